From an optimization exercise on the open Yosys and OpenROAD flow, aimed at small area, a short achievable clock period and few clock cycles; shortcuts taken in it are not production practice. At most, simulation tests tie the RTL to the original design; equivalence was not proved. The runs stand in the order in which they began. Some may have run side by side, so a run need not build on the results above it, and the first need not be the original design. Not every run is shown, and edits may drop behaviour that the tests do not exercise. No functional check of the RTL was part of runs 5, 6, 14, 20 and 27. In runs 11 to 29 the design's own scripts or RTL, not TritonCTS, make the clock network. No driver is modelled on the clock port, so clock power and skew are understated where the tree is cut down; a real chip needs a root buffer or a tree.

==> flow/design.v <==
`timescale 1ns/10ps
module LBP ( clk, reset, gray_addr, gray_req, gray_ready, gray_data, lbp_addr, lbp_valid, lbp_data, finish);
input clk;
input reset;
output reg [13:0] gray_addr;
output reg gray_req;
input gray_ready;
input [7:0] gray_data;
output reg [13:0] lbp_addr;
output reg lbp_valid;
output reg [7:0] lbp_data;
output reg finish;
reg [2:0] state, next_state;
reg [6:0] x, y;
reg [3:0] counter;
wire [6:0] x_b, x_f, y_b, y_f;
assign x_b = x - 7'd1;
assign x_f = x + 7'd1;
assign y_b = y - 7'd1;
assign y_f = y + 7'd1;
wire [13:0] g0_addr, g1_addr, g2_addr, g3_addr, g4_addr, g5_addr, g6_addr, g7_addr;
reg [13:0] gc_addr;
assign g0_addr = {y_b, x_b};  
assign g1_addr = {y_b, x};    
assign g2_addr = {y_b, x_f};  
assign g3_addr = {y, x_b};    
assign g4_addr = {y, x_f};    
assign g5_addr = {y_f, x_b};  
assign g6_addr = {y_f, x};    
assign g7_addr = {y_f, x_f};  
reg [7:0] gc_data;
wire [3:0] counter_minus_one;
assign counter_minus_one = counter - 4'd1;
parameter IDLE = 3'd0;
parameter READ_CENTER = 3'd1;
parameter READ_NEIGHBORS = 3'd2;
parameter RESULT = 3'd3;
parameter FINISH = 3'd4;
always@(posedge clk or posedge reset) begin
    if(reset) state <= IDLE;
    else state <= next_state;
end
always@(*) begin
    case(state)
        IDLE: begin
            if(gray_ready) next_state = READ_CENTER;
            else next_state = IDLE;
        end
        READ_CENTER: next_state = READ_NEIGHBORS;
        READ_NEIGHBORS: begin
            if(counter == 4'd8) next_state = RESULT;
            else next_state = READ_NEIGHBORS;
        end
        RESULT: begin
            if(gc_addr == 14'd16254) next_state = FINISH;  
            else next_state = READ_CENTER;
        end
        FINISH: next_state = FINISH;
        default: next_state = IDLE;
    endcase
end
always@(posedge clk or posedge reset) begin
    if(reset) begin
        x <= 7'd1;
        y <= 7'd1;
    end
    else if(next_state == RESULT && x == 7'd126) begin
        x <= 7'd1;
        y <= y + 7'd1;
    end
    else if(next_state == RESULT) begin
        x <= x + 7'd1;
    end
end
always@(posedge clk or posedge reset) begin
    if(reset) counter <= 4'd0;
    else if(next_state == READ_NEIGHBORS) counter <= counter + 4'd1;
    else if(state == RESULT) counter <= 4'd0;
end
always@(posedge clk or posedge reset) begin
    if(reset) gc_addr <= 14'd129;  
    else if(next_state == READ_CENTER) gc_addr <= {y, x};
end
always@(posedge clk or posedge reset) begin
    if(reset) gray_req <= 1'b0;
    else if(next_state == READ_CENTER || next_state == READ_NEIGHBORS) gray_req <= 1'b1;
    else gray_req <= 1'b0;
end
always@(posedge clk or posedge reset) begin
    if(reset) lbp_valid <= 1'b0;
    else if(next_state == RESULT) lbp_valid <= 1'b1;
    else lbp_valid <= 1'b0;
end
always@(posedge clk or posedge reset) begin
    if(reset) finish <= 1'b0;
    else if(state == FINISH) finish <= 1'b1;
end
always@(posedge clk or posedge reset) begin
    if(reset) gray_addr <= 14'd0;
    else if(next_state == READ_CENTER) gray_addr <= {y, x};
    else if(next_state == READ_NEIGHBORS) begin
        case(counter)
            4'd0: gray_addr <= g0_addr;
            4'd1: gray_addr <= g1_addr;
            4'd2: gray_addr <= g2_addr;
            4'd3: gray_addr <= g3_addr;
            4'd4: gray_addr <= g4_addr;
            4'd5: gray_addr <= g5_addr;
            4'd6: gray_addr <= g6_addr;
            4'd7: gray_addr <= g7_addr;
            default: gray_addr <= 14'd0;
        endcase
    end
end
always@(posedge clk or posedge reset) begin
    if(reset) lbp_addr <= 14'd0;
    else if(next_state == RESULT) lbp_addr <= gc_addr;
end
always@(posedge clk or posedge reset) begin
    if(reset) begin
        lbp_data <= 8'd0;
        gc_data <= 8'd0;
    end
    else if(state == READ_CENTER) begin
        gc_data <= gray_data;  
        lbp_data <= 8'd0;     
    end
    else if(state == READ_NEIGHBORS) begin
        if(counter > 4'd0 && gray_data >= gc_data) begin
            lbp_data <= lbp_data | (8'd1 << counter_minus_one);
        end
    end
end
endmodule
==> flow/run.sh <==
#!/bin/bash
# synth_recipe.tcl (not shown) runs the flow's synth.tcl, then flattens the netlist and writes it again
# the make line also repeats each setting of config.mk as NAME=value (left out here)
make -C /OpenROAD-flow-scripts/flow DESIGN_CONFIG=/design/flow/config.mk WORK_HOME=/design/flow/orfs CLKGATE_MAP_FILE= SYNTH_SCRIPT=/design/flow/synth_recipe.tcl finish
==> flow/config.mk <==
export PLATFORM = sky130hd
export DESIGN_NAME = LBP
export DESIGN_NICKNAME = LBP
export VERILOG_FILES = /design/flow/design.v
export SDC_FILE = /design/flow/constraint.sdc
export NUM_CORES = 4
export LEC_CHECK = 0
export CAP_MARGIN = 20
export CORE_MARGIN = 2
export CORE_UTILIZATION = 40
export SLEW_MARGIN = 20
==> flow/constraint.sdc <==
create_clock -name core_clock -period 4.0 [get_ports {clk}]
set_input_delay 0.8000 -clock core_clock [delete_from_list [all_inputs] [get_ports {clk}]]
set_output_delay 0.8000 -clock core_clock [all_outputs]
set_load 0.01 [all_outputs]
==> flow_summary.yaml, run 1 <==
synthesis:
  netlist_area_um2: 4450
  syn_nets: 491
  synth_area_per_cell_um2: 9.65
  synth_ff_type: "dfrtp_1"
  yosysWarnings: 1
  yosysUniqueCellTypes: 58
  netlist_instances: 461
  ys_ff_latch: 82
  async_flop_share_pct: 100
  synth_commonest_cells: "83 x nand2_1, 78 x dfrtp_1, 29 x o21ai_0"
  yosysTopAreaCellShare_pct: 43.9
  yosysMostFrequentCell: "nand2_1"
  synth_edf_count: 0
  synthTopCellsByArea: "dfrtp_1 44%, nand2_1 7.0%, ha_1 5.3%"
  synth_top_area_cell: "dfrtp_1"
  seq_area_frac_synth_pct: 46.3
drt:
  ant_nets: 0
  m1WireLength_um: 4790
  wl_met2_um: 4430
  wire_per_inst_um: 15.3
  vias_per_cell: 5.45
  drt_iter0_markers: 157
  routed.top_layer: "met4"
  drc_errors: 0
  met3_length_um: 407
  drtPass1Iterations: 4
  wl_um: 9750
  num_vias: 3471
cts:
  cts.path.max_buffers: 2
  post_cts_resize_count: 0
  cts_setup_buffers: 0
  cts_tree: "built"
  clk_pin_slew_ns: 0.08
  insertion_delay_ns: 0.37
  hold_buffers: 0
  htreeDepth: 3
  cts-buffers-inserted: 9
  cts_root_buffer: "clkbuf_8"
  cts.sinks: 82
timing:
  fmax_ghz: 0.380
  tightestPinTransition_ns: 0.995
  setup-violations-final: 0
  tns_ns: 0
  rsz0062_at_grt: "no"
  slew_violations: 0
  min_period_ns: 2.63
  skew_ns: 0.0163
  finalHoldViolCount: 0
  period_share_pct: 65.8
  slew_headroom_pct: 33.7
critical_path:
  setup.worst_path.class: "register to register"
  path_cells: "inv_1, ha_1, and3b_2, o31a_1, nor2_1, o21ai_0, o211ai_1"
  critPathBufInv: 1
  start_kind: "register"
  cp_max_fo: 24
  critPathMaxStageDelay_ns: 0.80
  r2r_setup_slack_ns: 1.37
  arrival_ns: 2.84
  slowest_stage: "o31a_1"
  reg2reg_depth: 7
  cp_data_required_time_ns: 4.21
  worstSetupEndpointType: "register"
  reg2reg_to: "gray_addr[0]$_DFFE_PP0P_"
  cp_top_family: "compound AO/OA/AOI/OAI gates"
  regToRegStartpoint: "counter[0]$_DFFE_PP0P_"
worst_hold_path:
  holdPathEnd: "finish$_DFFE_PP0P_"
  hold_path_class: "register to register"
  min_delay_path_depth: 1
  worstHoldStart: "finish$_DFFE_PP0P_"
floorplan:
  rows: 38
  die_h_um: 109
  io_pins: 50
  die_width_um: 109
  core_area_um2: 10800
  start_util_pct: 41.0
  die_area_um2: 12000
place:
  gp_congestion: 0.878
  io_buffers: 49
  hpwl_um: 6600
finish:
  drive_gt1_share_pct: 10.7
  multi_input_area_um2: 2130
  syn_to_final_growth_pct: 17.2
  regArea_um2: 2060
  nFillCells: 1044
  finalNetCount: 522
  diodes: 0
outcome:
  outcome: "timing/DRC/antenna clean"
global_route:
  grt_pass1_vias: 3306
  antenna_found_initial: 0
  grt_usage_pct: 17.8
  grt_overflow: 0
  grt_pass1_wl_um: 16600
  grt_max_degree: 39
job:
  cap_violations: 0
[per-layer routing]
metal	vias to the layer above	GRT usage (%)
met4	0	6.24
li1	1681	-
met2	67	26.3
met5	-	0
met1	1710	25.2
met3	13	4.51
[cell usage in the layout, fill, tap and decap left out, drive strengths merged, types with 2 or more instances in the layout]
master and count:
a211oi 3, a21o 3, a21oi 7, a221o 3
a221oi 12, a22oi 12, a311oi 3, a32o 3
a41o 2, and3 6, buf 3, bufinv 3
clkbuf 10, clkdlybuf4s50 49, clkinv 3, dfrtp 78
dfstp 4, ha 19, inv 23, mux2 14
mux2i 4, nand2 83, nand2b 7, nand3 10
nand4 3, nand4b 2, nor2 25, nor2b 3
nor3 12, nor4 2, o211ai 3, o21ai 43
o31a 2, o31ai 9, or3 4, or3b 2
or4 2, xnor2 8
[flip-flops by register name, summed over array words and instances, names as in the netlist, 3 cells and up]
| name | cells |
|---|---|
| y | 7 |
| lbp_addr | 14 |
| gray_addr | 14 |
| lbp_data | 8 |
| counter | 4 |
| gc_addr | 14 |
| x | 7 |
| state | 3 |
| gc_data | 8 |
[how the worst max path moves through the flow]
stage | start | to | slack [ns] | cells past startpoint
detailed placement | gray_data[0] | lbp_data[3]$_DFFE_PP0P_ | 1.30 | 8
CTS | counter[0]$_DFFE_PP0P_ | gray_addr[0]$_DFFE_PP0P_ | 1.38 | 7
finish | counter[0]$_DFFE_PP0P_ | gray_addr[0]$_DFFE_PP0P_ | 1.37 | 7
global placement | gray_data[0] | lbp_data[3]$_DFFE_PP0P_ | 1.39 | 8
global route | counter[0]$_DFFE_PP0P_ | gray_addr[0]$_DFFE_PP0P_ | 1.16 | 7
floorplan | reset | counter[0]$_DFFE_PP0P_ | 1.10 | 1
[final cells by class]
type	instances	share of cell area (%)
Sequential cell	82	39.5
Multi-Input combinational cell	323	40.8
Timing Repair Buffer	52	9.84
Inverter	24	1.75
Tap cell	140	3.36
Clock inverter	6	2.14
Clock buffer	10	2.64
[per-stage QoR]
step           worst slack, ns  utilization [%]  std cells  cell area (um^2)  hold slack, ns
2_1_floorplan             1.10                -        461              4450           0.454
3_3_place_gp              1.39             45.7        621              4960           0.452
3_5_place_dp              1.30             45.8        621              4960           0.457
4_1_cts                   1.38             48.1        637              5210           0.473
5_1_grt                   1.16             48.1        637              5210           0.513
6_report                  1.37             48.1        637              5210           0.468
[cells by family (layout without fill, tap and decap cells)]
group	Yosys count	count (layout)	share of synthesized area, %
multiplexers	18	18	4.45
flip-flops	82	82	46.3
AND/OR/NAND/NOR	168	168	18.8
buffers and inverters	56	92	6.11
AO/OA/AOI/OAI	110	110	17.5
XOR/XNOR	8	8	1.58
adder cells (fa/ha/maj)	19	19	5.35
Testbench counts, summed over its fixed seeds: cycles 1,270,096.
Power of run 1 is not shown: the default activity estimate is doubtful for this run.
==> run 2: changes to the inputs <==
==> flow/design.v (replaced) <==
`timescale 1ns/10ps
module LBP ( clk, reset, gray_addr, gray_req, gray_ready, gray_data, lbp_addr, lbp_valid, lbp_data, finish);
input clk;
input reset;
output reg [13:0] gray_addr;
output reg gray_req;
input gray_ready;
input [7:0] gray_data;
output reg [13:0] lbp_addr;
output reg lbp_valid;
output reg [7:0] lbp_data;
output reg finish;
reg [2:0] r;                        
wire [6:0] gx = gray_addr[6:0];
wire [6:0] gy = gray_addr[13:7];
wire col_end = &r;
wire strip_end = col_end & (&gx);
wire is_last = (&gx) & (&gy);
always @(posedge clk or posedge reset) begin
    if (reset) begin
        gray_addr <= 14'd0;
        r <= 3'd0;
        gray_req <= 1'b0;
        finish <= 1'b0;
        lbp_valid <= 1'b0;
    end else begin
        lbp_valid <= gray_req & (|r[2:1]) & (|gx[6:1]);
        if (gray_req) begin
            r <= r + 3'd1;
            if (col_end) begin
                gray_addr[6:0] <= gx + 7'd1;
                gray_addr[13:7] <= strip_end ? gy - 7'd1 : gy - 7'd7;
            end else begin
                gray_addr[13:7] <= gy + 7'd1;
            end
            if (is_last) begin
                gray_req <= 1'b0;
                finish <= 1'b1;
            end
        end else if (gray_ready & ~finish) begin
            gray_req <= 1'b1;
        end
    end
end
reg [7:0] c1, c2, c3, c4, c5, c6, c7, c8, c9;
wire ge0 = gray_data >= c9;
wire le0 = c9 >= gray_data;
wire ge1 = c1 >= c9;
wire le1 = c9 >= c1;
wire ge2 = c2 >= c9;
wire le2 = c9 >= c2;
wire ge8 = c8 >= c9;
wire le8 = c9 >= c8;
reg [8:0] d0;    
reg [7:0] d1;    
reg [6:0] d2;    
reg       d8;    
always @(posedge clk) begin
    c1 <= gray_data; c2 <= c1; c3 <= c2; c4 <= c3; c5 <= c4;
    c6 <= c5; c7 <= c6; c8 <= c7; c9 <= c8;
    d0 <= {d0[7:0], le0};
    d1 <= {d1[6:0], le1};
    d2 <= {d2[5:0], le2};
    d8 <= le8;
    lbp_data <= {ge0, ge8, d2[6], ge1, d1[7], ge2, d8, d0[8]};
    lbp_addr <= {gy - 7'd1, gx - 7'd1};
end
endmodule
==> run 2 against run 1 <==
  * Still clean
  * Sequential share of layout area grew 11 points
  * Cell area up 9.4%
  * Clock-buffer cell count grew 9
  * Fmax rose by 6.3%
  * Clock skew down 0.010 ns
  * Global-route usage down 5.3 points
  * Non-clock buffer count is 2 lower
  * First-iteration DRC count is 68% lower
  * Critical path depth down 6
  * Via count fell by 25%
  * Routed wire length fell by 33%
  * Synthesized cell count decreased by 21%
  * Critical endpoint is now gray_addr[2]
==> flow_summary.yaml, run 2 <==
finish:
  syn_to_final_growth_pct: 27.1
  top_regs: "gray_addr (14), lbp_addr (14), d0 (9)"
  diodes: 0
  drive_gt1_share_pct: 10.3
  fin_cells: 577
  mostFrequentLayoutCells: "119 x dfxtp_1, 49 x clkdlybuf4s50_1, 41 x inv_1"
  finalNetCount: 473
  final_common_cell: "dfxtp_1"
  final_cell_area_um2: 5700
floorplan:
  io_pins: 50
  die_width_um: 110
  start_util_pct: 41.2
  rows: 38
  die_h_um: 110
  core_area_um2: 10900
  die_area_um2: 12100
synthesis:
  synth_ff_type: "dfxtp_1"
  yosysTopAreaCellShare_pct: 53.1
  ys_ff_latch: 139
  synth_commonest_cells: "119 x dfxtp_1, 41 x inv_1, 38 x ha_1"
  synthTopCellsByArea: "dfxtp_1 53%, dfrtp_1 11%, ha_1 11%"
  synthXorXnorAreaFrac_pct: 4.69
  synth_top_family_by_area: "adder cells"
  synth_top_area_cell: "dfxtp_1"
  syn_nets: 411
  synth.mux.area_fraction_pct: 0.502
  synth_compound_area_share_pct: 5.44
  yosysUniqueCellTypes: 44
  yosysMostFrequentCell: "dfxtp_1"
  yosysWarnings: 1
  netlist_instances: 362
  async_flop_share_pct: 14.4
  netlist_area_um2: 4490
  seq_area_frac_synth_pct: 64.3
  synth_edf_count: 0
  yosys.area_share.adder_pct: 10.6
  synth_area_per_cell_um2: 12.4
  synth-simple-area-share_pct: 9.96
global_route:
  grt_max_degree: 21
  use_met3_pct: 4.80
  grt_pass1_wl_um: 11000
  grt_overflow: 0
  grt_usage_pct: 12.4
  grt_pass1_vias: 2466
  top_usage_layer: "met2"
  grt_use_met1_pct: 14.6
  antenna_found_initial: 0
  grt_util_met2_pct: 18.8
timing:
  period_share_pct: 61.9
  finalHoldViolCount: 0
  rsz0062_at_grt: "no"
  skew_ns: 0.00628
  setup-violations-final: 0
  slew_violations: 0
  tns_ns: 0
  whs_ns: 0.323
  min_period_ns: 2.48
  tightestPinTransition_ns: 0.773
  fmax_ghz: 0.404
  slew_headroom_pct: 48.4
critical_path:
  arrival_ns: 1.68
  slowest_stage: "clkdlybuf4s50_1"
  critPathMaxStageDelay_ns: 0.61
  worstSetupEndpointType: "output port"
  critPathBufInv: 1
  cp_top_family: "buffers and inverters"
  path_cells: "clkdlybuf4s50_1"
  cp_data_required_time_ns: 3.20
  setup.worst_path.class: "register to output port"
  start_kind: "register"
  cp_max_fo: 9
drt:
  drt_iter0_markers: 50
  wire_per_inst_um: 11.3
  drtPass1Iterations: 4
  ant_nets: 0
  drc_errors: 0
  num_vias: 2601
  vias_per_cell: 4.51
  wl_um: 6530
cts:
  htreeDepth: 4
  cts_setup_buffers: 0
  insertion_delay_ns: 0.52
  cts_tree: "built"
  post_cts_resize_count: 0
  hold_buffers: 0
  cts_root_buffer: "clkbuf_8"
  cts.path.max_buffers: 2
  clk_pin_slew_ns: 0.06
  cts.sinks: 139
  cts-buffers-inserted: 17
place:
  gp_congestion: 0.719
  hpwl_um: 4710
  postPlaceCellArea_um2: 5110
  dp_cells: 545
  io_buffers: 49
worst_hold_path:
  hold_path_class: "register to register"
outcome:
  outcome: "timing/DRC/antenna clean"
job:
  cap_violations: 0
## run 2: cell types whose count changed in the layout (fill, tap and decap cells not counted), moves of 12 or more
cell and change:
dfxtp_1 +119, nand2_1 -75, dfrtp_1 -58, o21ai_0 -24
ha_1 +19, inv_1 +19, clkbuf_16 +17, mux2_2 -14
xor2_1 +14, a22oi_1 -12, nor2_1 -12
## run 2: per-stage QoR
stage | util (%) | worst slack, ns
floorplan | - | 1.98
global placement | 47.0 | 1.43
detailed placement | 47.0 | 1.40
CTS | 52.4 | 1.48
global route | 52.4 | 1.44
finish | 52.4 | 1.52
## run 2: cell type report
class	count	area [um^2]
clock buffers	19	453
clock inverters	13	136
fillers	984	5190
inverters	42	158
multi-input cells	174	1400
flip-flops and latches	139	2880
well taps	140	175
repair buffers	50	498
## run 2: kinds of logic after synthesis
logic type / Yosys count
xor+xnor: 24
fa+ha+maj: 38
simple gates: 72
flops: 139
compound gates: 38
buf+inv: 49
mux: 2
## run 2: layer usage
| metal | vias up | routed length, um | part of all wire (%) |
|---|---|---|---|
| li1 | 1322 | - | - |
| met1 | 1204 | 3090 | 47 |
| met2 | 57 | 2890 | 44 |
| met3 | 18 | 355 | 5.4 |
| met4 | 0 | 196 | 3.0 |
| met5 | - | 0 | 0 |
## run 2: worst paths after layout
kind / startpoint / end / slack (ns) / cells past startpoint
min: c6[0]$_DFF_P_ / c7[0]$_DFF_P_ / 0.32 / 0
max reg2reg: r[0]$_DFFE_PP0P_ / gray_addr[13]$_DFFE_PP0P_ / 2.28 / 6
min in group asynchronous: reset / gray_addr[3]$_DFFE_PP0P_ / 0.73 / 2
min reg2reg: c6[0]$_DFF_P_ / c7[0]$_DFF_P_ / 0.32 / 0
max: gray_addr[2]$_DFFE_PP0P_ / gray_addr[2] / 1.52 / 1
max in group asynchronous: reset / gray_addr[11]$_DFFE_PP0P_ / 2.79 / 2
Testbench counts for the RTL of run 2, summed over its fixed seeds: cycles 172,040.
Power of run 2 is not shown: the default activity estimate is doubtful for this run.
==> run 3: changes to the inputs <==
--- a/flow/config.mk
+++ b/flow/config.mk
@@ -8,4 +8,5 @@
 export CAP_MARGIN = 20
 export CORE_MARGIN = 2
 export CORE_UTILIZATION = 40
+export SETUP_SLACK_MARGIN = 2.2
 export SLEW_MARGIN = 20
==> run 3 against run 2 <==
  * Cell area is 2.4% higher
  * Synthesized area unchanged
  * Worst hold slack got worse by 0.0019 ns
  * Synthesized cell count unchanged
  * Sequential share of layout area decreased by 0.81 points
  * Die area is the same
  * Still clean on timing, DRC and antenna
  * Flip-flop and latch count is the same
  * Fmax increased by 32%
  * Critical path depth did not move
  * First-iteration DRC count rose by 22%
==> flow_summary.yaml, run 3 <==
drt:
  drtPass1Iterations: 4
  num_vias: 2672
  drt_iter0_markers: 61
  ant_nets: 0
  vias_per_cell: 4.49
  wl_um: 6880
  drc_errors: 0
  wire_per_inst_um: 11.6
timing:
  slew_headroom_pct: 48.6
  period_share_pct: 46.8
  skew_ns: 0.00808
  min_period_ns: 1.87
  rsz0062_at_grt: "yes"
  setup-violations-final: 0
  tightestPinTransition_ns: 0.769
  finalHoldViolCount: 0
  slew_violations: 0
  setup_ws_ns: 2.13
  fmax_ghz: 0.534
  whs_ns: 0.321
  tns_ns: 0
floorplan:
  start_util_pct: 41.2
  die_area_um2: 12100
  die_h_um: 110
  die_width_um: 110
  io_pins: 50
  core_area_um2: 10900
  rows: 38
critical_path:
  critPathBufInv: 1
  reg2reg_depth: 7
  r2r_setup_slack_ns: 2.29
  critPathMaxStageDelay_ns: 0.43
  reg2reg_to: "gray_addr[12]$_DFFE_PP0P_"
  cp_max_fo: 2
  regToRegStartpoint: "gray_addr[0]$_DFFE_PP0P_"
  start_kind: "register"
  worstSetupEndpointType: "output port"
  cp_top_family: "flip-flops"
  arrival_ns: 1.07
  path_cells: "buf_6"
  cp_data_required_time_ns: 3.20
  setup.worst_path.class: "register to output port"
  slowest_stage: "dfrtp_2"
synthesis:
  synth_ff_type: "dfxtp_1"
  yosysWarnings: 1
  yosysUniqueCellTypes: 44
  synth_commonest_cells: "119 x dfxtp_1, 41 x inv_1, 38 x ha_1"
  netlist_instances: 362
  async_flop_share_pct: 14.4
  synth_edf_count: 0
  synthTopCellsByArea: "dfxtp_1 53%, dfrtp_1 11%, ha_1 11%"
  ys_ff_latch: 139
  synth_top_area_cell: "dfxtp_1"
  syn_nets: 411
  yosysTopAreaCellShare_pct: 53.1
  yosysMostFrequentCell: "dfxtp_1"
  netlist_area_um2: 4490
  seq_area_frac_synth_pct: 64.3
  synth_area_per_cell_um2: 12.4
global_route:
  grt_use_met1_pct: 16.3
  grt_pass1_wl_um: 11800
  grt_max_degree: 21
  grt_pass1_vias: 2632
  grt_overflow: 0
  antenna_found_initial: 0
  grt_usage_pct: 13.1
  use_met3_pct: 4.80
  grt_util_met2_pct: 19.7
  top_usage_layer: "met2"
worst_hold_path:
  min_delay_path_depth: 0
  hold_path_class: "register to register"
  worstHoldStart: "c6[7]$_DFF_P_"
  holdPathEnd: "c7[7]$_DFF_P_"
cts:
  hold_buffers: 0
  clk_pin_slew_ns: 0.06
  cts-buffers-inserted: 17
  cts_root_buffer: "clkbuf_8"
  insertion_delay_ns: 0.52
  htreeDepth: 4
  cts.path.max_buffers: 2
  cts.sinks: 139
  cts_tree: "built"
job:
  cap_violations: 0
finish:
  finalNetCount: 491
  top_regs: "gray_addr (14), lbp_addr (14), d0 (9)"
  drive_gt1_share_pct: 28.4
  syn_to_final_growth_pct: 30.1
  diodes: 0
  mostFrequentLayoutCells: "115 x dfxtp_1, 38 x inv_1, 31 x ha_1"
  final_common_cell: "dfxtp_1"
place:
  io_buffers: 49
  dp_slack_ns: 1.40
  hpwl_um: 4640
  gp_congestion: 0.720
outcome:
  outcome: "timing/DRC/antenna clean"
[run 3: cell count changes in the layout (fill, tap and decap cells not counted), moves of 7 or more]
cell / change
buf_4: +19
clkdlybuf4s50_1: -45
dfrtp_1: -13
buf_6: +15
dfrtp_2: +13
buf_2: +23
ha_1: -7
[run 3: worst max-delay path by stage]
stage,from,to,slack (ns),cells after the start
after detailed placement,gray_data[1],d0[0]$_DFF_P_,1.40,8
after CTS,gray_addr[7]$_DFFE_PP0P_,gray_addr[7],2.10,1
final,gray_addr[10]$_DFFE_PP0P_,gray_addr[10],2.13,1
after global placement,gray_data[1],d0[0]$_DFF_P_,1.44,8
after global routing,gray_addr[7]$_DFFE_PP0P_,gray_addr[7],2.09,1
after floorplan,gray_data[1],d0[0]$_DFF_P_,2.10,7
[run 3: area by class of cell]
| class | instances | area (um^2) |
|---|---|---|
| Fill cell | 962 | 5050 |
| Sequential cell | 139 | 2900 |
| Inverter | 42 | 165 |
| Timing Repair Buffer | 68 | 539 |
| Multi-Input combinational cell | 174 | 1460 |
| Clock inverter | 11 | 134 |
| Clock buffer | 21 | 459 |
| Tap cell | 140 | 175 |
[run 3: worst reg2reg max path: stages (launching register included)]
cell	delay (ns)
dfrtp_2	0.40
buf_4	0.16
ha_1	0.25
nand4_4	0.15
nor3_2	0.07
o21a_1	0.19
o31ai_2	0.25
xor2_1	0.16
[run 3: kinds of logic (layout without fill, tap and decap cells)]
group                    Yosys count  count (layout)  share of synthesized area (%)
AO/OA/AOI/OAI                     38              38                           5.44
adder cells (fa/ha/maj)           38              38                           10.6
XOR/XNOR                          24              24                           4.69
flip-flops                       139             139                           64.3
multiplexers                       2               2                          0.502
buffers and inverters             49             142                           4.55
AND/OR/NAND/NOR                   72              72                           9.96
[run 3: layer usage]
metal / part of all wire (%) / wire length, um / vias up
met1: 47 / 3210 / 1237
met3: 6.1 / 420 / 15
met2: 45 / 3080 / 58
met4: 2.4 / 168 / 0
li1: - / - / 1362
met5: 0 / 0 / -
[run 3: per-stage QoR]
stage	cells	instance area [um^2]	util, %
finish	595	5840	53.6
global route	595	5840	53.6
CTS	593	5770	53.0
detailed placement	545	5140	47.3
global placement	545	5140	47.3
floorplan	362	4520	-
[run 3: timing repair]
action	in CTS	in global routing
pin swaps	2	4
setup endpoints to repair	41	25
buffers inserted	16	2
gates cloned	0	0
hold endpoints to repair	0	0
resized for setup	188	15
Power of run 3 is not shown: the default activity estimate is doubtful for this run.
==> run 4: changes to the inputs <==
--- a/flow/config.mk
+++ b/flow/config.mk
@@ -8,5 +8,6 @@
 export CAP_MARGIN = 20
 export CORE_MARGIN = 2
 export CORE_UTILIZATION = 40
-export SETUP_SLACK_MARGIN = 2.2
+export CTS_BUF_LIST = sky130_fd_sc_hd__clkbuf_4 sky130_fd_sc_hd__clkbuf_8
+export SETUP_SLACK_MARGIN = 2.6
 export SLEW_MARGIN = 20
==> run 4 against run 3 <==
  * Global-route usage increased by 0.33 points
  * Worst setup slack improved by 0.10 ns
  * Worst hold slack improved by 0.0067 ns
  * Register-to-register slack improved by 0.11 ns
  * Die area unchanged
  * Core utilization increased by 3.3 points
  * Critical endpoint is now gray_addr[11]
  * Largest cell class unchanged
  * First-iteration DRC count increased by 18%
==> flow_summary.yaml, run 4 <==
synthesis:
  yosysWarnings: 1
  yosysTopAreaCellShare_pct: 53.1
  synth_edf_count: 0
  synth_commonest_cells: "119 x dfxtp_1, 41 x inv_1, 38 x ha_1"
  synth_ff_type: "dfxtp_1"
  yosysMostFrequentCell: "dfxtp_1"
  synth_area_per_cell_um2: 12.4
  syn_nets: 411
  yosysUniqueCellTypes: 44
  netlist_area_um2: 4490
  netlist_instances: 362
  async_flop_share_pct: 14.4
  seq_area_frac_synth_pct: 64.3
  ys_ff_latch: 139
  synth_top_area_cell: "dfxtp_1"
  synthTopCellsByArea: "dfxtp_1 53%, dfrtp_1 11%, ha_1 11%"
floorplan:
  die_h_um: 110
  die_width_um: 110
  start_util_pct: 41.2
  rows: 38
  core_area_um2: 10900
  io_pins: 50
  die_area_um2: 12100
critical_path:
  reg2reg_depth: 7
  start_kind: "register"
  worstSetupEndpointType: "output port"
  arrival_ns: 0.97
  slowest_stage: "dfrtp_2"
  critPathMaxStageDelay_ns: 0.43
  cp_top_family: "flip-flops"
  cp_max_fo: 2
  cp_data_required_time_ns: 3.20
  setup.worst_path.class: "register to output port"
  regToRegStartpoint: "c9[1]$_DFF_P_"
  reg2reg_to: "d0[0]$_DFF_P_"
  r2r_setup_slack_ns: 2.40
  path_cells: "buf_6"
  critPathBufInv: 1
worst_hold_path:
  worstHoldStart: "c6[7]$_DFF_P_"
  hold_path_class: "register to register"
  holdPathEnd: "c7[7]$_DFF_P_"
  min_delay_path_depth: 0
global_route:
  grt_overflow: 0
  grt_pass1_wl_um: 12100
  grt_usage_pct: 13.5
  grt_pass1_vias: 2732
  antenna_found_initial: 0
  grt_max_degree: 21
drt:
  vias_per_cell: 4.49
  wl_um: 7550
  drtPass1Iterations: 5
  ant_nets: 0
  num_vias: 2745
  wire_per_inst_um: 12.3
  drc_errors: 0
  drt_iter0_markers: 72
cts:
  cts.path.max_buffers: 2
  insertion_delay_ns: 0.42
  htreeDepth: 4
  cts.sinks: 139
  cts-buffers-inserted: 17
  cts_tree: "built"
  cts_root_buffer: "clkbuf_8"
  clk_pin_slew_ns: 0.08
finish:
  nFillCells: 911
  diodes: 0
  final_common_cell: "dfxtp_1"
  syn_to_final_growth_pct: 38.1
  multi_input_area_um2: 1770
  mostFrequentLayoutCells: "101 x dfxtp_1, 29 x inv_1, 29 x buf_6"
  finalNetCount: 508
  regArea_um2: 2930
  top_regs: "gray_addr (14), lbp_addr (14), d0 (9)"
  finish.utilization_pct: 56.9
  drive_gt1_share_pct: 44.5
timing:
  tightestPinTransition_ns: 0.456
  finalHoldViolCount: 0
  rsz0062_at_grt: "yes"
  min_period_ns: 1.77
  slew_headroom_pct: 69.5
  slew_violations: 0
  tns_ns: 0
  setup-violations-final: 0
  fmax_ghz: 0.564
  period_share_pct: 44.3
  whs_ns: 0.328
  skew_ns: 0.0102
job:
  cap_violations: 0
place:
  io_buffers: 49
  gp_congestion: 0.709
  hpwl_um: 4730
outcome:
  outcome: "timing/DRC/antenna clean"
-- run 4: worst max-delay path by stage --
| stage | start | endpoint | slack (ns) | cells past startpoint |
|---|---|---|---|---|
| 6_report | gray_addr[11]$_DFFE_PP0P_ | gray_addr[11] | 2.23 | 1 |
| 5_1_grt | gray_addr[11]$_DFFE_PP0P_ | gray_addr[11] | 2.17 | 1 |
| 4_1_cts | gray_addr[11]$_DFFE_PP0P_ | gray_addr[11] | 2.19 | 1 |
| 3_5_place_dp | gray_data[1] | d0[0]$_DFF_P_ | 1.44 | 8 |
| 3_3_place_gp | gray_data[1] | d0[0]$_DFF_P_ | 1.44 | 8 |
| 2_1_floorplan | gray_data[1] | d0[0]$_DFF_P_ | 2.11 | 7 |
-- run 4: area by class of cell --
class / instances / area share [%]
flip-flops and latches: 139 / 47.3
multi-input cells: 174 / 28.5
repair buffers: 85 / 11.5
clock buffers: 19 / 4.22
clock inverters: 13 / 2.87
well taps: 140 / 2.83
inverters: 42 / 2.77
-- run 4: per-stage QoR --
| stage | instance area (um^2) | cells | setup WS (ns) |
|---|---|---|---|
| 2_1_floorplan | 4550 | 362 | 2.11 |
| 3_3_place_gp | 5180 | 545 | 1.44 |
| 3_5_place_dp | 5180 | 545 | 1.44 |
| 4_1_cts | 5880 | 601 | 2.19 |
| 5_1_grt | 6190 | 612 | 2.17 |
| 6_report | 6190 | 612 | 2.23 |
-- run 4: cell families (layout without fill, tap and decap cells) --
logic type,Yosys count,in the layout,synth area share [%]
simple gates,72,72,9.96
xor+xnor,24,24,4.69
compound gates,38,38,5.44
mux,2,2,0.502
flops,139,139,64.3
fa+ha+maj,38,38,10.6
buf+inv,49,159,4.55
-- run 4: metal layers --
layer  routed length (um)  track usage [%]
met4                   70             6.78
met3                  395             4.51
met2                 3720             22.0
met1                 3360             15.7
met5                    0                0
-- run 4: what timing repair did --
action / 4_1_cts / 5_1_grt
cloned: 0 / 0
hold buffers: 0 / 0
setup endpoints to repair: 57 / 60
buffers inserted: 24 / 11
gates resized for setup: 248 / 48
pin swaps: 29 / 20
Power of run 4 is not shown: the default activity estimate is doubtful for this run.
==> run 5: changes to the inputs <==
--- a/flow/design.v
+++ b/flow/design.v
@@ -18,27 +18,32 @@
 wire is_last = (&gx) & (&gy);
 always @(posedge clk or posedge reset) begin
     if (reset) begin
-        gray_addr <= 14'd0;
-        r <= 3'd0;
         gray_req <= 1'b0;
         finish <= 1'b0;
         lbp_valid <= 1'b0;
     end else begin
         lbp_valid <= gray_req & (|r[2:1]) & (|gx[6:1]);
         if (gray_req) begin
-            r <= r + 3'd1;
-            if (col_end) begin
-                gray_addr[6:0] <= gx + 7'd1;
-                gray_addr[13:7] <= strip_end ? gy - 7'd1 : gy - 7'd7;
-            end else begin
-                gray_addr[13:7] <= gy + 7'd1;
-            end
             if (is_last) begin
                 gray_req <= 1'b0;
                 finish <= 1'b1;
             end
         end else if (gray_ready & ~finish) begin
             gray_req <= 1'b1;
+        end
+    end
+end
+always @(posedge clk) begin
+    if (!gray_req) begin
+        gray_addr <= 14'd0;
+        r <= 3'd0;
+    end else begin
+        r <= r + 3'd1;
+        if (col_end) begin
+            gray_addr[6:0] <= gx + 7'd1;
+            gray_addr[13:7] <= strip_end ? gy - 7'd1 : gy - 7'd7;
+        end else begin
+            gray_addr[13:7] <= gy + 7'd1;
         end
     end
 end
==> flow/flow/run.sh (new file) <==
#!/bin/bash
# Layout flow: the standard synthesis, then the ORFS flow with port buffers, clock tree
# and timing repair chosen here (see params.sh). Each tool's output is logged in this folder.
set -euo pipefail
W=$PWD
source flow/params.sh
bash standard.sh synth > synth.log 2>&1
make -C "$FLOW_HOME" DESIGN_CONFIG="$FLOW_CONFIG" WORK_HOME="$W/orfs" CLKGATE_MAP_FILE= \
  SYNTH_SCRIPT="$W/synth_recipe.tcl" "${PARAMS[@]}" finish > layout.log 2>&1
R=$W/orfs/results/$FLOW_PLATFORM/LBP/base
: # left out here: write the final layout as DEF
==> flow/flow/params.sh (new file) <==
PARAMS=(
  CORE_UTILIZATION=40 CORE_MARGIN=2 CAP_MARGIN=20 SLEW_MARGIN=20
  SETUP_SLACK_MARGIN=2.5
  "BUFFER_PORTS_ARGS=-buffer_cell sky130_fd_sc_hd__buf_2"
  "CTS_ARGS=-sink_clustering_enable -repair_clock_nets -sink_clustering_size 30 -sink_clustering_max_diameter 60 -buf_list sky130_fd_sc_hd__clkbuf_8 -root_buf sky130_fd_sc_hd__clkbuf_16"
)
==> flow/standard.sh (new file) <==
#!/bin/bash
# synth_recipe.tcl (not shown) runs the flow's synth.tcl, then flattens the netlist and writes it again
# the make line also repeats each setting of config.mk as NAME=value (left out here)
make -C /OpenROAD-flow-scripts/flow DESIGN_CONFIG=/design/flow/config.mk WORK_HOME=/design/flow/orfs CLKGATE_MAP_FILE= SYNTH_SCRIPT=/design/flow/synth_recipe.tcl "${@:-finish}"
--- a/flow/config.mk
+++ b/flow/config.mk
@@ -8,6 +8,4 @@
 export CAP_MARGIN = 20
 export CORE_MARGIN = 2
 export CORE_UTILIZATION = 40
-export CTS_BUF_LIST = sky130_fd_sc_hd__clkbuf_4 sky130_fd_sc_hd__clkbuf_8
-export SETUP_SLACK_MARGIN = 2.6
 export SLEW_MARGIN = 20
removed: flow/run.sh
==> run 5 against run 4 <==
  * Core utilization is 2.6 points lower
  * Global-route usage is 0.15 points higher
  * Synthesized area is 1.4% lower
  * First-iteration DRC count is 56% higher
  * Die area is 1.4% lower
  * Clock-buffer cell count stayed put
  * Via count is 2.3% higher
  * Synthesized cell count is 5.8% higher
  * Critical endpoint is now gray_req
  * Cell area is 5.5% lower
  * Routed wire length is 1.6% lower
  * Fmax is 5.3% higher
==> flow_summary.yaml, run 5 <==
outcome:
  outcome: "timing/DRC/antenna clean"
critical_path:
  reg2reg_to: "d8$_DFF_P_"
  slowest_stage: "dfrtp_2"
  setup.worst_path.class: "register to output port"
  arrival_ns: 0.88
  regToRegStartpoint: "c9[1]$_DFF_P_"
  critPathMaxStageDelay_ns: 0.41
  path_depth: 1
  cp_data_required_time_ns: 3.20
  path_cells: "buf_6"
  setup.worst_path.end: "gray_req"
  critPathBufInv: 1
  reg2reg_depth: 6
  cp_top_family: "flip-flops"
  worstSetupEndpointType: "output port"
  r2r_setup_slack_ns: 2.36
  critPathLaunch: "gray_req$_DFF_PP0_"
  start_kind: "register"
  cp_max_fo: 2
floorplan:
  start_util_pct: 41.0
  die_area_um2: 11900
  io_pins: 50
  rows: 38
  core_area_um2: 10800
  die_width_um: 109
  die_h_um: 109
finish:
  drive_gt1_share_pct: 35.3
  final_cell_area_um2: 5860
  finish.utilization_pct: 54.3
  top_regs: "gray_addr (14), lbp_addr (14), d0 (9)"
  nFillCells: 914
  diodes: 0
  finalNetCount: 523
  mostFrequentLayoutCells: "110 x dfxtp_1, 37 x inv_1, 29 x ha_1"
  final_common_cell: "dfxtp_1"
  syn_to_final_growth_pct: 32.4
synthesis:
  synth_area_per_cell_um2: 11.5
  synth_top_area_cell: "dfxtp_1"
  syn_nets: 432
  yosysWarnings: 1
  yosysTopAreaCellShare_pct: 61.6
  seq_area_frac_synth_pct: 63.3
  netlist_area_um2: 4420
  synth_commonest_cells: "136 x dfxtp_1, 41 x inv_1, 38 x ha_1"
  yosysMostFrequentCell: "dfxtp_1"
  ys_ff_latch: 139
  synthTopCellsByArea: "dfxtp_1 62%, ha_1 11%, inv_1 3.5%"
  synth_ff_type: "dfxtp_1"
  yosysUniqueCellTypes: 39
  async_flop_share_pct: 2.16
  netlist_instances: 383
  synth_edf_count: 0
timing:
  setup-violations-final: 0
  slew_violations: 0
  min_period_ns: 1.68
  fmax_ghz: 0.595
  finalHoldViolCount: 0
  skew_ns: 0.00838
  tightestPinTransition_ns: 0.504
  slew_headroom_pct: 66.4
  period_share_pct: 42.0
  tns_ns: 0
  rsz0062_at_grt: "yes"
cts:
  cts-buffers-inserted: 17
  htreeDepth: 4
  clk_pin_slew_ns: 0.07
  cts.path.max_buffers: 2
  cts.sinks: 139
  cts_root_buffer: "clkbuf_16"
  cts_tree: "built"
  insertion_delay_ns: 0.36
  hold_buffers: 0
global_route:
  grt_usage_pct: 13.6
  grt_overflow: 0
  grt_pass1_vias: 2733
  grt_max_degree: 17
  grt_pass1_wl_um: 12300
  antenna_found_initial: 0
place:
  gp_congestion: 0.782
  io_buffers: 49
  postPlaceCellArea_um2: 4840
  hpwl_um: 4710
drt:
  wire_per_inst_um: 11.8
  num_vias: 2809
  vias_per_cell: 4.48
  drc_errors: 0
  wl_um: 7430
  drtPass1Iterations: 5
  drt_iter0_markers: 112
  ant_nets: 0
job:
  cap_violations: 0
worst_hold_path:
  hold_path_class: "input port to async pin"
==> run 5: changes by cell type in the layout (fill, tap and decap cells not counted), moves of 9 or more <==
cell and change:
dfxtp_4 +14, dfrtp_2 -12, nor2_1 +12, ha_1 +11, dfxtp_1 +9, ha_4 -9
==> run 5: worst min path at each step <==
stage,from,end,depth (start not counted)
after floorplan,c3[0]$_DFF_P_,c4[0]$_DFF_P_,0
after global placement,c7[0]$_DFF_P_,c8[0]$_DFF_P_,0
after detailed placement,c7[6]$_DFF_P_,c8[6]$_DFF_P_,0
after CTS,reset,gray_req$_DFF_PP0_,2
after global routing,reset,gray_req$_DFF_PP0_,2
final,reset,finish$_DFFE_PP0P_,2
==> run 5: metal layers <==
| layer | global-route usage (%) | up-vias | wire length (um) |
|---|---|---|---|
| met5 | 0 | - | 0 |
| met3 | 5.08 | 6 | 333 |
| li1 | - | 1454 | - |
| met4 | 6.41 | 0 | 81 |
| met2 | 21.8 | 53 | 3660 |
| met1 | 16.1 | 1296 | 3360 |
==> run 5: cell families (layout without fill, tap and decap cells) <==
family / Yosys count / count (layout) / share of synthesized area, %
flip-flops: 139 / 139 / 63.3
adder cells (fa/ha/maj): 38 / 38 / 10.8
XOR/XNOR: 17 / 17 / 3.37
buffers and inverters: 51 / 155 / 4.61
AND/OR/NAND/NOR: 85 / 85 / 9.88
multiplexers: 6 / 6 / 1.36
AO/OA/AOI/OAI: 47 / 47 / 6.76
==> run 5: layout make-up <==
class,count,area (um^2),area share [%]
Clock buffer,19,273,4.66
Clock inverter,13,118,2.01
Inverter,41,161,2.76
Multi-Input combinational cell,193,1610,27.5
Sequential cell,139,2870,49.0
Tap cell,140,175,2.99
Timing Repair Buffer,82,649,11.1
==> run 5: timing repair <==
item / 4_1_cts / 5_1_grt
pin swaps: 9 / 16
resized for setup: 65 / 34
setup endpoints to repair: 60 / 54
setup buffers: 25 / 8
==> run 5: through the flow <==
step | std cells | hold WS [ns] | worst slack, ns
finish | 627 | 0.292 | 2.32
CTS | 619 | 0.281 | 2.29
global placement | 562 | 0.310 | 1.89
global route | 627 | 0.281 | 2.26
floorplan | 383 | 0.310 | 2.11
detailed placement | 562 | 0.312 | 1.86
==> run 5: worst register-to-register path, cell delays in order, from the launching register on <==
cell and delay (ns):
dfxtp_4 0.38, ha_1 0.28, nor2b_1 0.14, o21a_1 0.18
o21ai_2 0.10, a21oi_1 0.09, or3_1 0.35
Power of run 5 is not shown: the default activity estimate is doubtful for this run.
==> run 6: changes to the inputs <==
==> flow/flow/params.sh (replaced) <==
PARAMS=(
  CORE_UTILIZATION=40 CORE_MARGIN=2 CAP_MARGIN=20 SLEW_MARGIN=20
  SETUP_SLACK_MARGIN=2.0
  "BUFFER_PORTS_ARGS=-buffer_cell sky130_fd_sc_hd__buf_2"
  "CTS_ARGS=-sink_clustering_enable -repair_clock_nets -sink_clustering_size 30 -sink_clustering_max_diameter 60 -buf_list sky130_fd_sc_hd__clkbuf_8 -root_buf sky130_fd_sc_hd__clkbuf_16"
)
==> run 6 against run 5 <==
  * Cell count down 5.3%
  * Fmax is 12% lower
  * Die area unchanged
  * Clock skew down 0.00085 ns
  * Sequential share of layout area rose by 4.8 points
  * Non-clock buffer count is 33 lower
  * Synthesized area unchanged
  * Routed wire length decreased by 14%
  * Worst hold slack gained 0.0080 ns
==> flow_summary.yaml, run 6 <==
outcome:
  outcome: "timing/DRC/antenna clean"
drt:
  num_vias: 2615
  drtPass1Iterations: 4
  wire_per_inst_um: 10.8
  wl_um: 6420
  vias_per_cell: 4.40
  ant_nets: 0
  drt_iter0_markers: 91
  drc_errors: 0
synthesis:
  ys_ff_latch: 139
  netlist_instances: 383
  yosysTopAreaCellShare_pct: 61.6
  synthTopCellsByArea: "dfxtp_1 62%, ha_1 11%, inv_1 3.5%"
  seq_area_frac_synth_pct: 63.3
  synth_commonest_cells: "136 x dfxtp_1, 41 x inv_1, 38 x ha_1"
  synth_top_area_cell: "dfxtp_1"
  synth_edf_count: 0
  synth_ff_type: "dfxtp_1"
  yosysMostFrequentCell: "dfxtp_1"
  yosysUniqueCellTypes: 39
  async_flop_share_pct: 2.16
  syn_nets: 432
  netlist_area_um2: 4420
  yosysWarnings: 1
  synth_area_per_cell_um2: 11.5
global_route:
  grt_util_met2_pct: 18.7
  grt_pass1_wl_um: 10900
  grt_pass1_vias: 2439
  use_met3_pct: 4.78
  grt_max_degree: 21
  top_usage_layer: "met2"
  antenna_found_initial: 0
  grt_usage_pct: 12.2
  grt_overflow: 0
  grt_use_met1_pct: 14.7
cts:
  cts-buffers-inserted: 17
  cts.sinks: 139
  insertion_delay_ns: 0.35
  cts_setup_buffers: 0
  cts.path.max_buffers: 2
  clk_pin_slew_ns: 0.07
  cts_root_buffer: "clkbuf_16"
  cts_tree: "built"
  htreeDepth: 4
critical_path:
  cp_top_family: "flip-flops"
  worstSetupEndpointType: "output port"
  setup.worst_path.class: "register to output port"
  r2r_setup_slack_ns: 2.17
  start_kind: "register"
  arrival_ns: 1.12
  critPathBufInv: 1
  path_cells: "buf_2"
  cp_data_required_time_ns: 3.20
  slowest_stage: "dfxtp_1"
  reg2reg_depth: 7
  critPathMaxStageDelay_ns: 0.56
  cp_max_fo: 11
  path_depth: 1
finish:
  nFillCells: 994
  drive_gt1_share_pct: 19.4
  finalNetCount: 490
  finish.utilization_pct: 48.3
  final_common_cell: "dfxtp_1"
  top_regs: "gray_addr (14), lbp_addr (14), d0 (9)"
  diodes: 0
  mostFrequentLayoutCells: "132 x dfxtp_1, 49 x buf_2, 43 x inv_1"
  syn_to_final_growth_pct: 17.8
timing:
  min_period_ns: 1.92
  setup-violations-final: 0
  tns_ns: 0
  skew_ns: 0.00753
  setup_ws_ns: 2.08
  finalHoldViolCount: 0
  fmax_ghz: 0.520
  slew_headroom_pct: 68.4
  slew_violations: 0
  period_share_pct: 48.0
  rsz0062_at_grt: "no"
  tightestPinTransition_ns: 0.474
place:
  hpwl_um: 4530
  gp_congestion: 0.801
  dp_slack_ns: 1.79
  io_buffers: 49
floorplan:
  io_pins: 50
  die_area_um2: 11900
  die_width_um: 109
  rows: 38
  core_area_um2: 10800
  start_util_pct: 41.0
  die_h_um: 109
job:
  cap_violations: 0
worst_hold_path:
  hold_path_class: "input port to async pin"
run 6: worst paths after layout:
kind | start | endpoint
max in group asynchronous | reset | gray_req$_DFF_PP0_
worst min-delay path | reset | gray_req$_DFF_PP0_
worst min register to register | d2[2]$_DFF_P_ | d2[3]$_DFF_P_
min in group core_clock | d2[2]$_DFF_P_ | d2[3]$_DFF_P_
worst max-delay path | gray_addr[11]$_SDFF_PN0_ | gray_addr[11]
worst max register to register | gray_addr[7]$_SDFF_PN0_ | gray_addr[11]$_SDFF_PN0_
run 6: kinds of logic (layout without fill, tap and decap cells):
| logic type | after synthesis | count (layout) | share of synthesized area, % |
|---|---|---|---|
| flip-flops | 139 | 139 | 63.3 |
| AND/OR/NAND/NOR | 85 | 85 | 9.88 |
| buffers and inverters | 51 | 122 | 4.61 |
| AO/OA/AOI/OAI | 47 | 47 | 6.76 |
| adder cells (fa/ha/maj) | 38 | 38 | 10.8 |
| XOR/XNOR | 17 | 17 | 3.37 |
| multiplexers | 6 | 6 | 1.36 |
run 6: per-stage QoR:
| step | cell area (um^2) | hold WS [ns] | std cells |
|---|---|---|---|
| floorplan | 4420 | 0.310 | 383 |
| CTS | 5200 | 0.278 | 594 |
| global placement | 4790 | 0.310 | 562 |
| detailed placement | 4790 | 0.312 | 562 |
| finish | 5210 | 0.299 | 594 |
| global route | 5210 | 0.290 | 594 |
run 6: timing repair:
action / CTS / global route
endpoints found under the setup margin: 1 / 7
resized for setup: 1 / 5
cloned: 0 / 0
hold buffers: 0 / 0
run 6: cell type report:
class	count	area, um^2	share of cell area, %
Clock buffer	20	287	5.50
Tap cell	140	175	3.36
Sequential cell	139	2800	53.8
Clock inverter	12	123	2.35
Multi-Input combinational cell	193	1420	27.3
Inverter	41	154	2.95
Timing Repair Buffer	49	245	4.71
run 6: metal layers:
| metal | vias up | wire [um] |
|---|---|---|
| met1 | 1164 | 3120 |
| li1 | 1384 | - |
| met2 | 57 | 2870 |
| met3 | 10 | 326 |
| met5 | - | 0 |
| met4 | 0 | 104 |
Power of run 6 is not shown: the default activity estimate is doubtful for this run.
==> run 7: changes to the inputs <==
==> flow/design.v (replaced) <==
`timescale 1ns/10ps
module LBP ( clk, reset, gray_addr, gray_req, gray_ready, gray_data, lbp_addr, lbp_valid, lbp_data, finish);
input clk;
input reset;
output reg [13:0] gray_addr;
output reg gray_req;
input gray_ready;
input [7:0] gray_data;
output reg [13:0] lbp_addr;
output reg lbp_valid;
output reg [7:0] lbp_data;
output reg finish;
reg [2:0] r;         
reg col_end;         
reg x_last;          
wire [6:0] gx = gray_addr[6:0];
wire [6:0] gy = gray_addr[13:7];
wire strip_end = col_end & x_last;
wire is_last = strip_end & (&gy);
always @(posedge clk or posedge reset) begin
    if (reset) begin
        gray_req <= 1'b0;
        finish <= 1'b0;
        lbp_valid <= 1'b0;
    end else begin
        lbp_valid <= gray_req & (|r[2:1]) & (|gx[6:1]);
        if (gray_req) begin
            if (is_last) begin
                gray_req <= 1'b0;
                finish <= 1'b1;
            end
        end else if (gray_ready & ~finish) begin
            gray_req <= 1'b1;
        end
    end
end
wire [6:0] y_step = {{4{col_end}}, {2{strip_end}}, 1'b1};
always @(posedge clk) begin
    x_last <= &gx;
    if (!gray_req) begin
        gray_addr <= 14'd0;
        r <= 3'd0;
        col_end <= 1'b0;
    end else begin
        r <= r + 3'd1;
        col_end <= (r == 3'd6);
        gray_addr[13:7] <= gy + y_step;
        if (col_end) gray_addr[6:0] <= gx + 7'd1;
    end
end
function [1:0] cmp_merge;
    input [1:0] hi, lo;
    cmp_merge = {hi[1] | (~hi[0] & lo[1]), hi[0] | (~hi[1] & lo[0])};
endfunction
function [1:0] cmp;
    input [7:0] a, b;
    reg [1:0] p0, p1, p2, p3, p4, p5, p6, p7;
    begin
        p0 = {a[0] & ~b[0], ~a[0] & b[0]};
        p1 = {a[1] & ~b[1], ~a[1] & b[1]};
        p2 = {a[2] & ~b[2], ~a[2] & b[2]};
        p3 = {a[3] & ~b[3], ~a[3] & b[3]};
        p4 = {a[4] & ~b[4], ~a[4] & b[4]};
        p5 = {a[5] & ~b[5], ~a[5] & b[5]};
        p6 = {a[6] & ~b[6], ~a[6] & b[6]};
        p7 = {a[7] & ~b[7], ~a[7] & b[7]};
        cmp = cmp_merge(cmp_merge(cmp_merge(p7, p6), cmp_merge(p5, p4)),
                        cmp_merge(cmp_merge(p3, p2), cmp_merge(p1, p0)));
    end
endfunction
reg [7:0] c1, c2, c3, c4, c5, c6, c7, c8, c9;
wire [1:0] k0 = cmp(gray_data, c9);
wire [1:0] k1 = cmp(c1, c9);
wire [1:0] k2 = cmp(c2, c9);
wire [1:0] k8 = cmp(c8, c9);
reg [8:0] d0;    
reg [7:0] d1;    
reg [6:0] d2;    
reg       d8;    
always @(posedge clk) begin
    c1 <= gray_data; c2 <= c1; c3 <= c2; c4 <= c3; c5 <= c4;
    c6 <= c5; c7 <= c6; c8 <= c7; c9 <= c8;
    d0 <= {d0[7:0], ~k0[1]};
    d1 <= {d1[6:0], ~k1[1]};
    d2 <= {d2[5:0], ~k2[1]};
    d8 <= ~k8[1];
    lbp_data <= {~k0[0], ~k8[0], d2[6], ~k1[0], d1[7], ~k2[0], d8, d0[8]};
    lbp_addr <= {gy - 7'd1, gx - 7'd1};
end
endmodule
==> flow/flow/params.sh (replaced) <==
PARAMS=(
  CORE_UTILIZATION=40 CORE_MARGIN=2 CAP_MARGIN=20 SLEW_MARGIN=20
  SETUP_SLACK_MARGIN=2.5
  "BUFFER_PORTS_ARGS=-buffer_cell sky130_fd_sc_hd__buf_2"
  "CTS_ARGS=-sink_clustering_enable -repair_clock_nets -sink_clustering_size 30 -sink_clustering_max_diameter 60 -buf_list sky130_fd_sc_hd__clkbuf_8 -root_buf sky130_fd_sc_hd__clkbuf_16"
)
==> run 7 against run 6 <==
  * Core utilization is 5.2 points higher
  * Via count increased by 6.4%
  * Non-clock buffer count up 19
  * Routed wire length up 14%
  * Cell area grew 10%
  * Sequential share of layout area decreased by 3.0 points
  * Clock-buffer cell count shrank 2
  * Die area fell by 1.4%
  * Critical path depth up 5
  * Synthesized cell count is 1.6% lower
==> flow_summary.yaml, run 7 <==
outcome:
  outcome: "timing/DRC/antenna clean"
synthesis:
  netlist_instances: 377
  seq_area_frac_synth_pct: 65.1
  yosysUniqueCellTypes: 40
  yosysTopAreaCellShare_pct: 63.4
  synth_area_per_cell_um2: 11.6
  synth_commonest_cells: "138 x dfxtp_1, 33 x nor2_1, 25 x inv_1"
  netlist_area_um2: 4360
  syn_nets: 398
  synth_edf_count: 0
  ys_ff_latch: 141
  synth_top_area_cell: "dfxtp_1"
  synthTopCellsByArea: "dfxtp_1 63%, maj3_2 5.4%, ha_1 2.9%"
  yosysWarnings: 1
  synth_ff_type: "dfxtp_1"
  async_flop_share_pct: 2.13
  yosysMostFrequentCell: "dfxtp_1"
finish:
  final_common_cell: "dfxtp_1"
  diodes: 0
  drive_gt1_share_pct: 38.1
  mostFrequentLayoutCells: "109 x dfxtp_1, 33 x nor2_1, 25 x buf_2"
  finalNetCount: 478
  syn_to_final_growth_pct: 31.9
  fin_cells: 610
  top_regs: "gray_addr (14), lbp_addr (14), d0 (9)"
timing:
  tns_ns: 0
  finalHoldViolCount: 0
  tightestPinTransition_ns: 0.473
  fmax_ghz: 0.554
  slew_headroom_pct: 68.3
  skew_ns: 0.00869
  slew_violations: 0
  min_period_ns: 1.80
  period_share_pct: 45.1
  setup-violations-final: 0
  rsz0062_at_grt: "yes"
critical_path:
  cp_data_required_time_ns: 4.27
  critPathBufInv: 1
  slowest_stage: "maj3_2"
  reg2reg_depth: 8
  regToRegStartpoint: "col_end$_SDFF_PN0_"
  cp_max_fo: 3
  crit_top_cell: "maj3_2"
  setup.worst_path.class: "input port to register"
  path_depth: 6
  critPathMaxStageDelay_ns: 0.30
  reg2reg_to: "gray_addr[13]$_SDFF_PN0_"
  critPathLaunch: "gray_data[0]"
  arrival_ns: 2.07
  setup.worst_path.end: "lbp_data[7]$_DFF_P_"
  r2r_setup_slack_ns: 2.25
  cp_top_family: "adder cells"
  worstSetupEndpointType: "register"
  start_kind: "input port"
  path_cells: "buf_6, nand2b_4, maj3_2, maj3_2, maj3_2, o22a_1"
cts:
  cts_tree: "built"
  htreeDepth: 4
  cts.path.max_buffers: 2
  cts.sinks: 141
  hold_buffers: 0
  cts_root_buffer: "clkbuf_16"
  insertion_delay_ns: 0.37
  clk_pin_slew_ns: 0.08
  cts-buffers-inserted: 17
drt:
  vias_per_cell: 4.56
  drt_iter0_markers: 110
  drtPass1Iterations: 4
  drc_errors: 0
  num_vias: 2782
  ant_nets: 0
  wire_per_inst_um: 12.0
  wl_um: 7290
floorplan:
  core_area_um2: 10700
  io_pins: 50
  start_util_pct: 40.5
  die_area_um2: 11700
  rows: 38
  die_h_um: 108
  die_width_um: 108
place:
  io_buffers: 49
  gp_congestion: 0.764
  dp_cells: 559
  hpwl_um: 4680
job:
  cap_violations: 0
global_route:
  grt_max_degree: 18
  grt_overflow: 0
  antenna_found_initial: 0
  grt_usage_pct: 14.1
  grt_pass1_vias: 2819
  grt_pass1_wl_um: 12400
worst_hold_path:
  hold_path_class: "input port to async pin"
==> run 7: cell types whose count changed in the layout (fill, tap and decap cells not counted), moves of 5 or more <==
cell       change
maj3_2        +24
buf_4         +19
buf_6         +24
dfxtp_2        +7
dfxtp_4       +18
buf_2         -24
xnor2_1        +7
ha_1          -29
nand4_1        -7
dfxtp_1       -23
inv_1         -19
nor2_1        +11
a2111oi_4      +5
==> run 7: cells by family (layout without fill, tap and decap cells) <==
logic type                 count (synthesis)  in the layout  synth area share, %
AOI/OAI and AO/OA                         53             53                 7.81
DFF                                      141            141                 65.1
buffers and inverters                     35            128                 3.04
adders and majority gates                 36             36                 9.45
muxes                                      2              2                0.460
and+or+nand+nor                           88             88                 9.68
xor gates and xnor gates                  22             22                 4.42
==> run 7: worst min-delay path by stage <==
| stage | startpoint | end | slack (ns) | cells past startpoint |
|---|---|---|---|---|
| after detailed placement | c4[4]$_DFF_P_ | c5[4]$_DFF_P_ | 0.31 | 0 |
| after floorplan | c3[0]$_DFF_P_ | c4[0]$_DFF_P_ | 0.31 | 0 |
| after global routing | reset | finish$_DFFE_PP0P_ | 0.27 | 2 |
| after CTS | reset | finish$_DFFE_PP0P_ | 0.26 | 2 |
| final | reset | finish$_DFFE_PP0P_ | 0.28 | 2 |
| after global placement | c5[1]$_DFF_P_ | c6[1]$_DFF_P_ | 0.31 | 0 |
==> run 7: layout make-up <==
| cell class | instances | area [um^2] |
|---|---|---|
| repair buffers | 68 | 538 |
| well taps | 140 | 175 |
| multi-input cells | 201 | 1590 |
| fillers | 969 | 5000 |
| clock inverters | 14 | 160 |
| inverters | 28 | 105 |
| clock buffers | 18 | 259 |
| flip-flops and latches | 141 | 2920 |
==> run 7: what timing repair did <==
item,CTS,global route
pin swaps,14,7
setup buffers,17,2
resized for setup,68,22
endpoints found under the setup margin,51,50
==> run 7: routing by layer <==
metal	track usage, %	up-vias	share of wire, %
met5	0	-	0
met4	8.24	0	2.1
met3	4.94	16	4.4
met2	22.7	53	48
met1	16.3	1286	46
li1	-	1427	-
==> run 7: per-stage QoR <==
stage | hold WS, ns | cell area (um^2) | utilization, % | setup slack [ns]
after floorplan | 0.310 | 4410 | - | 1.93
final | 0.280 | 5750 | 53.5 | 2.20
after CTS | 0.264 | 5630 | 52.4 | 2.22
after global placement | 0.309 | 4810 | 44.7 | 1.78
after global routing | 0.269 | 5750 | 53.5 | 2.12
after detailed placement | 0.312 | 4810 | 44.7 | 1.78
Testbench counts for the RTL of run 7, summed over its fixed seeds: cycles 172,040.
Power of run 7 is not shown: the default activity estimate is doubtful for this run.
==> run 8: changes to the inputs <==
==> flow/flow/params.sh (replaced) <==
PARAMS=(
  CORE_UTILIZATION=40 CORE_MARGIN=2 CAP_MARGIN=20 SLEW_MARGIN=20
  SETUP_SLACK_MARGIN=2.6
  "BUFFER_PORTS_ARGS=-buffer_cell sky130_fd_sc_hd__buf_2"
  "CTS_ARGS=-sink_clustering_enable -repair_clock_nets -sink_clustering_size 40 -sink_clustering_max_diameter 150 -buf_list sky130_fd_sc_hd__clkbuf_16 -root_buf sky130_fd_sc_hd__clkbuf_16"
)
==> run 8 against run 7 <==
  * Still clean on timing, DRC and antenna
  * Cell area rose by 3.5%
  * Sequential share of layout area is 1.7 points lower
  * Register-to-register slack hardly changed
  * Die area stayed put
  * Highest routed layer unchanged
==> flow_summary.yaml, run 8 <==
floorplan:
  core_area_um2: 10700
  die_width_um: 108
  rows: 38
  die_h_um: 108
  io_pins: 50
  start_util_pct: 40.5
  die_area_um2: 11700
synthesis:
  synth_compound_area_share_pct: 7.81
  yosysTopAreaCellShare_pct: 63.4
  synthTopCellsByArea: "dfxtp_1 63%, maj3_2 5.4%, ha_1 2.9%"
  synth_edf_count: 0
  synth_top_family_by_area: "simple AND/OR/NAND/NOR gates"
  yosysWarnings: 1
  seq_area_frac_synth_pct: 65.1
  synth-simple-area-share_pct: 9.68
  synthXorXnorAreaFrac_pct: 4.42
  netlist_area_um2: 4360
  yosysUniqueCellTypes: 40
  synth.mux.area_fraction_pct: 0.460
  synth_commonest_cells: "138 x dfxtp_1, 33 x nor2_1, 25 x inv_1"
  netlist_instances: 377
  yosysMostFrequentCell: "dfxtp_1"
  async_flop_share_pct: 2.13
  synth_ff_type: "dfxtp_1"
  yosys.area_share.adder_pct: 9.45
  ys_ff_latch: 141
  synth_area_per_cell_um2: 11.6
  synth_top_area_cell: "dfxtp_1"
  syn_nets: 398
critical_path:
  regToRegStartpoint: "col_end$_SDFF_PN0_"
  crit_top_cell: "o211ai_1"
  slowest_stage: "dfxtp_4"
  critPathBufInv: 0
  setup.worst_path.class: "register to register"
  start_kind: "register"
  cp_data_required_time_ns: 4.30
  path_cells: "nand2_4, xnor2_2, ha_2, o211ai_1, a211oi_2, o211ai_1, a21oi_1, a31o_2"
  arrival_ns: 2.06
  critPathMaxStageDelay_ns: 0.37
  cp_top_family: "compound AO/OA/AOI/OAI gates"
  critPathLaunch: "col_end$_SDFF_PN0_"
  worstSetupEndpointType: "register"
  cp_max_fo: 4
timing:
  skew_ns: 0.00613
  min_period_ns: 1.76
  tns_ns: 0
  slew_violations: 0
  whs_ns: 0.251
  slew_headroom_pct: 71.8
  period_share_pct: 44.1
  rsz0062_at_grt: "yes"
  fmax_ghz: 0.567
  tightestPinTransition_ns: 0.423
  finalHoldViolCount: 0
  setup-violations-final: 0
global_route:
  grt_max_degree: 18
  antenna_found_initial: 0
  grt_usage_pct: 13.9
  grt_pass1_vias: 2671
  grt_overflow: 0
  grt_pass1_wl_um: 12200
drt:
  drt_iter0_markers: 164
  wl_um: 7390
  vias_per_cell: 4.57
  num_vias: 2795
  drc_errors: 0
  drtPass1Iterations: 5
  ant_nets: 0
  wire_per_inst_um: 12.1
finish:
  regArea_um2: 2920
  finalNetCount: 480
  nFillCells: 936
  mostFrequentLayoutCells: "110 x dfxtp_1, 30 x nor2_1, 27 x buf_2"
  final_cell_area_um2: 5950
  final_common_cell: "dfxtp_1"
  fin_cells: 612
  syn_to_final_growth_pct: 36.5
  diodes: 0
  multi_input_area_um2: 1610
  top_regs: "gray_addr (14), lbp_addr (14), d0 (9)"
  drive_gt1_share_pct: 39.2
cts:
  cts-buffers-inserted: 17
  cts.path.max_buffers: 2
  cts_tree: "built"
  htreeDepth: 4
  insertion_delay_ns: 0.41
  cts_root_buffer: "clkbuf_16"
  cts.sinks: 141
  clk_pin_slew_ns: 0.06
place:
  io_buffers: 49
  gp_congestion: 0.760
  hpwl_um: 4590
  postPlaceCellArea_um2: 4810
  dp_cells: 559
outcome:
  outcome: "timing/DRC/antenna clean"
job:
  cap_violations: 0
worst_hold_path:
  hold_path_class: "input port to async pin"
==> run 8: cell counts after synthesis <==
No cell type changed its count.
==> run 8: final timing paths <==
| check | end | slack [ns] | cells past startpoint |
|---|---|---|---|
| max | gray_addr[13]$_SDFF_PN0_ | 2.24 | 8 |
| min | finish$_DFFE_PP0P_ | 0.25 | 2 |
| max reg2reg | gray_addr[13]$_SDFF_PN0_ | 2.24 | 8 |
| min reg2reg | d1[6]$_DFF_P_ | 0.32 | 0 |
| max in group asynchronous | gray_req$_DFF_PP0_ | 3.60 | 2 |
| min in group core_clock | d1[6]$_DFF_P_ | 0.32 | 0 |
==> run 8: cell type report <==
type,count,share of cell area [%]
sequential,141,49.1
inverter,28,1.83
clock inverter,15,2.78
multi-input combinational,201,27.0
timing repair buffer,70,9.15
tap,140,2.94
clock buffer,17,7.15
==> run 8: cells by family (layout without fill, tap and decap cells) <==
| family | count (synthesis) | count (layout) |
|---|---|---|
| flip-flops | 141 | 141 |
| AND/OR/NAND/NOR | 88 | 88 |
| AO/OA/AOI/OAI | 53 | 53 |
| adder cells (fa/ha/maj) | 36 | 36 |
| buffers and inverters | 35 | 130 |
| XOR/XNOR | 22 | 22 |
| multiplexers | 2 | 2 |
==> run 8: metal layers <==
layer,global-route usage (%),vias to the layer above,part of all wire (%)
li1,-,1432,-
met1,15.8,1294,46
met2,22.4,51,48
met3,4.94,18,3.8
met4,8.24,0,2.3
met5,0,-,0
==> run 8: per-stage QoR <==
stage                     setup WS [ns]  util, %
after floorplan                    1.93        -
after global placement             1.79     44.7
after detailed placement           1.77     44.7
after CTS                          2.23     54.0
after global routing               2.16     55.4
final                              2.24     55.4
==> run 8: what timing repair did <==
item / 4_1_cts / 5_1_grt
pin swaps: 7 / 10
setup endpoints to repair: 51 / 55
hold buffers: 0 / 0
buffers inserted: 16 / 5
gates resized for setup: 68 / 27
cloned: 0 / 0
Power of run 8 is not shown: the default activity estimate is doubtful for this run.
==> run 9: changes to the inputs <==
==> flow/flow/params.sh (replaced) <==
PARAMS=(
  CORE_UTILIZATION=40 CORE_MARGIN=2 CAP_MARGIN=20 SLEW_MARGIN=20
  SETUP_SLACK_MARGIN=2.5
  "BUFFER_PORTS_ARGS=-buffer_cell sky130_fd_sc_hd__buf_2"
  "CTS_ARGS=-sink_clustering_enable -repair_clock_nets -sink_clustering_size 40 -sink_clustering_max_diameter 400 -sink_clustering_levels 1 -buf_list sky130_fd_sc_hd__clkbuf_16 -root_buf sky130_fd_sc_hd__clkbuf_16"
)
==> run 9 against run 8 <==
  * Still clean
  * Routed wire length down 1.0%
  * Fmax down 0.26%
  * Flip-flop and latch count unchanged
  * Global-route usage about the same
  * Clock skew up 0.0026 ns
  * Cell area down 0.59%
  * Critical path depth down 2
  * Die area unchanged
  * Sequential share of layout area up 0.29 points
==> flow_summary.yaml, run 9 <==
finish:
  finish.utilization_pct: 55.0
  final_common_cell: "dfxtp_1"
  diodes: 0
  nFillCells: 950
  regArea_um2: 2920
  mostFrequentLayoutCells: "108 x dfxtp_1, 33 x nor2_1, 25 x buf_2"
  finalNetCount: 479
  top_regs: "gray_addr (14), lbp_addr (14), d0 (9)"
  multi_input_area_um2: 1580
  drive_gt1_share_pct: 38.2
  syn_to_final_growth_pct: 35.7
drt:
  num_vias: 2777
  wire_per_inst_um: 12.0
  ant_nets: 0
  drc_errors: 0
  wl_um: 7320
  vias_per_cell: 4.55
  drt_iter0_markers: 145
  drtPass1Iterations: 4
synthesis:
  synth_edf_count: 0
  netlist_area_um2: 4360
  yosysWarnings: 1
  yosysMostFrequentCell: "dfxtp_1"
  synth_ff_type: "dfxtp_1"
  synth_commonest_cells: "138 x dfxtp_1, 33 x nor2_1, 25 x inv_1"
  async_flop_share_pct: 2.13
  synth_area_per_cell_um2: 11.6
  syn_nets: 398
  synthTopCellsByArea: "dfxtp_1 63%, maj3_2 5.4%, ha_1 2.9%"
  yosysTopAreaCellShare_pct: 63.4
  seq_area_frac_synth_pct: 65.1
  ys_ff_latch: 141
  netlist_instances: 377
  synth_top_area_cell: "dfxtp_1"
  yosysUniqueCellTypes: 40
critical_path:
  arrival_ns: 2.08
  worstSetupEndpointType: "register"
  cp_max_fo: 3
  setup.worst_path.class: "input port to register"
  start_kind: "input port"
  cp_data_required_time_ns: 4.31
floorplan:
  rows: 38
  start_util_pct: 40.5
  io_pins: 50
  die_h_um: 108
  die_area_um2: 11700
  die_width_um: 108
  core_area_um2: 10700
cts:
  cts_tree: "built"
  cts-buffers-inserted: 17
  insertion_delay_ns: 0.41
  cts_root_buffer: "clkbuf_16"
  htreeDepth: 4
  clk_pin_slew_ns: 0.06
  cts.sinks: 141
  cts.path.max_buffers: 2
global_route:
  grt_max_degree: 18
  grt_pass1_wl_um: 12300
  grt_pass1_vias: 2783
  grt_usage_pct: 13.9
  grt_overflow: 0
  antenna_found_initial: 0
place:
  gp_congestion: 0.764
  io_buffers: 49
  hpwl_um: 4680
worst_hold_path:
  hold_path_class: "input port to async pin"
outcome:
  outcome: "timing/DRC/antenna clean"
timing:
  slew_headroom_pct: 68.3
  slew_violations: 0
  tns_ns: 0
  rsz0062_at_grt: "yes"
  finalHoldViolCount: 0
  fmax_ghz: 0.566
  setup-violations-final: 0
  period_share_pct: 44.2
  skew_ns: 0.00875
  tightestPinTransition_ns: 0.472
  min_period_ns: 1.77
job:
  cap_violations: 0
[run 9: cell counts after synthesis]
No cell type changed its count.
[run 9: worst max-delay path, cell delays in order]
cell and delay [ns]:
buf_6 0.09, nand2b_4 0.13, maj3_2 0.29, maj3_2 0.30
maj3_2 0.29, o22a_1 0.18
[run 9: cells by family (layout without fill, tap and decap cells)]
logic type	count (synthesis)	in the layout	share of synthesized area [%]
buffers and inverters	35	129	3.04
adders and majority gates	36	36	9.45
muxes	2	2	0.460
DFF	141	141	65.1
xor gates and xnor gates	22	22	4.42
and+or+nand+nor	88	88	9.68
AOI/OAI and AO/OA	53	53	7.81
[run 9: layer usage]
metal	track usage, %	share of wire (%)
met1	16.2	46
met2	22.6	48
met3	5.12	4.2
met4	6.87	1.5
met5	0	0
[run 9: per-stage QoR]
stage | hold slack, ns | cells | setup WS (ns) | instance area [um^2]
6_report | 0.246 | 611 | 2.23 | 5910
5_1_grt | 0.238 | 611 | 2.14 | 5910
4_1_cts | 0.233 | 608 | 2.24 | 5800
3_5_place_dp | 0.312 | 559 | 1.78 | 4810
3_3_place_gp | 0.309 | 559 | 1.78 | 4810
2_1_floorplan | 0.310 | 377 | 1.93 | 4410
[run 9: path summary, 6_finish.rpt]
| kind | from | endpoint | slack [ns] | cells after the start |
|---|---|---|---|---|
| setup / recovery | gray_data[0] | lbp_data[7]$_DFF_P_ | 2.23 | 6 |
| hold / removal | reset | finish$_DFFE_PP0P_ | 0.25 | 2 |
| setup reg to reg | x_last$_DFF_P_ | gray_addr[13]$_SDFF_PN0_ | 2.24 | 8 |
| hold reg to reg | d2[2]$_DFF_P_ | d2[3]$_DFF_P_ | 0.32 | 0 |
| max in group asynchronous | reset | gray_req$_DFF_PP0_ | 3.62 | 2 |
| min in group core_clock | d2[2]$_DFF_P_ | d2[3]$_DFF_P_ | 0.32 | 0 |
[run 9: layout make-up]
type,instances,share of cell area [%]
multi-input combinational,201,26.7
sequential,141,49.4
tap,140,2.96
inverter,28,1.78
clock inverter,15,2.77
clock buffer,17,7.19
timing repair buffer,69,9.23
[run 9: timing repair]
item / CTS / global route
endpoints found under the setup margin: 50 / 51
hold endpoints to repair: 0 / 0
hold buffers: 0 / 0
resized for setup: 69 / 20
pin swaps: 13 / 7
setup buffers: 17 / 3
Power of run 9 is not shown: the default activity estimate is doubtful for this run.
==> run 10: changes to the inputs <==
==> flow/flow/params.sh (replaced) <==
PARAMS=(
  CORE_UTILIZATION=40 CORE_MARGIN=2 CAP_MARGIN=20 SLEW_MARGIN=20
  SETUP_SLACK_MARGIN=2.5
  "BUFFER_PORTS_ARGS=-buffer_cell sky130_fd_sc_hd__buf_2"
  "CTS_ARGS=-repair_clock_nets -buf_list sky130_fd_sc_hd__clkbuf_16 -root_buf sky130_fd_sc_hd__clkbuf_16"
)
==> run 10 against run 9 <==
  * Synthesized cell count unchanged
  * Core utilization is the same
  * Global-route usage unchanged
  * Via count did not move
  * Still clean
  * Non-clock buffer count stayed put
==> flow_summary.yaml, run 10 <==
outcome:
  outcome: "timing/DRC/antenna clean"
critical_path:
  path_cells: "buf_6, nand2b_4, maj3_2, maj3_2, maj3_2, o22a_1"
  setup.worst_path.class: "input port to register"
  start_kind: "input port"
  reg2reg_to: "gray_addr[13]$_SDFF_PN0_"
  reg2reg_depth: 8
  slowest_stage: "maj3_2"
  critPathLaunch: "gray_data[0]"
  critPathBufInv: 1
  cp_max_fo: 3
  cp_data_required_time_ns: 4.31
  r2r_setup_slack_ns: 2.24
  worstSetupEndpointType: "register"
  arrival_ns: 2.08
  regToRegStartpoint: "x_last$_DFF_P_"
  critPathMaxStageDelay_ns: 0.30
  cp_top_family: "adder cells"
  crit_top_cell: "maj3_2"
cts:
  cts.sinks: 141
  cts.path.max_buffers: 2
  cts_root_buffer: "clkbuf_16"
  cts-buffers-inserted: 17
  cts_tree: "built"
  clk_pin_slew_ns: 0.06
  htreeDepth: 4
  insertion_delay_ns: 0.41
timing:
  setup_ws_ns: 2.23
  tns_ns: 0
  finalHoldViolCount: 0
  slew_violations: 0
  fmax_ghz: 0.566
  tightestPinTransition_ns: 0.472
  skew_ns: 0.00875
  slew_headroom_pct: 68.3
  rsz0062_at_grt: "yes"
  period_share_pct: 44.2
  min_period_ns: 1.77
  setup-violations-final: 0
drt:
  drt_iter0_markers: 145
  ant_nets: 0
  wl_um: 7320
  drc_errors: 0
  drtPass1Iterations: 4
  vias_per_cell: 4.55
  num_vias: 2777
  wire_per_inst_um: 12.0
place:
  dp_slack_ns: 1.78
  hpwl_um: 4680
  gp_congestion: 0.764
  io_buffers: 49
synthesis:
  synth_commonest_cells: "138 x dfxtp_1, 33 x nor2_1, 25 x inv_1"
  synthTopCellsByArea: "dfxtp_1 63%, maj3_2 5.4%, ha_1 2.9%"
  syn_nets: 398
  synth_edf_count: 0
  netlist_area_um2: 4360
  synth_area_per_cell_um2: 11.6
  yosysWarnings: 1
  yosysMostFrequentCell: "dfxtp_1"
  async_flop_share_pct: 2.13
  netlist_instances: 377
  ys_ff_latch: 141
  synth_ff_type: "dfxtp_1"
  synth_top_area_cell: "dfxtp_1"
  seq_area_frac_synth_pct: 65.1
  yosysTopAreaCellShare_pct: 63.4
  yosysUniqueCellTypes: 40
finish:
  drive_gt1_share_pct: 38.2
  mostFrequentLayoutCells: "108 x dfxtp_1, 33 x nor2_1, 25 x buf_2"
  diodes: 0
  nFillCells: 950
  final_common_cell: "dfxtp_1"
  top_regs: "gray_addr (14), lbp_addr (14), d0 (9)"
  finalNetCount: 479
  syn_to_final_growth_pct: 35.7
floorplan:
  die_area_um2: 11700
  die_width_um: 108
  core_area_um2: 10700
  rows: 38
  start_util_pct: 40.5
  die_h_um: 108
  io_pins: 50
job:
  cap_violations: 0
worst_hold_path:
  hold_path_class: "input port to async pin"
global_route:
  grt_max_degree: 18
  grt_usage_pct: 13.9
  grt_pass1_vias: 2783
  antenna_found_initial: 0
  grt_pass1_wl_um: 12300
  grt_overflow: 0
run 10: cell type report:
class | instances | area (um^2) | share of cell area (%)
Inverter | 28 | 105 | 1.78
Clock buffer | 17 | 425 | 7.19
Sequential cell | 141 | 2920 | 49.4
Clock inverter | 15 | 164 | 2.77
Tap cell | 140 | 175 | 2.96
Multi-Input combinational cell | 201 | 1580 | 26.7
Timing Repair Buffer | 69 | 546 | 9.23
run 10: worst register-to-register path, cell delays in order (launching register included):
cell,delay (ns)
dfxtp_4,0.37
nand2_4,0.06
xnor2_2,0.13
ha_2,0.21
o211ai_1,0.21
a211oi_2,0.12
o211ai_1,0.24
a21oi_1,0.10
a31o_2,0.22
run 10: timing repair:
action	CTS	global route
setup buffers	17	3
hold buffers	0	0
pin swaps	13	7
setup endpoints to repair	50	51
gates resized for setup	69	20
run 10: per-layer routing:
layer	global-route usage, %	routed length [um]
met3	5.12	310
met4	6.87	111
met5	0	0
met1	16.2	3380
met2	22.6	3520
run 10: cell families after synthesis:
family / share of synthesized area (%)
flops: 65.1
mux: 0.460
xor+xnor: 4.42
buf+inv: 3.04
fa+ha+maj: 9.45
simple gates: 9.68
compound gates: 7.81
run 10: how the worst max path moves through the flow:
| stage | endpoint | cells past startpoint |
|---|---|---|
| floorplan | lbp_data[7]$_DFF_P_ | 5 |
| global placement | lbp_data[7]$_DFF_P_ | 6 |
| detailed placement | lbp_data[7]$_DFF_P_ | 6 |
| CTS | gray_req | 1 |
| global route | gray_addr[13]$_SDFF_PN0_ | 8 |
| finish | lbp_data[7]$_DFF_P_ | 6 |
run 10: metrics by stage:
stage	cell area, um^2	hold WS (ns)	utilization [%]	instances
global placement	4810	0.309	44.7	559
detailed placement	4810	0.312	44.7	559
global route	5910	0.238	55.0	611
CTS	5800	0.233	54.0	608
floorplan	4410	0.310	-	377
finish	5910	0.246	55.0	611
Power of run 10 is not shown: the default activity estimate is doubtful for this run.
==> run 11: changes to the inputs <==
--- a/flow/design.v
+++ b/flow/design.v
@@ -13,6 +13,8 @@
 reg [2:0] r;         
 reg col_end;         
 reg x_last;          
+reg valid1;          
+reg last1;           
 wire [6:0] gx = gray_addr[6:0];
 wire [6:0] gy = gray_addr[13:7];
 wire strip_end = col_end & x_last;
@@ -22,19 +24,23 @@
         gray_req <= 1'b0;
         finish <= 1'b0;
         lbp_valid <= 1'b0;
+        valid1 <= 1'b0;
+        last1 <= 1'b0;
     end else begin
-        lbp_valid <= gray_req & (|r[2:1]) & (|gx[6:1]);
+        valid1 <= gray_req & (|r[2:1]) & (|gx[6:1]);
+        lbp_valid <= valid1;
+        last1 <= gray_req & is_last;
+        if (last1) finish <= 1'b1;
         if (gray_req) begin
-            if (is_last) begin
-                gray_req <= 1'b0;
-                finish <= 1'b1;
-            end
-        end else if (gray_ready & ~finish) begin
+            if (is_last) gray_req <= 1'b0;
+        end else if (gray_ready & ~finish & ~last1) begin
             gray_req <= 1'b1;
         end
     end
 end
-wire [6:0] y_step = {{4{col_end}}, {2{strip_end}}, 1'b1};
+wire [6:0] y_inc = gy + 7'd1;
+wire [6:0] y_col = gy - 7'd7;
+wire [6:0] y_dec = gy - 7'd1;
 always @(posedge clk) begin
     x_last <= &gx;
     if (!gray_req) begin
@@ -44,10 +50,13 @@
     end else begin
         r <= r + 3'd1;
         col_end <= (r == 3'd6);
-        gray_addr[13:7] <= gy + y_step;
+        gray_addr[13:7] <= !col_end ? y_inc : x_last ? y_dec : y_col;
         if (col_end) gray_addr[6:0] <= gx + 7'd1;
     end
 end
+wire prev_col_end = (r == 3'd0);
+wire [6:0] lx = gx - {5'd0, prev_col_end, ~prev_col_end};
+wire [6:0] ly = !prev_col_end ? gy - 7'd2 : x_last ? gy : gy + 7'd6;
 function [1:0] cmp_merge;
     input [1:0] hi, lo;
     cmp_merge = {hi[1] | (~hi[0] & lo[1]), hi[0] | (~hi[1] & lo[0])};
@@ -68,8 +77,8 @@
                         cmp_merge(cmp_merge(p3, p2), cmp_merge(p1, p0)));
     end
 endfunction
-reg [7:0] c1, c2, c3, c4, c5, c6, c7, c8, c9;
-wire [1:0] k0 = cmp(gray_data, c9);
+reg [7:0] c0, c1, c2, c3, c4, c5, c6, c7, c8, c9;
+wire [1:0] k0 = cmp(c0, c9);
 wire [1:0] k1 = cmp(c1, c9);
 wire [1:0] k2 = cmp(c2, c9);
 wire [1:0] k8 = cmp(c8, c9);
@@ -78,13 +87,13 @@
 reg [6:0] d2;    
 reg       d8;    
 always @(posedge clk) begin
-    c1 <= gray_data; c2 <= c1; c3 <= c2; c4 <= c3; c5 <= c4;
+    c0 <= gray_data; c1 <= c0; c2 <= c1; c3 <= c2; c4 <= c3; c5 <= c4;
     c6 <= c5; c7 <= c6; c8 <= c7; c9 <= c8;
     d0 <= {d0[7:0], ~k0[1]};
     d1 <= {d1[6:0], ~k1[1]};
     d2 <= {d2[5:0], ~k2[1]};
     d8 <= ~k8[1];
     lbp_data <= {~k0[0], ~k8[0], d2[6], ~k1[0], d1[7], ~k2[0], d8, d0[8]};
-    lbp_addr <= {gy - 7'd1, gx - 7'd1};
+    lbp_addr <= {ly, lx};
 end
 endmodule
==> flow/flow/run.sh (replaced) <==
#!/bin/bash
# Layout flow: the standard synthesis, then the ORFS flow with the port buffers, the
# timing repair margins and a hand-built clock tree (flow/cts_manual.tcl, run in place of
# TritonCTS) chosen in flow/params.sh. Each tool's output is logged in this folder.
set -euo pipefail
W=$PWD
source flow/params.sh
bash standard.sh synth > synth.log 2>&1
make -C "$FLOW_HOME" DESIGN_CONFIG="$FLOW_CONFIG" WORK_HOME="$W/orfs" CLKGATE_MAP_FILE= \
  SYNTH_SCRIPT="$W/synth_recipe.tcl" PRE_CTS_TCL="$W/flow/cts_manual.tcl" "${PARAMS[@]}" \
  finish > layout.log 2>&1
R=$W/orfs/results/$FLOW_PLATFORM/LBP/base
: # left out here: write the final layout as DEF
==> flow/flow/cts_manual.tcl (new file) <==
set block [ord::get_db_block]
set db [ord::get_db]
set clk_net [$block findNet clk]
set master [$db findMaster $::env(MY_CTS_BUF)]
set sinks {}
foreach it [$clk_net getITerms] {
  set inst [$it getInst]
  set bb [$inst getBBox]
  lappend sinks [list $it [expr {([$bb xMin] + [$bb xMax]) / 2}] [expr {([$bb yMin] + [$bb yMax]) / 2}]]
}
puts "manual CTS: [llength $sinks] sinks"
# split into groups: by x into NX slices, each slice by y into NY parts
set nx $::env(MY_CTS_NX)
set ny $::env(MY_CTS_NY)
set sx [lsort -integer -index 1 $sinks]
set n [llength $sx]
set groups {}
for {set i 0} {$i < $nx} {incr i} {
  set a [expr {$i * $n / $nx}]
  set b [expr {($i + 1) * $n / $nx - 1}]
  set sl [lsort -integer -index 2 [lrange $sx $a $b]]
  set m [llength $sl]
  for {set j 0} {$j < $ny} {incr j} {
    lappend groups [lrange $sl [expr {$j * $m / $ny}] [expr {($j + 1) * $m / $ny - 1}]]
  }
}
# optional root buffer between the clock port and the group buffers
set drv_net $clk_net
if {$::env(MY_CTS_ROOT) ne ""} {
  set root [odb::dbInst_create $block [$db findMaster $::env(MY_CTS_ROOT)] "cts_root"]
  set rnet [odb::dbNet_create $block "clknet_root"]
  $rnet setSigType CLOCK
  [$root findITerm A] connect $clk_net
  [$root findITerm X] connect $rnet
  set drv_net $rnet
}
set k 0
set tx 0; set ty 0
foreach g $groups {
  set buf [odb::dbInst_create $block $master "cts_buf_$k"]
  set net [odb::dbNet_create $block "clknet_$k"]
  $net setSigType CLOCK
  [$buf findITerm A] connect $drv_net
  [$buf findITerm X] connect $net
  set sx 0; set sy 0
  foreach s $g {
    set it [lindex $s 0]
    $it disconnect
    $it connect $net
    incr sx [lindex $s 1]; incr sy [lindex $s 2]
  }
  set cx [expr {$sx / [llength $g]}]
  set cy [expr {$sy / [llength $g]}]
  $buf setLocation $cx $cy
  $buf setPlacementStatus PLACED
  incr tx $cx; incr ty $cy
  puts "manual CTS: buffer $k drives [llength $g] sinks at $cx $cy"
  incr k
}
if {$::env(MY_CTS_ROOT) ne ""} {
  $root setLocation [expr {$tx / $k}] [expr {$ty / $k}]
  $root setPlacementStatus PLACED
}
$clk_net setSigType CLOCK
set_placement_padding -global -left $::env(CELL_PAD_IN_SITES_DETAIL_PLACEMENT) -right $::env(CELL_PAD_IN_SITES_DETAIL_PLACEMENT)
detailed_placement
set_propagated_clock [all_clocks]
estimate_parasitics -placement
report_clock_skew
repair_timing_helper
detailed_placement
check_placement -verbose
report_checks -path_delay max -format full_clock_expanded
orfs_write_db $::env(RESULTS_DIR)/4_1_cts.odb
orfs_write_sdc $::env(RESULTS_DIR)/4_cts.sdc
exit
==> flow/flow/params.sh (replaced) <==
export MY_CTS_BUF=sky130_fd_sc_hd__clkbuf_16 MY_CTS_NX=3 MY_CTS_NY=2 MY_CTS_ROOT=sky130_fd_sc_hd__clkbuf_16
PARAMS=(
  CORE_UTILIZATION=60 CORE_MARGIN=2 CAP_MARGIN=20 SLEW_MARGIN=20
  SETUP_SLACK_MARGIN=2.5
  "BUFFER_PORTS_ARGS=-buffer_cell sky130_fd_sc_hd__buf_2"
)
==> run 11 against run 10 <==
  * Still clean
  * Fmax grew 2.4%
  * Register-to-register slack improved by 0.03 ns
  * Flip-flop and latch count up 10
  * Worst hold slack improved by 0.077 ns
  * Sequential share of layout area increased by 2.4 points
  * Routed wire length up 25%
  * Die area down 27%
  * Cell area increased by 2.5%
  * Critical endpoint is now gray_addr[13]$_SDFF_PN0_
==> flow_summary.yaml, run 11 <==
outcome:
  outcome: "timing/DRC/antenna clean"
timing:
  tns_ns: 0
  period_share_pct: 43.2
  slew_headroom_pct: 64.0
  min_period_ns: 1.73
  fmax_ghz: 0.579
  setup-violations-final: 0
  finalHoldViolCount: 0
  skew_ns: 0.00902
  rsz0062_at_grt: "yes"
  tightestPinTransition_ns: 0.534
  slew_violations: 0
  setup_ws_ns: 2.27
finish:
  finalNetCount: 511
  fin_cells: 588
  top_regs: "gray_addr (14), lbp_addr (14), d0 (9)"
  final_common_cell: "dfxtp_1"
  drive_gt1_share_pct: 41.2
  diodes: 0
  syn_to_final_growth_pct: 29.1
  finish.utilization_pct: 79.3
  mostFrequentLayoutCells: "112 x dfxtp_1, 31 x buf_4, 27 x buf_2"
synthesis:
  synth_top_area_cell: "dfxtp_1"
  synth_area_per_cell_um2: 11.6
  synth_ff_type: "dfxtp_1"
  yosysMostFrequentCell: "dfxtp_1"
  yosysTopAreaCellShare_pct: 62.2
  seq_area_frac_synth_pct: 64.9
  synthTopCellsByArea: "dfxtp_1 62%, xnor2_1 3.4%, ha_1 2.9%"
  synth_commonest_cells: "146 x dfxtp_1, 27 x inv_1, 23 x nand2_1"
  netlist_instances: 404
  synth_edf_count: 0
  yosysUniqueCellTypes: 43
  syn_nets: 427
  yosysWarnings: 1
  ys_ff_latch: 151
  async_flop_share_pct: 3.31
  netlist_area_um2: 4700
floorplan:
  rows: 32
  io_pins: 50
  die_h_um: 92.5
  die_area_um2: 8550
  start_util_pct: 61.4
  die_width_um: 92.5
  core_area_um2: 7650
global_route:
  top_usage_layer: "met2"
  grt_overflow: 0
  grt_use_met1_pct: 23.8
  grt_util_met2_pct: 38.3
  grt_pass1_vias: 2948
  grt_max_degree: 27
  grt_usage_pct: 19.6
  antenna_found_initial: 0
  grt_pass1_wl_um: 13700
  use_met3_pct: 1.95
job:
  cap_violations: 0
cts:
  insertion_delay_ns: 0.34
  clk_pin_slew_ns: 0.10
  hold_buffers: 0
place:
  gp_congestion: 0.854
  dp_slack_ns: 2.13
  dp_cells: 545
  hpwl_um: 5270
  io_buffers: 49
critical_path:
  cp_max_fo: 3
  cp_data_required_time_ns: 4.25
  setup.worst_path.class: "register to register"
  arrival_ns: 1.97
  start_kind: "register"
  worstSetupEndpointType: "register"
drt:
  drc_errors: 0
  wire_per_inst_um: 15.6
  ant_nets: 0
  num_vias: 3078
  wl_um: 9170
  vias_per_cell: 5.23
  drtPass1Iterations: 4
  drt_iter0_markers: 93
worst_hold_path:
  hold_path_class: "register to register"
## run 11: cell types whose count changed in the layout (fill, tap and decap cells not counted), sizes merged, moves of 5 or more
cell and change:
nor2 -12, a221oi +5, clkbuf -10, nand2 +6
dfxtp +8, a2111oi -5, clkinv -7, nor2b +5
buf +16, xor2 -5, maj3 -5, xnor2 +6
and2 +12, nor4 +5
## run 11: final timing paths
path                                    startpoint                        to  slack, ns  cells past startpoint
worst max-delay path            col_end$_SDFF_PN0_  gray_addr[13]$_SDFF_PN0_       2.27                      8
worst min-delay path                 c6[7]$_DFF_P_             c7[7]$_DFF_P_       0.32                      0
worst max register to register  col_end$_SDFF_PN0_  gray_addr[13]$_SDFF_PN0_       2.27                      8
worst min register to register       c6[7]$_DFF_P_             c7[7]$_DFF_P_       0.32                      0
max in group asynchronous                    reset        gray_req$_DFF_PP0_       3.49                      2
min in group asynchronous                    reset           last1$_DFF_PP0_       0.33                      2
## run 11: cell families after synthesis
| logic type | Yosys count | share of synthesized area (%) |
|---|---|---|
| flops | 151 | 64.9 |
| mux | 2 | 0.426 |
| xor+xnor | 23 | 4.29 |
| buf+inv | 37 | 3.04 |
| fa+ha+maj | 33 | 8.10 |
| simple gates | 106 | 11.6 |
| compound gates | 52 | 7.62 |
## run 11: timing repair
action / in CTS / in global routing
buffers inserted: 30 / 6
pin swaps: 35 / 34
endpoints found under the setup margin: 58 / 60
resized for setup: 85 / 53
## run 11: final cells by class
type	count	area, um^2
Sequential cell	151	3140
Multi-Input combinational cell	216	1840
Fill cell	439	1590
Timing Repair Buffer	85	681
Buffer	7	175
Tap cell	102	128
Inverter	27	101
## run 11: routing by layer
| layer | up-vias | wire (um) |
|---|---|---|
| met5 | - | 0 |
| met3 | 14 | 320 |
| met1 | 1482 | 3820 |
| li1 | 1515 | - |
| met2 | 67 | 4900 |
| met4 | 0 | 135 |
## run 11: through the flow
step / hold WS [ns] / area (um^2)
3_5_place_dp: 0.312 / 5100
6_report: 0.323 / 6060
3_3_place_gp: 0.310 / 5100
2_1_floorplan: 0.310 / 4780
5_1_grt: 0.336 / 6060
## run 11: worst max-delay path, stage by stage (launching register included)
cell and delay, ns:
dfxtp_4 0.39, nand2_4 0.07, xnor2_2 0.13, ha_2 0.20, a221oi_2 0.28, nor3_2 0.08
a31oi_1 0.24, xnor2_1 0.11, and2_1 0.13
Testbench counts for the RTL of run 11, summed over its fixed seeds: cycles 172,048.
Power of run 11 is not shown: the default activity estimate is doubtful for this run.
==> run 12: changes to the inputs <==
==> flow/flow/run.sh (replaced) <==
#!/bin/bash
# Layout flow: the standard synthesis; its combinational logic re-mapped by
# flow/remap.tcl (flip-flops untouched); then the ORFS flow with the port buffers, the
# timing repair margins and a hand-built clock tree (flow/cts_manual.tcl, run in place of
# TritonCTS) chosen in flow/params.sh. Each tool's output is logged in this folder.
set -euo pipefail
W=$PWD
source flow/params.sh
bash standard.sh synth > synth.log 2>&1
R=$W/orfs/results/$FLOW_PLATFORM/LBP/base
cp "$R/1_2_yosys.v" "$W/standard_1_2_yosys.v"
LIB_FILE="$FLOW_HOME/platforms/$FLOW_PLATFORM/lib/sky130_fd_sc_hd__tt_025C_1v80.lib" \
NETLIST_IN="$W/standard_1_2_yosys.v" NETLIST_OUT="$W/remapped.v" \
DONT_USE="$(cat flow/dont_use.txt)" \
  yosys -c flow/remap.tcl > remap.log 2>&1
cp "$W/remapped.v" "$R/1_2_yosys.v"
make -C "$FLOW_HOME" DESIGN_CONFIG="$FLOW_CONFIG" WORK_HOME="$W/orfs" CLKGATE_MAP_FILE= \
  SYNTH_SCRIPT="$W/synth_recipe.tcl" PRE_CTS_TCL="$W/flow/cts_manual.tcl" "${PARAMS[@]}" \
  finish > layout.log 2>&1
: # left out here: write the final layout as DEF
==> flow/flow/dont_use.txt (new file) <==
sky130_fd_sc_hd__lpflow_bleeder_1
sky130_fd_sc_hd__lpflow_clkbufkapwr_1
sky130_fd_sc_hd__lpflow_clkbufkapwr_16
sky130_fd_sc_hd__lpflow_clkbufkapwr_2
sky130_fd_sc_hd__lpflow_clkbufkapwr_4
sky130_fd_sc_hd__lpflow_clkbufkapwr_8
sky130_fd_sc_hd__lpflow_clkinvkapwr_1
sky130_fd_sc_hd__lpflow_clkinvkapwr_16
sky130_fd_sc_hd__lpflow_clkinvkapwr_2
sky130_fd_sc_hd__lpflow_clkinvkapwr_4
sky130_fd_sc_hd__lpflow_clkinvkapwr_8
sky130_fd_sc_hd__lpflow_decapkapwr_12
sky130_fd_sc_hd__lpflow_decapkapwr_3
sky130_fd_sc_hd__lpflow_decapkapwr_4
sky130_fd_sc_hd__lpflow_decapkapwr_6
sky130_fd_sc_hd__lpflow_decapkapwr_8
sky130_fd_sc_hd__lpflow_inputiso0n_1
sky130_fd_sc_hd__lpflow_inputiso0p_1
sky130_fd_sc_hd__lpflow_inputiso1n_1
sky130_fd_sc_hd__lpflow_inputiso1p_1
sky130_fd_sc_hd__lpflow_inputisolatch_1
sky130_fd_sc_hd__lpflow_isobufsrc_1
sky130_fd_sc_hd__lpflow_isobufsrc_16
sky130_fd_sc_hd__lpflow_isobufsrc_2
sky130_fd_sc_hd__lpflow_isobufsrc_4
sky130_fd_sc_hd__lpflow_isobufsrc_8
sky130_fd_sc_hd__lpflow_isobufsrckapwr_16
sky130_fd_sc_hd__lpflow_lsbuf_lh_hl_isowell_tap_1
sky130_fd_sc_hd__lpflow_lsbuf_lh_hl_isowell_tap_2
sky130_fd_sc_hd__lpflow_lsbuf_lh_hl_isowell_tap_4
sky130_fd_sc_hd__lpflow_lsbuf_lh_isowell_4
sky130_fd_sc_hd__lpflow_lsbuf_lh_isowell_tap_1
sky130_fd_sc_hd__lpflow_lsbuf_lh_isowell_tap_2
sky130_fd_sc_hd__lpflow_lsbuf_lh_isowell_tap_4
sky130_fd_sc_hd__probe_p_8
sky130_fd_sc_hd__probec_p_8
==> flow/flow/params.sh (replaced) <==
export MY_CTS_BUF=sky130_fd_sc_hd__clkbuf_8 MY_CTS_NX=4 MY_CTS_NY=2 MY_CTS_ROOT=sky130_fd_sc_hd__clkbuf_16
PARAMS=(
  CORE_UTILIZATION=50 CORE_MARGIN=2 CAP_MARGIN=20 SLEW_MARGIN=20
  SETUP_SLACK_MARGIN=2.4
  "BUFFER_PORTS_ARGS=-buffer_cell sky130_fd_sc_hd__buf_2"
)
==> flow/flow/remap.tcl (new file) <==
# Re-maps the combinational logic of the standard synthesis's netlist with Yosys's
# default ABC script. The flip-flops are kept as they are (same instances, names and
# cells): their cell modules are kept as hierarchy, everything else is flattened into
# gates and mapped again.
yosys read_liberty -ignore_miss_func $::env(LIB_FILE)
yosys read_verilog $::env(NETLIST_IN)
yosys hierarchy -top $::env(FLOW_TOP)
yosys setattr -mod -set keep_hierarchy 1 sky130_fd_sc_hd__df*
yosys flatten
yosys opt -purge
yosys techmap
yosys opt
set du {}
foreach c $::env(DONT_USE) { lappend du -dont_use $c }
yosys abc -liberty $::env(LIB_FILE) {*}$du
yosys opt_clean -purge
yosys hilomap -singleton -hicell sky130_fd_sc_hd__conb_1 HI -locell sky130_fd_sc_hd__conb_1 LO
yosys splitnets
yosys opt_clean -purge
yosys write_verilog -noattr -noexpr -nohex -nodec $::env(NETLIST_OUT)
yosys stat -liberty $::env(LIB_FILE)
==> run 12 against run 11 <==
  * Via count down 10%
  * Routed wire length down 25%
  * Register-to-register slack improved by 0.14 ns
  * Highest routed layer unchanged
  * Worst setup slack improved by 0.046 ns
  * Die area grew 9.2%
  * First-iteration DRC count grew 23%
  * Still clean on timing, DRC and antenna
  * Synthesized area decreased by 8.7%
  * Fmax up 2.7%
  * Worst hold slack got worse by 0.015 ns
  * Critical path depth decreased by 7
  * Flip-flop and latch count is the same
  * Cell count is 5.4% lower
==> flow_summary.yaml, run 12 <==
drt:
  vias_per_cell: 4.98
  drtPass1Iterations: 4
  num_vias: 2771
  drc_errors: 0
  drt_iter0_markers: 114
  wire_per_inst_um: 12.4
  wl_um: 6890
  ant_nets: 0
finish:
  nFillCells: 693
  top_regs: "gray_addr (14), lbp_addr (14), d0 (9)"
  finalNetCount: 464
  multi_input_area_um2: 1230
  syn_to_final_growth_pct: 22.6
  mostFrequentLayoutCells: "121 x dfxtp_1, 27 x buf_2, 24 x buf_6"
  final_common_cell: "dfxtp_1"
  regArea_um2: 3120
  diodes: 0
  drive_gt1_share_pct: 26.8
timing:
  tightestPinTransition_ns: 0.437
  period_share_pct: 42.0
  slew_headroom_pct: 70.6
  setup-violations-final: 0
  tns_ns: 0
  slew_violations: 0
  skew_ns: 0.0159
  rsz0062_at_grt: "yes"
  fmax_ghz: 0.595
  finalHoldViolCount: 0
  min_period_ns: 1.68
critical_path:
  start_kind: "register"
  cp_max_fo: 2
  critPathMaxStageDelay_ns: 0.43
  path_cells: "buf_6"
  cp_top_family: "flip-flops"
  slowest_stage: "dfrtp_2"
  arrival_ns: 0.88
  worstSetupEndpointType: "output port"
  critPathBufInv: 1
  cp_data_required_time_ns: 3.20
  setup.worst_path.class: "register to output port"
synthesis:
  yosysWarnings: 1
  syn_nets: 379
  synth_area_per_cell_um2: 11.7
  netlist_instances: 368
  netlist_area_um2: 4290
worst_hold_path:
  hold_path_class: "input port to async pin"
global_route:
  grt_pass1_wl_um: 11500
  antenna_found_initial: 0
  grt_max_degree: 20
  grt_pass1_vias: 2625
  grt_usage_pct: 14.1
  grt_overflow: 0
cts:
  hold_buffers: 0
  clk_pin_slew_ns: 0.11
  insertion_delay_ns: 0.34
floorplan:
  core_area_um2: 8260
  start_util_pct: 51.9
  die_h_um: 96.6
  die_area_um2: 9340
  io_pins: 50
  rows: 33
  die_width_um: 96.6
job:
  cap_violations: 0
place:
  gp_congestion: 0.773
  hpwl_um: 4420
  io_buffers: 49
outcome:
  outcome: "timing/DRC/antenna clean"
-- run 12: worst paths after layout --
check                                   start                   end  slack [ns]  depth (start not counted)
max                        gray_req$_DFF_PP0_              gray_req        2.32                          1
min                                     reset    finish$_DFFE_PP0P_        0.31                          2
max reg2reg                   r[2]$_SDFF_PN0_  lbp_addr[11]$_DFF_P_        2.41                          4
min reg2reg                     d1[7]$_DFF_P_   lbp_data[3]$_DFF_P_        0.32                          0
max in group asynchronous               reset    gray_req$_DFF_PP0_        3.53                          2
min in group core_clock         d1[7]$_DFF_P_   lbp_data[3]$_DFF_P_        0.32                          0
-- run 12: layout make-up --
cell class | count | share of cell area, %
Sequential cell | 151 | 59.3
Tap cell | 105 | 2.50
Multi-Input combinational cell | 200 | 23.4
Buffer | 9 | 2.57
Timing Repair Buffer | 74 | 11.0
Inverter | 17 | 1.21
-- run 12: routing by layer --
metal / up-vias / track usage (%) / wire [um]
li1: 1435 / - / -
met1: 1274 / 19.0 / 3280
met2: 55 / 25.1 / 3220
met3: 7 / 1.88 / 302
met4: 0 / 1.63 / 89
met5: - / 0 / 0
-- run 12: timing repair --
| action | in CTS | in global routing |
|---|---|---|
| endpoints found under the setup margin | 26 | 47 |
| buffers inserted | 23 | 2 |
| resized for setup | 51 | 25 |
| pin swaps | 2 | 6 |
-- run 12: stage by stage --
stage          cells  utilization [%]  area, um^2  hold WS (ns)  setup WS (ns)
2_1_floorplan    368                -        4300         0.310           2.40
3_3_place_gp     522             56.7        4680         0.310           2.27
3_5_place_dp     522             56.7        4680         0.312           2.24
5_1_grt          556             63.7        5260         0.290           2.26
6_report         556             63.7        5260         0.308           2.32
Power of run 12 is not shown: the default activity estimate is doubtful for this run.
==> run 13: changes to the inputs <==
==> flow/flow/params.sh (replaced) <==
export MY_CTS_BUF=sky130_fd_sc_hd__clkbuf_16 MY_CTS_NX=2 MY_CTS_NY=2 MY_CTS_ROOT=
PARAMS=(
  CORE_UTILIZATION=50 CORE_MARGIN=2 CAP_MARGIN=20 SLEW_MARGIN=20
  SETUP_SLACK_MARGIN=2.4
  "BUFFER_PORTS_ARGS=-buffer_cell sky130_fd_sc_hd__buf_2"
)
==> run 13 against run 12 <==
  * Still clean
  * Core utilization decreased by 3.7 points
  * First-iteration DRC count decreased by 12%
  * Fmax increased by 5.1%
  * Cell count decreased by 3.2%
  * Via count decreased by 2.6%
  * Routed wire length decreased by 6.2%
  * Die area unchanged
  * Synthesized area unchanged
  * Critical path type is now register to register
==> flow_summary.yaml, run 13 <==
floorplan:
  die_width_um: 96.6
  core_area_um2: 8260
  die_h_um: 96.6
  io_pins: 50
  die_area_um2: 9340
  start_util_pct: 51.9
  rows: 33
critical_path:
  reg2reg_depth: 4
  critPathLaunch: "r[2]$_SDFF_PN0_"
  cp_top_family: "simple AND/OR/NAND/NOR gates"
  crit_top_cell: "or3_4"
  r2r_setup_slack_ns: 2.40
  regToRegStartpoint: "r[2]$_SDFF_PN0_"
  setup.worst_path.end: "lbp_addr[11]$_DFF_P_"
  path_depth: 4
  reg2reg_to: "lbp_addr[11]$_DFF_P_"
  worstSetupEndpointType: "register"
  critPathMaxStageDelay_ns: 0.41
  arrival_ns: 1.69
  setup.worst_path.class: "register to register"
  cp_max_fo: 4
  path_cells: "or3_4, or3_4, mux2_4, xnor2_1"
  cp_data_required_time_ns: 4.09
  slowest_stage: "or3_4"
  start_kind: "register"
  critPathBufInv: 0
finish:
  top_regs: "gray_addr (14), lbp_addr (14), d0 (9)"
  final_common_cell: "dfxtp_1"
  multi_input_area_um2: 1220
  drive_gt1_share_pct: 22.2
  finalNetCount: 446
  diodes: 0
  nFillCells: 733
  regArea_um2: 3100
  syn_to_final_growth_pct: 15.4
  mostFrequentLayoutCells: "128 x dfxtp_1, 49 x buf_2, 24 x o21ai_0"
cts:
  hold_buffers: 0
  clk_pin_slew_ns: 0.12
  insertion_delay_ns: 0.19
synthesis:
  yosysWarnings: 1
  netlist_area_um2: 4290
  syn_nets: 379
  netlist_instances: 368
  synth_area_per_cell_um2: 11.7
global_route:
  grt_max_degree: 39
  top_usage_layer: "met2"
  antenna_found_initial: 0
  use_met3_pct: 1.37
  grt_overflow: 0
  grt_usage_pct: 13.0
  grt_util_met2_pct: 24.1
  grt_pass1_wl_um: 10800
  grt_use_met1_pct: 17.2
  grt_pass1_vias: 2480
drt:
  drtPass1Iterations: 4
  drc_errors: 0
  ant_nets: 0
  vias_per_cell: 5.02
  num_vias: 2699
  wire_per_inst_um: 12.0
  drt_iter0_markers: 100
  wl_um: 6460
timing:
  skew_ns: 0.0148
  finalHoldViolCount: 0
  fmax_ghz: 0.625
  rsz0062_at_grt: "yes"
  whs_ns: 0.328
  period_share_pct: 40.0
  min_period_ns: 1.60
  slew_violations: 0
  slew_headroom_pct: 71.0
  tns_ns: 0
  tightestPinTransition_ns: 0.432
  setup-violations-final: 0
job:
  cap_violations: 0
place:
  io_buffers: 49
  hpwl_um: 4420
  gp_congestion: 0.773
outcome:
  outcome: "timing/DRC/antenna clean"
worst_hold_path:
  hold_path_class: "register to register"
==> run 13: metal layers <==
layer | up-vias | part of all wire [%]
li1 | 1406 | -
met1 | 1241 | 48
met2 | 47 | 48
met3 | 5 | 3.7
met4 | 0 | 0.87
met5 | - | 0
==> run 13: repair_timing <==
| item | CTS | global route |
|---|---|---|
| pin swaps | 2 | 3 |
| resized for setup | 23 | 15 |
| setup buffers | 4 | 8 |
| setup endpoints to repair | 20 | 13 |
==> run 13: final cells by class <==
class,count,share of cell area (%)
Buffer,4,2.02
Inverter,17,1.29
Multi-Input combinational cell,200,24.7
Sequential cell,151,62.6
Tap cell,105,2.65
Timing Repair Buffer,61,6.77
==> run 13: worst reg2reg max path, stage by stage, from the launching register on <==
cell and delay (ns):
dfxtp_2 0.34, or3_4 0.41, or3_4 0.36, mux2_4 0.27
xnor2_1 0.12
==> run 13: how the worst min path moves through the flow <==
| stage | endpoint | cells after the start | startpoint |
|---|---|---|---|
| final | c4[2]$_DFF_P_ | 0 | c3[2]$_DFF_P_ |
| after global routing | d2[1]$_DFF_P_ | 0 | d2[0]$_DFF_P_ |
| after detailed placement | c8[4]$_DFF_P_ | 0 | c7[4]$_DFF_P_ |
| after global placement | c7[1]$_DFF_P_ | 0 | c6[1]$_DFF_P_ |
| after floorplan | c4[0]$_DFF_P_ | 0 | c3[0]$_DFF_P_ |
==> run 13: metrics by stage <==
step / utilization, % / instance area (um^2) / setup slack (ns) / instances
2_1_floorplan: - / 4300 / 2.40 / 368
3_3_place_gp: 56.7 / 4680 / 2.27 / 522
3_5_place_dp: 56.7 / 4680 / 2.24 / 522
5_1_grt: 59.9 / 4950 / 2.36 / 538
6_report: 59.9 / 4950 / 2.40 / 538
Power of run 13 is not shown: the default activity estimate is doubtful for this run.
==> run 14: changes to the inputs <==
--- a/flow/design.v
+++ b/flow/design.v
@@ -15,6 +15,8 @@
 reg x_last;          
 reg valid1;          
 reg last1;           
+reg prev_col_end;    
+reg prev_strip_end;  
 wire [6:0] gx = gray_addr[6:0];
 wire [6:0] gy = gray_addr[13:7];
 wire strip_end = col_end & x_last;
@@ -43,6 +45,8 @@
 wire [6:0] y_dec = gy - 7'd1;
 always @(posedge clk) begin
     x_last <= &gx;
+    prev_col_end <= col_end;
+    prev_strip_end <= strip_end;
     if (!gray_req) begin
         gray_addr <= 14'd0;
         r <= 3'd0;
@@ -54,9 +58,8 @@
         if (col_end) gray_addr[6:0] <= gx + 7'd1;
     end
 end
-wire prev_col_end = (r == 3'd0);
 wire [6:0] lx = gx - {5'd0, prev_col_end, ~prev_col_end};
-wire [6:0] ly = !prev_col_end ? gy - 7'd2 : x_last ? gy : gy + 7'd6;
+wire [6:0] ly = !prev_col_end ? gy - 7'd2 : prev_strip_end ? gy : gy + 7'd6;
 function [1:0] cmp_merge;
     input [1:0] hi, lo;
     cmp_merge = {hi[1] | (~hi[0] & lo[1]), hi[0] | (~hi[1] & lo[0])};
==> flow/flow/params.sh (replaced) <==
export MY_CTS_BUF=sky130_fd_sc_hd__clkbuf_16 MY_CTS_NX=2 MY_CTS_NY=2 MY_CTS_ROOT=
PARAMS=(
  CORE_UTILIZATION=65 CORE_MARGIN=2 CAP_MARGIN=20 SLEW_MARGIN=20
  SETUP_SLACK_MARGIN=2.6
  "BUFFER_PORTS_ARGS=-buffer_cell sky130_fd_sc_hd__buf_2"
)
==> run 14 against run 13 <==
  * Still clean
  * Routed wire length increased by 35%
  * Fmax decreased by 9.3%
  * Worst setup slack got worse by 0.16 ns
  * Die area decreased by 21%
  * Critical path depth increased by 2
  * Clock skew decreased by 0.0044 ns
  * Synthesized cell count increased by 1.6%
  * Register-to-register slack got worse by 0.16 ns
  * First-iteration DRC count increased by 72%
  * Core utilization increased by 26 points
  * Critical endpoint is now gray_addr[13]$_SDFF_PN0_
==> flow_summary.yaml, run 14 <==
critical_path:
  critPathBufInv: 0
  r2r_setup_slack_ns: 2.24
  critPathMaxStageDelay_ns: 0.39
  arrival_ns: 1.89
  setup.worst_path.class: "register to register"
  regToRegStartpoint: "gray_addr[7]$_SDFF_PN0_"
  worstSetupEndpointType: "register"
  cp_max_fo: 5
  reg2reg_to: "gray_addr[13]$_SDFF_PN0_"
  path_cells: "o311a_1, a21o_1, a31oi_4, a22o_1, a21oi_1, and3b_1"
  slowest_stage: "o311a_1"
  cp_top_family: "compound AO/OA/AOI/OAI gates"
  critPathLaunch: "gray_addr[7]$_SDFF_PN0_"
  start_kind: "register"
  reg2reg_depth: 6
  cp_data_required_time_ns: 4.13
global_route:
  grt_overflow: 0
  grt_usage_pct: 19.8
  grt_max_degree: 40
  grt_pass1_wl_um: 12100
  grt_pass1_vias: 2740
  antenna_found_initial: 0
timing:
  rsz0062_at_grt: "yes"
  period_share_pct: 44.1
  tightestPinTransition_ns: 0.604
  finalHoldViolCount: 0
  tns_ns: 0
  fmax_ghz: 0.567
  setup-violations-final: 0
  skew_ns: 0.0104
  slew_headroom_pct: 59.4
  min_period_ns: 1.76
  slew_violations: 0
finish:
  finalNetCount: 482
  mostFrequentLayoutCells: "122 x dfxtp_1, 36 x buf_4, 30 x nand2_1"
  top_regs: "gray_addr (14), lbp_addr (14), d0 (9)"
  drive_gt1_share_pct: 31.1
  diodes: 0
  final_common_cell: "dfxtp_1"
  final_cell_area_um2: 5460
  syn_to_final_growth_pct: 25.9
floorplan:
  io_pins: 50
  start_util_pct: 67.9
  core_area_um2: 6390
  die_h_um: 85.7
  die_area_um2: 7350
  rows: 29
  die_width_um: 85.7
synthesis:
  yosysWarnings: 1
  netlist_instances: 374
  syn_nets: 385
  synth_area_per_cell_um2: 11.6
  netlist_area_um2: 4340
drt:
  drt_iter0_markers: 172
  wire_per_inst_um: 16.0
  ant_nets: 0
  wl_um: 8740
  drtPass1Iterations: 4
  vias_per_cell: 5.60
  drc_errors: 0
  num_vias: 3059
place:
  gp_congestion: 0.761
  io_buffers: 49
  hpwl_um: 4540
  postPlaceCellArea_um2: 4710
cts:
  clk_pin_slew_ns: 0.12
  insertion_delay_ns: 0.18
  hold_buffers: 0
worst_hold_path:
  min_delay_path_depth: 0
  worstHoldStart: "d1[3]$_DFF_P_"
  holdPathEnd: "d1[4]$_DFF_P_"
  hold_path_class: "register to register"
job:
  cap_violations: 0
outcome:
  outcome: "timing/DRC/antenna clean"
-- run 14: routing by layer --
metal / GRT usage (%) / part of all wire (%) / vias up / routed length [um]
met4: 4.18 / 2.5 / 0 / 218
met2: 37.6 / 52 / 129 / 4530
li1: - / - / 1469 / -
met1: 24.4 / 40 / 1440 / 3470
met5: 0 / 0 / - / 0
met3: 1.92 / 6.0 / 21 / 525
-- run 14: worst max-delay path by stage --
stage | to | cells after the start
after floorplan | gray_addr[13]$_SDFF_PN0_ | 6
after global placement | gray_req | 1
after detailed placement | gray_req | 1
after global routing | gray_addr[13]$_SDFF_PN0_ | 6
final | gray_addr[13]$_SDFF_PN0_ | 6
-- run 14: layout make-up --
cell class                      count  area, um^2
Sequential cell                   153        3160
Multi-Input combinational cell    205        1330
Fill cell                         296         925
Timing Repair Buffer               91         709
Buffer                              4         100
Tap cell                           77        96.3
Inverter                           16        70.1
-- run 14: timing repair --
action / in CTS / in global routing
buffers inserted: 27 / 15
resized for setup: 49 / 42
endpoints found under the setup margin: 52 / 58
gates cloned: 0 / 0
pin swaps: 4 / 8
-- run 14: stage by stage --
| step | utilization (%) | setup slack [ns] | std cells | hold slack (ns) |
|---|---|---|---|---|
| 2_1_floorplan | - | 2.42 | 374 | 0.310 |
| 3_3_place_gp | 73.7 | 2.29 | 500 | 0.310 |
| 3_5_place_dp | 73.7 | 2.26 | 500 | 0.312 |
| 5_1_grt | 85.5 | 2.19 | 546 | 0.341 |
| 6_report | 85.5 | 2.24 | 546 | 0.332 |
Power of run 14 is not shown: the default activity estimate is doubtful for this run.
==> run 15: changes to the inputs <==
--- a/flow/design.v
+++ b/flow/design.v
@@ -15,8 +15,6 @@
 reg x_last;          
 reg valid1;          
 reg last1;           
-reg prev_col_end;    
-reg prev_strip_end;  
 wire [6:0] gx = gray_addr[6:0];
 wire [6:0] gy = gray_addr[13:7];
 wire strip_end = col_end & x_last;
@@ -45,8 +43,6 @@
 wire [6:0] y_dec = gy - 7'd1;
 always @(posedge clk) begin
     x_last <= &gx;
-    prev_col_end <= col_end;
-    prev_strip_end <= strip_end;
     if (!gray_req) begin
         gray_addr <= 14'd0;
         r <= 3'd0;
@@ -58,8 +54,9 @@
         if (col_end) gray_addr[6:0] <= gx + 7'd1;
     end
 end
+wire prev_col_end = (r == 3'd0);
 wire [6:0] lx = gx - {5'd0, prev_col_end, ~prev_col_end};
-wire [6:0] ly = !prev_col_end ? gy - 7'd2 : prev_strip_end ? gy : gy + 7'd6;
+wire [6:0] ly = !prev_col_end ? gy - 7'd2 : x_last ? gy : gy + 7'd6;
 function [1:0] cmp_merge;
     input [1:0] hi, lo;
     cmp_merge = {hi[1] | (~hi[0] & lo[1]), hi[0] | (~hi[1] & lo[0])};
==> flow/flow/run.sh (replaced) <==
#!/bin/bash
set -euo pipefail
W=$PWD
source flow/params.sh
bash standard.sh synth > synth.log 2>&1
R=$W/orfs/results/$FLOW_PLATFORM/LBP/base
cp "$R/1_2_yosys.v" "$W/standard_1_2_yosys.v"
LIB_FILE="$FLOW_HOME/platforms/$FLOW_PLATFORM/lib/sky130_fd_sc_hd__tt_025C_1v80.lib" \
NETLIST_IN="$W/standard_1_2_yosys.v" NETLIST_OUT="$W/remapped.v" \
DONT_USE="$(cat flow/dont_use.txt)" \
  yosys -c flow/remap.tcl > remap.log 2>&1
cp "$W/remapped.v" "$R/1_2_yosys.v"
bash standard.sh PRE_CTS_TCL="$W/flow/cts_manual.tcl" \
  "BUFFER_PORTS_ARGS=-buffer_cell $PORT_BUF" finish > layout.log 2>&1
==> flow/flow/params.sh (replaced) <==
# clock tree of flow/cts_manual.tcl: MY_CTS_NX x MY_CTS_NY groups of flip-flops, each
# driven by one MY_CTS_BUF; MY_CTS_ROOT, if set, is a buffer between them and the port.
export MY_CTS_BUF=sky130_fd_sc_hd__clkbuf_16 MY_CTS_NX=2 MY_CTS_NY=2 MY_CTS_ROOT=
PORT_BUF=sky130_fd_sc_hd__buf_2
--- a/flow/config.mk
+++ b/flow/config.mk
@@ -7,5 +7,6 @@
 export LEC_CHECK = 0
 export CAP_MARGIN = 20
 export CORE_MARGIN = 2
-export CORE_UTILIZATION = 40
+export CORE_UTILIZATION = 50
+export SETUP_SLACK_MARGIN = 2.4
 export SLEW_MARGIN = 20
==> run 15 against run 14 <==
  * Worst setup slack better by 0.16 ns
  * Critical path depth down 2
  * Highest routed layer unchanged
  * Synthesized area down 1.2%
  * Critical endpoint is now lbp_addr[11]$_DFF_P_
  * Synthesized cell count down 1.6%
  * Via count down 12%
  * Cell count down 1.5%
==> flow_summary.yaml, run 15 <==
timing:
  period_share_pct: 40.0
  slew_headroom_pct: 71.0
  whs_ns: 0.328
  setup-violations-final: 0
  slew_violations: 0
  tns_ns: 0
  tightestPinTransition_ns: 0.432
  skew_ns: 0.0148
  finalHoldViolCount: 0
  fmax_ghz: 0.625
  min_period_ns: 1.60
  rsz0062_at_grt: "yes"
synthesis:
  netlist_area_um2: 4290
  netlist_instances: 368
  synth_area_per_cell_um2: 11.7
  syn_nets: 379
  yosysWarnings: 1
place:
  hpwl_um: 4420
  io_buffers: 49
  gp_congestion: 0.773
  dp_cells: 522
drt:
  num_vias: 2699
  ant_nets: 0
  m1WireLength_um: 3090
  drt_iter0_markers: 100
  drc_errors: 0
  wl_um: 6460
  wire_per_inst_um: 12.0
  routed.top_layer: "met4"
  vias_per_cell: 5.02
  wl_met2_um: 3080
  met3_length_um: 239
  drtPass1Iterations: 4
finish:
  fin_cells: 538
  diodes: 0
  nFillCells: 733
  syn_to_final_growth_pct: 15.4
  drive_gt1_share_pct: 22.2
  multi_input_area_um2: 1220
  finalNetCount: 446
  mostFrequentLayoutCells: "128 x dfxtp_1, 49 x buf_2, 24 x o21ai_0"
  finish.utilization_pct: 59.9
  final_common_cell: "dfxtp_1"
  regArea_um2: 3100
  top_regs: "gray_addr (14), lbp_addr (14), d0 (9)"
critical_path:
  path_cells: "or3_4, or3_4, mux2_4, xnor2_1"
  worstSetupEndpointType: "register"
  regToRegStartpoint: "r[2]$_SDFF_PN0_"
  critPathBufInv: 0
  cp_top_family: "simple AND/OR/NAND/NOR gates"
  crit_top_cell: "or3_4"
  cp_data_required_time_ns: 4.09
  critPathMaxStageDelay_ns: 0.41
  start_kind: "register"
  slowest_stage: "or3_4"
  cp_max_fo: 4
  arrival_ns: 1.69
  setup.worst_path.class: "register to register"
  critPathLaunch: "r[2]$_SDFF_PN0_"
worst_hold_path:
  worstHoldStart: "c3[2]$_DFF_P_"
  hold_path_class: "register to register"
global_route:
  grt_pass1_vias: 2480
  grt_usage_pct: 13.0
  grt_overflow: 0
  antenna_found_initial: 0
  grt_max_degree: 39
  grt_pass1_wl_um: 10800
cts:
  clk_pin_slew_ns: 0.12
  hold_buffers: 0
  insertion_delay_ns: 0.19
outcome:
  outcome: "timing/DRC/antenna clean"
floorplan:
  rows: 33
  die_width_um: 96.6
  start_util_pct: 51.9
  core_area_um2: 8260
  die_h_um: 96.6
  die_area_um2: 9340
  io_pins: 50
job:
  cap_violations: 0
run 15: cell types whose count changed in the layout (fill, tap and decap cells not counted), moves of 5 or more:
cell,previous run,this run
buf_4,36,12
buf_6,24,0
buf_2,29,49
nand2_1,30,19
nor2_1,11,20
dfxtp_1,122,128
dfxtp_4,15,10
run 15: stage by stage:
stage	instance area (um^2)	worst slack, ns
2_1_floorplan	4300	2.40
3_3_place_gp	4680	2.27
3_5_place_dp	4680	2.24
5_1_grt	4950	2.36
6_report	4950	2.40
run 15: final timing paths:
kind / endpoint / depth (start not counted) / slack (ns)
setup reg to reg: lbp_addr[11]$_DFF_P_ / 4 / 2.40
hold reg to reg: c4[2]$_DFF_P_ / 0 / 0.33
max in group asynchronous: gray_req$_DFF_PP0_ / 2 / 3.39
min in group asynchronous: last1$_DFF_PP0_ / 2 / 0.46
hold / removal: c4[2]$_DFF_P_ / 0 / 0.33
setup / recovery: lbp_addr[11]$_DFF_P_ / 4 / 2.40
run 15: routing by layer:
metal	vias up	GRT usage, %
li1	1406	-
met1	1241	17.2
met2	47	24.1
met3	5	1.37
met4	0	0.975
met5	-	0
run 15: final cells by class:
class | instances | area share (%)
sequential | 151 | 62.6
timing repair buffer | 61 | 6.77
inverter | 17 | 1.29
tap | 105 | 2.65
multi-input combinational | 200 | 24.7
buffer | 4 | 2.02
run 15: repair_timing:
item	in CTS	in global routing
setup endpoints to repair	20	13
pin swaps	2	3
buffers inserted	4	8
gates resized for setup	23	15
Testbench counts for the RTL of run 15, summed over its fixed seeds: cycles 172,048.
Power of run 15 is not shown: the default activity estimate is doubtful for this run.
==> run 16: changes to the inputs <==
==> flow/design.v: back to that of run 7 <==
==> run 16 against run 15 <==
  * Global-route usage rose by 0.18 points
  * Sequential share of layout area barely moved
  * Worst hold slack improved by 0.0061 ns
  * First-iteration DRC count fell by 9.0%
  * Worst setup slack got worse by 0.0039 ns
  * Die area fell by 7.6%
  * Cell area fell by 7.0%
==> flow_summary.yaml, run 16 <==
outcome:
  outcome: "timing/DRC/antenna clean"
drt:
  drt_iter0_markers: 91
  vias_per_cell: 5.08
  ant_nets: 0
  wl_um: 6080
  drtPass1Iterations: 4
  wire_per_inst_um: 12.5
  drc_errors: 0
  num_vias: 2477
place:
  io_buffers: 49
  hpwl_um: 4070
  gp_congestion: 0.776
  dp_slack_ns: 2.11
synthesis:
  netlist_area_um2: 3950
  syn_nets: 339
  synth_area_per_cell_um2: 12.0
  netlist_instances: 328
  yosysWarnings: 1
finish:
  final_common_cell: "dfxtp_1"
  finalNetCount: 399
  syn_to_final_growth_pct: 16.5
  nFillCells: 675
  drive_gt1_share_pct: 25.6
  diodes: 0
  mostFrequentLayoutCells: "119 x dfxtp_1, 48 x buf_2, 18 x clkinv_1, 18 x a21oi_1"
  top_regs: "gray_addr (14), lbp_addr (14), d0 (9)"
timing:
  tightestPinTransition_ns: 0.428
  setup-violations-final: 0
  min_period_ns: 1.60
  fmax_ghz: 0.624
  slew_violations: 0
  whs_ns: 0.334
  skew_ns: 0.00745
  period_share_pct: 40.1
  setup_ws_ns: 2.40
  tns_ns: 0
  slew_headroom_pct: 71.2
  rsz0062_at_grt: "yes"
  finalHoldViolCount: 0
cts:
  insertion_delay_ns: 0.18
  clk_pin_slew_ns: 0.12
  hold_buffers: 0
floorplan:
  rows: 32
  die_width_um: 92.9
  die_area_um2: 8630
  die_h_um: 92.9
  start_util_pct: 51.4
  core_area_um2: 7690
  io_pins: 50
global_route:
  grt_pass1_wl_um: 9620
  grt_overflow: 0
  grt_pass1_vias: 2171
  antenna_found_initial: 0
  grt_max_degree: 37
  grt_usage_pct: 13.2
job:
  cap_violations: 0
critical_path:
  critPathMaxStageDelay_ns: 0.31
  cp_data_required_time_ns: 4.09
  slowest_stage: "maj3_2"
  cp_max_fo: 3
  arrival_ns: 1.69
  setup.worst_path.class: "input port to register"
  path_cells: "buf_2, o22ai_1, o21ai_1, maj3_2, a21o_1"
  start_kind: "input port"
  worstSetupEndpointType: "register"
worst_hold_path:
  hold_path_class: "register to register"
-- run 16: area by class of cell --
class / instances / area (um^2) / area share [%]
buffer: 4 / 100 / 2.17
inverter: 22 / 88.8 / 1.93
multi-input combinational: 165 / 1120 / 24.3
sequential: 141 / 2880 / 62.5
tap: 102 / 128 / 2.77
timing repair buffer: 54 / 289 / 6.28
-- run 16: path summary, 6_finish.rpt --
check / cells past startpoint / start / slack [ns] / end
setup / recovery: 5 / gray_data[6] / 2.40 / lbp_data[7]$_DFF_P_
hold / removal: 0 / c5[2]$_DFF_P_ / 0.33 / c6[2]$_DFF_P_
setup reg to reg: 5 / gray_addr[9]$_SDFF_PN0_ / 2.48 / gray_addr[12]$_SDFF_PN0_
hold reg to reg: 0 / c5[2]$_DFF_P_ / 0.33 / c6[2]$_DFF_P_
max in group asynchronous: 2 / reset / 3.43 / gray_req$_DFF_PP0_
min in group asynchronous: 2 / reset / 0.45 / finish$_DFFE_PP0P_
-- run 16: routing by layer --
metal / track usage [%] / wire, um / vias to the layer above
met2: 23.4 / 2750 / 59
met3: 1.46 / 309 / 4
met1: 18.1 / 2960 / 1154
li1: - / - / 1260
met4: 1.47 / 68 / 0
met5: 0 / 0 / -
-- run 16: repair_timing --
action	in CTS	in global routing
resized for setup	27	23
endpoints found under the setup margin	20	19
buffers inserted	1	4
hold endpoints to repair	0	0
pin swaps	7	8
-- run 16: critical path, delay by kind of cell --
kind	cells	cell delay (ns)
adders and majority gates	1	0.31
buffers and inverters	1	0.11
AOI/OAI and AO/OA	3	0.46
-- run 16: metrics by stage --
| stage | area, um^2 | std cells | utilization (%) |
|---|---|---|---|
| 5_1_grt | 4600 | 488 | 59.9 |
| 3_3_place_gp | 4350 | 479 | 56.5 |
| 6_report | 4600 | 488 | 59.9 |
| 3_5_place_dp | 4350 | 479 | 56.5 |
| 2_1_floorplan | 3970 | 328 | - |
Testbench counts for the RTL of run 16, summed over its fixed seeds: cycles 172,040.
Power of run 16 is not shown: the default activity estimate is doubtful for this run.
==> run 17: changes to the inputs <==
--- a/flow/flow/params.sh
+++ b/flow/flow/params.sh
@@ -2,3 +2,5 @@
 # driven by one MY_CTS_BUF; MY_CTS_ROOT, if set, is a buffer between them and the port.
 export MY_CTS_BUF=sky130_fd_sc_hd__clkbuf_16 MY_CTS_NX=2 MY_CTS_NY=2 MY_CTS_ROOT=
 PORT_BUF=sky130_fd_sc_hd__buf_2
+# ABC script flow/remap.tcl maps the logic with
+export ABC_SCRIPT="+strash;dch;map -a;topo;stime"
--- a/flow/flow/remap.tcl
+++ b/flow/flow/remap.tcl
@@ -1,4 +1,5 @@
-# Re-maps the combinational logic of the standard synthesis's netlist with Yosys's
+# Re-maps the combinational logic of the standard synthesis's netlist with the ABC script
+# ABC_SCRIPT when set (else Yosys's default one) for the
 # default ABC script. The flip-flops are kept as they are (same instances, names and
 # cells): their cell modules are kept as hierarchy, everything else is flattened into
 # gates and mapped again.
@@ -12,7 +13,7 @@
 yosys opt
 set du {}
 foreach c $::env(DONT_USE) { lappend du -dont_use $c }
-yosys abc -liberty $::env(LIB_FILE) {*}$du
+if {[info exists ::env(ABC_SCRIPT)]} { yosys abc -script $::env(ABC_SCRIPT) -liberty $::env(LIB_FILE) {*}$du } else { yosys abc -liberty $::env(LIB_FILE) {*}$du }
 yosys opt_clean -purge
 yosys hilomap -singleton -hicell sky130_fd_sc_hd__conb_1 HI -locell sky130_fd_sc_hd__conb_1 LO
 yosys splitnets
==> run 17 against run 16 <==
  * Synthesized area is 0.32% higher
  * Core utilization is 1.1 points lower
  * Cell count is 11% higher
  * Critical path type is now register to output port
  * Global-route usage is 0.091 points higher
  * Critical path depth is 4 lower
  * Sequential share of layout area is 0.76 points higher
  * Routed wire length is 4.0% lower
  * Synthesized cell count is 17% higher
  * Via count is 4.4% higher
==> flow_summary.yaml, run 17 <==
outcome:
  outcome: "timing/DRC/antenna clean"
critical_path:
  r2r_setup_slack_ns: 2.51
  critPathMaxStageDelay_ns: 0.40
  slowest_stage: "dfxtp_1"
  setup.worst_path.class: "register to output port"
  start_kind: "register"
  path_cells: "buf_2"
  cp_top_family: "flip-flops"
  worstSetupEndpointType: "output port"
  cp_max_fo: 3
  critPathBufInv: 1
  arrival_ns: 0.73
  cp_data_required_time_ns: 3.20
drt:
  drc_errors: 0
  wl_met2_um: 2710
  vias_per_cell: 4.77
  m1WireLength_um: 2740
  ant_nets: 0
  drt_iter0_markers: 55
  num_vias: 2587
  drtPass1Iterations: 4
  wire_per_inst_um: 10.8
  wl_um: 5840
  met3_length_um: 257
  routed.top_layer: "met4"
finish:
  top_regs: "gray_addr (14), lbp_addr (14), d0 (9)"
  final_common_cell: "dfxtp_1"
  mostFrequentLayoutCells: "126 x dfxtp_1, 49 x buf_2, 48 x nand2_1"
  finish.utilization_pct: 58.8
  diodes: 0
  drive_gt1_share_pct: 19.1
  finalNetCount: 453
  syn_to_final_growth_pct: 14.0
timing:
  min_period_ns: 1.53
  tightestPinTransition_ns: 0.374
  fmax_ghz: 0.652
  tns_ns: 0
  period_share_pct: 38.3
  slew_violations: 0
  rsz0062_at_grt: "yes"
  skew_ns: 0.00984
  slew_headroom_pct: 74.9
  setup-violations-final: 0
  finalHoldViolCount: 0
place:
  hpwl_um: 4360
  io_buffers: 49
  gp_congestion: 0.860
floorplan:
  die_h_um: 93.0
  start_util_pct: 51.6
  core_area_um2: 7690
  die_width_um: 93.0
  io_pins: 50
  rows: 32
  die_area_um2: 8660
global_route:
  grt_pass1_vias: 2371
  antenna_found_initial: 0
  grt_pass1_wl_um: 9780
  grt_usage_pct: 13.3
  grt_overflow: 0
  grt_max_degree: 37
synthesis:
  netlist_area_um2: 3960
  synth_area_per_cell_um2: 10.3
  syn_nets: 394
  netlist_instances: 383
  yosysWarnings: 1
cts:
  clk_pin_slew_ns: 0.12
  insertion_delay_ns: 0.18
job:
  cap_violations: 0
worst_hold_path:
  hold_path_class: "register to register"
## run 17: worst paths after layout
path                                                start                         to  cells after the start
min in group asynchronous                           reset         gray_req$_DFF_PP0_                      2
worst max-delay path             gray_addr[13]$_SDFF_PN0_              gray_addr[13]                      1
worst min-delay path                        c4[0]$_DFF_P_              c5[0]$_DFF_P_                      0
max in group asynchronous                           reset         gray_req$_DFF_PP0_                      2
worst min register to register              c4[0]$_DFF_P_              c5[0]$_DFF_P_                      0
worst max register to register  gray_addr[1]$_SDFFE_PN0P_  gray_addr[5]$_SDFFE_PN0P_                     10
## run 17: per-stage QoR
stage          cells  area (um^2)  hold WS [ns]  setup WS (ns)
2_1_floorplan    383         3960         0.310           2.42
3_3_place_gp     534         4340         0.310           2.25
3_5_place_dp     534         4340         0.312           2.19
5_1_grt          542         4520         0.339           2.35
6_report         542         4520         0.329           2.47
## run 17: timing repair
action	CTS	global route
pin swaps	0	2
hold buffers	0	0
setup buffers	1	3
endpoints found under the setup margin	8	13
gates resized for setup	9	20
## run 17: layout make-up
type                            instances  area [um^2]
Inverter                               44          165
Tap cell                              102          128
Buffer                                  4          100
Multi-Input combinational cell        198          991
Timing Repair Buffer                   53          275
Sequential cell                       141         2860
Fill cell                             667         3170
## run 17: worst reg2reg max path, cell delays in order (launching register included)
cell      delay (ns)
dfxtp_4         0.39
clkinv_1        0.07
nor2_2          0.13
clkinv_1        0.11
nor2_2          0.17
inv_2           0.06
nor2_2          0.14
nand2_1         0.10
nor2_2          0.10
o21ai_0         0.08
nor2_1          0.08
## run 17: per-layer routing
| metal | global-route usage (%) | vias up |
|---|---|---|
| met5 | 0 | - |
| met4 | 2.82 | 0 |
| met3 | 0.967 | 10 |
| met2 | 24.3 | 55 |
| met1 | 17.4 | 1148 |
| li1 | - | 1374 |
Power of run 17 is not shown: the default activity estimate is doubtful for this run.
==> run 18: changes to the inputs <==
--- a/flow/flow/remap.tcl
+++ b/flow/flow/remap.tcl
@@ -1,8 +1,7 @@
-# Re-maps the combinational logic of the standard synthesis's netlist with the ABC script
-# ABC_SCRIPT when set (else Yosys's default one) for the
-# default ABC script. The flip-flops are kept as they are (same instances, names and
-# cells): their cell modules are kept as hierarchy, everything else is flattened into
-# gates and mapped again.
+# Re-maps the combinational logic of the standard synthesis's netlist, with the ABC script
+# ABC_SCRIPT when it is set (else Yosys's default one). The flip-flops are kept as they
+# are (same instances, names and cells): their cell modules are kept as hierarchy,
+# everything else is flattened into gates and mapped again.
 yosys read_liberty -ignore_miss_func $::env(LIB_FILE)
 yosys read_verilog $::env(NETLIST_IN)
 yosys hierarchy -top $::env(FLOW_TOP)
==> run 18 against run 17 <==
  * Synthesized cell count unchanged
  * Flip-flop and latch count did not move
  * Via count unchanged
  * Routed wire length is the same
  * Clock skew unchanged
  * Fmax unchanged
  * Sequential share of layout area unchanged
  * Die area is the same
==> flow_summary.yaml, run 18 <==
synthesis:
  synth_area_per_cell_um2: 10.3
  yosysWarnings: 1
  netlist_area_um2: 3960
  syn_nets: 394
  netlist_instances: 383
timing:
  finalHoldViolCount: 0
  rsz0062_at_grt: "yes"
  whs_ns: 0.329
  setup_ws_ns: 2.47
  slew_violations: 0
  skew_ns: 0.00984
  fmax_ghz: 0.652
  tightestPinTransition_ns: 0.374
  slew_headroom_pct: 74.9
  min_period_ns: 1.53
  tns_ns: 0
  setup-violations-final: 0
  period_share_pct: 38.3
finish:
  final_common_cell: "dfxtp_1"
  mostFrequentLayoutCells: "126 x dfxtp_1, 49 x buf_2, 48 x nand2_1"
  top_regs: "gray_addr (14), lbp_addr (14), d0 (9)"
  fin_cells: 542
  diodes: 0
  syn_to_final_growth_pct: 14.0
  nFillCells: 667
  drive_gt1_share_pct: 19.1
  finalNetCount: 453
floorplan:
  die_area_um2: 8660
  rows: 32
  start_util_pct: 51.6
  die_width_um: 93.0
  die_h_um: 93.0
  core_area_um2: 7690
  io_pins: 50
place:
  dp_slack_ns: 2.19
  dp_cells: 534
  io_buffers: 49
  gp_congestion: 0.860
  hpwl_um: 4360
critical_path:
  reg2reg_depth: 10
  cp_top_family: "flip-flops"
  path_depth: 1
  critPathBufInv: 1
  start_kind: "register"
  slowest_stage: "dfxtp_1"
  cp_data_required_time_ns: 3.20
  reg2reg_to: "gray_addr[5]$_SDFFE_PN0P_"
  arrival_ns: 0.73
  regToRegStartpoint: "gray_addr[1]$_SDFFE_PN0P_"
  cp_max_fo: 3
  r2r_setup_slack_ns: 2.51
  path_cells: "buf_2"
  setup.worst_path.class: "register to output port"
  worstSetupEndpointType: "output port"
  critPathMaxStageDelay_ns: 0.40
global_route:
  grt_pass1_vias: 2371
  grt_overflow: 0
  antenna_found_initial: 0
  grt_max_degree: 37
  grt_pass1_wl_um: 9780
  grt_usage_pct: 13.3
cts:
  clk_pin_slew_ns: 0.12
  insertion_delay_ns: 0.18
  hold_buffers: 0
drt:
  drt_iter0_markers: 55
  wire_per_inst_um: 10.8
  num_vias: 2587
  drtPass1Iterations: 4
  ant_nets: 0
  vias_per_cell: 4.77
  drc_errors: 0
  wl_um: 5840
outcome:
  outcome: "timing/DRC/antenna clean"
worst_hold_path:
  min_delay_path_depth: 0
  worstHoldStart: "c4[0]$_DFF_P_"
  hold_path_class: "register to register"
  holdPathEnd: "c5[0]$_DFF_P_"
job:
  cap_violations: 0
-- run 18: what timing repair did --
item	CTS	global route
buffers inserted	1	3
pin swaps	0	2
gates resized for setup	9	20
endpoints found under the setup margin	8	13
-- run 18: per-stage QoR --
stage                     utilization [%]  area, um^2
after floorplan                         -        3960
after global placement               56.4        4340
after detailed placement             56.4        4340
after global routing                 58.8        4520
final                                58.8        4520
-- run 18: how the worst max path moves through the flow --
| stage | to | slack, ns | startpoint |
|---|---|---|---|
| floorplan | lbp_data[7]$_DFF_P_ | 2.42 | gray_data[6] |
| global route | gray_addr[13]$_SDFF_PN0_ | 2.35 | col_end$_SDFF_PN0_ |
| global placement | lbp_data[7]$_DFF_P_ | 2.25 | gray_data[6] |
| detailed placement | lbp_data[7]$_DFF_P_ | 2.19 | gray_data[6] |
| finish | gray_addr[13] | 2.47 | gray_addr[13]$_SDFF_PN0_ |
-- run 18: cell type report --
cell class	instances	area (um^2)	share of cell area, %
Buffer	4	100	2.22
Inverter	44	165	3.66
Multi-Input combinational cell	198	991	21.9
Sequential cell	141	2860	63.3
Tap cell	102	128	2.82
Timing Repair Buffer	53	275	6.09
-- run 18: routing by layer --
layer | part of all wire, % | GRT usage, % | vias to the layer above
li1 | - | - | 1374
met3 | 4.4 | 0.967 | 10
met4 | 2.3 | 2.82 | 0
met2 | 46 | 24.3 | 55
met5 | 0 | 0 | -
met1 | 47 | 17.4 | 1148
Power of run 18 is not shown: the default activity estimate is doubtful for this run.
==> run 19: changes to the inputs <==
--- a/flow/flow/params.sh
+++ b/flow/flow/params.sh
@@ -3,4 +3,4 @@
 export MY_CTS_BUF=sky130_fd_sc_hd__clkbuf_16 MY_CTS_NX=2 MY_CTS_NY=2 MY_CTS_ROOT=
 PORT_BUF=sky130_fd_sc_hd__buf_2
 # ABC script flow/remap.tcl maps the logic with
-export ABC_SCRIPT="+strash;dch;map -a;topo;stime"
+export ABC_SCRIPT="+strash;dch;map;topo;stime"
==> run 19 against run 18 <==
  * Still clean on timing, DRC and antenna
  * Core utilization shrank 0.53 points
  * Die area grew 1.5%
  * Synthesized area grew 1.6%
  * Critical endpoint is now gray_addr[11]
==> flow_summary.yaml, run 19 <==
timing:
  tns_ns: 0
  skew_ns: 0.00868
  setup-violations-final: 0
  slew_violations: 0
  setup_ws_ns: 2.44
  slew_headroom_pct: 77.8
  fmax_ghz: 0.642
  period_share_pct: 39.0
  rsz0062_at_grt: "no"
  tightestPinTransition_ns: 0.330
  finalHoldViolCount: 0
  min_period_ns: 1.56
synthesis:
  netlist_instances: 387
  yosysWarnings: 1
  netlist_area_um2: 4030
  synth_area_per_cell_um2: 10.4
  syn_nets: 398
drt:
  ant_nets: 0
  num_vias: 2655
  drt_iter0_markers: 80
  vias_per_cell: 4.89
  wire_per_inst_um: 11.4
  drtPass1Iterations: 4
  drc_errors: 0
  wl_um: 6200
global_route:
  grt_usage_pct: 14.1
  grt_max_degree: 37
  antenna_found_initial: 0
  grt_overflow: 0
  grt_pass1_wl_um: 10500
  grt_pass1_vias: 2339
finish:
  finalNetCount: 454
  final_cell_area_um2: 4520
  diodes: 0
  fin_cells: 543
  drive_gt1_share_pct: 15.9
  final_common_cell: "dfxtp_1"
  nFillCells: 692
  mostFrequentLayoutCells: "125 x dfxtp_1, 56 x nand2_1, 49 x buf_2"
  top_regs: "gray_addr (14), lbp_addr (14), d0 (9)"
  syn_to_final_growth_pct: 12.4
critical_path:
  start_kind: "register"
  critPathBufInv: 1
  arrival_ns: 0.76
  cp_max_fo: 8
  setup.worst_path.class: "register to output port"
  path_cells: "buf_2"
  worstSetupEndpointType: "output port"
  cp_data_required_time_ns: 3.20
  reg2reg_depth: 5
  path_depth: 1
  critPathLaunch: "gray_addr[11]$_SDFF_PN0_"
  slowest_stage: "dfxtp_2"
  critPathMaxStageDelay_ns: 0.42
  cp_top_family: "flip-flops"
  regToRegStartpoint: "c9[6]$_DFF_P_"
worst_hold_path:
  min_delay_path_depth: 0
  worstHoldStart: "c4[7]$_DFF_P_"
  hold_path_class: "register to register"
place:
  hpwl_um: 4460
  dp_cells: 538
  dp_slack_ns: 2.30
  io_buffers: 49
  gp_congestion: 0.838
  postPlaceCellArea_um2: 4400
cts:
  clk_pin_slew_ns: 0.12
  insertion_delay_ns: 0.18
floorplan:
  die_h_um: 93.7
  core_area_um2: 7770
  start_util_pct: 51.8
  die_width_um: 93.7
  die_area_um2: 8790
  io_pins: 50
  rows: 32
job:
  cap_violations: 0
outcome:
  outcome: "timing/DRC/antenna clean"
run 19: final cells by class:
class                      instances  area, um^2  area share (%)
tap                              102         128            2.82
multi-input combinational        205        1030            22.9
buffer                             4         100            2.21
sequential                       141        2860            63.1
timing repair buffer              50         253            5.59
inverter                          41         154            3.40
run 19: path summary, 6_finish.rpt:
kind / endpoint / slack, ns
worst max-delay path: gray_addr[11] / 2.44
worst min-delay path: c5[7]$_DFF_P_ / 0.33
worst max register to register: d2[0]$_DFF_P_ / 2.60
worst min register to register: c5[7]$_DFF_P_ / 0.33
max in group asynchronous: gray_req$_DFF_PP0_ / 3.44
min in group asynchronous: gray_req$_DFF_PP0_ / 0.44
run 19: metrics by stage:
| stage | utilization, % | hold slack (ns) |
|---|---|---|
| after global placement | 56.6 | 0.310 |
| after detailed placement | 56.6 | 0.312 |
| after global routing | 58.2 | 0.339 |
| after floorplan | - | 0.310 |
| final | 58.2 | 0.333 |
run 19: metal layers:
metal | global-route usage (%) | up-vias | routed length [um]
met5 | 0 | - | 0
met4 | 1.09 | 0 | 57
met3 | 1.04 | 2 | 273
met2 | 24.0 | 58 | 2880
met1 | 20.7 | 1185 | 2990
li1 | - | 1410 | -
run 19: repair_timing:
action                                  4_1_cts  5_1_grt
hold buffers                                  0        0
resized for setup                             6        9
setup buffers                                 1        0
pin swaps                                     0        0
endpoints found under the setup margin        6       16
Power of run 19 is not shown: the default activity estimate is doubtful for this run.
==> run 20: changes to the inputs <==
--- a/flow/design.v
+++ b/flow/design.v
@@ -11,11 +11,10 @@
 output reg [7:0] lbp_data;
 output reg finish;
 reg [2:0] r;         
-reg col_end;         
-reg x_last;          
 wire [6:0] gx = gray_addr[6:0];
 wire [6:0] gy = gray_addr[13:7];
-wire strip_end = col_end & x_last;
+wire col_end = &r;
+wire strip_end = col_end & (&gx);
 wire is_last = strip_end & (&gy);
 always @(posedge clk or posedge reset) begin
     if (reset) begin
@@ -36,14 +35,11 @@
 end
 wire [6:0] y_step = {{4{col_end}}, {2{strip_end}}, 1'b1};
 always @(posedge clk) begin
-    x_last <= &gx;
     if (!gray_req) begin
         gray_addr <= 14'd0;
         r <= 3'd0;
-        col_end <= 1'b0;
     end else begin
         r <= r + 3'd1;
-        col_end <= (r == 3'd6);
         gray_addr[13:7] <= gy + y_step;
         if (col_end) gray_addr[6:0] <= gx + 7'd1;
     end
--- a/flow/flow/params.sh
+++ b/flow/flow/params.sh
@@ -3,4 +3,4 @@
 export MY_CTS_BUF=sky130_fd_sc_hd__clkbuf_16 MY_CTS_NX=2 MY_CTS_NY=2 MY_CTS_ROOT=
 PORT_BUF=sky130_fd_sc_hd__buf_2
 # ABC script flow/remap.tcl maps the logic with
-export ABC_SCRIPT="+strash;dch;map;topo;stime"
+export ABC_SCRIPT="+strash;dch;map -a;topo;stime"
==> run 20 against run 19 <==
  * Worst setup slack got worse by 0.13 ns
  * Worst hold slack worse by 0.0012 ns
  * Fmax is 7.5% lower
  * Synthesized area down 1.6%
  * Clock skew hardly changed
  * Synthesized cell count is 0.78% higher
  * Core utilization rose by 3.0 points
  * Via count grew 0.38%
  * Global-route usage hardly changed
  * Cell area up 4.1%
  * Die area down 1.5%
==> flow_summary.yaml, run 20 <==
global_route:
  grt_max_degree: 36
  grt_overflow: 0
  grt_usage_pct: 14.1
  antenna_found_initial: 0
  grt_pass1_wl_um: 10300
  grt_pass1_vias: 2382
finish:
  final_common_cell: "dfxtp_1"
  syn_to_final_growth_pct: 18.9
  drive_gt1_share_pct: 25.7
  nFillCells: 689
  top_regs: "gray_addr (14), lbp_addr (14), d0 (9)"
  finalNetCount: 469
  mostFrequentLayoutCells: "122 x dfxtp_1, 49 x clkinv_1, 48 x buf_2"
  diodes: 0
place:
  io_buffers: 49
  hpwl_um: 4370
  gp_congestion: 0.774
synthesis:
  yosysWarnings: 1
  synth_area_per_cell_um2: 10.2
  netlist_area_um2: 3960
  netlist_instances: 390
  syn_nets: 401
drt:
  drt_iter0_markers: 88
  num_vias: 2665
  wire_per_inst_um: 11.1
  wl_um: 6210
  drc_errors: 0
  ant_nets: 0
  drtPass1Iterations: 4
  vias_per_cell: 4.78
critical_path:
  cp_data_required_time_ns: 4.13
  cp_max_fo: 5
  start_kind: "register"
  arrival_ns: 1.81
  critPathMaxStageDelay_ns: 0.35
  path_cells: "nand2_2, inv_4, nand2_4, nor2_4, nand2_2, clkinv_4, nand2_4, nor2_4, inv_4, o22ai_4, a21oi_2, clkinv_1, o21ai_2, a21oi_2, o21a_1"
  setup.worst_path.class: "register to register"
  slowest_stage: "dfxtp_2"
  worstSetupEndpointType: "register"
timing:
  slew_headroom_pct: 82.8
  rsz0062_at_grt: "yes"
  period_share_pct: 42.1
  min_period_ns: 1.69
  fmax_ghz: 0.593
  finalHoldViolCount: 0
  slew_violations: 0
  tns_ns: 0
  setup-violations-final: 0
  tightestPinTransition_ns: 0.258
  skew_ns: 0.00862
cts:
  clk_pin_slew_ns: 0.12
  insertion_delay_ns: 0.18
  hold_buffers: 0
floorplan:
  io_pins: 50
  die_area_um2: 8650
  core_area_um2: 7690
  rows: 32
  die_width_um: 93.0
  die_h_um: 93.0
  start_util_pct: 51.5
job:
  cap_violations: 0
outcome:
  outcome: "timing/DRC/antenna clean"
worst_hold_path:
  hold_path_class: "register to register"
-- run 20: stage by stage --
stage | hold WS, ns | area, um^2 | cells | setup WS, ns | utilization, %
after floorplan | 0.310 | 4030 | 390 | 2.31 | -
after global placement | 0.310 | 4400 | 541 | 2.23 | 57.3
after detailed placement | 0.312 | 4400 | 541 | 2.17 | 57.3
after global routing | 0.334 | 4710 | 558 | 2.17 | 61.3
final | 0.332 | 4710 | 558 | 2.31 | 61.3
-- run 20: final cells by class --
class	count	area, um^2	share of cell area (%)
plain buffers	4	100	2.13
multi-input cells	194	1070	22.8
inverters	57	228	4.84
repair buffers	62	357	7.57
well taps	102	128	2.71
flip-flops and latches	139	2820	60.0
-- run 20: routing by layer --
metal / vias up / share of wire (%) / GRT usage, %
met1: 1212 / 48 / 19.2
met4: 0 / 1.4 / 2.08
met2: 50 / 47 / 25.4
met3: 6 / 4.1 / 0.967
li1: 1397 / - / -
met5: - / 0 / 0
-- run 20: path summary, 6_finish.rpt --
path | from | depth (start not counted) | slack, ns | endpoint
setup / recovery | r[0]$_SDFF_PN0_ | 15 | 2.31 | gray_addr[13]$_SDFF_PN0_
hold / removal | d1[1]$_DFF_P_ | 0 | 0.33 | d1[2]$_DFF_P_
setup reg to reg | r[0]$_SDFF_PN0_ | 15 | 2.31 | gray_addr[13]$_SDFF_PN0_
hold reg to reg | d1[1]$_DFF_P_ | 0 | 0.33 | d1[2]$_DFF_P_
max in group asynchronous | reset | 2 | 3.44 | gray_req$_DFF_PP0_
min in group asynchronous | reset | 2 | 0.45 | gray_req$_DFF_PP0_
-- run 20: what timing repair did --
item	CTS	global route
setup buffers	7	6
gates cloned	0	0
endpoints found under the setup margin	13	13
resized for setup	17	28
pin swaps	5	7
-- run 20: critical path: cells and delay by family, from the launching register on --
kind,cells,cell delay [ns]
compound gates,5,0.62
simple gates,6,0.42
flops,1,0.35
buf+inv,4,0.23
Power of run 20 is not shown: the default activity estimate is doubtful for this run.
==> run 21: changes to the inputs <==
--- a/flow/design.v
+++ b/flow/design.v
@@ -11,10 +11,11 @@
 output reg [7:0] lbp_data;
 output reg finish;
 reg [2:0] r;         
+reg col_end;         
+reg x_last;          
 wire [6:0] gx = gray_addr[6:0];
 wire [6:0] gy = gray_addr[13:7];
-wire col_end = &r;
-wire strip_end = col_end & (&gx);
+wire strip_end = col_end & x_last;
 wire is_last = strip_end & (&gy);
 always @(posedge clk or posedge reset) begin
     if (reset) begin
@@ -35,11 +36,14 @@
 end
 wire [6:0] y_step = {{4{col_end}}, {2{strip_end}}, 1'b1};
 always @(posedge clk) begin
+    x_last <= &gx;
     if (!gray_req) begin
         gray_addr <= 14'd0;
         r <= 3'd0;
+        col_end <= 1'b0;
     end else begin
         r <= r + 3'd1;
+        col_end <= (r == 3'd6);
         gray_addr[13:7] <= gy + y_step;
         if (col_end) gray_addr[6:0] <= gx + 7'd1;
     end
--- a/flow/config.mk
+++ b/flow/config.mk
@@ -8,5 +8,5 @@
 export CAP_MARGIN = 20
 export CORE_MARGIN = 2
 export CORE_UTILIZATION = 50
-export SETUP_SLACK_MARGIN = 2.4
+export SETUP_SLACK_MARGIN = 2.55
 export SLEW_MARGIN = 20
==> run 21 against run 20 <==
  * Synthesized cell count shrank 1.8%
  * Worst hold slack barely moved
  * Core utilization up 3.8 points
  * Sequential share of layout area down 2.1 points
  * Worst setup slack gained 0.16 ns
  * Critical path type is now register to output port
  * Critical endpoint is now gray_req
  * Highest routed layer unchanged
==> flow_summary.yaml, run 21 <==
timing:
  slew_headroom_pct: 71.3
  skew_ns: 0.0100
  fmax_ghz: 0.654
  period_share_pct: 38.3
  finalHoldViolCount: 0
  setup-violations-final: 0
  min_period_ns: 1.53
  slew_violations: 0
  tightestPinTransition_ns: 0.428
  tns_ns: 0
  rsz0062_at_grt: "yes"
outcome:
  outcome: "timing/DRC/antenna clean"
finish:
  nFillCells: 635
  drive_gt1_share_pct: 31.3
  top_regs: "gray_addr (14), lbp_addr (14), d0 (9)"
  syn_to_final_growth_pct: 26.2
  finalNetCount: 477
  final_common_cell: "dfxtp_1"
  mostFrequentLayoutCells: "117 x dfxtp_1, 40 x nand2_1, 34 x nor2_1"
  diodes: 0
drt:
  drt_iter0_markers: 93
  num_vias: 2688
  drtPass1Iterations: 4
  wl_um: 6530
  drc_errors: 0
  wire_per_inst_um: 11.5
  ant_nets: 0
  vias_per_cell: 4.75
synthesis:
  syn_nets: 394
  yosysWarnings: 1
  synth_area_per_cell_um2: 10.3
  netlist_area_um2: 3960
  netlist_instances: 383
worst_hold_path:
  hold_path_class: "register to register"
place:
  gp_congestion: 0.872
  io_buffers: 49
  hpwl_um: 4300
critical_path:
  cp_max_fo: 2
  critPathBufInv: 1
  slowest_stage: "dfrtp_2"
  setup.worst_path.class: "register to output port"
  critPathMaxStageDelay_ns: 0.44
  start_kind: "register"
  cp_data_required_time_ns: 3.20
  arrival_ns: 0.73
  cp_top_family: "flip-flops"
  path_cells: "buf_6"
  worstSetupEndpointType: "output port"
global_route:
  grt_max_degree: 37
  grt_pass1_vias: 2407
  grt_usage_pct: 14.3
  grt_pass1_wl_um: 10400
  antenna_found_initial: 0
  grt_overflow: 0
cts:
  insertion_delay_ns: 0.18
  clk_pin_slew_ns: 0.12
  hold_buffers: 0
floorplan:
  rows: 32
  io_pins: 50
  die_h_um: 93.0
  core_area_um2: 7690
  die_area_um2: 8660
  die_width_um: 93.0
  start_util_pct: 51.6
job:
  cap_violations: 0
## run 21: layer usage
| layer | part of all wire, % | track usage [%] |
|---|---|---|
| met3 | 4.2 | 1.05 |
| met2 | 48 | 26.0 |
| met1 | 46 | 18.9 |
| met5 | 0 | 0 |
| met4 | 1.7 | 2.45 |
## run 21: path summary, 6_finish.rpt
path                               startpoint                  end  slack (ns)  cells after the start
setup / recovery           gray_req$_DFF_PP0_             gray_req        2.47                      1
hold / removal                  c4[0]$_DFF_P_        c5[0]$_DFF_P_        0.33                      0
setup reg to reg                c9[6]$_DFF_P_  lbp_data[7]$_DFF_P_        2.60                      8
hold reg to reg                 c4[0]$_DFF_P_        c5[0]$_DFF_P_        0.33                      0
max in group asynchronous               reset   gray_req$_DFF_PP0_        3.43                      2
min in group asynchronous               reset   finish$_DFFE_PP0P_        0.45                      2
## run 21: cell type report
cell class,count,area [um^2],area share (%)
flip-flops and latches,141,2900,57.9
multi-input cells,198,1100,22.0
repair buffers,76,592,11.8
inverters,44,180,3.60
well taps,102,128,2.55
plain buffers,4,100,2.00
repair inverters,1,5.00,0.100
## run 21: what timing repair did
item                                    CTS  global route
gates resized for setup                  43            62
buffers inserted                         21             6
endpoints found under the setup margin   23            43
pin swaps                                 8            11
cloned                                    0             1
## run 21: stage by stage
stage               worst slack [ns]  cell area (um^2)  utilization, %  hold WS [ns]  cells
detailed placement              2.25              4360            56.7         0.312    534
finish                          2.47              5000            65.1         0.332    566
global route                    2.44              5000            65.1         0.337    566
floorplan                       2.46              3990               -         0.310    383
global placement                2.28              4360            56.7         0.310    534
Testbench counts for the RTL of run 21, summed over its fixed seeds: cycles 172,040.
Power of run 21 is not shown: the default activity estimate is doubtful for this run.
==> run 22: changes to the inputs <==
--- a/flow/config.mk
+++ b/flow/config.mk
@@ -8,5 +8,5 @@
 export CAP_MARGIN = 20
 export CORE_MARGIN = 2
 export CORE_UTILIZATION = 50
-export SETUP_SLACK_MARGIN = 2.55
+export SETUP_SLACK_MARGIN = 2.3
 export SLEW_MARGIN = 20
==> run 22 against run 21 <==
  * Fmax shrank 5.1%
  * Flip-flop and latch count unchanged
  * Critical endpoint is now gray_addr[6]
  * Clock skew barely moved
  * Cell count is 4.8% lower
  * Sequential share of layout area is 5.8 points higher
  * Still clean
  * Core utilization fell by 6.9 points
  * Via count is 4.5% lower
==> flow_summary.yaml, run 22 <==
outcome:
  outcome: "timing/DRC/antenna clean"
drt:
  drtPass1Iterations: 4
  drt_iter0_markers: 47
  ant_nets: 0
  vias_per_cell: 4.76
  drc_errors: 0
  wire_per_inst_um: 10.8
  wl_um: 5800
  num_vias: 2566
critical_path:
  setup.worst_path.class: "register to output port"
  reg2reg_depth: 10
  path_depth: 1
  r2r_setup_slack_ns: 2.48
  path_cells: "buf_2"
  cp_data_required_time_ns: 3.20
  slowest_stage: "dfxtp_1"
  worstSetupEndpointType: "output port"
  arrival_ns: 0.81
  critPathMaxStageDelay_ns: 0.46
  reg2reg_to: "gray_addr[5]$_SDFFE_PN0P_"
  regToRegStartpoint: "gray_addr[0]$_SDFFE_PN0P_"
  cp_max_fo: 6
  critPathBufInv: 1
  start_kind: "register"
  cp_top_family: "flip-flops"
floorplan:
  io_pins: 50
  die_area_um2: 8660
  core_area_um2: 7690
  die_h_um: 93.0
  start_util_pct: 51.6
  die_width_um: 93.0
  rows: 32
worst_hold_path:
  holdPathEnd: "c5[0]$_DFF_P_"
  hold_path_class: "register to register"
  min_delay_path_depth: 0
  worstHoldStart: "c4[0]$_DFF_P_"
finish:
  mostFrequentLayoutCells: "134 x dfxtp_1, 49 x buf_2, 48 x nand2_1"
  finalNetCount: 450
  drive_gt1_share_pct: 15.1
  final_common_cell: "dfxtp_1"
  diodes: 0
  syn_to_final_growth_pct: 12.8
  top_regs: "gray_addr (14), lbp_addr (14), d0 (9)"
global_route:
  antenna_found_initial: 0
  grt_max_degree: 37
  grt_pass1_vias: 2366
  grt_pass1_wl_um: 9780
  grt_overflow: 0
  grt_usage_pct: 13.3
timing:
  whs_ns: 0.330
  tightestPinTransition_ns: 0.361
  period_share_pct: 40.3
  slew_headroom_pct: 75.7
  min_period_ns: 1.61
  finalHoldViolCount: 0
  setup-violations-final: 0
  slew_violations: 0
  rsz0062_at_grt: "yes"
  fmax_ghz: 0.620
  skew_ns: 0.00979
  tns_ns: 0
synthesis:
  yosysWarnings: 1
  netlist_instances: 383
  netlist_area_um2: 3960
  syn_nets: 394
  synth_area_per_cell_um2: 10.3
place:
  io_buffers: 49
  gp_congestion: 0.860
  hpwl_um: 4360
cts:
  clk_pin_slew_ns: 0.12
  insertion_delay_ns: 0.18
  hold_buffers: 0
job:
  cap_violations: 0
==> run 22: stage by stage <==
| step | setup slack (ns) | cells | area (um^2) | util (%) |
|---|---|---|---|---|
| finish | 2.39 | 539 | 4470 | 58.2 |
| global route | 2.28 | 539 | 4470 | 58.2 |
| detailed placement | 2.19 | 534 | 4340 | 56.4 |
| global placement | 2.25 | 534 | 4340 | 56.4 |
| floorplan | 2.42 | 383 | 3960 | - |
==> run 22: worst max-delay path by stage <==
stage                                         start                       end  slack, ns
final                     gray_addr[6]$_SDFFE_PN0P_              gray_addr[6]       2.39
after global routing             col_end$_SDFF_PN0_  gray_addr[13]$_SDFF_PN0_       2.28
after detailed placement               gray_data[6]       lbp_data[7]$_DFF_P_       2.19
after global placement                 gray_data[6]       lbp_data[7]$_DFF_P_       2.25
after floorplan                        gray_data[6]       lbp_data[7]$_DFF_P_       2.42
==> run 22: per-layer routing <==
| metal | vias to the layer above | routed length [um] | track usage [%] |
|---|---|---|---|
| met5 | - | 0 | 0 |
| met4 | 0 | 137 | 2.82 |
| met3 | 10 | 246 | 0.967 |
| met2 | 51 | 2680 | 24.3 |
| met1 | 1137 | 2730 | 17.4 |
| li1 | 1368 | - | - |
==> run 22: area by class of cell <==
cell class                      instances  area, um^2
Timing Repair Buffer                   50         253
Tap cell                              102         128
Fill cell                             675        3220
Buffer                                  4         100
Inverter                               44         165
Sequential cell                       141        2850
Multi-Input combinational cell        198         978
==> run 22: repair_timing <==
item                       CTS  global route
hold endpoints to repair     0             0
resized for setup            3            10
pin swaps                    0             0
setup endpoints to repair    3             5
setup buffers                0             1
Power of run 22 is not shown: the default activity estimate is doubtful for this run.
==> run 23: changes to the inputs <==
--- a/flow/config.mk
+++ b/flow/config.mk
@@ -8,5 +8,5 @@
 export CAP_MARGIN = 20
 export CORE_MARGIN = 2
 export CORE_UTILIZATION = 50
-export SETUP_SLACK_MARGIN = 2.3
+export SETUP_SLACK_MARGIN = 2.45
 export SLEW_MARGIN = 20
==> run 23 against run 22 <==
  * Die area stayed put
  * Critical endpoint is now finish
  * Critical path type unchanged
  * Global-route usage is 0.15 points lower
  * Worst setup slack better by 0.092 ns
  * Flip-flop and latch count stayed put
  * Critical path depth stayed put
  * Worst hold slack worse by 0.0081 ns
  * Routed wire length is 0.85% higher
  * Synthesized cell count stayed put
  * Cell area is 1.9% higher
  * Cell count is 0.19% higher
  * Clock skew is 0.0060 ns higher
  * Via count is 1.9% higher
==> flow_summary.yaml, run 23 <==
outcome:
  outcome: "timing/DRC/antenna clean"
drt:
  vias_per_cell: 4.84
  drt_iter0_markers: 65
  routed.top_layer: "met4"
  wl_met2_um: 2690
  met3_length_um: 268
  wire_per_inst_um: 10.8
  wl_um: 5840
  ant_nets: 0
  drtPass1Iterations: 6
  m1WireLength_um: 2790
  num_vias: 2615
  drc_errors: 0
floorplan:
  die_area_um2: 8660
  io_pins: 50
  die_h_um: 93.0
  rows: 32
  die_width_um: 93.0
  core_area_um2: 7690
  start_util_pct: 51.6
global_route:
  grt_max_degree: 37
  antenna_found_initial: 0
  grt_pass1_vias: 2206
  grt_pass1_wl_um: 9680
  grt_overflow: 0
  grt_usage_pct: 13.2
place:
  hpwl_um: 4270
  gp_congestion: 0.840
  io_buffers: 49
  postPlaceCellArea_um2: 4350
cts:
  insertion_delay_ns: 0.18
  hold_buffers: 0
  clk_pin_slew_ns: 0.12
finish:
  top_regs: "gray_addr (14), lbp_addr (14), d0 (9)"
  finalNetCount: 451
  mostFrequentLayoutCells: "125 x dfxtp_1, 47 x nand2_1, 47 x buf_2"
  final_cell_area_um2: 4560
  final_common_cell: "dfxtp_1"
  drive_gt1_share_pct: 19.9
  nFillCells: 695
  diodes: 0
  syn_to_final_growth_pct: 15.0
job:
  cap_violations: 0
synthesis:
  netlist_area_um2: 3960
  netlist_instances: 383
  syn_nets: 394
  yosysWarnings: 1
  synth_area_per_cell_um2: 10.3
timing:
  tightestPinTransition_ns: 0.392
  finalHoldViolCount: 0
  period_share_pct: 38.0
  tns_ns: 0
  skew_ns: 0.0158
  fmax_ghz: 0.658
  slew_headroom_pct: 73.7
  slew_violations: 0
  setup-violations-final: 0
  min_period_ns: 1.52
  rsz0062_at_grt: "yes"
critical_path:
  cp_top_family: "flip-flops"
  worstSetupEndpointType: "output port"
  cp_data_required_time_ns: 3.20
  start_kind: "register"
  cp_max_fo: 3
  setup.worst_path.class: "register to output port"
  slowest_stage: "dfrtp_1"
  arrival_ns: 0.72
  critPathMaxStageDelay_ns: 0.41
  critPathBufInv: 1
  path_cells: "buf_2"
worst_hold_path:
  hold_path_class: "register to register"
run 23: metal layers:
| metal | up-vias | global-route usage, % |
|---|---|---|
| met2 | 53 | 23.5 |
| met4 | 0 | 1.72 |
| li1 | 1369 | - |
| met1 | 1187 | 18.2 |
| met3 | 6 | 0.967 |
| met5 | - | 0 |
run 23: path summary, 6_finish.rpt:
kind,from,to,slack (ns),depth (start not counted)
min,c7[2]$_DFF_P_,c8[2]$_DFF_P_,0.32,0
max reg2reg,col_end$_SDFF_PN0_,gray_addr[13]$_SDFF_PN0_,2.55,10
max,finish$_DFFE_PP0P_,finish,2.48,1
min in group asynchronous,reset,lbp_valid$_DFF_PP0_,0.45,2
min reg2reg,c7[2]$_DFF_P_,c8[2]$_DFF_P_,0.32,0
max in group asynchronous,reset,gray_req$_DFF_PP0_,3.44,2
run 23: area by class of cell:
type,count,area (um^2),area share (%)
Multi-Input combinational cell,198,1010,22.2
Timing Repair Buffer,51,277,6.07
Sequential cell,141,2870,63.0
Tap cell,102,128,2.80
Buffer,4,100,2.20
Inverter,44,170,3.73
run 23: stage by stage:
stage               worst slack (ns)  cells  util (%)  hold WS, ns
finish                          2.48    540      59.3        0.322
global route                    2.38    540      59.3        0.339
detailed placement              2.25    534      56.6        0.312
global placement                2.28    534      56.6        0.310
floorplan                       2.45    383         -        0.310
run 23: repair_timing:
action,CTS,global route
setup endpoints to repair,16,21
setup buffers,1,1
pin swaps,0,7
gates resized for setup,18,22
endpoints found under the hold margin,0,0
Power of run 23 is not shown: the default activity estimate is doubtful for this run.
==> run 24: changes to the inputs <==
--- a/flow/config.mk
+++ b/flow/config.mk
@@ -7,6 +7,6 @@
 export LEC_CHECK = 0
 export CAP_MARGIN = 20
 export CORE_MARGIN = 2
-export CORE_UTILIZATION = 50
-export SETUP_SLACK_MARGIN = 2.45
+export CORE_UTILIZATION = 45
+export SETUP_SLACK_MARGIN = 2.4
 export SLEW_MARGIN = 20
==> run 24 against run 23 <==
  * Clock skew is 0.0029 ns lower
  * Global-route usage is 1.5 points lower
  * Sequential share of layout area hardly changed
==> flow_summary.yaml, run 24 <==
drt:
  drc_errors: 0
  wl_um: 5880
  drtPass1Iterations: 5
  ant_nets: 0
  num_vias: 2608
  wire_per_inst_um: 10.7
  drt_iter0_markers: 69
  vias_per_cell: 4.77
critical_path:
  start_kind: "register"
  slowest_stage: "dfxtp_1"
  critPathBufInv: 1
  arrival_ns: 0.76
  setup.worst_path.class: "register to output port"
  critPathMaxStageDelay_ns: 0.42
  worstSetupEndpointType: "output port"
  r2r_setup_slack_ns: 2.54
  path_cells: "buf_2"
  cp_max_fo: 5
  cp_data_required_time_ns: 3.20
  cp_top_family: "flip-flops"
global_route:
  grt_max_degree: 37
  antenna_found_initial: 0
  grt_pass1_wl_um: 9850
  grt_overflow: 0
  grt_pass1_vias: 2306
  grt_usage_pct: 11.7
cts:
  insertion_delay_ns: 0.18
  clk_pin_slew_ns: 0.12
  hold_buffers: 0
floorplan:
  rows: 34
  core_area_um2: 8640
  io_pins: 50
  start_util_pct: 45.9
  die_h_um: 97.9
  die_area_um2: 9580
  die_width_um: 97.9
job:
  cap_violations: 0
finish:
  drive_gt1_share_pct: 18.9
  diodes: 0
  final_common_cell: "dfxtp_1"
  finalNetCount: 452
  finish.utilization_pct: 52.5
  syn_to_final_growth_pct: 14.3
  top_regs: "gray_addr (14), lbp_addr (14), d0 (9)"
  mostFrequentLayoutCells: "128 x dfxtp_1, 49 x buf_2, 48 x nand2_1"
timing:
  skew_ns: 0.0129
  period_share_pct: 39.0
  slew_violations: 0
  tns_ns: 0
  slew_headroom_pct: 73.3
  setup-violations-final: 0
  fmax_ghz: 0.641
  rsz0062_at_grt: "yes"
  min_period_ns: 1.56
  tightestPinTransition_ns: 0.398
  finalHoldViolCount: 0
place:
  io_buffers: 49
  gp_congestion: 0.778
  hpwl_um: 4240
synthesis:
  syn_nets: 394
  netlist_instances: 383
  yosysWarnings: 1
  synth_area_per_cell_um2: 10.3
  netlist_area_um2: 3960
outcome:
  outcome: "timing/DRC/antenna clean"
worst_hold_path:
  hold_path_class: "register to register"
run 24: timing repair:
item / CTS / global route
resized for setup: 12 / 17
pin swaps: 0 / 3
gates cloned: 0 / 0
setup buffers: 1 / 2
hold endpoints to repair: 0 / 0
setup endpoints to repair: 10 / 11
run 24: per-layer routing:
layer  GRT usage [%]  part of all wire, %
met5               0                    0
met2            20.7                   46
met1            16.1                   48
met3            1.00                  4.4
met4            1.50                  1.4
run 24: worst paths after layout:
kind                                                start                         to  cells past startpoint
max in group asynchronous                           reset         gray_req$_DFF_PP0_                      2
worst max register to register  gray_addr[1]$_SDFFE_PN0P_  gray_addr[5]$_SDFFE_PN0P_                     10
worst max-delay path              gray_addr[9]$_SDFF_PN0_               gray_addr[9]                      1
worst min-delay path                        c7[5]$_DFF_P_              c8[5]$_DFF_P_                      0
worst min register to register              c7[5]$_DFF_P_              c8[5]$_DFF_P_                      0
min in group asynchronous                           reset         finish$_DFFE_PP0P_                      2
run 24: through the flow:
step	hold slack, ns	std cells	setup WS (ns)	instance area [um^2]
final	0.327	547	2.44	4530
after global routing	0.340	547	2.38	4530
after detailed placement	0.312	540	2.19	4340
after global placement	0.310	540	2.25	4340
after floorplan	0.310	383	2.42	3960
run 24: area by class of cell:
type,count,area (um^2)
well taps,108,135
flip-flops and latches,141,2860
repair buffers,52,268
plain buffers,4,100
multi-input cells,198,1000
fillers,778,4100
inverters,44,169
Power of run 24 is not shown: the default activity estimate is doubtful for this run.
==> run 25: changes to the inputs <==
--- a/flow/config.mk
+++ b/flow/config.mk
@@ -7,6 +7,6 @@
 export LEC_CHECK = 0
 export CAP_MARGIN = 20
 export CORE_MARGIN = 2
-export CORE_UTILIZATION = 45
+export CORE_UTILIZATION = 55
 export SETUP_SLACK_MARGIN = 2.4
 export SLEW_MARGIN = 20
==> run 25 against run 24 <==
  * Still clean on timing, DRC and antenna
  * Die area shrank 17%
  * Synthesized cell count unchanged
  * First-iteration DRC count up 23%
  * Sequential share of layout area is 0.15 points higher
  * Core utilization is 13 points higher
  * Clock skew fell by 0.0013 ns
  * Critical path type unchanged
==> flow_summary.yaml, run 25 <==
floorplan:
  die_area_um2: 7900
  core_area_um2: 6870
  die_h_um: 88.9
  rows: 30
  io_pins: 50
  die_width_um: 88.9
  start_util_pct: 57.7
drt:
  drtPass1Iterations: 4
  drc_errors: 0
  wl_um: 5620
  wire_per_inst_um: 10.5
  vias_per_cell: 4.84
  drt_iter0_markers: 85
  num_vias: 2582
  ant_nets: 0
worst_hold_path:
  hold_path_class: "register to register"
synthesis:
  netlist_instances: 383
  synth_area_per_cell_um2: 10.3
  syn_nets: 394
  yosysWarnings: 1
  netlist_area_um2: 3960
place:
  hpwl_um: 4080
  io_buffers: 49
  postPlaceCellArea_um2: 4330
  gp_congestion: 0.813
  dp_slack_ns: 2.19
cts:
  clk_pin_slew_ns: 0.12
  insertion_delay_ns: 0.18
  hold_buffers: 0
critical_path:
  critPathMaxStageDelay_ns: 0.42
  cp_data_required_time_ns: 3.20
  start_kind: "register"
  slowest_stage: "dfxtp_1"
  critPathBufInv: 1
  path_cells: "buf_2"
  cp_max_fo: 5
  setup.worst_path.class: "register to output port"
  cp_top_family: "flip-flops"
  worstSetupEndpointType: "output port"
  arrival_ns: 0.75
timing:
  rsz0062_at_grt: "yes"
  slew_violations: 0
  slew_headroom_pct: 74.8
  finalHoldViolCount: 0
  skew_ns: 0.0117
  min_period_ns: 1.55
  setup-violations-final: 0
  tns_ns: 0
  fmax_ghz: 0.644
  period_share_pct: 38.8
  setup_ws_ns: 2.45
  tightestPinTransition_ns: 0.376
global_route:
  grt_usage_pct: 14.2
  grt_pass1_wl_um: 9340
  grt_pass1_vias: 2165
  grt_max_degree: 37
  grt_use_met1_pct: 20.1
  grt_util_met2_pct: 24.4
  grt_overflow: 0
  antenna_found_initial: 0
  top_usage_layer: "met2"
  use_met3_pct: 1.75
finish:
  syn_to_final_growth_pct: 14.0
  mostFrequentLayoutCells: "127 x dfxtp_1, 48 x nand2_1, 48 x buf_2"
  final_cell_area_um2: 4520
  diodes: 0
  final_common_cell: "dfxtp_1"
  finish.utilization_pct: 65.8
  drive_gt1_share_pct: 18.9
  finalNetCount: 451
  top_regs: "gray_addr (14), lbp_addr (14), d0 (9)"
job:
  cap_violations: 0
outcome:
  outcome: "timing/DRC/antenna clean"
-- run 25: final cells by class --
type,count,area [um^2]
tap,96,120
sequential,141,2860
multi-input combinational,198,1010
inverter,44,169
buffer,4,100
fill,549,2350
timing repair buffer,51,267
-- run 25: path summary, 6_finish.rpt --
path | startpoint | to | slack (ns) | cells past startpoint
max reg2reg | col_end$_SDFF_PN0_ | gray_addr[13]$_SDFF_PN0_ | 2.55 | 10
max in group asynchronous | reset | gray_req$_DFF_PP0_ | 3.44 | 2
min | c6[4]$_DFF_P_ | c7[4]$_DFF_P_ | 0.33 | 0
max | gray_addr[7]$_SDFF_PN0_ | gray_addr[7] | 2.45 | 1
min in group asynchronous | reset | gray_req$_DFF_PP0_ | 0.44 | 2
min reg2reg | c6[4]$_DFF_P_ | c7[4]$_DFF_P_ | 0.33 | 0
-- run 25: per-layer routing --
metal	wire, um	vias up
li1	-	1372
met1	2700	1156
met2	2550	50
met3	307	4
met4	53	0
met5	0	-
-- run 25: what timing repair did --
item,4_1_cts,5_1_grt
pin swaps,0,6
gates resized for setup,8,23
buffers inserted,1,1
setup endpoints to repair,9,13
-- run 25: stage by stage --
stage,std cells,hold slack (ns)
after global placement,528,0.310
after floorplan,383,0.310
after global routing,534,0.335
after detailed placement,528,0.312
final,534,0.327
Power of run 25 is not shown: the default activity estimate is doubtful for this run.
==> run 26: changes to the inputs <==
--- a/flow/config.mk
+++ b/flow/config.mk
@@ -7,6 +7,6 @@
 export LEC_CHECK = 0
 export CAP_MARGIN = 20
 export CORE_MARGIN = 2
-export CORE_UTILIZATION = 55
+export CORE_UTILIZATION = 60
 export SETUP_SLACK_MARGIN = 2.4
 export SLEW_MARGIN = 20
==> run 26 against run 25 <==
  * Critical path depth did not move
  * Fmax rose by 0.16%
  * First-iteration DRC count fell by 35%
  * Synthesized area did not move
  * Via count fell by 1.9%
  * Synthesized cell count did not move
  * Die area fell by 8.0%
  * Worst hold slack improved by 0.0028 ns
  * Worst setup slack improved by 0.0025 ns
  * Routed wire length rose by 3.2%
  * Largest cell class unchanged
  * Highest routed layer unchanged
==> flow_summary.yaml, run 26 <==
global_route:
  grt_pass1_wl_um: 9380
  grt_overflow: 0
  grt_pass1_vias: 2204
  grt_max_degree: 37
  antenna_found_initial: 0
  grt_usage_pct: 15.1
timing:
  min_period_ns: 1.55
  setup_ws_ns: 2.45
  setup-violations-final: 0
  tightestPinTransition_ns: 0.366
  slew_headroom_pct: 75.4
  finalHoldViolCount: 0
  tns_ns: 0
  period_share_pct: 38.7
  slew_violations: 0
  fmax_ghz: 0.645
  skew_ns: 0.00965
  rsz0062_at_grt: "yes"
floorplan:
  die_h_um: 85.3
  die_width_um: 85.3
  rows: 29
  io_pins: 50
  core_area_um2: 6390
  die_area_um2: 7270
  start_util_pct: 62.1
drt:
  num_vias: 2533
  drc_errors: 0
  ant_nets: 0
  drtPass1Iterations: 4
  wl_um: 5800
  drt_iter0_markers: 55
  vias_per_cell: 4.91
  wire_per_inst_um: 11.2
critical_path:
  slowest_stage: "dfxtp_1"
  arrival_ns: 0.75
  critPathMaxStageDelay_ns: 0.42
  cp_max_fo: 5
  cp_data_required_time_ns: 3.20
  worstSetupEndpointType: "output port"
  cp_top_family: "flip-flops"
  critPathBufInv: 1
  path_cells: "buf_2"
  setup.worst_path.class: "register to output port"
  start_kind: "register"
cts:
  clk_pin_slew_ns: 0.12
  insertion_delay_ns: 0.18
finish:
  multi_input_area_um2: 993
  top_regs: "gray_addr (14), lbp_addr (14), d0 (9)"
  final_common_cell: "dfxtp_1"
  fin_cells: 516
  mostFrequentLayoutCells: "127 x dfxtp_1, 49 x buf_2, 48 x nand2_1"
  diodes: 0
  regArea_um2: 2860
  finalNetCount: 452
  drive_gt1_share_pct: 17.8
  syn_to_final_growth_pct: 13.0
  nFillCells: 497
synthesis:
  synth_area_per_cell_um2: 10.3
  netlist_area_um2: 3960
  netlist_instances: 383
  syn_nets: 394
  yosysWarnings: 1
worst_hold_path:
  hold_path_class: "register to register"
place:
  hpwl_um: 4180
  io_buffers: 49
  gp_congestion: 0.763
  dp_cells: 509
  dp_slack_ns: 2.20
outcome:
  outcome: "timing/DRC/antenna clean"
job:
  cap_violations: 0
run 26: cell types whose count changed in the layout (fill, tap and decap cells not counted), sizes merged:
cell | previous run | this run
buf | 51 | 52
clkinvlp | 1 | 0
clkinv | 41 | 43
inv | 2 | 1
run 26: per-stage QoR:
step                instance area, um^2  hold WS (ns)  utilization (%)
finish                             4480         0.330             70.1
global route                       4480         0.342             70.1
detailed placement                 4310         0.312             67.4
global placement                   4310         0.310             67.4
floorplan                          3960         0.310                -
run 26: cell type report:
| type | instances | share of cell area [%] |
|---|---|---|
| buffer | 4 | 2.24 |
| inverter | 44 | 3.69 |
| multi-input combinational | 198 | 22.2 |
| sequential | 141 | 63.8 |
| tap | 77 | 2.15 |
| timing repair buffer | 52 | 5.98 |
run 26: path summary, 6_finish.rpt:
check | from | cells after the start | endpoint | slack, ns
worst max-delay path | gray_addr[5]$_SDFFE_PN0P_ | 1 | gray_addr[5] | 2.45
worst min-delay path | c4[0]$_DFF_P_ | 0 | c5[0]$_DFF_P_ | 0.33
worst max register to register | col_end$_SDFF_PN0_ | 10 | gray_addr[13]$_SDFF_PN0_ | 2.54
worst min register to register | c4[0]$_DFF_P_ | 0 | c5[0]$_DFF_P_ | 0.33
max in group asynchronous | reset | 2 | gray_req$_DFF_PP0_ | 3.42
min in group asynchronous | reset | 2 | finish$_DFFE_PP0P_ | 0.45
run 26: routing by layer:
metal  track usage [%]  share of wire, %  vias up
met2              27.0                46       43
met5                 0                 0        -
li1                  -                 -     1367
met3              1.07               3.5        7
met4              1.59               1.2        0
met1              20.9                50     1116
run 26: repair_timing:
action                     in CTS  in global routing
pin swaps                       0                  1
buffers inserted                1                  2
setup endpoints to repair       6                 16
gates resized for setup         7                 16
gates cloned                    0                  0
hold buffers                    0                  0
hold endpoints to repair        0                  0
Power of run 26 is not shown: the default activity estimate is doubtful for this run.
==> run 27: changes to the inputs <==
--- a/flow/design.v
+++ b/flow/design.v
@@ -12,10 +12,9 @@
 output reg finish;
 reg [2:0] r;         
 reg col_end;         
-reg x_last;          
 wire [6:0] gx = gray_addr[6:0];
 wire [6:0] gy = gray_addr[13:7];
-wire strip_end = col_end & x_last;
+wire strip_end = col_end & (&gx);
 wire is_last = strip_end & (&gy);
 always @(posedge clk or posedge reset) begin
     if (reset) begin
@@ -36,7 +35,6 @@
 end
 wire [6:0] y_step = {{4{col_end}}, {2{strip_end}}, 1'b1};
 always @(posedge clk) begin
-    x_last <= &gx;
     if (!gray_req) begin
         gray_addr <= 14'd0;
         r <= 3'd0;
--- a/flow/config.mk
+++ b/flow/config.mk
@@ -7,6 +7,6 @@
 export LEC_CHECK = 0
 export CAP_MARGIN = 20
 export CORE_MARGIN = 2
-export CORE_UTILIZATION = 60
+export CORE_UTILIZATION = 50
 export SETUP_SLACK_MARGIN = 2.4
 export SLEW_MARGIN = 20
==> run 27 against run 26 <==
  * Still clean
  * Die area up 20%
  * Clock skew up 0.0051 ns
  * Flip-flop and latch count down 1
  * Global-route usage down 0.37 points
  * Synthesized cell count up 3.7%
  * Routed wire length up 15%
  * Cell area up 8.5%
  * Critical path type is now register to register
  * Critical endpoint is now gray_addr[12]$_SDFF_PN0_
==> flow_summary.yaml, run 27 <==
outcome:
  outcome: "timing/DRC/antenna clean"
drt:
  wire_per_inst_um: 11.6
  drt_iter0_markers: 89
  num_vias: 2729
  drtPass1Iterations: 4
  drc_errors: 0
  ant_nets: 0
  wl_um: 6670
  vias_per_cell: 4.75
timing:
  whs_ns: 0.330
  slew_violations: 0
  finalHoldViolCount: 0
  skew_ns: 0.0147
  rsz0062_at_grt: "yes"
  slew_headroom_pct: 67.4
  setup-violations-final: 0
  min_period_ns: 1.87
  period_share_pct: 46.9
  fmax_ghz: 0.533
  tns_ns: 0
  tightestPinTransition_ns: 0.484
global_route:
  grt_overflow: 0
  grt_max_degree: 36
  grt_usage_pct: 14.7
  antenna_found_initial: 0
  grt_pass1_wl_um: 10700
  grt_pass1_vias: 2429
critical_path:
  critPathBufInv: 3
  worstSetupEndpointType: "register"
  setup.worst_path.class: "register to register"
  critPathMaxStageDelay_ns: 0.38
  cp_top_family: "simple AND/OR/NAND/NOR gates"
  r2r_setup_slack_ns: 2.13
  slowest_stage: "dfxtp_4"
  path_cells: "nand2_4, nor2_4, nand2_2, inv_4, nand2_4, nor2_4, nand2_2, nor2_4, inv_4, a21oi_2, nand2_1, clkinv_2, nor2_4, nor2_1, nor2_1, o21ai_1, a21oi_1"
  arrival_ns: 1.95
  start_kind: "register"
  crit_top_cell: "nor2_4"
  cp_max_fo: 3
  reg2reg_depth: 17
  regToRegStartpoint: "gray_addr[0]$_SDFFE_PN0P_"
  cp_data_required_time_ns: 4.08
  reg2reg_to: "gray_addr[12]$_SDFF_PN0_"
floorplan:
  core_area_um2: 7730
  die_h_um: 93.3
  die_area_um2: 8700
  io_pins: 50
  rows: 32
  die_width_um: 93.3
  start_util_pct: 51.6
place:
  io_buffers: 49
  hpwl_um: 4530
  dp_cells: 548
  gp_congestion: 0.820
synthesis:
  yosysWarnings: 1
  netlist_instances: 397
  netlist_area_um2: 3990
  synth_area_per_cell_um2: 10.0
  syn_nets: 408
finish:
  top_regs: "gray_addr (14), lbp_addr (14), d0 (9)"
  mostFrequentLayoutCells: "127 x dfxtp_1, 55 x nor2_1, 43 x clkinv_1, 43 x buf_2, 41 x nand2_1"
  diodes: 0
  final_common_cell: "dfxtp_1"
  finalNetCount: 485
  finish.utilization_pct: 62.9
  drive_gt1_share_pct: 27.3
  fin_cells: 574
  syn_to_final_growth_pct: 21.9
worst_hold_path:
  worstHoldStart: "d8$_DFF_P_"
  holdPathEnd: "lbp_data[1]$_DFF_P_"
  min_delay_path_depth: 0
  hold_path_class: "register to register"
job:
  cap_violations: 0
cts:
  insertion_delay_ns: 0.18
  clk_pin_slew_ns: 0.12
  hold_buffers: 0
## run 27: worst max path at each step
stage	slack, ns	cells after the start	startpoint	endpoint
5_1_grt	1.98	17	gray_addr[0]$_SDFFE_PN0P_	gray_addr[12]$_SDFF_PN0_
6_report	2.13	17	gray_addr[0]$_SDFFE_PN0P_	gray_addr[12]$_SDFF_PN0_
3_3_place_gp	2.03	18	col_end$_SDFF_PN0_	gray_addr[13]$_SDFF_PN0_
2_1_floorplan	2.13	18	col_end$_SDFF_PN0_	gray_addr[13]$_SDFF_PN0_
3_5_place_dp	1.96	18	col_end$_SDFF_PN0_	gray_addr[13]$_SDFF_PN0_
## run 27: area by class of cell
cell class / count / area (um^2)
Inverter: 54 / 225
Sequential cell: 140 / 2840
Timing Repair Buffer: 71 / 467
Multi-Input combinational cell: 203 / 1100
Buffer: 4 / 100
Tap cell: 102 / 128
Fill cell: 634 / 2870
## run 27: worst register-to-register path: stages, from the launching register on
cell and delay [ns]:
dfxtp_4 0.38, nand2_4 0.06, nor2_4 0.13, nand2_2 0.08, inv_4 0.07, nand2_4 0.05, nor2_4 0.10, nand2_2 0.08
nor2_4 0.12, inv_4 0.04, a21oi_2 0.14, nand2_1 0.08, clkinv_2 0.07, nor2_4 0.04, nor2_1 0.09, nor2_1 0.06
o21ai_1 0.14, a21oi_1 0.06
## run 27: per-stage QoR
| step | area [um^2] | setup WS (ns) |
|---|---|---|
| finish | 4860 | 2.13 |
| global route | 4860 | 1.98 |
| detailed placement | 4430 | 1.96 |
| global placement | 4430 | 2.03 |
| floorplan | 4060 | 2.13 |
## run 27: what timing repair did
item,in CTS,in global routing
pin swaps,8,13
buffers inserted,11,11
gates resized for setup,13,46
endpoints found under the setup margin,12,22
## run 27: routing by layer
| layer | global-route usage [%] | routed length, um | vias to the layer above |
|---|---|---|---|
| li1 | - | - | 1428 |
| met1 | 19.3 | 2980 | 1226 |
| met2 | 26.7 | 3210 | 65 |
| met3 | 1.69 | 370 | 10 |
| met4 | 1.96 | 103 | 0 |
| met5 | 0 | 0 | - |
Power of run 27 is not shown: the default activity estimate is doubtful for this run.
==> run 28: changes to the inputs <==
--- a/flow/design.v
+++ b/flow/design.v
@@ -12,9 +12,10 @@
 output reg finish;
 reg [2:0] r;         
 reg col_end;         
+reg x_last;          
 wire [6:0] gx = gray_addr[6:0];
 wire [6:0] gy = gray_addr[13:7];
-wire strip_end = col_end & (&gx);
+wire strip_end = col_end & x_last;
 wire is_last = strip_end & (&gy);
 always @(posedge clk or posedge reset) begin
     if (reset) begin
@@ -35,6 +36,7 @@
 end
 wire [6:0] y_step = {{4{col_end}}, {2{strip_end}}, 1'b1};
 always @(posedge clk) begin
+    x_last <= &gx;
     if (!gray_req) begin
         gray_addr <= 14'd0;
         r <= 3'd0;
==> flow/flow/params.sh (replaced) <==
# clock tree of flow/cts_manual.tcl: MY_CTS_NX x MY_CTS_NY groups of flip-flops, each
# driven by one MY_CTS_BUF; MY_CTS_ROOT, if set, is a buffer between them and the port.
export MY_CTS_BUF=sky130_fd_sc_hd__clkbuf_16 MY_CTS_NX=1 MY_CTS_NY=4 MY_CTS_ROOT=
PORT_BUF=sky130_fd_sc_hd__buf_2
# ABC script flow/remap.tcl maps the logic with
export ABC_SCRIPT="+strash;dch;map -a;topo;stime"
==> run 28 against run 27 <==
  * Still clean on timing, DRC and antenna
  * Core utilization shrank 4.1 points
  * Via count shrank 5.8%
  * Routed wire length shrank 13%
  * Register-to-register slack gained 0.38 ns
  * Flip-flop and latch count grew 1
  * Cell area shrank 7.1%
  * Worst hold slack gained 0.0083 ns
  * Synthesized area shrank 0.56%
  * First-iteration DRC count shrank 30%
  * Cell count shrank 5.6%
  * Synthesized cell count shrank 3.5%
  * Critical endpoint is now gray_addr[5]
==> flow_summary.yaml, run 28 <==
outcome:
  outcome: "timing/DRC/antenna clean"
timing:
  tns_ns: 0
  skew_ns: 0.0101
  period_share_pct: 39.0
  tightestPinTransition_ns: 0.373
  finalHoldViolCount: 0
  min_period_ns: 1.56
  rsz0062_at_grt: "yes"
  setup-violations-final: 0
  fmax_ghz: 0.641
  setup_ws_ns: 2.44
  slew_violations: 0
  slew_headroom_pct: 75.0
worst_hold_path:
  min_delay_path_depth: 0
  hold_path_class: "register to register"
  holdPathEnd: "c6[3]$_DFF_P_"
  worstHoldStart: "c5[3]$_DFF_P_"
critical_path:
  cp_top_family: "flip-flops"
  cp_max_fo: 5
  start_kind: "register"
  reg2reg_to: "gray_addr[5]$_SDFFE_PN0P_"
  setup.worst_path.class: "register to output port"
  cp_data_required_time_ns: 3.20
  slowest_stage: "dfxtp_1"
  reg2reg_depth: 10
  critPathBufInv: 1
  worstSetupEndpointType: "output port"
  r2r_setup_slack_ns: 2.51
  regToRegStartpoint: "gray_addr[1]$_SDFFE_PN0P_"
  critPathMaxStageDelay_ns: 0.42
  path_cells: "buf_2"
  arrival_ns: 0.76
job:
  cap_violations: 0
floorplan:
  io_pins: 50
  die_area_um2: 8660
  die_h_um: 93.0
  die_width_um: 93.0
  start_util_pct: 51.6
  core_area_um2: 7690
  rows: 32
drt:
  drtPass1Iterations: 4
  drc_errors: 0
  wire_per_inst_um: 10.7
  vias_per_cell: 4.75
  num_vias: 2572
  wl_um: 5800
  ant_nets: 0
  drt_iter0_markers: 62
synthesis:
  syn_nets: 394
  yosysWarnings: 1
  netlist_area_um2: 3960
  synth_area_per_cell_um2: 10.3
  netlist_instances: 383
cts:
  insertion_delay_ns: 0.18
  clk_pin_slew_ns: 0.12
global_route:
  grt_pass1_wl_um: 9750
  antenna_found_initial: 0
  grt_usage_pct: 13.2
  grt_max_degree: 37
  grt_overflow: 0
  grt_pass1_vias: 2355
place:
  io_buffers: 49
  gp_congestion: 0.860
  dp_slack_ns: 2.19
  hpwl_um: 4360
finish:
  mostFrequentLayoutCells: "127 x dfxtp_1, 49 x buf_2, 48 x nand2_1"
  diodes: 0
  final_common_cell: "dfxtp_1"
  top_regs: "gray_addr (14), lbp_addr (14), d0 (9)"
  finalNetCount: 453
  drive_gt1_share_pct: 18.9
  syn_to_final_growth_pct: 14.0
[run 28: changes by cell type in the layout (fill, tap and decap cells not counted), moves of 4 or more]
cell     before  now
nor2_1       55   37
buf_4        18    4
o21ai_0      16   24
nand2_1      41   48
nand3_1       0    4
a31oi_1       6    2
a21oi_1      22   32
buf_6         9    0
buf_2        43   49
nor2_4        6    0
[run 28: stage by stage]
stage	utilization, %	cell area (um^2)	hold slack (ns)	instances
2_1_floorplan	-	3960	0.310	383
3_3_place_gp	56.4	4340	0.310	534
3_5_place_dp	56.4	4340	0.312	534
5_1_grt	58.8	4520	0.345	542
6_report	58.8	4520	0.338	542
[run 28: area by class of cell]
class / count / area, um^2
multi-input cells: 198 / 991
flip-flops and latches: 141 / 2860
fillers: 669 / 3170
well taps: 102 / 128
repair buffers: 53 / 275
inverters: 44 / 165
plain buffers: 4 / 100
[run 28: worst max-delay path by stage]
stage / slack [ns] / start / endpoint / cells past startpoint
6_report: 2.44 / gray_addr[5]$_SDFFE_PN0P_ / gray_addr[5] / 1
5_1_grt: 2.35 / col_end$_SDFF_PN0_ / gray_addr[13]$_SDFF_PN0_ / 10
3_5_place_dp: 2.19 / gray_data[6] / lbp_data[7]$_DFF_P_ / 6
3_3_place_gp: 2.25 / gray_data[6] / lbp_data[7]$_DFF_P_ / 6
2_1_floorplan: 2.42 / gray_data[6] / lbp_data[7]$_DFF_P_ / 5
[run 28: worst register-to-register path: cells and delay by family (launching register included)]
kind            cells  cell delay (ns)
simple gates        6             0.72
flops               1             0.39
buf+inv             3             0.25
compound gates      1             0.08
[run 28: what timing repair did]
action	in CTS	in global routing
gates cloned	0	0
hold buffers	0	0
gates resized for setup	9	19
pin swaps	0	2
buffers inserted	1	3
endpoints found under the setup margin	8	12
[run 28: metal layers]
metal | vias up | GRT usage [%] | share of wire, %
met1 | 1142 | 17.6 | 49
met4 | 0 | 2.45 | 1.8
met5 | - | 0 | 0
met3 | 7 | 0.806 | 4.0
li1 | 1372 | - | -
met2 | 51 | 23.9 | 45
Testbench counts for the RTL of run 28, summed over its fixed seeds: cycles 172,040.
Power of run 28 is not shown: the default activity estimate is doubtful for this run.
==> run 29: changes to the inputs <==
==> flow/flow/params.sh (replaced) <==
# clock tree of flow/cts_manual.tcl: MY_CTS_NX x MY_CTS_NY groups of flip-flops, each
# driven by one MY_CTS_BUF; MY_CTS_ROOT, if set, is a buffer between them and the port.
export MY_CTS_BUF=sky130_fd_sc_hd__clkbuf_16 MY_CTS_NX=4 MY_CTS_NY=1 MY_CTS_ROOT=
PORT_BUF=sky130_fd_sc_hd__buf_2
# ABC script flow/remap.tcl maps the logic with
export ABC_SCRIPT="+strash;dch;map -a;topo;stime"
==> run 29 against run 28 <==
  * Still clean
  * Register-to-register slack better by 0.05 ns
  * Cell area is 0.14% higher
  * Clock skew shrank 0.0041 ns
  * Sequential share of layout area decreased by 0.060 points
  * First-iteration DRC count shrank 9.7%
  * Synthesized cell count stayed put
  * Routed wire length fell by 0.53%
  * Worst setup slack gained 0.028 ns
  * Worst hold slack worse by 0.0019 ns
  * Via count grew 0.62%
  * Flip-flop and latch count unchanged
==> flow_summary.yaml, run 29 <==
outcome:
  outcome: "timing/DRC/antenna clean"
critical_path:
  setup.worst_path.class: "register to output port"
  arrival_ns: 0.73
  cp_top_family: "flip-flops"
  cp_data_required_time_ns: 3.20
  path_cells: "buf_2"
  slowest_stage: "dfxtp_1"
  critPathMaxStageDelay_ns: 0.40
  worstSetupEndpointType: "output port"
  start_kind: "register"
  critPathBufInv: 1
  cp_max_fo: 3
synthesis:
  netlist_area_um2: 3960
  yosysWarnings: 1
  synth_area_per_cell_um2: 10.3
  syn_nets: 394
  netlist_instances: 383
global_route:
  grt_usage_pct: 13.3
  grt_pass1_wl_um: 9850
  grt_max_degree: 37
  grt_overflow: 0
  antenna_found_initial: 0
  grt_pass1_vias: 2382
place:
  hpwl_um: 4360
  gp_congestion: 0.860
  io_buffers: 49
cts:
  insertion_delay_ns: 0.18
  clk_pin_slew_ns: 0.12
drt:
  vias_per_cell: 4.77
  num_vias: 2588
  wl_um: 5770
  ant_nets: 0
  wire_per_inst_um: 10.6
  drc_errors: 0
  drt_iter0_markers: 56
  drtPass1Iterations: 4
timing:
  min_period_ns: 1.53
  skew_ns: 0.00601
  slew_violations: 0
  period_share_pct: 38.3
  tns_ns: 0
  setup-violations-final: 0
  fmax_ghz: 0.652
  tightestPinTransition_ns: 0.373
  finalHoldViolCount: 0
  slew_headroom_pct: 75.0
  rsz0062_at_grt: "yes"
floorplan:
  die_area_um2: 8660
  die_width_um: 93.0
  rows: 32
  io_pins: 50
  start_util_pct: 51.6
  core_area_um2: 7690
  die_h_um: 93.0
finish:
  drive_gt1_share_pct: 19.3
  final_common_cell: "dfxtp_1"
  mostFrequentLayoutCells: "126 x dfxtp_1, 49 x buf_2, 48 x nand2_1"
  finish.utilization_pct: 58.8
  top_regs: "gray_addr (14), lbp_addr (14), d0 (9)"
  diodes: 0
  syn_to_final_growth_pct: 14.1
  finalNetCount: 453
  nFillCells: 663
job:
  cap_violations: 0
worst_hold_path:
  hold_path_class: "register to register"
==> run 29: changes by cell type in the layout (fill, tap and decap cells not counted) <==
cell,previous run,this run
inv_2,3,4
dfxtp_1,127,126
nor2_2,6,5
dfxtp_2,9,10
nor2_4,0,1
clkinv_1,41,40
==> run 29: final timing paths <==
check / start / endpoint / slack, ns / cells past startpoint
min in group asynchronous: reset / gray_req$_DFF_PP0_ / 0.44 / 2
setup / recovery: gray_addr[13]$_SDFF_PN0_ / gray_addr[13] / 2.47 / 1
setup reg to reg: col_end$_SDFF_PN0_ / gray_addr[13]$_SDFF_PN0_ / 2.56 / 11
hold reg to reg: c4[0]$_DFF_P_ / c5[0]$_DFF_P_ / 0.34 / 0
hold / removal: c4[0]$_DFF_P_ / c5[0]$_DFF_P_ / 0.34 / 0
max in group asynchronous: reset / gray_req$_DFF_PP0_ / 3.44 / 2
==> run 29: per-layer routing <==
metal / GRT usage (%) / up-vias / part of all wire [%]
li1: - / 1369 / -
met1: 16.9 / 1158 / 46
met2: 25.2 / 55 / 48
met3: 1.05 / 6 / 4.4
met4: 2.08 / 0 / 1.6
met5: 0 / - / 0
==> run 29: layout make-up <==
cell class | instances | area [um^2] | area share [%]
Tap cell | 102 | 128 | 2.82
Multi-Input combinational cell | 198 | 996 | 22.0
Sequential cell | 141 | 2860 | 63.2
Inverter | 44 | 165 | 3.65
Timing Repair Buffer | 53 | 275 | 6.09
Buffer | 4 | 100 | 2.21
==> run 29: repair_timing <==
action / in CTS / in global routing
resized for setup: 11 / 20
hold buffers: 0 / 0
setup endpoints to repair: 9 / 12
pin swaps: 0 / 2
setup buffers: 1 / 3
==> run 29: through the flow <==
step	setup slack [ns]	hold slack [ns]	cells	cell area, um^2
5_1_grt	2.35	0.344	542	4520
3_3_place_gp	2.25	0.310	534	4340
3_5_place_dp	2.19	0.312	534	4340
2_1_floorplan	2.42	0.310	383	3960
6_report	2.47	0.336	542	4520
Power of run 29 is not shown: the default activity estimate is doubtful for this run.

port drivers added, routing unchanged:
The results above use ideal ports. As a check the final layouts listed here were re-extracted and re-timed, cells and wires unchanged.
Step 1 sets driving cells, clkbuf_16 on the clock port and buf_2 on the other inputs (assumed; they add their load-dependent delay and slew).
Step 2 also shifts input and output timing later by t, the mid clock arrival at the registers, as if the neighbouring blocks saw the same clock.
Slacks: ideal / step 1 / step 2; pairs: ideal / step 1.
| run | t (ns) | setup slack, ns | worst setup path after step 2 | worst data-port slew with drivers (ns) | pins driven straight from the clock port |
|---|---|---|---|---|---|
| run 1 | 0.397 | 1.369 / 1.369 / 1.288 | input to register | 0.03 | 1 |
| run 2 | 0.551 | 1.524 / 1.493 / 1.421 | input to register | 0.04 | 1 |
| run 3 | 0.547 | 2.128 / 2.097 / 1.715 | input to register | 0.03 | 1 |
| run 4 | 0.448 | 2.228 / 2.196 / 1.970 | input to register | 0.05 | 1 |
| run 5 | 0.391 | 2.318 / 2.281 / 1.925 | input to register | 0.05 | 1 |
| run 6 | 0.384 | 2.078 / 2.042 / 1.805 | input to register | 0.03 | 1 |
| run 7 | 0.401 | 2.196 / 2.200 / 1.800 | input to register | 0.04 | 1 |
| run 8 | 0.449 | 2.238 / 2.210 / 1.802 | input to register | 0.04 | 1 |
| run 9 | 0.444 | 2.233 / 2.223 / 1.793 | input to register | 0.04 | 1 |
| run 10 | 0.444 | 2.233 / 2.223 / 1.793 | input to register | 0.04 | 1 |
| run 11 | 0.371 | 2.274 / 2.274 / 2.274 | register to register | 0.03 | 1 |
| run 12 | 0.366 | 2.320 / 2.286 / 2.406 | register to register | 0.03 | 1 |
| run 13 | 0.255 | 2.401 / 2.363 / 2.401 | register to register | 0.03 | 4 |
| run 14 | 0.250 | 2.237 / 2.237 / 2.237 | register to register | 0.04 | 4 |
| run 15 | 0.255 | 2.401 / 2.363 / 2.401 | register to register | 0.03 | 4 |
| run 16 | 0.251 | 2.397 / 2.356 / 2.192 | input to register | 0.04 | 4 |
| run 17 | 0.246 | 2.466 / 2.391 / 2.302 | input to register | 0.03 | 4 |
| run 18 | 0.246 | 2.466 / 2.391 / 2.302 | input to register | 0.03 | 4 |
| run 19 | 0.245 | 2.442 / 2.368 / 2.334 | input to register | 0.03 | 4 |
| run 20 | 0.248 | 2.314 / 2.311 / 2.314 | register to register | 0.03 | 4 |
| run 21 | 0.250 | 2.470 / 2.393 / 2.345 | input to register | 0.04 | 4 |
| run 22 | 0.246 | 2.388 / 2.312 / 2.198 | input to register | 0.03 | 4 |
| run 23 | 0.249 | 2.479 / 2.401 / 2.298 | input to register | 0.05 | 4 |
| run 24 | 0.253 | 2.441 / 2.363 / 2.261 | input to register | 0.03 | 4 |
| run 25 | 0.246 | 2.448 / 2.374 / 2.316 | input to register | 0.04 | 4 |
| run 26 | 0.243 | 2.450 / 2.379 / 2.293 | input to register | 0.03 | 4 |
| run 27 | 0.247 | 2.125 / 2.125 / 2.125 | register to register | 0.05 | 4 |
| run 28 | 0.241 | 2.439 / 2.371 / 2.304 | input to register | 0.03 | 4 |
| run 29 | 0.240 | 2.466 / 2.398 / 2.294 | input to register | 0.03 | 4 |
After both steps setup and hold are still met in every run listed.
